This design comes from an exercise in tuning for small area on the open sky130 flow, not from production work. Where RTL was checked, it was by simulation tests only, not by an equivalence proof against the original. Order is by start time. A run may have started before the one above it ended, and the first run may already hold edits. Some runs may be left out. An edit can pass the tests and still lose a function that they never use. No functional check of the RTL was part of runs 1 to 3, 5, 6, 8, 15 and 16. No activity file was given, so power comes from the tool's default toggle rates.

$ cat config.mk
export PLATFORM = sky130hd
export DESIGN_NAME = sync_fifo
export DESIGN_NICKNAME = sync_fifo
export VERILOG_FILES = /design/flow/design.v
export SDC_FILE = /design/flow/constraint.sdc
export NUM_CORES = 4
export LEC_CHECK = 0
export CAP_MARGIN = 20
export CORE_MARGIN = 2
export CORE_UTILIZATION = 40
export SLEW_MARGIN = 20
$ cat constraint.sdc
create_clock -name core_clock -period 5.0 [get_ports {clk}]
set_input_delay 1.0000 -clock core_clock [delete_from_list [all_inputs] [get_ports {clk}]]
set_output_delay 1.0000 -clock core_clock [all_outputs]
set_load 0.01 [all_outputs]
$ cat design.v
`timescale 1ns / 1ps
module sync_fifo #(
	parameter	DEPTH=8,
	parameter	WIDTH=32,	
	parameter	AF_LEVEL = 1,
	parameter	AE_LEVEL = 1,
  	parameter	DEPTH_LOG=$clog2(DEPTH)
)(
	input					clk, rstn,
	input					push, pop,	
	input 		[WIDTH-1:0]	din,
	output 		[WIDTH-1:0]	dout,
	output					full,empty,a_full,a_empty
);
	reg [WIDTH-1:0]		mem[DEPTH-1:0];
	reg [DEPTH_LOG-1:0]	wr_ptr, rd_ptr;
	reg [DEPTH_LOG  :0] diff_ptr;
	always @(posedge clk, negedge rstn)
	if	(!rstn)	begin
		for (int i=0;i<DEPTH;i++)	mem[i] = 0;
	end else if (push) begin
		mem[wr_ptr]	<= din;
	end
	always @(posedge clk, negedge rstn)
	if		(!rstn)	wr_ptr	<= 0;
	else if (push)	wr_ptr	<= wr_ptr + 1;
	always @(posedge clk, negedge rstn)
	if		(!rstn)	rd_ptr	<= 0;
	else if (pop)	rd_ptr	<= rd_ptr + 1;
	assign dout = mem[rd_ptr];
	always @(posedge clk, negedge rstn)
	if		(!rstn)	diff_ptr <= 0;
	else			diff_ptr <= diff_ptr + push - pop;	
	assign	full 	= diff_ptr >= DEPTH;
	assign	a_full	= diff_ptr >= DEPTH - AF_LEVEL;
	assign	empty	= diff_ptr == 0;
	assign	a_empty = diff_ptr <= AE_LEVEL;	
endmodule
$ cat run.sh
#!/bin/bash
# synth_recipe.tcl (not shown) runs the flow's synth.tcl, then flattens the netlist and writes it again
# the make line also repeats each setting of config.mk as NAME=value (left out here)
make -C /OpenROAD-flow-scripts/flow DESIGN_CONFIG=/design/flow/config.mk WORK_HOME=/design/flow/orfs CLKGATE_MAP_FILE= SYNTH_SCRIPT=/design/flow/synth_recipe.tcl finish
==> results of run 1 <==
-- worst max-delay path: stages, from the launching register on --
cell and delay, ns:
dfrtp_1 0.42, ha_1 0.24, ha_2 0.18, or4_1 0.51, or2_2 0.57, buf_12 0.28
a41oi_1 0.18, clkdlybuf4s50_1 0.56
-- per-layer routing --
metal | share of wire [%] | up-vias
li1 | - | 3374
met1 | 47 | 3960
met2 | 47 | 171
met3 | 4.3 | 41
met4 | 2.2 | 0
met5 | 0 | -
-- path summary, 6_finish.rpt --
| kind | from | to | slack, ns | cells after the start |
|---|---|---|---|---|
| worst max-delay path | rd_ptr[0] | dout[27] | 0.48 | 7 |
| worst min-delay path | mem[1][26] | mem[1][26] | 0.50 | 1 |
| worst max register to register | wr_ptr[1] | mem[5][16] | 2.68 | 5 |
| worst min register to register | mem[1][26] | mem[1][26] | 0.50 | 1 |
| max in group asynchronous | rstn | mem[7][29] | 3.29 | 2 |
| min in group asynchronous | rstn | mem[5][8] | 0.57 | 1 |
-- flip-flops by register name, indices dropped and copies added, names as in the netlist --
signal and count:
mem 256, diff_ptr 4, rd_ptr 3, wr_ptr 3
-- layout make-up --
class,instances,area (um^2)
Fill cell,2611,15520
Sequential cell,266,6658
Multi-Input combinational cell,532,5234
Timing Repair Buffer,90,903.4
Clock buffer,43,848.3
Tap cell,390,488.0
Clock inverter,8,96.34
Inverter,14,52.55
-- power groups by stage --
| stage | Combinational, uW | Clock [uW] | Sequential (uW) |
|---|---|---|---|
| 2_1_floorplan | 3240 | 0 | 3650 |
| 3_3_place_gp | 4830 | 0 | 3760 |
| 3_5_place_dp | 4890 | 0 | 3810 |
| 4_1_cts | 4920 | 2170 | 3770 |
| 5_1_grt | 5260 | 2260 | 3910 |
| 6_report | 4860 | 2120 | 3770 |
-- cell families after synthesis --
kind of cell             count (synthesis)
adder cells (fa/ha/maj)                 20
AO/OA/AOI/OAI                          103
buffers and inverters                   79
AND/OR/NAND/NOR                        117
multiplexers                           288
XOR/XNOR                                 4
flip-flops                             266
-- stage by stage --
step	hold WS [ns]	cell area [um^2]
after floorplan	0.4736	12170
after global placement	0.4811	13300
after detailed placement	0.4896	13300
after CTS	0.5032	14250
after global routing	0.5114	14280
final	0.4983	14280
-- cells in the final DEF (no fill, tap or decap), types with 2 or more instances in the layout --
cell type        count
a21oi_1              3
a222oi_1            32
a22o_1              32
a41oi_1              2
a41oi_2             30
and2_1               2
buf_12               2
buf_4               16
bufinv_16            2
clkbuf_1             7
clkbuf_16           29
clkbuf_8             7
clkdlybuf4s50_1     70
clkinv_2             4
dfrtp_1            265
ha_1                16
ha_2                 3
inv_1               14
mux2_2             288
nand2_1             67
nand2_2              4
nand3_2              3
nor2_1               2
nor2b_1              2
nor3_1              32
o21ai_0              2
xor2_1               3
==> impl_metrics.py, run 1 <==
metrics = {
    "run_status": {
        "status": "no timing/DRC/antenna violations",
    },
    "synthesis": {
        "ys_warn_count": 2,
        "yosys.area_share.adder_pct": 2.117,
        "ys_top_cells_by_count": "mux2_2 (288), dfrtp_1 (266), nand2_1 (72), clkbuf_1 (34)",
        "yosys.cell_count.top_type": "mux2_2",
        "synth_seq_cells": 266,
        "synth_top_family_by_area": "multiplexers",
        "synth.top_cells.by_area": "dfrtp_1 (55%), mux2_2 (27%), a41oi_2 (4.0%), a222oi_1 (2.6%), a22o_1 (2.3%)",
        "synth_top_area_share_pct": 54.68,
        "synthMuxAreaShare_pct": 26.64,
        "syn-cell-area_um2": 12170,
        "ys_async_sr_fraction_pct": 100.0,
        "synth_compound_area_share_pct": 9.425,
        "syn_nets": 933,
        "synth_top_area_cell": "dfrtp_1",
        "synth-edff-count": 0,
        "syn_area_per_cell_um2": 13.88,
        "yosys.area_share.simple_pct": 4.132,
        "ys_types": 28,
        "syn_inst": 877,
        "yosysSeqAreaShare_pct": 54.68,
        "synth-xor-area-share_pct": 0.2878,
        "synthFlopType": "dfrtp_1",
    },
    "power_and_ir_drop": {
        "p_int_uw": 7109,
        "swShare_pct": 33.88,
        "finalPower_uw": 10750,
        "power_density_nw_per_um2": 753.0,
        "p_comb_share_pct": 45.2,
        "seq_power_share_pct": 35.1,
        "p_leak_uw": 0.005988,
        "ir_drop_mv": 0.4066,
        "clock_power_share_pct": 19.7,
        "p_sw_uw": 3643,
    },
    "sta": {
        "hold_viol_final": 0,
        "setup_slack_ns": 0.4843,
        "max_freq_mhz": 221.5,
        "min_period_ns": 4.516,
        "setup_viol": 0,
        "max_slew.worst_pin.slew_ns": 1.109,
        "setup_tns_ns": 0,
        "rsz0062_at_grt": "no",
        "maxSlewViolCount": 0,
        "slew_headroom_pct": 25.79,
        "skew_ns": 0.008402,
        "period_share_pct": 90.31,
    },
    "min_path": {
        "hold_class": "reg -> reg",
    },
    "cts": {
        "cts_buffer_depth": 3,
        "clk_latency_ns": 0.54,
        "numCtsBuffers": 29,
        "root_buffer": "clkbuf_16",
        "clkSinkCount": 266,
        "htreeDepth": 1,
        "clk_pin_slew_ns": 0.06,
        "ctsHoldBuffers": 0,
        "cts_resized": 0,
        "cts_tree": "done",
        "post_cts_buffers": 0,
    },
    "grt": {
        "overflow": 0,
        "grt_use_total_pct": 18.89,
        "grt_pass1_wl_um": 46200,
        "grt_max_degree": 124,
        "top_usage_layer": "met2",
        "grt_use_met2_pct": 30.73,
        "antenna_found_initial": 0,
        "met3_usage_pct": 2.089,
        "grtUsageMet1_pct": 27.07,
        "grt_pass1_vias": 7871,
    },
    "place": {
        "portBuffers": 71,
        "globalplace.congestion": 0.7089,
        "dp_cells": 1291,
        "dp_hpwl_um": 16310,
        "place_ws_ns": 1.043,
    },
    "floorplanning": {
        "ioPinCount": 72,
        "chipWidth_um": 178.5,
        "die_area_um2": 31840,
        "core_area_um2": 29800,
        "fp-row-count": 63,
        "die_y_um": 178.5,
        "initial_core_util_pct": 40.85,
    },
    "detailed_routing": {
        "vias": 7546,
        "wire_per_inst_um": 21.68,
        "drc": 0,
        "drt_wl_total_um": 29120,
        "ant_nets": 0,
        "first_pass_iters": 6,
        "via_per_inst": 5.619,
        "initialDrtViolationCount": 510,
    },
    "critical_path": {
        "end_kind": "primary output",
        "path_class": "reg -> out",
        "crit_arrival_ns": 3.52,
        "cp-start-kind": "flop",
        "path_max_fanout": 17,
        "cp.required_ns": 4.00,
    },
    "finish": {
        "layout.cells.non_filler": 1343,
        "syn_to_final_growth_pct": 17.31,
        "post-route-util_pct": 47.93,
        "diodes": 0,
        "drive_gt1_share_pct": 41.66,
        "nNetsFinal": 989,
    },
    "run": {
        "cap_viol_max_count": 0,
    },
}
==> run 2, diff against run 1 <==
==> design.v (replaced) <==
`timescale 1ns / 1ps
module sync_fifo #(
	parameter	DEPTH=8,
	parameter	WIDTH=32,
	parameter	AF_LEVEL = 1,
	parameter	AE_LEVEL = 1,
	parameter	DEPTH_LOG=$clog2(DEPTH)
)(
	input					clk, rstn,
	input					push, pop,
	input 		[WIDTH-1:0]	din,
	output 		[WIDTH-1:0]	dout,
	output					full,empty,a_full,a_empty
);
	reg [WIDTH-1:0]		mem[DEPTH-1:0];
	reg [DEPTH_LOG-1:0]	wr_ptr, rd_ptr;
	reg [DEPTH_LOG  :0]	cnt;
	always @(posedge clk)
	if (push) mem[wr_ptr] <= din;
	always @(posedge clk, negedge rstn)
	if		(!rstn)	wr_ptr	<= 0;
	else if (push)	wr_ptr	<= wr_ptr + 1'b1;
	always @(posedge clk, negedge rstn)
	if		(!rstn)	rd_ptr	<= 0;
	else if (pop)	rd_ptr	<= rd_ptr + 1'b1;
	wire [DEPTH-1:0] rsel = {{(DEPTH-1){1'b0}},1'b1} << rd_ptr;
	genvar b;
	generate for (b=0;b<WIDTH;b++) begin : g_rd
		fifo_rmux u_mux (.s(rsel), .d({mem[7][b],mem[6][b],mem[5][b],mem[4][b],mem[3][b],mem[2][b],mem[1][b],mem[0][b]}), .y(dout[b]));
	end endgenerate
	always @(posedge clk, negedge rstn)
	if		(!rstn)			cnt <= 0;
	else if (push != pop)	cnt <= push ? cnt + 1'b1 : cnt - 1'b1;
	assign	full 	= cnt[DEPTH_LOG];
	assign	a_full	= cnt >= DEPTH - AF_LEVEL;
	assign	empty	= cnt == 0;
	assign	a_empty = cnt <= AE_LEVEL;
endmodule
module fifo_rmux (input [7:0] s, input [7:0] d, output y);
	assign y = |(s & d);
endmodule
--- a/config.mk
+++ b/config.mk
@@ -9,3 +9,5 @@
 export CORE_MARGIN = 2
 export CORE_UTILIZATION = 40
 export SLEW_MARGIN = 20
+export SYNTH_HIERARCHICAL = 1
+export SYNTH_MINIMUM_KEEP_SIZE = 0
==> run 2 against run 1 <==
Still clean. Cell count is 30% lower. Non-clock buffer count stayed put. Total power is 35% lower. Die area is 21% lower. Largest power group is now sequential cells.
==> impl_metrics.py, run 2 <==
metrics = {
    "critical_path": {
        "cp.required_ns": 4.00,
        "rr_startpoint": "wr_ptr[0]",
        "reg2reg_slack_ns": 2.92,
        "crit_arrival_ns": 3.10,
        "path_max_fanout": 22,
        "end_kind": "primary output",
        "cp-start-kind": "flop",
        "critPathLaunch": "rd_ptr[0]",
        "path_class": "reg -> out",
    },
    "power_and_ir_drop": {
        "swShare_pct": 29.85,
        "clock_power_share_pct": 28.0,
        "power_density_nw_per_um2": 596.3,
        "p_leak_uw": 0.003769,
        "p_sw_uw": 2102,
        "p_comb_share_pct": 30.4,
        "ir_drop_mv": 0.2498,
        "seq_power_share_pct": 41.6,
        "p_int_uw": 4940,
    },
    "floorplanning": {
        "core_area_um2": 23470,
        "chipWidth_um": 158.8,
        "ioPinCount": 72,
        "die_area_um2": 25210,
        "die_y_um": 158.8,
        "initial_core_util_pct": 40.82,
        "fp-row-count": 56,
    },
    "cts": {
        "cts_tree": "done",
        "clk_pin_slew_ns": 0.06,
        "clk_latency_ns": 0.53,
        "ctsHoldBuffers": 0,
        "cts_resized": 0,
        "cts_buffer_depth": 3,
        "htreeDepth": 1,
        "post_cts_buffers": 0,
        "numCtsBuffers": 26,
        "clkSinkCount": 266,
        "root_buffer": "clkbuf_16",
    },
    "grt": {
        "grt_pass1_wl_um": 32310,
        "overflow": 0,
        "grt_max_degree": 33,
        "grt_pass1_vias": 5449,
        "antenna_found_initial": 0,
        "grt_use_total_pct": 16.69,
    },
    "finish": {
        "largest_register_ffs": 256,
        "diodes": 0,
        "drive_gt1_share_pct": 12.14,
        "layout_commonest_cell": "edfxtp_1",
        "nNetsFinal": 653,
        "mostFrequentLayoutCells": "edfxtp_1 (256), a22oi_1 (128), clkdlybuf4s50_1 (71)",
        "nFillCells": 1906,
        "post-route-util_pct": 50.31,
        "syn_to_final_growth_pct": 23.26,
        "top_register": "mem",
        "reg.largest.list": "mem (256), cnt (4)",
    },
    "run": {
        "cap_viol_max_count": 0,
    },
    "detailed_routing": {
        "ant_nets": 0,
        "wire_per_inst_um": 22.12,
        "initialDrtViolationCount": 406,
        "drt_wl_total_um": 20900,
        "first_pass_iters": 4,
        "via_per_inst": 5.496,
        "drc": 0,
        "vias": 5194,
    },
    "sta": {
        "hold_viol_final": 0,
        "skew_ns": 0.009189,
        "setup_viol": 0,
        "max_freq_mhz": 243.7,
        "maxSlewViolCount": 0,
        "slew_headroom_pct": 47.89,
        "rsz0062_at_grt": "no",
        "setup_tns_ns": 0,
        "min_period_ns": 4.103,
        "period_share_pct": 82.05,
        "hold_ws_ns": 0.5103,
        "max_slew.worst_pin.slew_ns": 0.7798,
    },
    "run_status": {
        "status": "no timing/DRC/antenna violations",
    },
    "synthesis": {
        "syn_area_per_cell_um2": 19.55,
        "yosysSeqAreaShare_pct": 82.84,
        "ys_warn_count": 7,
        "synth.top_cells.by_area": "edfxtp_1 (80%), a22oi_1 (10%), dfrtp_1 (2.6%), nand4_1 (2.1%), ha_1 (1.4%)",
        "synth_top_area_cell": "edfxtp_1",
        "ys_async_sr_fraction_pct": 3.759,
        "synth_top_area_share_pct": 80.23,
        "ys_top_cells_by_count": "edfxtp_1 (256), a22oi_1 (128), nand4_1 (32), ha_1 (11), dfrtp_1 (10)",
        "synthFlopType": "edfxtp_1",
        "synth_seq_cells": 266,
        "syn_nets": 537,
        "syn_inst": 490,
        "synth-edff-count": 256,
        "yosys.cell_count.top_type": "edfxtp_1",
        "ys_types": 24,
        "syn-cell-area_um2": 9582,
    },
    "min_path": {
        "hp-start": "wr_ptr[0]",
        "hold_class": "reg -> reg",
    },
    "place": {
        "globalplace.congestion": 0.7085,
        "dp_hpwl_um": 12160,
        "portBuffers": 71,
    },
}
-- run 2: area by class of cell --
type	instances	area [um^2]	share of cell area (%)
sequential	266	7938	67.21
tap	319	399.1	3.380
clock buffer	30	686.9	5.816
timing repair buffer	90	918.4	7.776
multi-input combinational	217	1665	14.10
clock inverter	18	183.9	1.557
inverter	5	18.77	0.1589
-- run 2: Yosys stat by module (local to each module, per instance) --
| module | cells | times used | flip-flops and latches |
|---|---|---|---|
| sync_fifo | 330 | 1 | 266 |
| fifo_rmux | 5 | 32 | 0 |
-- run 2: final timing paths --
path	to	cells after the start
setup / recovery	dout[15]	7
hold / removal	wr_ptr[0]	1
setup reg to reg	mem[6][27]	3
hold reg to reg	wr_ptr[0]	1
max in group asynchronous	cnt[0]	1
min in group asynchronous	wr_ptr[1]	1
-- run 2: metrics by stage --
stage,cells,cell area [um^2],total power (uW),setup slack [ns]
after floorplan,490,9582,3942,1.112
after global placement,893,10840,5079,1.452
after detailed placement,896,10910,5143,1.424
after CTS,944,11780,7112,0.8585
after global routing,945,11810,7377,0.6978
final,945,11810,7042,0.8974
-- run 2: metal layers --
layer,routed length (um),global-route usage (%),vias to the layer above
met4,371,4.712,0
met1,9097,22.91,2655
li1,-,-,2326
met2,9928,27.23,181
met5,0,0,-
met3,1504,3.318,32
-- run 2: critical path, stage by stage, from the launching register on --
cell and delay (ns):
dfrtp_1 0.42, inv_1 0.10, ha_1 0.16, nor2b_2 0.58, buf_4 0.45, a22oi_1 0.15
nand4_1 0.14, clkdlybuf4s50_1 0.58
-- run 2: power by group through the flow --
stage	Clock, uW	Combinational (uW)	Sequential, uW
floorplan	0	983	2960
global placement	0	2110	2970
detailed placement	0	2160	2980
CTS	2010	2170	2930
global route	2100	2320	2960
finish	1970	2140	2930
-- run 2: kinds of logic after synthesis --
| group | count (synthesis) | share of synthesized area [%] |
|---|---|---|
| flip-flops | 266 | 82.84 |
| AO/OA/AOI/OAI | 133 | 10.47 |
| AND/OR/NAND/NOR | 64 | 3.944 |
| adder cells (fa/ha/maj) | 11 | 1.436 |
| buffers and inverters | 7 | 0.4309 |
| XOR/XNOR | 6 | 0.5484 |
| multiplexers | 3 | 0.3265 |
==> run 3, diff against run 2 <==
--- a/config.mk
+++ b/config.mk
@@ -8,6 +8,7 @@
 export CAP_MARGIN = 20
 export CORE_MARGIN = 2
 export CORE_UTILIZATION = 40
+export CTS_BUF_LIST = sky130_fd_sc_hd__clkbuf_4 sky130_fd_sc_hd__clkbuf_8
 export SLEW_MARGIN = 20
 export SYNTH_HIERARCHICAL = 1
 export SYNTH_MINIMUM_KEEP_SIZE = 0
==> run 3 against run 2 <==
Fmax down 1.2%. Worst setup slack worse by 0.048 ns. First-iteration DRC count rose by 2.7%. Global-route usage grew 0.33 points. Critical path depth did not move. Synthesized cell count unchanged. Count of clock-buffer cells in the layout rose by 31. Clock skew is 0.0084 ns higher. Sequential share of layout area increased by 0.34 points.
==> impl_metrics.py, run 3 <==
metrics = {
    "run": {
        "cap_viol_max_count": 0,
    },
    "critical_path": {
        "crit_buf_inv": 3,
        "crit_arrival_ns": 3.15,
        "cp-endpoint": "dout[14]",
        "cp-start-kind": "flop",
        "crit_chain": "inv_1, ha_1, nor2b_2, buf_4, a22oi_1, nand4_1, clkdlybuf4s50_1",
        "cp.required_ns": 4.00,
        "end_kind": "primary output",
        "rr_startpoint": "wr_ptr[0]",
        "cp_slowest_cell": "nor2b_2",
        "path_class": "reg -> out",
        "reg2reg_slack_ns": 2.92,
        "rr_worst_depth": 3,
        "critPathLaunch": "rd_ptr[1]",
        "crit_family": "buffers and inverters",
        "worst_r2r_endpoint": "mem[6][22]",
        "path_max_fanout": 22,
        "slowest_delay_ns": 0.60,
        "crit_cells": 7,
    },
    "place": {
        "globalplace.congestion": 0.7085,
        "portBuffers": 71,
        "place_area_um2": 10910,
        "dp_hpwl_um": 12160,
        "place_ws_ns": 1.424,
    },
    "detailed_routing": {
        "initialDrtViolationCount": 417,
        "vias": 5276,
        "drt_wl_total_um": 21270,
        "first_pass_iters": 4,
        "drc": 0,
        "wire_per_inst_um": 21.86,
        "ant_nets": 0,
        "via_per_inst": 5.422,
    },
    "sta": {
        "skew_ns": 0.01762,
        "slew_headroom_pct": 48.76,
        "max_slew.worst_pin.slew_ns": 0.7668,
        "setup_slack_ns": 0.8493,
        "period_share_pct": 83.01,
        "min_period_ns": 4.151,
        "setup_viol": 0,
        "maxSlewViolCount": 0,
        "hold_ws_ns": 0.5098,
        "hold_viol_final": 0,
        "setup_tns_ns": 0,
        "max_freq_mhz": 240.9,
        "rsz0062_at_grt": "no",
    },
    "synthesis": {
        "syn-cell-area_um2": 9582,
        "ys_warn_count": 7,
        "ys_async_sr_fraction_pct": 3.759,
        "synth_top_area_share_pct": 80.23,
        "syn_area_per_cell_um2": 19.55,
        "syn_nets": 537,
        "synthFlopType": "edfxtp_1",
        "ys_top_cells_by_count": "edfxtp_1 (256), a22oi_1 (128), nand4_1 (32), ha_1 (11), dfrtp_1 (10)",
        "syn_inst": 490,
        "synth-edff-count": 256,
        "synth_top_area_cell": "edfxtp_1",
        "yosys.cell_count.top_type": "edfxtp_1",
        "synth_seq_cells": 266,
        "ys_types": 24,
        "synth.top_cells.by_area": "edfxtp_1 (80%), a22oi_1 (10%), dfrtp_1 (2.6%), nand4_1 (2.1%), ha_1 (1.4%)",
        "yosysSeqAreaShare_pct": 82.84,
    },
    "grt": {
        "met3_usage_pct": 3.814,
        "overflow": 0,
        "grt_use_total_pct": 17.02,
        "grt_use_met2_pct": 27.31,
        "top_usage_layer": "met2",
        "grt_pass1_wl_um": 32660,
        "grt_max_degree": 33,
        "grtUsageMet1_pct": 22.98,
        "grt_pass1_vias": 5589,
        "antenna_found_initial": 0,
    },
    "cts": {
        "root_buffer": "clkbuf_8",
        "clk_pin_slew_ns": 0.06,
        "clk_latency_ns": 0.53,
        "htreeDepth": 2,
        "cts_buffer_depth": 3,
        "cts_resized": 0,
        "ctsHoldBuffers": 0,
        "cts_tree": "done",
        "post_cts_buffers": 0,
        "clkSinkCount": 266,
        "numCtsBuffers": 42,
    },
    "floorplanning": {
        "die_y_um": 158.8,
        "fp-row-count": 56,
        "core_area_um2": 23470,
        "chipWidth_um": 158.8,
        "die_area_um2": 25210,
        "ioPinCount": 72,
        "initial_core_util_pct": 40.82,
    },
    "finish": {
        "syn_to_final_growth_pct": 22.64,
        "design_area_um2": 11750,
        "post-route-util_pct": 50.06,
        "largest_register_ffs": 256,
        "mostFrequentLayoutCells": "edfxtp_1 (256), a22oi_1 (128), clkdlybuf4s50_1 (71)",
        "nNetsFinal": 669,
        "diodes": 0,
        "drive_gt1_share_pct": 15.29,
        "layout_commonest_cell": "edfxtp_1",
        "top_register": "mem",
        "reg.largest.list": "mem (256), cnt (4)",
    },
    "power_and_ir_drop": {
        "p_leak_uw": 0.003766,
        "power_density_nw_per_um2": 581.5,
        "ir_drop_mv": 0.2462,
    },
    "min_path": {
        "hold_class": "reg -> reg",
    },
    "run_status": {
        "status": "no timing/DRC/antenna violations",
    },
}
-- run 3: cell counts after synthesis --
Identical to the previous run, type by type.
-- run 3: final cells by class --
| type | instances | area (um^2) |
|---|---|---|
| Sequential cell | 266 | 7938 |
| Clock buffer | 61 | 752.0 |
| Clock inverter | 15 | 60.06 |
| Timing Repair Buffer | 90 | 918.4 |
| Multi-Input combinational cell | 217 | 1665 |
| Tap cell | 319 | 399.1 |
| Inverter | 5 | 18.77 |
| Fill cell | 1912 | 11720 |
-- run 3: worst min path at each step --
stage / to / slack (ns) / depth (start not counted) / startpoint
after floorplan: wr_ptr[0] / 0.48 / 1 / wr_ptr[0]
after detailed placement: wr_ptr[0] / 0.50 / 1 / wr_ptr[0]
final: wr_ptr[0] / 0.51 / 1 / wr_ptr[0]
after global routing: wr_ptr[0] / 0.55 / 1 / wr_ptr[0]
after global placement: wr_ptr[0] / 0.50 / 1 / wr_ptr[0]
after CTS: wr_ptr[0] / 0.51 / 1 / wr_ptr[0]
-- run 3: cells by family after synthesis --
logic type | share of synthesized area (%)
adders and majority gates | 1.436
xor gates and xnor gates | 0.5484
and+or+nand+nor | 3.944
DFF | 82.84
buffers and inverters | 0.4309
muxes | 0.3265
AOI/OAI and AO/OA | 10.47
-- run 3: report_power, final --
group	total, uW	switching (uW)	internal, uW
clock network	1750	793	962
registers	2930	122	2810
logic	2150	1200	946
-- run 3: metal layers --
layer,vias to the layer above,share of wire [%]
li1,2366,-
met2,180,48
met4,0,2.3
met5,-,0
met1,2681,43
met3,49,6.5
-- run 3: per-module statistics from Yosys (local to each module, per instance) --
module	area (um^2)	flops+latches	cells inside
fifo_rmux	36.28	0	5
sync_fifo	8421	266	330
-- run 3: stage by stage --
stage | instances | total power, uW
3_3_place_gp | 893 | 5079
3_5_place_dp | 896 | 5143
5_1_grt | 973 | 7169
6_report | 973 | 6834
2_1_floorplan | 490 | 3942
4_1_cts | 972 | 6903
==> run 4, diff against run 3 <==
==> design.v (replaced) <==
`timescale 1ns / 1ps
module sync_fifo #(
	parameter	DEPTH=8,
	parameter	WIDTH=32,
	parameter	AF_LEVEL = 1,
	parameter	AE_LEVEL = 1,
	parameter	DEPTH_LOG=$clog2(DEPTH)
)(
	input					clk, rstn,
	input					push, pop,
	input 		[WIDTH-1:0]	din,
	output 		[WIDTH-1:0]	dout,
	output					full,empty,a_full,a_empty
);
	reg [WIDTH-1:0]		mem[DEPTH-1:0];
	reg [DEPTH_LOG:0]	k;		 
	always @(posedge clk)
	if (push) begin
		mem[0] <= din;
		for (int i=1;i<DEPTH;i++) mem[i] <= mem[i-1];
	end
	always @(posedge clk, negedge rstn)
	if		(!rstn)			k <= {(DEPTH_LOG+1){1'b1}};
	else if (push != pop)	k <= push ? k + 1'b1 : k - 1'b1;
	assign	empty	= k[DEPTH_LOG];
	assign	full 	= k == DEPTH - 1;
	assign	a_full	= !k[DEPTH_LOG] && k >= DEPTH - 1 - AF_LEVEL;
	assign	a_empty = k[DEPTH_LOG] || k <= AE_LEVEL - 1;
	wire [DEPTH-1:0] rsel = {{(DEPTH-1){1'b0}},1'b1} << k[DEPTH_LOG-1:0];
	genvar b;
	generate for (b=0;b<WIDTH;b++) begin : g_rd
		wire n0, n1;
		fifo_aoi222 u_a (.a1(rsel[0]), .a2(mem[0][b]), .b1(rsel[1]), .b2(mem[1][b]), .c1(rsel[2]), .c2(mem[2][b]), .y(n0));
		fifo_aoi222 u_b (.a1(rsel[3]), .a2(mem[3][b]), .b1(rsel[4]), .b2(mem[4][b]), .c1(rsel[5]), .c2(mem[5][b]), .y(n1));
		fifo_rdfin  u_c (.n0(n0), .n1(n1), .a1(rsel[6]), .a2(mem[6][b]), .b1(rsel[7]), .b2(mem[7][b]), .y(dout[b]));
	end endgenerate
endmodule
module fifo_aoi222 (input a1, a2, b1, b2, c1, c2, output y);
	assign y = ~((a1 & a2) | (b1 & b2) | (c1 & c2));
endmodule
module fifo_rdfin (input n0, n1, a1, a2, b1, b2, output y);
	assign y = ~(n0 & n1) | (a1 & a2) | (b1 & b2);
endmodule
==> flow/run.sh (new file) <==
#!/bin/bash
# Standard ORFS layout (standard.sh, unchanged synthesis), with two
# changes: ports are buffered with the smallest buffer, and CTS inserts no
# dummy loads. Each tool's output is kept in the ORFS logs folder; the make
# output is also kept in standard.log here.
set -e
cp standard.sh standard.sh.txt 2>/dev/null || true
export BUFFER_PORTS_ARGS="-buffer_cell sky130_fd_sc_hd__buf_1"
export CTS_ARGS="-sink_clustering_enable -repair_clock_nets -buf_list sky130_fd_sc_hd__clkbuf_8 -sink_clustering_size 20 -sink_clustering_max_diameter 80 -dont_use_dummy_load"
bash standard.sh > standard.log 2>&1
==> standard.sh (new file) <==
#!/bin/bash
# synth_recipe.tcl (not shown) runs the flow's synth.tcl, then flattens the netlist and writes it again
# the make line also repeats each setting of config.mk as NAME=value (left out here)
make -C /OpenROAD-flow-scripts/flow DESIGN_CONFIG=/design/flow/config.mk WORK_HOME=/design/flow/orfs CLKGATE_MAP_FILE= SYNTH_SCRIPT=/design/flow/synth_recipe.tcl "${@:-finish}"
--- a/config.mk
+++ b/config.mk
@@ -7,8 +7,10 @@
 export LEC_CHECK = 0
 export CAP_MARGIN = 20
 export CORE_MARGIN = 2
-export CORE_UTILIZATION = 40
-export CTS_BUF_LIST = sky130_fd_sc_hd__clkbuf_4 sky130_fd_sc_hd__clkbuf_8
+export CORE_UTILIZATION = 60
+export CTS_BUF_LIST = sky130_fd_sc_hd__clkbuf_8
+export CTS_CLUSTER_DIAMETER = 80
+export CTS_CLUSTER_SIZE = 20
 export SLEW_MARGIN = 20
 export SYNTH_HIERARCHICAL = 1
 export SYNTH_MINIMUM_KEEP_SIZE = 0
removed: run.sh
==> run 4 against run 3 <==
Still clean on timing, DRC and antenna. Sequential cell count fell by 6. Worst setup slack gained 0.45 ns. Die area fell by 36%. Design area decreased by 16%. Clock skew shrank 0.0060 ns. Cell count is 29% lower. Clock power shrank about 50%. Critical endpoint is now dout[25]. Hold slack got worse by 0.062 ns.
==> impl_metrics.py, run 4 <==
metrics = {
    "run_status": {
        "status": "no timing/DRC/antenna violations",
    },
    "finish": {
        "mostFrequentLayoutCells": "edfxtp_1 (256), buf_1 (70), a222oi_1 (64)",
        "nFillCells": 957,
        "post-route-util_pct": 67.54,
        "layout_commonest_cell": "edfxtp_1",
        "top_register": "mem",
        "nNetsFinal": 552,
        "syn_to_final_growth_pct": 9.125,
        "reg.largest.list": "mem (256), k (4)",
        "drive_gt1_share_pct": 8.219,
        "diodes": 0,
        "largest_register_ffs": 256,
    },
    "synthesis": {
        "synth.top_cells.by_area": "edfxtp_1 (85%), a222oi_1 (7.1%), a22oi_1 (2.7%), nand3_1 (1.8%), dfstp_2 (1.2%)",
        "syn_inst": 416,
        "synth_seq_cells": 260,
        "ys_types": 24,
        "syn_area_per_cell_um2": 21.79,
        "ys_warn_count": 9,
        "syn_nets": 455,
        "synth_top_area_cell": "edfxtp_1",
        "synth_top_area_share_pct": 84.82,
        "yosys.cell_count.top_type": "edfxtp_1",
        "syn-cell-area_um2": 9064,
        "synthFlopType": "edfxtp_1",
        "ys_async_sr_fraction_pct": 1.538,
        "synth-edff-count": 256,
        "ys_top_cells_by_count": "edfxtp_1 (256), a222oi_1 (64), nand3_1 (33), a22oi_1 (32), dfstp_2 (4)",
        "yosysSeqAreaShare_pct": 85.97,
    },
    "sta": {
        "rsz0062_at_grt": "no",
        "max_freq_mhz": 270.3,
        "setup_tns_ns": 0,
        "period_share_pct": 74.00,
        "slew_headroom_pct": 31.18,
        "hold_ws_ns": 0.4473,
        "max_slew.worst_pin.slew_ns": 1.030,
        "maxSlewViolCount": 0,
        "hold_viol_final": 0,
        "setup_viol": 0,
        "min_period_ns": 3.700,
        "skew_ns": 0.01157,
    },
    "critical_path": {
        "cp_slowest_cell": "nor2_4",
        "path_class": "reg -> out",
        "slowest_delay_ns": 0.79,
        "cp.required_ns": 4.00,
        "rr_startpoint": "k[2]",
        "worst_r2r_endpoint": "k[3]",
        "path_max_fanout": 32,
        "crit_chain": "nand2_1, nor2_4, a22oi_1, nand3_1, buf_1",
        "crit_arrival_ns": 2.70,
        "rr_worst_depth": 5,
        "cp-start-kind": "flop",
        "end_kind": "primary output",
        "reg2reg_slack_ns": 3.36,
    },
    "power_and_ir_drop": {
        "ir_drop_mv": 0.3361,
        "power_density_nw_per_um2": 500.5,
        "p_leak_uw": 0.003174,
    },
    "grt": {
        "antenna_found_initial": 0,
        "grt_pass1_vias": 4680,
        "grt_use_total_pct": 20.96,
        "grt_max_degree": 142,
        "overflow": 0,
        "grt_pass1_wl_um": 26140,
    },
    "cts": {
        "cts_tree": "done",
        "numCtsBuffers": 16,
        "clkSinkCount": 260,
        "htreeDepth": 1,
        "root_buffer": "clkbuf_8",
        "clk_latency_ns": 0.50,
        "cts_buffer_depth": 3,
        "clk_pin_slew_ns": 0.11,
        "cts_resized": 0,
        "ctsHoldBuffers": 0,
        "post_cts_buffers": 0,
    },
    "place": {
        "portBuffers": 71,
        "dp_hpwl_um": 9088,
        "globalplace.congestion": 0.7318,
    },
    "floorplanning": {
        "die_area_um2": 16100,
        "die_y_um": 126.9,
        "initial_core_util_pct": 61.89,
        "core_area_um2": 14640,
        "fp-row-count": 44,
        "ioPinCount": 72,
        "chipWidth_um": 126.9,
    },
    "detailed_routing": {
        "initialDrtViolationCount": 780,
        "drt_wl_total_um": 16680,
        "first_pass_iters": 6,
        "vias": 4728,
        "via_per_inst": 6.803,
        "drc": 0,
        "wire_per_inst_um": 24.00,
        "ant_nets": 0,
    },
    "min_path": {
        "holdPathEnd": "mem[3][29]",
        "hp-start": "mem[2][29]",
        "min_path_cells": 0,
        "hold_class": "reg -> reg",
    },
    "run": {
        "cap_viol_max_count": 0,
    },
}
## run 4: cell count changes after synthesis, moves of 7 or more
cell and delta:
a22oi_1 -96, a222oi_1 +64, nand3_1 +33, nand4_1 -32, dfrtp_1 -10, ha_1 -9
nor2_1 -7
## run 4: where the power goes
| group | internal, uW | switching, uW |
|---|---|---|
| registers | 2580 | 110 |
| clock network | 293 | 583 |
| logic | 499 | 886 |
## run 4: area by class of cell
cell class | count | area (um^2) | share of cell area (%)
Sequential cell | 260 | 7792 | 78.79
Multi-Input combinational cell | 154 | 1294 | 13.08
Timing Repair Buffer | 80 | 350.3 | 3.542
Tap cell | 184 | 230.2 | 2.328
Clock buffer | 16 | 220.2 | 2.226
Inverter | 1 | 3.754 | 0.03795
## run 4: Yosys stat by module (local to each module, per instance)
module	flip-flops and latches	copies in the design
fifo_rdfin	0	32
fifo_aoi222	0	64
sync_fifo	260	1
## run 4: cells by family (layout without fill, tap and decap cells)
kind of cell | Yosys count | after routing | share of synthesized area (%)
muxes | 1 | 1 | 0.1656
xor gates and xnor gates | 4 | 4 | 0.4695
adders and majority gates | 3 | 3 | 0.4969
buffers and inverters | 2 | 97 | 0.09654
and+or+nand+nor | 46 | 46 | 2.692
DFF | 260 | 260 | 85.97
AOI/OAI and AO/OA | 100 | 100 | 10.10
## run 4: routing by layer
layer  wire, um  global-route usage (%)
met3       1285                   3.838
met2       8021                   32.67
met5          0                       0
met1       7181                   31.86
met4        193                   4.654
## run 4: critical path: cells and delay by family (launching register included)
family,cells,cell delay (ns)
flops,1,0.67
buf+inv,1,0.17
compound gates,1,0.22
simple gates,3,1.13
## run 4: worst max path at each step
stage / startpoint / to / slack, ns / cells past startpoint
floorplan: k[0] / dout[0] / 1.07 / 4
global placement: k[1] / dout[25] / 1.86 / 5
detailed placement: push / k[3] / 1.82 / 7
CTS: k[1] / dout[25] / 1.26 / 5
global route: k[1] / dout[25] / 1.14 / 5
finish: k[1] / dout[25] / 1.30 / 5
## run 4: stage by stage
step / cells / area, um^2 / setup slack [ns] / power, uW
global route: 695 / 9891 / 1.142 / 5196
finish: 695 / 9891 / 1.300 / 4950
CTS: 695 / 9891 / 1.264 / 4999
global placement: 679 / 9671 / 1.857 / 4099
floorplan: 416 / 9064 / 1.075 / 3505
detailed placement: 679 / 9671 / 1.821 / 4133
==> run 5, diff against run 4 <==
==> design.v (replaced) <==
`timescale 1ns / 1ps
module sync_fifo #(
	parameter	DEPTH=8,
	parameter	WIDTH=32,
	parameter	AF_LEVEL = 1,
	parameter	AE_LEVEL = 1,
	parameter	DEPTH_LOG=$clog2(DEPTH)
)(
	input					clk, rstn,
	input					push, pop,
	input 		[WIDTH-1:0]	din,
	output 		[WIDTH-1:0]	dout,
	output					full,empty,a_full,a_empty
);
	reg [WIDTH-1:0]		mem[DEPTH-1:0];
	reg [DEPTH_LOG:0]	k;		 
	always @(posedge clk)
	if (push) begin
		mem[0] <= din;
		for (int i=1;i<DEPTH;i++) mem[i] <= mem[i-1];
	end
	always @(posedge clk, negedge rstn)
	if		(!rstn)			k <= {(DEPTH_LOG+1){1'b1}};
	else if (push != pop)	k <= push ? k + 1'b1 : k - 1'b1;
	assign	empty	= k[DEPTH_LOG];
	assign	full 	= k == DEPTH - 1;
	assign	a_full	= !k[DEPTH_LOG] && k >= DEPTH - 1 - AF_LEVEL;
	assign	a_empty = k[DEPTH_LOG] || k <= AE_LEVEL - 1;
	wire [DEPTH-1:0] rsel_n = ~({{(DEPTH-1){1'b0}},1'b1} << k[DEPTH_LOG-1:0]);
	genvar b;
	generate for (b=0;b<WIDTH;b++) begin : g_rd
		wire [3:0] z;
		for (genvar j=0;j<4;j++) begin : g_p
			fifo_oai22 u_o (.a1(rsel_n[2*j]), .a2(mem[2*j][b]), .b1(rsel_n[2*j+1]), .b2(mem[2*j+1][b]), .y(z[j]));
		end
		assign dout[b] = ~|z;
	end endgenerate
endmodule
module fifo_oai22 (input a1, a2, b1, b2, output y);
	assign y = ~((a1 | a2) & (b1 | b2));
endmodule
--- a/config.mk
+++ b/config.mk
@@ -7,10 +7,8 @@
 export LEC_CHECK = 0
 export CAP_MARGIN = 20
 export CORE_MARGIN = 2
-export CORE_UTILIZATION = 60
-export CTS_BUF_LIST = sky130_fd_sc_hd__clkbuf_8
-export CTS_CLUSTER_DIAMETER = 80
-export CTS_CLUSTER_SIZE = 20
+export CORE_UTILIZATION = 80
+export PLACE_DENSITY = 0.85
 export SLEW_MARGIN = 20
 export SYNTH_HIERARCHICAL = 1
 export SYNTH_MINIMUM_KEEP_SIZE = 0
==> run 5 against run 4 <==
Still clean on timing, DRC and antenna. Register-to-register slack got worse by 0.03 ns. Synthesized cell count increased by 7.9%. Design area fell by 1.2%. Combinational power barely moved. Critical path depth decreased by 1. Critical path type unchanged. Largest power group unchanged. Highest routed layer unchanged.
==> impl_metrics.py, run 5 <==
metrics = {
    "grt": {
        "grt_max_degree": 205,
        "grt_use_total_pct": 30.42,
        "antenna_found_initial": 0,
        "grt_pass1_vias": 5030,
        "grt_pass1_wl_um": 26650,
        "overflow": 0,
    },
    "power_and_ir_drop": {
        "p_leak_uw": 0.003079,
        "ir_drop_mv": 0.5708,
        "power_density_nw_per_um2": 508.5,
    },
    "finish": {
        "diodes": 0,
        "nNetsFinal": 583,
        "syn_to_final_growth_pct": 8.310,
        "top_register": "mem",
        "drive_gt1_share_pct": 6.458,
        "mostFrequentLayoutCells": "edfxtp_1 (256), o22ai_1 (128), buf_1 (70)",
        "layout_commonest_cell": "edfxtp_1",
        "nFillCells": 389,
        "reg.largest.list": "mem (256), k (4)",
        "largest_register_ffs": 256,
    },
    "sta": {
        "slew_headroom_pct": 28.30,
        "min_period_ns": 3.827,
        "hold_viol_final": 0,
        "setup_slack_ns": 1.173,
        "setup_viol": 0,
        "max_freq_mhz": 261.3,
        "hold_ws_ns": 0.4472,
        "maxSlewViolCount": 0,
        "rsz0062_at_grt": "no",
        "period_share_pct": 76.54,
        "setup_tns_ns": 0,
        "max_slew.worst_pin.slew_ns": 1.076,
        "skew_ns": 0.02308,
    },
    "synthesis": {
        "synth-edff-count": 256,
        "syn_area_per_cell_um2": 20.09,
        "syn_nets": 488,
        "syn_inst": 449,
        "ys_warn_count": 9,
        "yosysSeqAreaShare_pct": 86.40,
        "yosys.cell_count.top_type": "edfxtp_1",
        "syn-cell-area_um2": 9019,
        "synth_top_area_share_pct": 85.24,
        "synth.top_cells.by_area": "edfxtp_1 (85%), o22ai_1 (8.9%), nor4_1 (2.2%), dfstp_2 (1.2%), xnor2_1 (0.39%)",
        "synth_top_area_cell": "edfxtp_1",
        "ys_top_cells_by_count": "edfxtp_1 (256), o22ai_1 (128), nor4_1 (32), dfstp_2 (4), xnor2_1 (4)",
        "ys_async_sr_fraction_pct": 1.538,
        "synthFlopType": "edfxtp_1",
        "ys_types": 22,
        "synth_seq_cells": 260,
    },
    "place": {
        "dp_hpwl_um": 10390,
        "place_ws_ns": 1.470,
        "globalplace.congestion": 0.7203,
        "portBuffers": 71,
    },
    "min_path": {
        "hp-start": "mem[6][5]",
        "holdPathEnd": "mem[7][5]",
        "hold_class": "reg -> reg",
        "min_path_cells": 0,
    },
    "detailed_routing": {
        "via_per_inst": 7.481,
        "wire_per_inst_um": 26.56,
        "initialDrtViolationCount": 815,
        "ant_nets": 0,
        "drc": 0,
        "vias": 5102,
        "first_pass_iters": 5,
        "drt_wl_total_um": 18110,
    },
    "critical_path": {
        "rr_startpoint": "k[2]",
        "cp.required_ns": 4.00,
        "rr_worst_depth": 5,
        "path_max_fanout": 32,
        "reg2reg_slack_ns": 3.33,
        "path_class": "reg -> out",
        "end_kind": "primary output",
        "crit_arrival_ns": 2.83,
        "cp-start-kind": "flop",
        "worst_r2r_endpoint": "k[3]",
    },
    "cts": {
        "numCtsBuffers": 16,
        "post_cts_buffers": 0,
        "ctsHoldBuffers": 0,
        "clk_pin_slew_ns": 0.11,
        "htreeDepth": 1,
        "clkSinkCount": 260,
        "root_buffer": "clkbuf_8",
        "cts_resized": 0,
        "clk_latency_ns": 0.51,
        "cts_buffer_depth": 3,
        "cts_tree": "done",
    },
    "run_status": {
        "status": "no timing/DRC/antenna violations",
    },
    "floorplanning": {
        "core_area_um2": 10940,
        "ioPinCount": 72,
        "chipWidth_um": 110.2,
        "fp-row-count": 38,
        "die_y_um": 110.2,
        "die_area_um2": 12140,
        "initial_core_util_pct": 82.47,
    },
    "run": {
        "cap_viol_max_count": 0,
    },
}
## run 5: per-layer routing
layer	wire length, um	track usage [%]
met1	6747	41.81
met4	506	13.84
met3	1831	6.173
met2	9029	48.55
met5	0	0
## run 5: worst max-delay path by stage
| stage | startpoint | to | slack [ns] | depth (start not counted) |
|---|---|---|---|---|
| 3_3_place_gp | k[0] | dout[19] | 1.52 | 5 |
| 4_1_cts | k[0] | dout[4] | 0.89 | 5 |
| 6_report | k[0] | dout[6] | 1.17 | 4 |
| 5_1_grt | k[0] | dout[6] | 1.02 | 4 |
| 3_5_place_dp | k[0] | dout[4] | 1.47 | 5 |
| 2_1_floorplan | k[0] | dout[0] | 2.15 | 4 |
## run 5: worst max-delay path: stages, from the launching register on
cell and delay (ns):
dfstp_2 0.68, or2_2 0.71, o22ai_1 0.21, nor4_1 0.46, buf_1 0.21
## run 5: per-module statistics from Yosys, one instance, submodules excluded
| module | flops+latches | area (um^2) | cells |
|---|---|---|---|
| sync_fifo | 260 | 8218 | 321 |
| fifo_oai22 | 0 | 6.256 | 1 |
## run 5: per-stage QoR
step | instance area [um^2] | util [%] | cells | total power (uW)
global placement | 9508 | 86.95 | 664 | 3996
finish | 9768 | 89.32 | 682 | 4967
global route | 9768 | 89.32 | 682 | 5147
detailed placement | 9508 | 86.95 | 664 | 4082
CTS | 9728 | 88.96 | 680 | 4925
floorplan | 9019 | - | 449 | 3476
## run 5: area by class of cell
class                   count  area [um^2]  area share, %
well taps                 140        175.2          1.793
repair buffers             78        359.1          3.676
inverters                   1        3.754        0.03843
clock buffers              16        220.2          2.254
multi-input cells         187         1217          12.46
flip-flops and latches    260         7792          79.77
## run 5: cells by family after synthesis
logic type | count (synthesis) | synth area share (%)
adder cells (fa/ha/maj) | 3 | 0.4994
AND/OR/NAND/NOR | 47 | 3.149
AO/OA/AOI/OAI | 132 | 9.267
flip-flops | 260 | 86.40
multiplexers | 1 | 0.1249
buffers and inverters | 2 | 0.1664
XOR/XNOR | 4 | 0.3884
## run 5: report_power, final
part	switching, uW	internal [uW]
clock	577	292
sequential	120	2580
combinational	933	465
total	1630	3340
==> run 6, diff against run 5 <==
--- a/flow/run.sh
+++ b/flow/run.sh
@@ -6,5 +6,6 @@
 set -e
 cp standard.sh standard.sh.txt 2>/dev/null || true
 export BUFFER_PORTS_ARGS="-buffer_cell sky130_fd_sc_hd__buf_1"
+export RECOVER_POWER=100
 export CTS_ARGS="-sink_clustering_enable -repair_clock_nets -buf_list sky130_fd_sc_hd__clkbuf_8 -sink_clustering_size 20 -sink_clustering_max_diameter 80 -dont_use_dummy_load"
 bash standard.sh > standard.log 2>&1
==> run 6 against run 5 <==
Now fails the layout checks on max-capacitance violations, max-slew violations. Worst setup slack worse by 0.49 ns. Hold slack better by 0.0025 ns. Critical path type unchanged. Core utilization fell by 0.17 points. Register-to-register slack got worse by 0.04 ns. Design area decreased by 0.19%. Sequential cell count is the same. Critical endpoint is now dout[18]. Largest cell class unchanged. Global-route usage unchanged. Cell count unchanged. First-iteration DRC count is 0.12% lower. Non-clock buffer count is the same. Fmax shrank 11%. Combinational power about the same.
==> impl_metrics.py, run 6 <==
metrics = {
    "run_status": {
        "status": "failed layout checks",
        "so.violations": "max-capacitance violations, max-slew violations",
    },
    "floorplanning": {
        "die_area_um2": 12140,
        "fp-row-count": 38,
        "initial_core_util_pct": 82.47,
        "die_y_um": 110.2,
        "chipWidth_um": 110.2,
        "ioPinCount": 72,
        "core_area_um2": 10940,
    },
    "critical_path": {
        "rr_worst_depth": 5,
        "cp.required_ns": 4.00,
        "rr_startpoint": "k[1]",
        "path_class": "reg -> out",
        "cp-start-kind": "flop",
        "crit_arrival_ns": 3.32,
        "reg2reg_slack_ns": 3.29,
        "worst_r2r_endpoint": "k[3]",
        "end_kind": "primary output",
        "crit_buf_inv": 2,
        "crit_family": "simple AND/OR/NAND/NOR gates",
        "path_max_fanout": 25,
        "cp_slowest_cell": "or3_1",
        "slowest_delay_ns": 0.99,
        "crit_chain": "or3_1, buf_4, o22ai_1, nor4_1, buf_1",
    },
    "detailed_routing": {
        "initialDrtViolationCount": 814,
        "vias": 5106,
        "first_pass_iters": 5,
        "drc": 0,
        "via_per_inst": 7.487,
        "drt_wl_total_um": 18070,
        "wire_per_inst_um": 26.50,
        "ant_nets": 0,
    },
    "sta": {
        "setup_slack_ns": 0.6820,
        "rsz0062_at_grt": "no",
        "min_period_ns": 4.318,
        "max_slew.worst_pin.slew_ns": 2.640,
        "period_share_pct": 86.36,
        "hold_viol_final": 0,
        "slew_headroom_pct": -76.00,
        "max_freq_mhz": 231.6,
        "maxSlewViolCount": 205,
        "setup_viol": 0,
        "skew_ns": 0.02145,
        "setup_tns_ns": 0,
    },
    "cts": {
        "cts_tree": "done",
        "clk_pin_slew_ns": 0.12,
        "ctsHoldBuffers": 0,
        "post_cts_buffers": 0,
        "root_buffer": "clkbuf_8",
        "cts_buffer_depth": 3,
        "clk_latency_ns": 0.51,
        "cts_resized": 0,
        "numCtsBuffers": 16,
        "htreeDepth": 1,
        "clkSinkCount": 260,
    },
    "min_path": {
        "holdPathEnd": "mem[7][5]",
        "hp-start": "mem[6][5]",
        "hold_class": "reg -> reg",
        "min_path_cells": 0,
    },
    "synthesis": {
        "synth-edff-count": 256,
        "synthFlopType": "edfxtp_1",
        "synth_seq_cells": 260,
        "synth.top_cells.by_area": "edfxtp_1 (85%), o22ai_1 (8.9%), nor4_1 (2.2%), dfstp_2 (1.2%), xnor2_1 (0.39%)",
        "syn_inst": 449,
        "yosys.cell_count.top_type": "edfxtp_1",
        "syn_area_per_cell_um2": 20.09,
        "synth_top_area_cell": "edfxtp_1",
        "synth_top_area_share_pct": 85.24,
        "yosysSeqAreaShare_pct": 86.40,
        "syn-cell-area_um2": 9019,
        "syn_nets": 488,
        "ys_types": 22,
        "ys_warn_count": 9,
        "ys_top_cells_by_count": "edfxtp_1 (256), o22ai_1 (128), nor4_1 (32), dfstp_2 (4), xnor2_1 (4)",
        "ys_async_sr_fraction_pct": 1.538,
    },
    "finish": {
        "diodes": 0,
        "syn_to_final_growth_pct": 8.102,
        "top_register": "mem",
        "nFillCells": 392,
        "nNetsFinal": 583,
        "drive_gt1_share_pct": 5.720,
        "layout_commonest_cell": "edfxtp_1",
        "layout.cells.non_filler": 682,
        "reg.largest.list": "mem (256), k (4)",
        "largest_register_ffs": 256,
        "mostFrequentLayoutCells": "edfxtp_1 (256), o22ai_1 (128), buf_1 (69)",
    },
    "run": {
        "cap_viol_max_count": 1,
    },
    "power_and_ir_drop": {
        "ir_drop_mv": 0.5685,
        "p_leak_uw": 0.003072,
        "power_density_nw_per_um2": 509.4,
    },
    "place": {
        "place_ws_ns": 1.470,
        "globalplace.congestion": 0.7203,
        "dp_cells": 664,
        "dp_hpwl_um": 10390,
        "portBuffers": 71,
    },
    "grt": {
        "overflow": 0,
        "grt_max_degree": 205,
        "grt_pass1_vias": 5030,
        "antenna_found_initial": 0,
        "grt_use_total_pct": 30.42,
        "grt_pass1_wl_um": 26650,
    },
}
## run 6: cell counts after synthesis
No cell type changed its count.
## run 6: cell families after synthesis
logic type | Yosys count | synth area share, %
flops | 260 | 86.40
compound gates | 132 | 9.267
simple gates | 47 | 3.149
xor+xnor | 4 | 0.3884
fa+ha+maj | 3 | 0.4994
mux | 1 | 0.1249
buf+inv | 2 | 0.1664
## run 6: worst max path at each step
stage               start  endpoint  slack (ns)  depth (start not counted)
floorplan            k[0]   dout[0]        2.15                          4
global placement     k[0]  dout[19]        1.52                          5
detailed placement   k[0]   dout[4]        1.47                          5
CTS                  k[0]   dout[4]        0.89                          5
global route         k[1]   dout[4]        0.63                          5
finish               k[1]  dout[18]        0.68                          5
## run 6: per-stage QoR
stage	utilization, %	instance area [um^2]	hold slack (ns)	total power [uW]
after floorplan	-	9019	0.4268	3476
after global placement	86.95	9508	0.4299	3996
after detailed placement	86.95	9508	0.4336	4082
after CTS	88.96	9728	0.4404	4925
after global routing	89.15	9749	0.4618	5146
final	89.15	9749	0.4497	4966
## run 6: Yosys stat by module, one instance, submodules excluded
module      flops+latches  times used  cell area [um^2]
fifo_oai22              0         128             6.256
sync_fifo             260           1              8218
## run 6: area by class of cell
| type | instances | area, um^2 | share of cell area (%) |
|---|---|---|---|
| multi-input cells | 187 | 1211 | 12.42 |
| inverters | 1 | 3.754 | 0.03850 |
| repair buffers | 78 | 346.6 | 3.555 |
| flip-flops and latches | 260 | 7792 | 79.93 |
| clock buffers | 16 | 220.2 | 2.259 |
| well taps | 140 | 175.2 | 1.797 |
## run 6: per-layer routing
metal	track usage (%)	wire, um
met1	41.81	6649
met2	48.55	9071
met3	6.173	1827
met4	13.84	524
met5	0	0
## run 6: report_power, final
part / internal, uW / switching (uW)
sequential: 2580 / 120
combinational: 463 / 932
clock: 292 / 577
total: 3340 / 1630
==> run 7, diff against run 6 <==
==> design.v (replaced) <==
`timescale 1ns / 1ps
module sync_fifo #(
	parameter	DEPTH=8,
	parameter	WIDTH=32,
	parameter	AF_LEVEL = 1,
	parameter	AE_LEVEL = 1,
	parameter	DEPTH_LOG=$clog2(DEPTH)
)(
	input					clk, rstn,
	input					push, pop,
	input 		[WIDTH-1:0]	din,
	output 		[WIDTH-1:0]	dout,
	output					full,empty,a_full,a_empty
);
	reg [WIDTH-1:0]		mem[DEPTH-1:0];
	reg					e;
	reg [2:0]			j;
	wire				e_nx;
	wire [2:0]			j_nx;
	wire [7:0]			rsel_n;
	always @(posedge clk)
	if (push) begin
		mem[0] <= din;
		for (int i=1;i<DEPTH;i++) mem[i] <= mem[i-1];
	end
	always @(posedge clk, negedge rstn)
	if (!rstn) begin
		e <= 1'b1;
		j <= 3'b111;
	end else begin
		e <= e_nx;
		j <= j_nx;
	end
	fifo_ctrl u_ctrl (.push(push), .pop(pop), .e(e), .j(j), .e_nx(e_nx), .j_nx(j_nx),
		.rsel_n(rsel_n), .empty(empty), .full(full), .a_full(a_full), .a_empty(a_empty));
	genvar b;
	generate for (b=0;b<WIDTH;b++) begin : g_rd
		wire [3:0] z;
		for (genvar i=0;i<4;i++) begin : g_p
			fifo_oai22 u_o (.a1(rsel_n[2*i]), .a2(mem[2*i][b]), .b1(rsel_n[2*i+1]), .b2(mem[2*i+1][b]), .y(z[i]));
		end
		assign dout[b] = ~|z;
	end endgenerate
endmodule
module fifo_ctrl (
	input			push, pop, e,
	input	[2:0]	j,
	output			e_nx,
	output	[2:0]	j_nx,
	output	[7:0]	rsel_n,
	output			empty, full, a_full, a_empty
);
	wire up = push & ~pop;
	wire dn = pop & ~push;
	genvar i;
	generate for (i=0;i<8;i++) begin : g_dec
		assign rsel_n[i] = ~(j == i);
	end endgenerate
	assign j_nx[0] = j[0] ^ (push ^ pop);
	assign j_nx[1] = j[1] ^ ((up & j[0]) | (dn & ~j[0]));
	assign j_nx[2] = j[2] ^ ((up & j[0] & j[1]) | (dn & ~j[0] & ~j[1]));
	assign e_nx    = (e & ~push) | (dn & ~rsel_n[0]);
	assign empty   = e;
	assign full    = ~e & ~rsel_n[7];
	assign a_full  = ~e & j[2] & j[1];
	assign a_empty = e | ~rsel_n[0];
endmodule
module fifo_oai22 (input a1, a2, b1, b2, output y);
	assign y = ~((a1 | a2) & (b1 | b2));
endmodule
==> run 7 against run 6 <==
The layout still fails its checks (max-capacitance violations, max-slew violations). Count of clock-buffer cells in the layout did not move. Routed wire length fell by 6.4%. Register-to-register slack got worse by 0.55 ns. Design area barely moved.
==> impl_metrics.py, run 7 <==
metrics = {
    "sta": {
        "setup_viol": 0,
        "rsz0062_at_grt": "no",
        "period_share_pct": 85.77,
        "setup_tns_ns": 0,
        "slew_headroom_pct": -56.43,
        "hold_ws_ns": 0.4389,
        "hold_viol_final": 0,
        "maxSlewViolCount": 125,
        "min_period_ns": 4.289,
        "setup_slack_ns": 0.7113,
        "max_freq_mhz": 233.2,
        "skew_ns": 0.02899,
        "max_slew.worst_pin.slew_ns": 2.346,
    },
    "synthesis": {
        "syn_inst": 450,
        "synth-edff-count": 256,
        "synth.top_cells.by_area": "edfxtp_1 (84%), o22ai_1 (8.7%), nor4_2 (4.3%), dfstp_2 (1.1%), xnor2_1 (0.29%)",
        "syn_nets": 488,
        "syn_area_per_cell_um2": 20.46,
        "synth_top_area_share_pct": 83.51,
        "yosysSeqAreaShare_pct": 84.65,
        "ys_types": 20,
        "synth_seq_cells": 260,
        "ys_async_sr_fraction_pct": 1.538,
        "ys_warn_count": 9,
        "yosys.cell_count.top_type": "edfxtp_1",
        "synthFlopType": "edfxtp_1",
        "ys_top_cells_by_count": "edfxtp_1 (256), o22ai_1 (128), nor4_2 (32), dfstp_2 (4), inv_1 (4)",
        "syn-cell-area_um2": 9205,
        "synth_top_area_cell": "edfxtp_1",
    },
    "cts": {
        "cts_tree": "done",
        "clkSinkCount": 260,
        "clk_latency_ns": 0.49,
        "post_cts_buffers": 0,
        "cts_buffer_depth": 3,
        "ctsHoldBuffers": 0,
        "cts_resized": 0,
        "numCtsBuffers": 16,
        "clk_pin_slew_ns": 0.11,
        "root_buffer": "clkbuf_8",
        "htreeDepth": 1,
    },
    "min_path": {
        "hold_class": "reg -> reg",
    },
    "critical_path": {
        "critPathLaunch": "push",
        "cp-start-kind": "input pin",
        "crit_chain": "clkbuf_1, clkbuf_2",
        "reg2reg_slack_ns": 2.74,
        "worst_r2r_endpoint": "e",
        "crit_cells": 2,
        "crit_buf_inv": 2,
        "cp-endpoint": "mem[2][13]",
        "path_max_fanout": 79,
        "slowest_delay_ns": 1.65,
        "cp_slowest_cell": "clkbuf_2",
        "rr_startpoint": "j[1]",
        "crit_family": "buffers and inverters",
        "rr_worst_depth": 2,
        "path_class": "in -> reg",
        "end_kind": "flop",
        "crit_arrival_ns": 4.35,
        "cp.required_ns": 5.07,
    },
    "detailed_routing": {
        "via_per_inst": 7.189,
        "ant_nets": 0,
        "vias": 4896,
        "initialDrtViolationCount": 614,
        "wire_per_inst_um": 24.85,
        "drt_wl_total_um": 16920,
        "first_pass_iters": 5,
        "drc": 0,
    },
    "floorplanning": {
        "fp-row-count": 39,
        "die_area_um2": 12380,
        "ioPinCount": 72,
        "initial_core_util_pct": 81.31,
        "core_area_um2": 11320,
        "chipWidth_um": 111.3,
        "die_y_um": 111.3,
    },
    "power_and_ir_drop": {
        "power_density_nw_per_um2": 500.3,
        "p_sw_uw": 1559,
        "ir_drop_mv": 0.3889,
        "p_int_uw": 3320,
        "swShare_pct": 31.96,
        "p_leak_uw": 0.003077,
        "seq_power_share_pct": 54.9,
        "p_comb_share_pct": 27.8,
        "clock_power_share_pct": 17.3,
    },
    "finish": {
        "largest_register_ffs": 256,
        "top_register": "mem",
        "nFillCells": 479,
        "design_area_um2": 9753,
        "layout_commonest_cell": "edfxtp_1",
        "nNetsFinal": 578,
        "diodes": 0,
        "mostFrequentLayoutCells": "edfxtp_1 (256), o22ai_1 (129), buf_1 (70)",
        "reg.largest.list": "mem (256), j (3), e (1)",
        "syn_to_final_growth_pct": 5.953,
        "post-route-util_pct": 86.15,
        "drive_gt1_share_pct": 7.249,
    },
    "run_status": {
        "so.violations": "max-capacitance violations, max-slew violations",
        "status": "failed layout checks",
    },
    "grt": {
        "antenna_found_initial": 0,
        "overflow": 0,
        "grt_pass1_wl_um": 25700,
        "grt_pass1_vias": 4922,
        "grt_use_total_pct": 26.91,
        "grt_max_degree": 138,
    },
    "place": {
        "place_ws_ns": 1.609,
        "place_area_um2": 9688,
        "dp_hpwl_um": 10100,
        "portBuffers": 71,
        "globalplace.congestion": 0.7849,
    },
    "run": {
        "cap_viol_max_count": 2,
    },
}
[run 7: worst register-to-register path: cells and delay by family (launching register included)]
kind	cells	cell delay, ns
AND/OR/NAND/NOR	1	1.17
flip-flops	1	0.70
AO/OA/AOI/OAI	1	0.25
[run 7: Yosys stat by module, one instance, submodules excluded]
module | cells inside | copies in the design | flip-flops and latches | area [um^2]
sync_fifo | 292 | 1 | 260 | 8193
fifo_oai22 | 1 | 128 | 0 | 6.256
fifo_ctrl | 30 | 1 | 0 | 211.5
[run 7: worst min-delay path by stage]
stage / start / end / slack (ns) / cells past startpoint
after floorplan: mem[0][0] / mem[1][0] / 0.43 / 0
after global placement: mem[4][11] / mem[5][11] / 0.43 / 0
after detailed placement: mem[4][9] / mem[5][9] / 0.43 / 0
after CTS: mem[4][6] / mem[5][6] / 0.43 / 0
after global routing: mem[4][6] / mem[5][6] / 0.45 / 0
final: mem[4][6] / mem[5][6] / 0.44 / 0
[run 7: stage by stage]
stage | total power [uW] | cells
after floorplan | 3621 | 450
after global placement | 4098 | 665
after detailed placement | 4173 | 665
after CTS | 4993 | 681
after global routing | 5070 | 681
final | 4879 | 681
[run 7: layer usage]
metal  up-vias  share of wire (%)  global-route usage (%)
met5         -                  0                       0
met4         0                2.5                   10.29
met3        42                9.0                   3.718
met2       289                 49                   43.66
met1      2444                 39                   38.71
li1       2121                  -                       -
[run 7: logic make-up (layout without fill, tap and decap cells)]
| group | count (synthesis) | in the layout | synth area share, % |
|---|---|---|---|
| AOI/OAI and AO/OA | 130 | 130 | 8.889 |
| xor gates and xnor gates | 3 | 3 | 0.2855 |
| adders and majority gates | 2 | 2 | 0.2718 |
| buffers and inverters | 8 | 96 | 0.5300 |
| DFF | 260 | 260 | 84.65 |
| muxes | 1 | 1 | 0.1087 |
| and+or+nand+nor | 46 | 46 | 5.260 |
[run 7: power groups by stage]
| stage | clock network, uW | logic, uW | registers [uW] |
|---|---|---|---|
| finish | 846 | 1360 | 2680 |
| global route | 924 | 1450 | 2690 |
| CTS | 860 | 1460 | 2680 |
| detailed placement | 0 | 1450 | 2720 |
| global placement | 0 | 1390 | 2710 |
| floorplan | 0 | 957 | 2660 |
[run 7: layout make-up]
type	count	area, um^2	share of cell area, %
clock buffers	16	220.2	2.258
inverters	4	15.01	0.1539
multi-input cells	182	1232	12.64
flip-flops and latches	260	7792	79.90
well taps	143	178.9	1.835
repair buffers	76	314.1	3.220
==> run 8, diff against run 7 <==
==> design.v (replaced) <==
`timescale 1ns / 1ps
module sync_fifo #(
	parameter	DEPTH=8,
	parameter	WIDTH=32,
	parameter	AF_LEVEL = 1,
	parameter	AE_LEVEL = 1,
	parameter	DEPTH_LOG=$clog2(DEPTH)
)(
	input					clk, rstn,
	input					push, pop,
	input 		[WIDTH-1:0]	din,
	output 		[WIDTH-1:0]	dout,
	output					full,empty,a_full,a_empty
);
	reg [WIDTH-1:0]		mem[DEPTH-1:0];
	reg [DEPTH_LOG:0]	k;		 
	always @(posedge clk)
	if (push) begin
		mem[0] <= din;
		for (int i=1;i<DEPTH;i++) mem[i] <= mem[i-1];
	end
	always @(posedge clk, negedge rstn)
	if		(!rstn)			k <= {(DEPTH_LOG+1){1'b1}};
	else if (push != pop)	k <= push ? k + 1'b1 : k - 1'b1;
	assign	empty	= k[DEPTH_LOG];
	assign	full 	= k == DEPTH - 1;
	assign	a_full	= !k[DEPTH_LOG] && k >= DEPTH - 1 - AF_LEVEL;
	assign	a_empty = k[DEPTH_LOG] || k <= AE_LEVEL - 1;
	wire [DEPTH-1:0] rsel_n = ~({{(DEPTH-1){1'b0}},1'b1} << k[DEPTH_LOG-1:0]);
	genvar b;
	generate for (b=0;b<WIDTH;b++) begin : g_rd
		wire [3:0] z;
		for (genvar j=0;j<4;j++) begin : g_p
			fifo_oai22 u_o (.a1(rsel_n[2*j]), .a2(mem[2*j][b]), .b1(rsel_n[2*j+1]), .b2(mem[2*j+1][b]), .y(z[j]));
		end
		assign dout[b] = ~|z;
	end endgenerate
endmodule
module fifo_oai22 (input a1, a2, b1, b2, output y);
	assign y = ~((a1 | a2) & (b1 | b2));
endmodule
==> flow/run.sh (replaced) <==
#!/bin/bash
# Standard ORFS layout (standard.sh with its unchanged synthesis),
# with three changes:
#  - after synthesis, combinational cells are set to their smallest drive
#    strength (flow/downsize.py); repair_design upsizes what needs it,
#  - ports are buffered with the smallest buffer,
#  - CTS inserts no dummy loads.
# The make output is kept in standard_*.log here, each tool's own log in
# orfs/logs/.
set -e
here=$(pwd)
res=$here/orfs/results/$FLOW_PLATFORM/sync_fifo/base
export BUFFER_PORTS_ARGS="-buffer_cell sky130_fd_sc_hd__buf_1"
export CTS_ARGS="-sink_clustering_enable -repair_clock_nets -buf_list sky130_fd_sc_hd__clkbuf_8 -sink_clustering_size 20 -sink_clustering_max_diameter 80 -dont_use_dummy_load"
bash standard.sh $res/1_2_yosys.v > standard_synth.log 2>&1
cp $res/1_2_yosys.v $res/1_2_yosys_orig.v
python3 flow/downsize.py $FLOW_HOME/platforms/$FLOW_PLATFORM/lib/sky130_fd_sc_hd__tt_025C_1v80.lib \
	$res/1_2_yosys_orig.v $res/1_2_yosys.v > downsize.log 2>&1
bash standard.sh > standard.log 2>&1
==> flow/downsize.py (new file) <==
#!/usr/bin/env python3
"""Replace each combinational standard cell in a Yosys netlist with the
smallest-area cell of the same family (same name up to the drive-strength
suffix, so the same pins and function). Flip-flops are left as they are.
The placer's repair_design later upsizes or buffers whatever needs it.
usage: downsize.py LIB NETLIST_IN NETLIST_OUT"""
import re, sys
from collections import defaultdict

lib, src, dst = sys.argv[1:4]
area = {}
name = None
for line in open(lib):
    m = re.match(r'\s*cell\s*\(\s*"?([\w]+)"?\s*\)', line)
    if m:
        name = m.group(1)
        continue
    m = re.match(r'\s*area\s*:\s*([\d.]+)', line)
    if m and name and name not in area:
        area[name] = float(m.group(1))

fam = defaultdict(list)
for c, a in area.items():
    m = re.match(r'(sky130_fd_sc_hd__\w+?)_(\d+)$', c)
    if m:
        fam[m.group(1)].append((a, 0 if m.group(2) == '1' else 1, c))

SKIP = ('df', 'edf', 'sdf', 'dl', 'conb', 'tap', 'fill', 'decap', 'lpflow',
        'probe', 'clkbuf', 'clkinv', 'clkdly', 'dlygate', 'dlymetal')
def smallest(c):
    m = re.match(r'(sky130_fd_sc_hd__(\w+?))_(\d+)$', c)
    if not m or m.group(2).startswith(SKIP):
        return c
    return min(fam[m.group(1)])[2]

count = defaultdict(int)
def sub(m):
    new = smallest(m.group(1))
    if new != m.group(1):
        count[(m.group(1), new)] += 1
    return new + m.group(2)

text = open(src).read()
text = re.sub(r'\b(sky130_fd_sc_hd__\w+)(\s+[\\\w])', sub, text)
open(dst, 'w').write(text)
for (a, b), n in sorted(count.items()):
    print(f'{n:5d} {a} -> {b}')
==> run 8 against run 7 <==
The run now finishes clean. Critical endpoint is now dout[19]. Fmax rose by 5.7%. Worst setup slack improved by 0.23 ns. Hold slack improved by 0.012 ns. Largest power group unchanged. Largest cell class unchanged.
==> impl_metrics.py, run 8 <==
metrics = {
    "min_path": {
        "hold_class": "reg -> reg",
    },
    "synthesis": {
        "synth_top_area_cell": "edfxtp_1",
        "synth_seq_cells": 260,
        "yosys_area_um2": 9019,
        "synth_top_area_share_pct": 85.24,
        "synthFlopType": "edfxtp_1",
        "synth-xor-area-share_pct": 0.3885,
        "yosys.area_share.adder_pct": 0.4994,
        "yosys.cell_count.top_type": "edfxtp_1",
        "yosysSeqAreaShare_pct": 86.40,
        "synth.top_cells.by_area": "edfxtp_1 (85%), o22ai_1 (8.9%), nor4_1 (2.2%), dfstp_2 (1.2%), xnor2_1 (0.39%)",
        "syn_area_per_cell_um2": 20.05,
        "synthMuxAreaShare_pct": 0.1249,
        "synth_top_family_by_area": "compound AO/OA/AOI/OAI gates",
        "syn_inst": 449,
        "syn_nets": 488,
        "yosys.area_share.simple_pct": 3.149,
        "ys_warn_count": 9,
        "ys_async_sr_fraction_pct": 1.538,
        "syn-cell-area_um2": 9002,
        "ys_top_cells_by_count": "edfxtp_1 (256), o22ai_1 (128), nor4_1 (32), dfstp_2 (4), xnor2_1 (4)",
        "ys_types": 22,
        "synth-edff-count": 256,
        "synth_compound_area_share_pct": 9.267,
    },
    "grt": {
        "grt_max_degree": 81,
        "overflow": 0,
        "grt_pass1_wl_um": 26570,
        "grt_pass1_vias": 4992,
        "antenna_found_initial": 0,
        "grt_use_total_pct": 30.06,
    },
    "place": {
        "dp_hpwl_um": 10900,
        "portBuffers": 71,
        "place_ws_ns": 1.473,
        "globalplace.congestion": 0.7767,
    },
    "run_status": {
        "status": "no timing/DRC/antenna violations",
    },
    "sta": {
        "setup_slack_ns": 0.9439,
        "max_freq_mhz": 246.5,
        "hold_viol_final": 0,
        "setup_viol": 0,
        "maxSlewViolCount": 0,
        "rsz0062_at_grt": "no",
        "max_slew.worst_pin.slew_ns": 1.047,
        "setup_tns_ns": 0,
        "slew_headroom_pct": 30.19,
        "period_share_pct": 81.12,
        "hold_ws_ns": 0.4510,
        "min_period_ns": 4.056,
        "skew_ns": 0.01051,
    },
    "finish": {
        "layout_commonest_cell": "edfxtp_1",
        "nNetsFinal": 586,
        "drive_gt1_share_pct": 5.872,
        "diodes": 0,
        "mostFrequentLayoutCells": "edfxtp_1 (256), o22ai_1 (128), buf_1 (70)",
        "reg.largest.list": "mem (256), k (4)",
        "syn_to_final_growth_pct": 8.242,
        "nFillCells": 360,
        "largest_register_ffs": 256,
        "top_register": "mem",
        "post-route-util_pct": 89.50,
    },
    "cts": {
        "clk_latency_ns": 0.50,
        "post_cts_buffers": 0,
        "ctsHoldBuffers": 0,
        "htreeDepth": 1,
        "root_buffer": "clkbuf_8",
        "numCtsBuffers": 16,
        "cts_buffer_depth": 3,
        "cts_resized": 0,
        "cts_tree": "done",
        "clk_pin_slew_ns": 0.11,
        "clkSinkCount": 260,
    },
    "critical_path": {
        "end_kind": "primary output",
        "rr_worst_depth": 5,
        "cp.required_ns": 4.00,
        "path_class": "reg -> out",
        "path_max_fanout": 21,
        "crit_arrival_ns": 3.06,
        "cp-start-kind": "flop",
        "reg2reg_slack_ns": 3.27,
        "worst_r2r_endpoint": "k[3]",
        "rr_startpoint": "k[2]",
        "critPathLaunch": "k[0]",
        "cp-endpoint": "dout[19]",
    },
    "power_and_ir_drop": {
        "power_density_nw_per_um2": 504.2,
        "p_leak_uw": 0.003076,
        "ir_drop_mv": 0.4471,
    },
    "floorplanning": {
        "die_y_um": 110.1,
        "ioPinCount": 72,
        "die_area_um2": 12120,
        "chipWidth_um": 110.1,
        "initial_core_util_pct": 82.68,
        "fp-row-count": 38,
        "core_area_um2": 10890,
    },
    "detailed_routing": {
        "ant_nets": 0,
        "vias": 5085,
        "first_pass_iters": 5,
        "drc": 0,
        "via_per_inst": 7.423,
        "drt_wl_total_um": 17960,
        "initialDrtViolationCount": 717,
        "wire_per_inst_um": 26.22,
    },
    "run": {
        "cap_viol_max_count": 0,
    },
}
run 8: stage by stage:
stage | cells | power, uW | cell area [um^2]
floorplan | 449 | 3463 | 9002
global placement | 669 | 4000 | 9524
detailed placement | 669 | 4069 | 9524
CTS | 685 | 4900 | 9744
global route | 685 | 5081 | 9744
finish | 685 | 4914 | 9744
run 8: worst max-delay path, cell delays in order (launching register included):
cell	delay (ns)
dfstp_2	0.67
or3b_1	0.79
buf_4	0.35
o22ai_1	0.11
nor4_1	0.44
buf_1	0.20
run 8: worst min path at each step:
stage | depth (start not counted) | slack [ns] | from | endpoint
floorplan | 0 | 0.43 | mem[0][0] | mem[1][0]
global placement | 0 | 0.43 | mem[1][17] | mem[2][17]
detailed placement | 0 | 0.43 | mem[0][21] | mem[1][21]
CTS | 0 | 0.45 | mem[1][25] | mem[2][25]
global route | 0 | 0.46 | mem[1][25] | mem[2][25]
finish | 0 | 0.45 | mem[1][25] | mem[2][25]
run 8: cell type report:
cell class | instances | area [um^2] | area share, %
well taps | 140 | 175.2 | 1.798
multi-input cells | 187 | 1207 | 12.39
flip-flops and latches | 260 | 7792 | 79.97
repair buffers | 81 | 345.3 | 3.544
clock buffers | 16 | 220.2 | 2.260
inverters | 1 | 3.754 | 0.03852
run 8: logic make-up after synthesis:
| kind of cell | count (synthesis) |
|---|---|
| adders and majority gates | 3 |
| buffers and inverters | 2 |
| and+or+nand+nor | 47 |
| DFF | 260 |
| AOI/OAI and AO/OA | 132 |
| xor gates and xnor gates | 4 |
| muxes | 1 |
run 8: report_power, final:
group          switching, uW  internal (uW)
logic                    914            446
clock network            568            292
registers                114           2580
total                   1600           3320
run 8: per-module statistics from Yosys (local to each module, per instance):
module | cell area [um^2] | copies in the design | cells | flops+latches
sync_fifo | 8218 | 1 | 321 | 260
fifo_oai22 | 6.256 | 128 | 1 | 0
run 8: metal layers:
layer / track usage [%] / up-vias / routed length [um]
met5: 0 / - / 0
met4: 11.21 / 0 / 567
met3: 5.644 / 52 / 1992
met2: 47.50 / 399 / 8656
met1: 43.21 / 2488 / 6746
li1: - / 2146 / -
==> run 9, diff against run 8 <==
==> design.v (replaced) <==
`timescale 1ns / 1ps
module sync_fifo #(
	parameter	DEPTH=8,
	parameter	WIDTH=32,
	parameter	AF_LEVEL = 1,
	parameter	AE_LEVEL = 1,
	parameter	DEPTH_LOG=$clog2(DEPTH)
)(
	input					clk, rstn,
	input					push, pop,
	input 		[WIDTH-1:0]	din,
	output 		[WIDTH-1:0]	dout,
	output					full,empty,a_full,a_empty
);
	reg [WIDTH-1:0]		mem[DEPTH-1:0];
	reg					e;
	reg [2:0]			j;
	wire				e_nx;
	wire [2:0]			j_nx;
	wire [7:0]			rsel_n;
	always @(posedge clk)
	if (push) begin
		mem[0] <= din;
		for (int i=1;i<DEPTH;i++) mem[i] <= mem[i-1];
	end
	always @(posedge clk, negedge rstn)
	if (!rstn) begin
		e <= 1'b1;
		j <= 3'b111;
	end else begin
		e <= e_nx;
		j <= j_nx;
	end
	fifo_ctrl u_ctrl (.push(push), .pop(pop), .e(e), .j(j), .e_nx(e_nx), .j_nx(j_nx),
		.rsel_n(rsel_n), .empty(empty), .full(full), .a_full(a_full), .a_empty(a_empty));
	genvar b;
	generate for (b=0;b<WIDTH;b++) begin : g_rd
		wire [3:0] z;
		for (genvar i=0;i<4;i++) begin : g_p
			fifo_oai22 u_o (.a1(rsel_n[2*i]), .a2(mem[2*i][b]), .b1(rsel_n[2*i+1]), .b2(mem[2*i+1][b]), .y(z[i]));
		end
		assign dout[b] = ~|z;
	end endgenerate
endmodule
module fifo_ctrl (
	input			push, pop, e,
	input	[2:0]	j,
	output			e_nx,
	output	[2:0]	j_nx,
	output	[7:0]	rsel_n,
	output			empty, full, a_full, a_empty
);
	wire up = push & ~pop;
	wire dn = pop & ~push;
	genvar i;
	generate for (i=0;i<8;i++) begin : g_dec
		assign rsel_n[i] = ~(j == i);
	end endgenerate
	assign j_nx[0] = j[0] ^ (push ^ pop);
	assign j_nx[1] = j[1] ^ ((up & j[0]) | (dn & ~j[0]));
	assign j_nx[2] = j[2] ^ ((up & j[0] & j[1]) | (dn & ~j[0] & ~j[1]));
	assign e_nx    = (e & ~push) | (dn & ~rsel_n[0]);
	assign empty   = e;
	assign full    = ~e & ~rsel_n[7];
	assign a_full  = ~e & j[2] & j[1];
	assign a_empty = e | ~rsel_n[0];
endmodule
module fifo_oai22 (input a1, a2, b1, b2, output y);
	assign y = ~((a1 | a2) & (b1 | b2));
endmodule
--- a/flow/run.sh
+++ b/flow/run.sh
@@ -11,7 +11,7 @@
 here=$(pwd)
 res=$here/orfs/results/$FLOW_PLATFORM/sync_fifo/base
 export BUFFER_PORTS_ARGS="-buffer_cell sky130_fd_sc_hd__buf_1"
-export CTS_ARGS="-sink_clustering_enable -repair_clock_nets -buf_list sky130_fd_sc_hd__clkbuf_8 -sink_clustering_size 20 -sink_clustering_max_diameter 80 -dont_use_dummy_load"
+export CTS_ARGS="-sink_clustering_enable -repair_clock_nets -dont_use_dummy_load -buf_list sky130_fd_sc_hd__clkbuf_16 -sink_clustering_size 30 -sink_clustering_max_diameter 50"
 bash standard.sh $res/1_2_yosys.v > standard_synth.log 2>&1
 cp $res/1_2_yosys.v $res/1_2_yosys_orig.v
 python3 flow/downsize.py $FLOW_HOME/platforms/$FLOW_PLATFORM/lib/sky130_fd_sc_hd__tt_025C_1v80.lib \
==> run 9 against run 8 <==
Still clean. Routed wire length grew 9.3%. Clock power increased by 34%. Synthesized cell count rose by 0.22%. Combinational power up 3%. Critical path depth grew 1. Sequential share of layout area decreased by 1.1 points. Die area fell by 0.30%. Synthesized area decreased by 0.31%. Register-to-register slack gained 0.31 ns. Critical path type unchanged. Critical endpoint is now dout[2].
==> impl_metrics.py, run 9 <==
metrics = {
    "min_path": {
        "hold_class": "reg -> reg",
    },
    "synthesis": {
        "syn_area_per_cell_um2": 19.94,
        "syn_nets": 488,
        "syn-cell-area_um2": 8975,
        "ys_warn_count": 9,
        "syn_inst": 450,
    },
    "sta": {
        "period_share_pct": 79.99,
        "slew_headroom_pct": 29.42,
        "setup_viol": 0,
        "rsz0062_at_grt": "no",
        "setup_tns_ns": 0,
        "max_freq_mhz": 250.0,
        "hold_viol_final": 0,
        "hold_ws_ns": 0.4291,
        "min_period_ns": 4.000,
        "maxSlewViolCount": 0,
        "max_slew.worst_pin.slew_ns": 1.056,
        "skew_ns": 0.03592,
    },
    "cts": {
        "ctsHoldBuffers": 0,
        "clk_pin_slew_ns": 0.10,
        "htreeDepth": 1,
        "post_cts_buffers": 0,
        "clkSinkCount": 260,
        "clk_latency_ns": 0.49,
        "cts_buffer_depth": 3,
        "cts_resized": 0,
        "cts_tree": "done",
        "numCtsBuffers": 15,
        "root_buffer": "clkbuf_16",
    },
    "run_status": {
        "status": "no timing/DRC/antenna violations",
    },
    "finish": {
        "mostFrequentLayoutCells": "edfxtp_1 (256), o22ai_1 (129), buf_1 (70)",
        "nFillCells": 345,
        "regArea_um2": 7792,
        "largest_register_ffs": 256,
        "multiInputGateArea_um2": 1157,
        "layout_commonest_cell": "edfxtp_1",
        "top_register": "mem",
        "drive_gt1_share_pct": 5.730,
        "syn_to_final_growth_pct": 10.07,
        "nNetsFinal": 581,
        "diodes": 0,
        "reg.largest.list": "mem (256), j (3), e (1)",
    },
    "place": {
        "dp_hpwl_um": 10460,
        "portBuffers": 71,
        "globalplace.congestion": 0.7978,
    },
    "critical_path": {
        "crit_buf_inv": 2,
        "cp_slowest_cell": "nand2_1",
        "cp-start-kind": "flop",
        "end_kind": "primary output",
        "path_max_fanout": 17,
        "crit_arrival_ns": 3.00,
        "slowest_delay_ns": 0.67,
        "crit_family": "simple AND/OR/NAND/NOR gates",
        "cp.required_ns": 4.00,
        "crit_chain": "nor2_1, nand2_1, buf_4, o22ai_1, nor4_1, buf_1",
        "path_class": "reg -> out",
    },
    "floorplanning": {
        "core_area_um2": 10890,
        "die_y_um": 109.9,
        "initial_core_util_pct": 82.43,
        "fp-row-count": 38,
        "die_area_um2": 12080,
        "chipWidth_um": 109.9,
        "ioPinCount": 72,
    },
    "detailed_routing": {
        "ant_nets": 0,
        "via_per_inst": 7.667,
        "drt_wl_total_um": 19640,
        "first_pass_iters": 6,
        "wire_per_inst_um": 28.84,
        "initialDrtViolationCount": 841,
        "drc": 0,
        "vias": 5221,
    },
    "grt": {
        "grt_pass1_wl_um": 28670,
        "grt_max_degree": 111,
        "antenna_found_initial": 0,
        "grt_use_total_pct": 32.99,
        "grt_pass1_vias": 5152,
        "overflow": 0,
    },
    "power_and_ir_drop": {
        "power_density_nw_per_um2": 529.9,
        "p_leak_uw": 0.003158,
        "ir_drop_mv": 0.5147,
    },
    "run": {
        "cap_viol_max_count": 0,
    },
}
==> run 9: per-layer routing <==
layer | vias to the layer above | global-route usage (%) | share of wire, %
met1 | 2514 | 45.98 | 35
li1 | 2132 | - | -
met4 | 0 | 12.93 | 3.3
met3 | 69 | 6.935 | 12
met2 | 506 | 52.54 | 49
met5 | - | 0 | 0
==> run 9: path summary, 6_finish.rpt <==
path,from,end,slack (ns),cells past startpoint
max in group asynchronous,rstn,e,4.35,1
min in group asynchronous,rstn,j[2],0.60,1
worst max register to register,j[0],e,3.58,2
worst min-delay path,mem[5][12],mem[6][12],0.43,0
worst min register to register,mem[5][12],mem[6][12],0.43,0
worst max-delay path,j[0],dout[2],1.00,6
==> run 9: per-stage QoR <==
step | util (%) | cell area, um^2 | cells | worst slack, ns | total power [uW]
finish | 90.73 | 9878 | 681 | 1.000 | 5235
global route | 90.73 | 9878 | 681 | 0.9587 | 5372
CTS | 90.73 | 9878 | 681 | 0.9934 | 5193
detailed placement | 87.28 | 9503 | 666 | 1.462 | 4034
global placement | 87.28 | 9503 | 666 | 1.549 | 3965
floorplan | - | 8975 | 450 | 1.960 | 3439
==> run 9: worst reg2reg max path, stage by stage, from the launching register on <==
cell     delay [ns]
dfstp_2        0.66
or3_1          0.47
o22ai_1        0.18
==> run 9: area by class of cell <==
| class | instances | share of cell area [%] |
|---|---|---|
| clock buffers | 15 | 3.800 |
| inverters | 4 | 0.1520 |
| multi-input cells | 182 | 11.72 |
| flip-flops and latches | 260 | 78.89 |
| well taps | 140 | 1.773 |
| repair buffers | 80 | 3.673 |
==> run 9: report_power, final <==
| group | switching, uW | internal (uW) |
|---|---|---|
| clock network | 609 | 537 |
| registers | 116 | 2580 |
| logic | 965 | 430 |
| total | 1690 | 3540 |
==> run 10, diff against run 9 <==
--- a/flow/run.sh
+++ b/flow/run.sh
@@ -11,7 +11,7 @@
 here=$(pwd)
 res=$here/orfs/results/$FLOW_PLATFORM/sync_fifo/base
 export BUFFER_PORTS_ARGS="-buffer_cell sky130_fd_sc_hd__buf_1"
-export CTS_ARGS="-sink_clustering_enable -repair_clock_nets -dont_use_dummy_load -buf_list sky130_fd_sc_hd__clkbuf_16 -sink_clustering_size 30 -sink_clustering_max_diameter 50"
+export CTS_ARGS="-sink_clustering_enable -repair_clock_nets -dont_use_dummy_load -buf_list sky130_fd_sc_hd__clkbuf_4 -sink_clustering_size 12 -sink_clustering_max_diameter 40"
 bash standard.sh $res/1_2_yosys.v > standard_synth.log 2>&1
 cp $res/1_2_yosys.v $res/1_2_yosys_orig.v
 python3 flow/downsize.py $FLOW_HOME/platforms/$FLOW_PLATFORM/lib/sky130_fd_sc_hd__tt_025C_1v80.lib \
==> run 10 against run 9 <==
Worst setup slack worse by 0.23 ns. Fmax is 5.5% lower. Critical path depth decreased by 1. Largest cell class unchanged.
==> impl_metrics.py, run 10 <==
metrics = {
    "grt": {
        "overflow": 0,
        "grt_max_degree": 111,
        "grt_use_total_pct": 29.63,
        "grt_pass1_vias": 4926,
        "grt_pass1_wl_um": 26160,
        "antenna_found_initial": 0,
    },
    "finish": {
        "nFillCells": 393,
        "post-route-util_pct": 89.14,
        "layout_commonest_cell": "edfxtp_1",
        "diodes": 0,
        "reg.largest.list": "mem (256), j (3), e (1)",
        "syn_to_final_growth_pct": 8.142,
        "largest_register_ffs": 256,
        "nNetsFinal": 593,
        "drive_gt1_share_pct": 7.595,
        "design_area_um2": 9706,
        "top_register": "mem",
        "mostFrequentLayoutCells": "edfxtp_1 (256), o22ai_1 (129), buf_1 (70)",
    },
    "sta": {
        "setup_viol": 0,
        "min_period_ns": 4.234,
        "skew_ns": 0.04140,
        "setup_tns_ns": 0,
        "hold_viol_final": 0,
        "period_share_pct": 84.67,
        "rsz0062_at_grt": "no",
        "max_freq_mhz": 236.2,
        "max_slew.worst_pin.slew_ns": 1.157,
        "slew_headroom_pct": 22.88,
        "maxSlewViolCount": 0,
    },
    "detailed_routing": {
        "vias": 5158,
        "wire_per_inst_um": 25.49,
        "first_pass_iters": 5,
        "ant_nets": 0,
        "drt_wl_total_um": 17670,
        "via_per_inst": 7.443,
        "initialDrtViolationCount": 838,
        "drc": 0,
    },
    "floorplanning": {
        "die_y_um": 109.9,
        "initial_core_util_pct": 82.43,
        "fp-row-count": 38,
        "chipWidth_um": 109.9,
        "die_area_um2": 12080,
        "core_area_um2": 10890,
        "ioPinCount": 72,
    },
    "cts": {
        "htreeDepth": 1,
        "cts_resized": 0,
        "cts_tree": "done",
        "ctsHoldBuffers": 0,
        "clkSinkCount": 260,
        "post_cts_buffers": 0,
        "cts_buffer_depth": 3,
        "clk_pin_slew_ns": 0.11,
        "clk_latency_ns": 0.62,
        "numCtsBuffers": 27,
        "root_buffer": "clkbuf_4",
    },
    "critical_path": {
        "rr_startpoint": "j[0]",
        "cp-start-kind": "flop",
        "crit_arrival_ns": 3.23,
        "cp.required_ns": 4.00,
        "end_kind": "primary output",
        "path_class": "reg -> out",
        "path_max_fanout": 25,
        "critPathLaunch": "j[0]",
    },
    "min_path": {
        "hp-start": "mem[6][12]",
        "hold_class": "reg -> reg",
    },
    "run": {
        "cap_viol_max_count": 0,
    },
    "synthesis": {
        "syn_nets": 488,
        "ys_warn_count": 9,
        "syn_area_per_cell_um2": 19.94,
        "syn-cell-area_um2": 8975,
        "syn_inst": 450,
    },
    "power_and_ir_drop": {
        "seq_power_share_pct": 55.3,
        "p_sw_uw": 1593,
        "power_density_nw_per_um2": 499.3,
        "clock_power_share_pct": 17.2,
        "swShare_pct": 32.87,
        "p_comb_share_pct": 27.5,
        "ir_drop_mv": 0.3818,
        "p_leak_uw": 0.003097,
        "p_int_uw": 3253,
    },
    "place": {
        "globalplace.congestion": 0.7978,
        "portBuffers": 71,
        "place_area_um2": 9503,
        "dp_hpwl_um": 10460,
    },
    "run_status": {
        "status": "no timing/DRC/antenna violations",
    },
}
run 10: final cells by class:
type	instances	area (um^2)	share of cell area, %
Sequential cell	260	7792	80.29
Multi-Input combinational cell	182	1157	11.92
Timing Repair Buffer	80	362.8	3.739
Clock buffer	27	202.7	2.088
Tap cell	140	175.2	1.805
Inverter	4	15.01	0.1547
run 10: layer usage:
| metal | global-route usage [%] | wire, um | share of wire (%) | up-vias |
|---|---|---|---|---|
| li1 | - | - | - | 2157 |
| met1 | 44.27 | 6713 | 38 | 2518 |
| met2 | 45.79 | 8452 | 48 | 429 |
| met3 | 4.624 | 1982 | 11 | 54 |
| met4 | 11.03 | 520 | 2.9 | 0 |
| met5 | 0 | 0 | 0 | - |
run 10: critical path: stages (launching register included):
cell and delay (ns):
dfstp_2 0.66, or3b_1 0.92, buf_4 0.34, o22ai_1 0.10, nor4_1 0.40, buf_1 0.19
run 10: power groups by stage:
stage	Sequential [uW]	Clock, uW	Combinational (uW)
2_1_floorplan	2660	0	776
3_3_place_gp	2710	0	1260
3_5_place_dp	2720	0	1310
4_1_cts	2680	852	1310
5_1_grt	2700	915	1410
6_report	2680	834	1330
run 10: stage by stage:
step	cells	setup WS (ns)	hold WS [ns]	power [uW]
final	693	0.7665	0.4152	4846
after global routing	693	0.6588	0.4344	5023
after CTS	693	0.7556	0.3854	4845
after detailed placement	666	1.462	0.4357	4034
after global placement	666	1.549	0.4288	3965
after floorplan	450	1.960	0.4268	3439
run 10: path summary, 6_finish.rpt:
check / end / slack (ns) / depth (start not counted)
min in group asynchronous: j[0] / 0.43 / 1
hold reg to reg: mem[7][12] / 0.42 / 0
setup reg to reg: e / 3.63 / 2
setup / recovery: dout[2] / 0.77 / 5
hold / removal: mem[7][12] / 0.42 / 0
max in group asynchronous: j[2] / 4.50 / 1
==> run 11, diff against run 10 <==
--- a/config.mk
+++ b/config.mk
@@ -5,10 +5,10 @@
 export SDC_FILE = /design/flow/constraint.sdc
 export NUM_CORES = 4
 export LEC_CHECK = 0
-export CAP_MARGIN = 20
+export CAP_MARGIN = 5
 export CORE_MARGIN = 2
 export CORE_UTILIZATION = 80
 export PLACE_DENSITY = 0.85
-export SLEW_MARGIN = 20
+export SLEW_MARGIN = 5
 export SYNTH_HIERARCHICAL = 1
 export SYNTH_MINIMUM_KEEP_SIZE = 0
==> run 11 against run 10 <==
Still clean on timing, DRC and antenna. Critical path depth unchanged. Sequential power about the same. Highest routed layer unchanged. Die area unchanged. Combinational power about the same. Routed wire length unchanged.
==> impl_metrics.py, run 11 <==
metrics = {
    "detailed_routing": {
        "initialDrtViolationCount": 838,
        "drc": 0,
        "via_per_inst": 7.443,
        "vias": 5158,
        "first_pass_iters": 5,
        "drt_wl_total_um": 17670,
        "ant_nets": 0,
        "wire_per_inst_um": 25.49,
    },
    "power_and_ir_drop": {
        "clock_power_share_pct": 17.2,
        "ir_drop_mv": 0.3818,
        "swShare_pct": 32.87,
        "seq_power_share_pct": 55.3,
        "p_leak_uw": 0.003097,
        "p_int_uw": 3253,
        "power_density_nw_per_um2": 499.3,
        "p_sw_uw": 1593,
        "p_comb_share_pct": 27.5,
    },
    "sta": {
        "skew_ns": 0.04140,
        "min_period_ns": 4.234,
        "hold_viol_final": 0,
        "max_freq_mhz": 236.2,
        "slew_headroom_pct": 22.88,
        "max_slew.worst_pin.slew_ns": 1.157,
        "setup_tns_ns": 0,
        "period_share_pct": 84.67,
        "setup_viol": 0,
        "rsz0062_at_grt": "no",
        "maxSlewViolCount": 0,
    },
    "place": {
        "portBuffers": 71,
        "place_area_um2": 9503,
        "dp_hpwl_um": 10460,
        "globalplace.congestion": 0.7978,
    },
    "finish": {
        "design_area_um2": 9706,
        "mostFrequentLayoutCells": "edfxtp_1 (256), o22ai_1 (129), buf_1 (70)",
        "drive_gt1_share_pct": 7.595,
        "top_register": "mem",
        "reg.largest.list": "mem (256), j (3), e (1)",
        "syn_to_final_growth_pct": 8.142,
        "nNetsFinal": 593,
        "layout_commonest_cell": "edfxtp_1",
        "largest_register_ffs": 256,
        "diodes": 0,
    },
    "critical_path": {
        "worst_r2r_endpoint": "e",
        "rr_worst_depth": 2,
        "path_class": "reg -> out",
        "critPathLaunch": "j[0]",
        "end_kind": "primary output",
        "rr_startpoint": "j[0]",
        "cp-start-kind": "flop",
        "cp-endpoint": "dout[2]",
        "path_max_fanout": 25,
        "reg2reg_slack_ns": 3.63,
        "cp.required_ns": 4.00,
        "crit_arrival_ns": 3.23,
    },
    "cts": {
        "cts_buffer_depth": 3,
        "clk_pin_slew_ns": 0.11,
        "htreeDepth": 1,
        "cts_tree": "done",
        "ctsHoldBuffers": 0,
        "clkSinkCount": 260,
        "clk_latency_ns": 0.62,
        "cts_resized": 0,
        "root_buffer": "clkbuf_4",
        "post_cts_buffers": 0,
        "numCtsBuffers": 27,
    },
    "grt": {
        "grt_max_degree": 111,
        "grt_pass1_wl_um": 26160,
        "grt_pass1_vias": 4926,
        "overflow": 0,
        "antenna_found_initial": 0,
        "grt_use_total_pct": 29.63,
    },
    "floorplanning": {
        "fp-row-count": 38,
        "die_y_um": 109.9,
        "die_area_um2": 12080,
        "core_area_um2": 10890,
        "initial_core_util_pct": 82.43,
        "chipWidth_um": 109.9,
        "ioPinCount": 72,
    },
    "run": {
        "cap_viol_max_count": 0,
    },
    "synthesis": {
        "syn_inst": 450,
        "syn_area_per_cell_um2": 19.94,
        "syn_nets": 488,
        "ys_warn_count": 9,
        "syn-cell-area_um2": 8975,
    },
    "min_path": {
        "hold_class": "reg -> reg",
        "min_path_cells": 0,
    },
    "run_status": {
        "status": "no timing/DRC/antenna violations",
    },
}
==> run 11: per-stage QoR <==
stage / total power [uW] / instances / util [%] / setup WS (ns) / hold slack (ns)
finish: 4846 / 693 / 89.14 / 0.7665 / 0.4152
global route: 5023 / 693 / 89.14 / 0.6588 / 0.4344
CTS: 4845 / 693 / 89.14 / 0.7556 / 0.3854
detailed placement: 4034 / 666 / 87.28 / 1.462 / 0.4357
global placement: 3965 / 666 / 87.28 / 1.549 / 0.4288
floorplan: 3439 / 450 / - / 1.960 / 0.4268
==> run 11: layer usage <==
| layer | vias up | GRT usage, % | routed length, um |
|---|---|---|---|
| li1 | 2157 | - | - |
| met1 | 2518 | 44.27 | 6713 |
| met2 | 429 | 45.79 | 8452 |
| met3 | 54 | 4.624 | 1982 |
| met4 | 0 | 11.03 | 520 |
| met5 | - | 0 | 0 |
==> run 11: worst max-delay path, cell delays in order (launching register included) <==
cell and delay [ns]:
dfstp_2 0.66, or3b_1 0.92, buf_4 0.34, o22ai_1 0.10
nor4_1 0.40, buf_1 0.19
==> run 11: power by group through the flow <==
stage                     Clock, uW  Sequential, uW  Combinational (uW)
after floorplan                   0            2660                 776
after global placement            0            2710                1260
after detailed placement          0            2720                1310
after CTS                       852            2680                1310
after global routing            915            2700                1410
final                           834            2680                1330
==> run 11: how the worst min path moves through the flow <==
stage,start,to
after floorplan,mem[0][0],mem[1][0]
after global routing,mem[2][24],mem[3][24]
after detailed placement,mem[5][30],mem[6][30]
after CTS,rstn,e
final,mem[6][12],mem[7][12]
after global placement,mem[1][14],mem[2][14]
==> run 11: layout make-up <==
cell class / instances / area [um^2]
timing repair buffer: 80 / 362.8
fill: 393 / 1182
clock buffer: 27 / 202.7
tap: 140 / 175.2
multi-input combinational: 182 / 1157
inverter: 4 / 15.01
sequential: 260 / 7792
==> run 12, diff against run 11 <==
--- a/flow/run.sh
+++ b/flow/run.sh
@@ -11,7 +11,7 @@
 here=$(pwd)
 res=$here/orfs/results/$FLOW_PLATFORM/sync_fifo/base
 export BUFFER_PORTS_ARGS="-buffer_cell sky130_fd_sc_hd__buf_1"
-export CTS_ARGS="-sink_clustering_enable -repair_clock_nets -dont_use_dummy_load -buf_list sky130_fd_sc_hd__clkbuf_4 -sink_clustering_size 12 -sink_clustering_max_diameter 40"
+export CTS_ARGS="-sink_clustering_enable -repair_clock_nets -dont_use_dummy_load -buf_list sky130_fd_sc_hd__clkbuf_4 -sink_clustering_size 11 -sink_clustering_max_diameter 40"
 bash standard.sh $res/1_2_yosys.v > standard_synth.log 2>&1
 cp $res/1_2_yosys.v $res/1_2_yosys_orig.v
 python3 flow/downsize.py $FLOW_HOME/platforms/$FLOW_PLATFORM/lib/sky130_fd_sc_hd__tt_025C_1v80.lib \
--- a/config.mk
+++ b/config.mk
@@ -5,10 +5,10 @@
 export SDC_FILE = /design/flow/constraint.sdc
 export NUM_CORES = 4
 export LEC_CHECK = 0
-export CAP_MARGIN = 5
+export CAP_MARGIN = 20
 export CORE_MARGIN = 2
 export CORE_UTILIZATION = 80
 export PLACE_DENSITY = 0.85
-export SLEW_MARGIN = 5
+export SLEW_MARGIN = 20
 export SYNTH_HIERARCHICAL = 1
 export SYNTH_MINIMUM_KEEP_SIZE = 0
==> run 12 against run 11 <==
Hold slack better by 0.0095 ns. Design area is 0.15% higher. Cell count is 0.29% higher. Critical path depth stayed put. Core utilization is 0.14 points higher. Register-to-register slack worse by 0.04 ns. Largest power group unchanged. Still clean. Total power is 0.88% higher. Synthesized area stayed put. Via count is 0.76% lower.
==> impl_metrics.py, run 12 <==
metrics = {
    "grt": {
        "grt_max_degree": 111,
        "met3_usage_pct": 7.410,
        "grt_pass1_vias": 5037,
        "top_usage_layer": "met2",
        "overflow": 0,
        "grt_use_met2_pct": 47.72,
        "grt_pass1_wl_um": 26890,
        "antenna_found_initial": 0,
        "grtUsageMet1_pct": 43.71,
        "grt_use_total_pct": 30.69,
    },
    "cts": {
        "ctsHoldBuffers": 0,
        "htreeDepth": 1,
        "cts_buffer_depth": 3,
        "clk_latency_ns": 0.62,
        "clkSinkCount": 260,
        "root_buffer": "clkbuf_4",
        "post_cts_buffers": 0,
        "cts_tree": "done",
        "numCtsBuffers": 29,
        "cts_resized": 0,
        "clk_pin_slew_ns": 0.11,
    },
    "critical_path": {
        "path_max_fanout": 17,
        "rr_worst_depth": 2,
        "worst_r2r_endpoint": "e",
        "slowest_delay_ns": 0.80,
        "rr_startpoint": "j[0]",
        "cp_slowest_cell": "nand3b_1",
        "cp-start-kind": "flop",
        "crit_arrival_ns": 3.11,
        "crit_buf_inv": 2,
        "crit_chain": "nand3b_1, buf_4, o22ai_1, nor4_1, buf_1",
        "reg2reg_slack_ns": 3.59,
        "cp.required_ns": 4.00,
        "end_kind": "primary output",
        "crit_family": "simple AND/OR/NAND/NOR gates",
        "path_class": "reg -> out",
    },
    "finish": {
        "nFillCells": 387,
        "mostFrequentLayoutCells": "edfxtp_1 (256), o22ai_1 (129), buf_1 (70)",
        "nNetsFinal": 595,
        "reg.largest.list": "mem (256), j (3), e (1)",
        "syn_to_final_growth_pct": 8.309,
        "layout_commonest_cell": "edfxtp_1",
        "design_area_um2": 9721,
        "diodes": 0,
        "largest_register_ffs": 256,
        "top_register": "mem",
        "drive_gt1_share_pct": 8.108,
    },
    "floorplanning": {
        "die_area_um2": 12080,
        "fp-row-count": 38,
        "chipWidth_um": 109.9,
        "ioPinCount": 72,
        "initial_core_util_pct": 82.43,
        "core_area_um2": 10890,
        "die_y_um": 109.9,
    },
    "detailed_routing": {
        "vias": 5119,
        "via_per_inst": 7.365,
        "drc": 0,
        "initialDrtViolationCount": 824,
        "wire_per_inst_um": 26.15,
        "ant_nets": 0,
        "drt_wl_total_um": 18170,
        "first_pass_iters": 6,
    },
    "sta": {
        "hold_ws_ns": 0.4246,
        "max_slew.worst_pin.slew_ns": 1.078,
        "skew_ns": 0.04560,
        "period_share_pct": 82.14,
        "min_period_ns": 4.107,
        "max_freq_mhz": 243.5,
        "setup_viol": 0,
        "rsz0062_at_grt": "no",
        "maxSlewViolCount": 0,
        "hold_viol_final": 0,
        "slew_headroom_pct": 27.93,
        "setup_tns_ns": 0,
    },
    "synthesis": {
        "syn-cell-area_um2": 8975,
        "ys_warn_count": 9,
        "syn_area_per_cell_um2": 19.94,
        "syn_inst": 450,
        "syn_nets": 488,
    },
    "power_and_ir_drop": {
        "ir_drop_mv": 0.3600,
        "p_leak_uw": 0.003106,
        "power_density_nw_per_um2": 502.9,
        "finalPower_uw": 4889,
    },
    "place": {
        "portBuffers": 71,
        "globalplace.congestion": 0.7978,
        "place_area_um2": 9503,
        "dp_hpwl_um": 10460,
    },
    "run": {
        "cap_viol_max_count": 0,
    },
    "min_path": {
        "holdPathEnd": "mem[2][22]",
        "min_path_cells": 0,
        "hold_class": "reg -> reg",
        "hp-start": "mem[1][22]",
    },
    "run_status": {
        "status": "no timing/DRC/antenna violations",
    },
}
run 12: cell count changes in the layout (fill, tap and decap cells not counted), sizes merged:
cell	change
clkbuf	+2
run 12: final cells by class:
cell class	count	area, um^2	share of cell area (%)
repair buffers	80	362.8	3.733
flip-flops and latches	260	7792	80.16
clock buffers	29	217.7	2.240
multi-input cells	182	1157	11.91
inverters	4	15.01	0.1545
well taps	140	175.2	1.802
run 12: per-stage QoR:
| stage | cells | util, % | setup WS [ns] |
|---|---|---|---|
| final | 695 | 89.28 | 0.8929 |
| after global routing | 695 | 89.28 | 0.7725 |
| after CTS | 695 | 89.28 | 0.7835 |
| after detailed placement | 666 | 87.28 | 1.462 |
| after global placement | 666 | 87.28 | 1.549 |
| after floorplan | 450 | - | 1.960 |
run 12: worst reg2reg max path, stage by stage (launching register included):
cell     delay (ns)
dfstp_2        0.65
or3_1          0.46
o22ai_1        0.18
run 12: power by group:
group / switching [uW] / total, uW / internal [uW]
clock network: 601 / 867 / 266
logic: 910 / 1340 / 430
registers: 106 / 2680 / 2580
run 12: metal layers:
layer | wire length, um | share of wire [%]
met1 | 6795 | 37
met2 | 8977 | 49
met3 | 2002 | 11
met4 | 399 | 2.2
met5 | 0 | 0
run 12: worst max-delay path by stage:
| stage | to | depth (start not counted) | start | slack (ns) |
|---|---|---|---|---|
| floorplan | dout[0] | 4 | j[0] | 1.96 |
| global placement | dout[2] | 5 | j[0] | 1.55 |
| detailed placement | dout[11] | 5 | j[0] | 1.46 |
| CTS | dout[11] | 5 | j[0] | 0.78 |
| global route | dout[2] | 6 | j[0] | 0.77 |
| finish | dout[22] | 5 | j[1] | 0.89 |
==> run 13, diff against run 12 <==
--- a/flow/run.sh
+++ b/flow/run.sh
@@ -11,7 +11,7 @@
 here=$(pwd)
 res=$here/orfs/results/$FLOW_PLATFORM/sync_fifo/base
 export BUFFER_PORTS_ARGS="-buffer_cell sky130_fd_sc_hd__buf_1"
-export CTS_ARGS="-sink_clustering_enable -repair_clock_nets -dont_use_dummy_load -buf_list sky130_fd_sc_hd__clkbuf_4 -sink_clustering_size 11 -sink_clustering_max_diameter 40"
+export CTS_ARGS="-sink_clustering_enable -repair_clock_nets -dont_use_dummy_load -buf_list sky130_fd_sc_hd__clkbuf_4 -sink_clustering_size 12 -sink_clustering_max_diameter 30"
 bash standard.sh $res/1_2_yosys.v > standard_synth.log 2>&1
 cp $res/1_2_yosys.v $res/1_2_yosys_orig.v
 python3 flow/downsize.py $FLOW_HOME/platforms/$FLOW_PLATFORM/lib/sky130_fd_sc_hd__tt_025C_1v80.lib \
==> run 13 against run 12 <==
Critical endpoint is now dout[9]. Routed wire length shrank 1.3%. First-iteration DRC count grew 10%. Clock power grew about 10%. Still clean. Largest cell class unchanged. Die area is the same. Critical path type unchanged.
==> impl_metrics.py, run 13 <==
metrics = {
    "place": {
        "place_area_um2": 9503,
        "dp_cells": 666,
        "globalplace.congestion": 0.7978,
        "dp_hpwl_um": 10460,
        "portBuffers": 71,
    },
    "min_path": {
        "hold_class": "reg -> reg",
        "hp-start": "mem[4][24]",
        "min_path_cells": 0,
        "holdPathEnd": "mem[5][24]",
    },
    "grt": {
        "antenna_found_initial": 0,
        "overflow": 0,
        "grt_use_total_pct": 30.45,
        "grt_pass1_wl_um": 26730,
        "grt_pass1_vias": 5012,
        "grt_max_degree": 111,
    },
    "run": {
        "cap_viol_max_count": 0,
    },
    "sta": {
        "setup_tns_ns": 0,
        "setup_viol": 0,
        "max_freq_mhz": 247.8,
        "slew_headroom_pct": 27.37,
        "hold_viol_final": 0,
        "skew_ns": 0.04348,
        "period_share_pct": 80.70,
        "rsz0062_at_grt": "no",
        "max_slew.worst_pin.slew_ns": 1.086,
        "min_period_ns": 4.035,
        "maxSlewViolCount": 0,
    },
    "floorplanning": {
        "ioPinCount": 72,
        "core_area_um2": 10890,
        "die_y_um": 109.9,
        "fp-row-count": 38,
        "die_area_um2": 12080,
        "initial_core_util_pct": 82.43,
        "chipWidth_um": 109.9,
    },
    "power_and_ir_drop": {
        "ir_drop_mv": 0.4096,
        "power_density_nw_per_um2": 508.2,
        "seq_power_share_pct": 53.9,
        "p_sw_uw": 1622,
        "clock_power_share_pct": 19.2,
        "swShare_pct": 32.63,
        "finalPower_uw": 4971,
        "p_comb_share_pct": 26.9,
        "p_leak_uw": 0.003143,
        "p_int_uw": 3349,
    },
    "critical_path": {
        "crit_buf_inv": 2,
        "worst_r2r_endpoint": "e",
        "rr_worst_depth": 2,
        "path_max_fanout": 17,
        "cp_slowest_cell": "nand3b_1",
        "path_class": "reg -> out",
        "reg2reg_slack_ns": 3.63,
        "crit_cells": 5,
        "slowest_delay_ns": 0.80,
        "rr_startpoint": "j[0]",
        "end_kind": "primary output",
        "cp.required_ns": 4.00,
        "cp-start-kind": "flop",
        "crit_arrival_ns": 3.04,
        "crit_family": "simple AND/OR/NAND/NOR gates",
        "crit_chain": "nand3b_1, buf_4, o22ai_1, nor4_1, buf_1",
    },
    "finish": {
        "design_area_um2": 9781,
        "drive_gt1_share_pct": 9.414,
        "reg.largest.list": "mem (256), j (3), e (1)",
        "layout.cells.non_filler": 703,
        "largest_register_ffs": 256,
        "nNetsFinal": 603,
        "post-route-util_pct": 89.83,
        "diodes": 0,
        "mostFrequentLayoutCells": "edfxtp_1 (256), o22ai_1 (129), buf_1 (70)",
        "layout_commonest_cell": "edfxtp_1",
        "syn_to_final_growth_pct": 8.978,
        "top_register": "mem",
        "nFillCells": 380,
    },
    "synthesis": {
        "syn-cell-area_um2": 8975,
        "ys_warn_count": 9,
        "syn_nets": 488,
        "syn_area_per_cell_um2": 19.94,
        "syn_inst": 450,
    },
    "detailed_routing": {
        "wire_per_inst_um": 25.52,
        "via_per_inst": 7.414,
        "drc": 0,
        "ant_nets": 0,
        "vias": 5212,
        "initialDrtViolationCount": 908,
        "drt_wl_total_um": 17940,
        "first_pass_iters": 5,
    },
    "cts": {
        "post_cts_buffers": 0,
        "htreeDepth": 2,
        "clk_pin_slew_ns": 0.11,
        "numCtsBuffers": 37,
        "cts_buffer_depth": 3,
        "ctsHoldBuffers": 0,
        "cts_resized": 0,
        "cts_tree": "done",
        "clk_latency_ns": 0.57,
        "root_buffer": "clkbuf_4",
        "clkSinkCount": 260,
    },
    "run_status": {
        "status": "no timing/DRC/antenna violations",
    },
}
[run 13: final cells by class]
cell class / count / area (um^2) / area share (%)
Timing Repair Buffer: 80 / 362.8 / 3.710
Multi-Input combinational cell: 182 / 1157 / 11.83
Tap cell: 140 / 175.2 / 1.791
Inverter: 4 / 15.01 / 0.1535
Clock buffer: 37 / 277.8 / 2.840
Sequential cell: 260 / 7792 / 79.67
[run 13: layer usage]
metal  track usage [%]  vias up  part of all wire, %
li1                  -     2183                    -
met1             45.18     2558                   38
met2             45.97      432                   49
met3             6.580       39                   11
met4             11.48        0                  2.2
met5                 0        -                    0
[run 13: power by group through the flow]
stage | Clock [uW] | Combinational, uW | Sequential, uW
floorplan | 0 | 776 | 2660
global placement | 0 | 1260 | 2710
detailed placement | 0 | 1310 | 2720
CTS | 967 | 1320 | 2680
global route | 1050 | 1420 | 2700
finish | 955 | 1340 | 2680
[run 13: how the worst max path moves through the flow]
stage / startpoint / endpoint / slack (ns)
after floorplan: j[0] / dout[0] / 1.96
after global placement: j[0] / dout[2] / 1.55
after detailed placement: j[0] / dout[11] / 1.46
after CTS: j[0] / dout[11] / 0.84
after global routing: j[1] / dout[5] / 0.87
final: j[1] / dout[9] / 0.96
[run 13: through the flow]
step	hold WS, ns	worst slack [ns]
2_1_floorplan	0.4268	1.960
3_5_place_dp	0.4357	1.462
3_3_place_gp	0.4288	1.549
6_report	0.4134	0.9650
4_1_cts	0.4059	0.8423
5_1_grt	0.4199	0.8750
==> run 14, diff against run 13 <==
--- a/flow/run.sh
+++ b/flow/run.sh
@@ -11,7 +11,7 @@
 here=$(pwd)
 res=$here/orfs/results/$FLOW_PLATFORM/sync_fifo/base
 export BUFFER_PORTS_ARGS="-buffer_cell sky130_fd_sc_hd__buf_1"
-export CTS_ARGS="-sink_clustering_enable -repair_clock_nets -dont_use_dummy_load -buf_list sky130_fd_sc_hd__clkbuf_4 -sink_clustering_size 12 -sink_clustering_max_diameter 30"
+export CTS_ARGS="-sink_clustering_enable -repair_clock_nets -dont_use_dummy_load -buf_list sky130_fd_sc_hd__clkbuf_4 -sink_clustering_size 11 -sink_clustering_max_diameter 40"
 bash standard.sh $res/1_2_yosys.v > standard_synth.log 2>&1
 cp $res/1_2_yosys.v $res/1_2_yosys_orig.v
 python3 flow/downsize.py $FLOW_HOME/platforms/$FLOW_PLATFORM/lib/sky130_fd_sc_hd__tt_025C_1v80.lib \
--- a/config.mk
+++ b/config.mk
@@ -7,8 +7,8 @@
 export LEC_CHECK = 0
 export CAP_MARGIN = 20
 export CORE_MARGIN = 2
-export CORE_UTILIZATION = 80
-export PLACE_DENSITY = 0.85
+export CORE_UTILIZATION = 90
+export PLACE_DENSITY = 0.93
 export SLEW_MARGIN = 20
 export SYNTH_HIERARCHICAL = 1
 export SYNTH_MINIMUM_KEEP_SIZE = 0
==> run 14 against run 13 <==
The run now fails in 3_5_place_dp. Synthesized area is the same. Synthesized cell count is the same.
==> impl_metrics.py, run 14 <==
metrics = {
    "synthesis": {
        "syn_area_per_cell_um2": 19.94,
        "syn_inst": 450,
        "syn-cell-area_um2": 8975,
        "syn_nets": 488,
        "ys_warn_count": 9,
    },
    "floorplanning": {
        "chipWidth_um": 103.9,
        "initial_core_util_pct": 92.25,
        "die_y_um": 103.9,
        "fp-row-count": 36,
        "ioPinCount": 72,
    },
    "run_status": {
        "error": "[ERROR DPL-0033] detailed placement checks failed during check placement.",
        "status": "stopped before the end",
        "haltStage": "3_5_place_dp",
    },
    "place": {
        "dp_hpwl_um": 14820,
        "portBuffers": 71,
        "globalplace.congestion": 0.7851,
    },
}
[run 14: how the worst max path moves through the flow]
stage             startpoint  cells past startpoint       to  slack [ns]
floorplan               j[0]                      4  dout[0]        1.96
global placement        j[0]                      5  dout[1]        1.48
[run 14: per-stage QoR]
stage          instances  hold slack, ns
2_1_floorplan        450          0.4268
3_3_place_gp         659          0.4296
[run 14: power by group through the flow]
stage,combinational (uW),clock (uW),sequential (uW)
floorplan,776,0,2660
global placement,1240,0,2710
==> run 15, diff against run 14 <==
--- a/design.v
+++ b/design.v
@@ -52,10 +52,7 @@
 );
 	wire up = push & ~pop;
 	wire dn = pop & ~push;
-	genvar i;
-	generate for (i=0;i<8;i++) begin : g_dec
-		assign rsel_n[i] = ~(j == i);
-	end endgenerate
+	fifo_dec u_dec (.j(j), .rsel_n(rsel_n));
 	assign j_nx[0] = j[0] ^ (push ^ pop);
 	assign j_nx[1] = j[1] ^ ((up & j[0]) | (dn & ~j[0]));
 	assign j_nx[2] = j[2] ^ ((up & j[0] & j[1]) | (dn & ~j[0] & ~j[1]));
@@ -68,3 +65,9 @@
 module fifo_oai22 (input a1, a2, b1, b2, output y);
 	assign y = ~((a1 | a2) & (b1 | b2));
 endmodule
+module fifo_dec (input [2:0] j, output [7:0] rsel_n);
+	genvar i;
+	generate for (i=0;i<8;i++) begin : g_dec
+		assign rsel_n[i] = ~(j == i);
+	end endgenerate
+endmodule
--- a/flow/run.sh
+++ b/flow/run.sh
@@ -11,7 +11,7 @@
 here=$(pwd)
 res=$here/orfs/results/$FLOW_PLATFORM/sync_fifo/base
 export BUFFER_PORTS_ARGS="-buffer_cell sky130_fd_sc_hd__buf_1"
-export CTS_ARGS="-sink_clustering_enable -repair_clock_nets -dont_use_dummy_load -buf_list sky130_fd_sc_hd__clkbuf_4 -sink_clustering_size 11 -sink_clustering_max_diameter 40"
+export CTS_ARGS="-sink_clustering_enable -repair_clock_nets -dont_use_dummy_load -buf_list sky130_fd_sc_hd__clkbuf_4 -sink_clustering_size 12 -sink_clustering_max_diameter 40"
 bash standard.sh $res/1_2_yosys.v > standard_synth.log 2>&1
 cp $res/1_2_yosys.v $res/1_2_yosys_orig.v
 python3 flow/downsize.py $FLOW_HOME/platforms/$FLOW_PLATFORM/lib/sky130_fd_sc_hd__tt_025C_1v80.lib \
--- a/config.mk
+++ b/config.mk
@@ -7,8 +7,8 @@
 export LEC_CHECK = 0
 export CAP_MARGIN = 20
 export CORE_MARGIN = 2
-export CORE_UTILIZATION = 90
-export PLACE_DENSITY = 0.93
+export CORE_UTILIZATION = 80
+export PLACE_DENSITY = 0.85
 export SLEW_MARGIN = 20
 export SYNTH_HIERARCHICAL = 1
 export SYNTH_MINIMUM_KEEP_SIZE = 0
==> run 15 against run 14 <==
Now clean on timing, DRC and antenna. Synthesized cell count fell by 1.1%. Synthesized area barely moved.
==> impl_metrics.py, run 15 <==
metrics = {
    "run_status": {
        "status": "no timing/DRC/antenna violations",
    },
    "critical_path": {
        "path_max_fanout": 21,
        "end_kind": "primary output",
        "crit_chain": "or3b_1, buf_4, o22ai_1, nor4_1, buf_1",
        "crit_arrival_ns": 3.09,
        "path_class": "reg -> out",
        "slowest_delay_ns": 0.83,
        "crit_family": "simple AND/OR/NAND/NOR gates",
        "cp.required_ns": 4.00,
        "crit_buf_inv": 2,
        "cp_slowest_cell": "or3b_1",
        "cp-start-kind": "flop",
    },
    "cts": {
        "root_buffer": "clkbuf_4",
        "cts_resized": 0,
        "post_cts_buffers": 0,
        "cts_tree": "done",
        "cts_buffer_depth": 3,
        "clkSinkCount": 260,
        "htreeDepth": 1,
        "clk_pin_slew_ns": 0.12,
        "clk_latency_ns": 0.66,
        "ctsHoldBuffers": 0,
        "numCtsBuffers": 28,
    },
    "detailed_routing": {
        "first_pass_iters": 6,
        "vias": 5157,
        "drc": 0,
        "wire_per_inst_um": 26.78,
        "via_per_inst": 7.420,
        "ant_nets": 0,
        "initialDrtViolationCount": 948,
        "drt_wl_total_um": 18610,
    },
    "sta": {
        "max_freq_mhz": 244.3,
        "hold_ws_ns": 0.4027,
        "setup_tns_ns": 0,
        "max_slew.worst_pin.slew_ns": 1.069,
        "min_period_ns": 4.093,
        "slew_headroom_pct": 28.70,
        "period_share_pct": 81.86,
        "maxSlewViolCount": 0,
        "hold_viol_final": 0,
        "rsz0062_at_grt": "no",
        "skew_ns": 0.07512,
        "setup_viol": 0,
    },
    "power_and_ir_drop": {
        "power_density_nw_per_um2": 504.7,
        "p_comb_share_pct": 27.9,
        "seq_power_share_pct": 54.7,
        "finalPower_uw": 4915,
        "p_leak_uw": 0.003110,
        "swShare_pct": 33.31,
        "clock_power_share_pct": 17.4,
        "p_sw_uw": 1637,
        "ir_drop_mv": 0.4646,
        "p_int_uw": 3278,
    },
    "finish": {
        "drive_gt1_share_pct": 8.288,
        "design_area_um2": 9739,
        "syn_to_final_growth_pct": 8.609,
        "nNetsFinal": 595,
        "layout_commonest_cell": "edfxtp_1",
        "reg.largest.list": "mem (256), j (3), e (1)",
        "mostFrequentLayoutCells": "edfxtp_1 (256), o22ai_1 (129), buf_1 (70)",
        "top_register": "mem",
        "largest_register_ffs": 256,
        "diodes": 0,
    },
    "place": {
        "portBuffers": 71,
        "dp_hpwl_um": 10680,
        "place_area_um2": 9529,
        "globalplace.congestion": 0.8005,
    },
    "grt": {
        "grt_use_total_pct": 31.91,
        "grt_pass1_vias": 5201,
        "grt_max_degree": 97,
        "grt_pass1_wl_um": 27970,
        "overflow": 0,
        "antenna_found_initial": 0,
    },
    "synthesis": {
        "ys_warn_count": 9,
        "syn-cell-area_um2": 8967,
        "syn_inst": 445,
        "syn_nets": 483,
        "syn_area_per_cell_um2": 20.15,
    },
    "floorplanning": {
        "initial_core_util_pct": 82.36,
        "die_y_um": 109.9,
        "fp-row-count": 38,
        "chipWidth_um": 109.9,
        "die_area_um2": 12070,
        "core_area_um2": 10890,
        "ioPinCount": 72,
    },
    "min_path": {
        "hold_class": "reg -> reg",
    },
    "run": {
        "cap_viol_max_count": 0,
    },
}
-- run 15: metal layers --
layer,share of wire [%],GRT usage [%]
met1,36,45.32
met4,2.5,12.66
met2,49,50.92
met5,0,0
met3,12,5.394
-- run 15: area by class of cell --
cell class / count / area (um^2)
Clock buffer: 28 / 210.2
Fill cell: 359 / 1149
Timing Repair Buffer: 83 / 385.4
Multi-Input combinational cell: 180 / 1161
Inverter: 4 / 15.01
Sequential cell: 260 / 7792
Tap cell: 140 / 175.2
-- run 15: path summary, 6_finish.rpt --
check | startpoint | endpoint | slack, ns | cells after the start
setup / recovery | j[0] | dout[29] | 0.91 | 5
hold / removal | mem[0][27] | mem[1][27] | 0.40 | 0
setup reg to reg | j[0] | e | 3.41 | 3
hold reg to reg | mem[0][27] | mem[1][27] | 0.40 | 0
max in group asynchronous | rstn | j[1] | 4.48 | 1
min in group asynchronous | rstn | e | 0.46 | 1
-- run 15: worst reg2reg max path: cells and delay by family (launching register included) --
family,cells,cell delay (ns)
AOI/OAI and AO/OA,1,0.12
buffers and inverters,1,0.31
DFF,1,0.67
and+or+nand+nor,1,0.39
-- run 15: per-stage QoR --
step                      setup slack, ns  utilization (%)  std cells
after global placement              1.653            87.52        667
after detailed placement            1.671            87.52        667
after floorplan                     2.154                -        445
after global routing               0.8571            89.45        695
after CTS                          0.9275            89.45        695
final                              0.9071            89.45        695
-- run 15: power groups by stage --
stage / Combinational (uW) / Clock (uW) / Sequential, uW
2_1_floorplan: 749 / 0 / 2690
6_report: 1370 / 856 / 2690
3_3_place_gp: 1280 / 0 / 2710
5_1_grt: 1450 / 930 / 2710
3_5_place_dp: 1320 / 0 / 2730
4_1_cts: 1350 / 857 / 2690
==> run 16, diff against run 15 <==
--- a/flow/run.sh
+++ b/flow/run.sh
@@ -11,7 +11,7 @@
 here=$(pwd)
 res=$here/orfs/results/$FLOW_PLATFORM/sync_fifo/base
 export BUFFER_PORTS_ARGS="-buffer_cell sky130_fd_sc_hd__buf_1"
-export CTS_ARGS="-sink_clustering_enable -repair_clock_nets -dont_use_dummy_load -buf_list sky130_fd_sc_hd__clkbuf_4 -sink_clustering_size 12 -sink_clustering_max_diameter 40"
+export CTS_ARGS="-sink_clustering_enable -repair_clock_nets -dont_use_dummy_load -buf_list sky130_fd_sc_hd__clkbuf_4 -sink_clustering_size 11 -sink_clustering_max_diameter 40"
 bash standard.sh $res/1_2_yosys.v > standard_synth.log 2>&1
 cp $res/1_2_yosys.v $res/1_2_yosys_orig.v
 python3 flow/downsize.py $FLOW_HOME/platforms/$FLOW_PLATFORM/lib/sky130_fd_sc_hd__tt_025C_1v80.lib \
==> run 16 against run 15 <==
Critical path depth is the same. Count of clock-buffer cells in the layout is 2 higher. Routed wire length fell by 2.2%. Clock power is 2.5% higher. Non-clock buffer count stayed put. Via count grew 1.2%. Critical endpoint is now dout[13]. Cell count grew 0.29%. Largest cell class unchanged. Global-route usage down 1.2 points.
==> impl_metrics.py, run 16 <==
metrics = {
    "sta": {
        "min_period_ns": 4.025,
        "max_freq_mhz": 248.5,
        "slew_headroom_pct": 29.55,
        "hold_viol_final": 0,
        "rsz0062_at_grt": "no",
        "maxSlewViolCount": 0,
        "setup_tns_ns": 0,
        "period_share_pct": 80.50,
        "max_slew.worst_pin.slew_ns": 1.057,
        "setup_viol": 0,
        "skew_ns": 0.05391,
    },
    "synthesis": {
        "syn_inst": 445,
        "syn-cell-area_um2": 8967,
        "ys_warn_count": 9,
        "syn_area_per_cell_um2": 20.15,
        "syn_nets": 483,
    },
    "place": {
        "dp_hpwl_um": 10680,
        "portBuffers": 71,
        "dp_cells": 667,
        "globalplace.congestion": 0.8005,
    },
    "detailed_routing": {
        "vias": 5218,
        "wire_per_inst_um": 26.12,
        "wl_met2_um": 8838,
        "first_pass_iters": 7,
        "drt_wl_total_um": 18200,
        "ant_nets": 0,
        "route.top_layer_used": "met4",
        "drt-met1-wl_um": 6607,
        "initialDrtViolationCount": 819,
        "met3_length_um": 2297,
        "via_per_inst": 7.486,
        "drc": 0,
    },
    "floorplanning": {
        "fp-row-count": 38,
        "initial_core_util_pct": 82.36,
        "die_area_um2": 12070,
        "die_y_um": 109.9,
        "core_area_um2": 10890,
        "chipWidth_um": 109.9,
        "ioPinCount": 72,
    },
    "critical_path": {
        "reg2reg_slack_ns": 3.44,
        "worst_r2r_endpoint": "e",
        "critPathLaunch": "j[0]",
        "path_class": "reg -> out",
        "rr_worst_depth": 3,
        "rr_startpoint": "j[0]",
        "path_max_fanout": 21,
        "cp-endpoint": "dout[13]",
        "cp-start-kind": "flop",
        "crit_arrival_ns": 3.02,
        "end_kind": "primary output",
        "cp.required_ns": 4.00,
    },
    "cts": {
        "clkSinkCount": 260,
        "cts_tree": "done",
        "root_buffer": "clkbuf_4",
        "ctsHoldBuffers": 0,
        "cts_buffer_depth": 3,
        "post_cts_buffers": 0,
        "htreeDepth": 1,
        "numCtsBuffers": 30,
        "cts_resized": 0,
        "clk_latency_ns": 0.65,
        "clk_pin_slew_ns": 0.11,
    },
    "finish": {
        "nNetsFinal": 597,
        "largest_register_ffs": 256,
        "layout.cells.non_filler": 697,
        "top_register": "mem",
        "nFillCells": 364,
        "drive_gt1_share_pct": 8.618,
        "layout_commonest_cell": "edfxtp_1",
        "diodes": 0,
        "mostFrequentLayoutCells": "edfxtp_1 (256), o22ai_1 (129), buf_1 (70)",
        "syn_to_final_growth_pct": 8.776,
        "reg.largest.list": "mem (256), j (3), e (1)",
    },
    "min_path": {
        "hp-start": "mem[4][18]",
        "hold_class": "reg -> reg",
    },
    "grt": {
        "grt_max_degree": 97,
        "antenna_found_initial": 0,
        "grt_use_total_pct": 30.73,
        "grt_pass1_wl_um": 26970,
        "overflow": 0,
        "grt_pass1_vias": 5103,
    },
    "run": {
        "cap_viol_max_count": 0,
    },
    "run_status": {
        "status": "no timing/DRC/antenna violations",
    },
    "power_and_ir_drop": {
        "ir_drop_mv": 0.3931,
        "p_leak_uw": 0.003119,
        "power_density_nw_per_um2": 504.8,
    },
}
[run 16: area by class of cell]
| type | instances | area (um^2) | area share (%) |
|---|---|---|---|
| multi-input cells | 180 | 1161 | 11.90 |
| clock buffers | 30 | 225.2 | 2.309 |
| flip-flops and latches | 260 | 7792 | 79.89 |
| well taps | 140 | 175.2 | 1.796 |
| repair buffers | 83 | 385.4 | 3.951 |
| inverters | 4 | 15.01 | 0.1539 |
[run 16: how the worst min path moves through the flow]
stage / to / slack [ns] / cells after the start
after floorplan: mem[1][0] / 0.43 / 0
after global placement: mem[2][26] / 0.43 / 0
after detailed placement: mem[4][31] / 0.43 / 0
after CTS: j[2] / 0.40 / 1
after global routing: mem[5][18] / 0.41 / 0
final: mem[5][18] / 0.41 / 0
[run 16: per-stage QoR]
stage / total power, uW / cell area, um^2 / setup slack, ns / hold slack, ns / utilization [%]
global route: 5092 / 9754 / 0.8664 / 0.4140 / 89.59
detailed placement: 4054 / 9529 / 1.671 / 0.4323 / 87.52
global placement: 3986 / 9529 / 1.653 / 0.4293 / 87.52
CTS: 4909 / 9754 / 0.9828 / 0.3965 / 89.59
finish: 4924 / 9754 / 0.9751 / 0.4074 / 89.59
floorplan: 3436 / 8967 / 2.154 / 0.4268 / -
[run 16: critical path, cell delays in order (launching register included)]
cell and delay (ns):
dfstp_2 0.66, or3b_1 0.78, buf_4 0.36, o22ai_1 0.12
nor4_1 0.29, buf_1 0.19
[run 16: metal layers]
| metal | up-vias | track usage (%) |
|---|---|---|
| li1 | 2168 | - |
| met1 | 2505 | 43.57 |
| met2 | 490 | 47.63 |
| met3 | 55 | 6.698 |
| met4 | 0 | 13.02 |
| met5 | - | 0 |
[run 16: where the power goes]
part	total, uW	internal (uW)	switching [uW]
logic	1360	445	915
registers	2690	2580	111
clock network	877	275	602
total	4920	3300	1630
==> run 17, diff against run 16 <==
--- a/design.v
+++ b/design.v
@@ -52,7 +52,10 @@
 );
 	wire up = push & ~pop;
 	wire dn = pop & ~push;
-	fifo_dec u_dec (.j(j), .rsel_n(rsel_n));
+	genvar i;
+	generate for (i=0;i<8;i++) begin : g_dec
+		assign rsel_n[i] = ~(j == i);
+	end endgenerate
 	assign j_nx[0] = j[0] ^ (push ^ pop);
 	assign j_nx[1] = j[1] ^ ((up & j[0]) | (dn & ~j[0]));
 	assign j_nx[2] = j[2] ^ ((up & j[0] & j[1]) | (dn & ~j[0] & ~j[1]));
@@ -65,9 +68,3 @@
 module fifo_oai22 (input a1, a2, b1, b2, output y);
 	assign y = ~((a1 | a2) & (b1 | b2));
 endmodule
-module fifo_dec (input [2:0] j, output [7:0] rsel_n);
-	genvar i;
-	generate for (i=0;i<8;i++) begin : g_dec
-		assign rsel_n[i] = ~(j == i);
-	end endgenerate
-endmodule
--- a/config.mk
+++ b/config.mk
@@ -7,8 +7,8 @@
 export LEC_CHECK = 0
 export CAP_MARGIN = 20
 export CORE_MARGIN = 2
-export CORE_UTILIZATION = 80
-export PLACE_DENSITY = 0.85
+export CORE_UTILIZATION = 85
+export PLACE_DENSITY = 0.88
 export SLEW_MARGIN = 20
 export SYNTH_HIERARCHICAL = 1
 export SYNTH_MINIMUM_KEEP_SIZE = 0
==> run 17 against run 16 <==
The flow now stops in 3_5_place_dp. Synthesized cell count is 1.1% higher. Synthesized area about the same.
==> impl_metrics.py, run 17 <==
metrics = {
    "synthesis": {
        "syn-cell-area_um2": 8975,
        "syn_nets": 488,
        "ys_warn_count": 9,
        "syn_area_per_cell_um2": 19.94,
        "syn_inst": 450,
    },
    "run_status": {
        "error": "[ERROR DPL-0033] detailed placement checks failed during check placement.",
        "status": "stopped before the end",
        "haltStage": "3_5_place_dp",
    },
    "floorplanning": {
        "ioPinCount": 72,
        "initial_core_util_pct": 87.33,
        "fp-row-count": 37,
        "chipWidth_um": 106.8,
        "die_y_um": 106.8,
    },
    "place": {
        "dp_hpwl_um": 13500,
        "globalplace.congestion": 0.8077,
        "portBuffers": 71,
    },
}
run 17: per-stage QoR:
step	cell area, um^2	power, uW	hold WS, ns	instances
after floorplan	8975	3439	0.4268	450
after global placement	9493	3958	0.4284	663
run 17: worst max-delay path by stage:
stage,from,to,depth (start not counted)
floorplan,j[0],dout[0],4
global placement,j[2],dout[14],5
run 17: power groups by stage:
stage	Combinational, uW	Sequential [uW]	Clock, uW
floorplan	776	2660	0
global placement	1250	2700	0
==> run 18, diff against run 17 <==
--- a/config.mk
+++ b/config.mk
@@ -7,8 +7,8 @@
 export LEC_CHECK = 0
 export CAP_MARGIN = 20
 export CORE_MARGIN = 2
-export CORE_UTILIZATION = 85
-export PLACE_DENSITY = 0.88
+export CORE_UTILIZATION = 75
+export PLACE_DENSITY = 0.8
 export SLEW_MARGIN = 20
 export SYNTH_HIERARCHICAL = 1
 export SYNTH_MINIMUM_KEEP_SIZE = 0
==> run 18 against run 17 <==
Now clean on timing, DRC and antenna. Synthesized area unchanged. Synthesized cell count unchanged.
==> impl_metrics.py, run 18 <==
metrics = {
    "finish": {
        "design_area_um2": 9732,
        "diodes": 0,
        "top_register": "mem",
        "nFillCells": 515,
        "layout_commonest_cell": "edfxtp_1",
        "reg.largest.list": "mem (256), j (3), e (1)",
        "syn_to_final_growth_pct": 8.434,
        "nNetsFinal": 596,
        "mostFrequentLayoutCells": "edfxtp_1 (256), o22ai_1 (129), buf_1 (70)",
        "largest_register_ffs": 256,
        "drive_gt1_share_pct": 8.094,
    },
    "floorplanning": {
        "fp-row-count": 39,
        "initial_core_util_pct": 77.60,
        "chipWidth_um": 113.4,
        "ioPinCount": 72,
        "die_y_um": 113.4,
        "core_area_um2": 11560,
        "die_area_um2": 12860,
    },
    "cts": {
        "numCtsBuffers": 30,
        "clk_latency_ns": 0.64,
        "cts_tree": "done",
        "clk_pin_slew_ns": 0.12,
        "htreeDepth": 1,
        "ctsHoldBuffers": 0,
        "post_cts_buffers": 0,
        "cts_resized": 0,
        "root_buffer": "clkbuf_4",
        "clkSinkCount": 260,
        "cts_buffer_depth": 3,
    },
    "critical_path": {
        "cp-start-kind": "flop",
        "rr_worst_depth": 2,
        "rr_startpoint": "j[0]",
        "crit_arrival_ns": 3.13,
        "worst_r2r_endpoint": "e",
        "path_class": "reg -> out",
        "end_kind": "primary output",
        "cp.required_ns": 4.00,
        "reg2reg_slack_ns": 3.48,
        "path_max_fanout": 18,
    },
    "sta": {
        "setup_slack_ns": 0.8707,
        "rsz0062_at_grt": "no",
        "hold_viol_final": 0,
        "setup_tns_ns": 0,
        "min_period_ns": 4.129,
        "max_freq_mhz": 242.2,
        "skew_ns": 0.02603,
        "maxSlewViolCount": 0,
        "slew_headroom_pct": 30.76,
        "max_slew.worst_pin.slew_ns": 1.039,
        "setup_viol": 0,
        "period_share_pct": 82.59,
        "hold_ws_ns": 0.3918,
    },
    "synthesis": {
        "syn_area_per_cell_um2": 19.94,
        "syn_nets": 488,
        "syn_inst": 450,
        "syn-cell-area_um2": 8975,
        "ys_warn_count": 9,
    },
    "power_and_ir_drop": {
        "ir_drop_mv": 0.3769,
        "finalPower_uw": 4867,
        "p_leak_uw": 0.003111,
        "power_density_nw_per_um2": 500.1,
    },
    "detailed_routing": {
        "ant_nets": 0,
        "initialDrtViolationCount": 683,
        "vias": 4952,
        "drt_wl_total_um": 16930,
        "first_pass_iters": 5,
        "drc": 0,
        "via_per_inst": 7.084,
        "wire_per_inst_um": 24.22,
    },
    "grt": {
        "grt_max_degree": 107,
        "antenna_found_initial": 0,
        "overflow": 0,
        "grt_pass1_wl_um": 25660,
        "grt_pass1_vias": 4936,
        "grt_use_total_pct": 26.16,
    },
    "place": {
        "globalplace.congestion": 0.7790,
        "place_ws_ns": 1.608,
        "dp_hpwl_um": 9742,
        "portBuffers": 71,
        "place_area_um2": 9507,
    },
    "run_status": {
        "status": "no timing/DRC/antenna violations",
    },
    "run": {
        "cap_viol_max_count": 0,
    },
    "min_path": {
        "hold_class": "in -> async",
    },
}
[run 18: worst max-delay path, cell delays in order, from the launching register on]
cell and delay, ns:
dfstp_2 0.66, or3b_1 0.68, buf_4 0.39, o22ai_1 0.12
nor4_1 0.42, buf_1 0.21
[run 18: area by class of cell]
class	instances	area, um^2	share of cell area (%)
multi-input cells	182	1157	11.89
clock buffers	30	225.2	2.314
flip-flops and latches	260	7792	80.07
well taps	143	178.9	1.839
inverters	4	15.01	0.1543
repair buffers	80	362.8	3.728
[run 18: worst max path at each step]
stage	from	end	slack (ns)
final	j[0]	dout[29]	0.87
after global placement	j[0]	dout[1]	1.61
after CTS	j[0]	dout[7]	0.83
after global routing	j[0]	dout[29]	0.70
after floorplan	j[0]	dout[0]	1.96
after detailed placement	j[0]	dout[7]	1.61
[run 18: layer usage]
metal	part of all wire (%)	GRT usage [%]	vias up
met2	49	40.64	312
met1	40	38.60	2440
met3	9.2	5.260	38
li1	-	-	2162
met5	0	0	-
met4	1.8	9.350	0
[run 18: power by group]
group	internal, uW	leakage, uW	switching (uW)	total (uW)
combinational	429	0.000426	883	1310
sequential	2580	0.00255	105	2680
clock	275	0.000138	599	874
total	3280	0.00311	1590	4870
[run 18: through the flow]
| step | utilization, % | std cells |
|---|---|---|
| global route | 84.15 | 699 |
| floorplan | - | 450 |
| finish | 84.15 | 699 |
| global placement | 82.20 | 669 |
| detailed placement | 82.20 | 669 |
| CTS | 84.15 | 699 |
==> run 19, diff against run 18 <==
--- a/flow/run.sh
+++ b/flow/run.sh
@@ -11,7 +11,7 @@
 here=$(pwd)
 res=$here/orfs/results/$FLOW_PLATFORM/sync_fifo/base
 export BUFFER_PORTS_ARGS="-buffer_cell sky130_fd_sc_hd__buf_1"
-export CTS_ARGS="-sink_clustering_enable -repair_clock_nets -dont_use_dummy_load -buf_list sky130_fd_sc_hd__clkbuf_4 -sink_clustering_size 11 -sink_clustering_max_diameter 40"
+export CTS_ARGS='-repair_clock_nets -dont_use_dummy_load -buf_list sky130_fd_sc_hd__clkbuf_4'
 bash standard.sh $res/1_2_yosys.v > standard_synth.log 2>&1
 cp $res/1_2_yosys.v $res/1_2_yosys_orig.v
 python3 flow/downsize.py $FLOW_HOME/platforms/$FLOW_PLATFORM/lib/sky130_fd_sc_hd__tt_025C_1v80.lib \
--- a/config.mk
+++ b/config.mk
@@ -7,8 +7,8 @@
 export LEC_CHECK = 0
 export CAP_MARGIN = 20
 export CORE_MARGIN = 2
-export CORE_UTILIZATION = 75
-export PLACE_DENSITY = 0.8
+export CORE_UTILIZATION = 80
+export PLACE_DENSITY = 0.85
 export SLEW_MARGIN = 20
 export SYNTH_HIERARCHICAL = 1
 export SYNTH_MINIMUM_KEEP_SIZE = 0
==> run 19 against run 18 <==
Combinational power rose by 3%. Die area fell by 6.0%. Synthesized cell count did not move. Non-clock buffer count did not move. Routed wire length rose by 12%.
==> impl_metrics.py, run 19 <==
metrics = {
    "run_status": {
        "status": "no timing/DRC/antenna violations",
    },
    "finish": {
        "largest_register_ffs": 256,
        "top_register": "mem",
        "reg.largest.list": "mem (256), j (3), e (1)",
        "layout.cells.non_filler": 715,
        "regArea_um2": 7792,
        "mostFrequentLayoutCells": "edfxtp_1 (256), o22ai_1 (129), buf_1 (70)",
        "nNetsFinal": 615,
        "layout_commonest_cell": "edfxtp_1",
        "nFillCells": 365,
        "diodes": 0,
        "drive_gt1_share_pct": 11.13,
        "multiInputGateArea_um2": 1157,
        "syn_to_final_growth_pct": 9.982,
    },
    "floorplanning": {
        "core_area_um2": 10890,
        "fp-row-count": 38,
        "chipWidth_um": 109.9,
        "ioPinCount": 72,
        "die_area_um2": 12080,
        "die_y_um": 109.9,
        "initial_core_util_pct": 82.43,
    },
    "critical_path": {
        "cp.required_ns": 4.00,
        "cp_slowest_cell": "or3b_1",
        "rr_startpoint": "j[0]",
        "crit_arrival_ns": 3.31,
        "path_max_fanout": 25,
        "rr_worst_depth": 2,
        "crit_chain": "or3b_1, buf_4, o22ai_1, nor4_1, buf_1",
        "slowest_delay_ns": 0.95,
        "worst_r2r_endpoint": "e",
        "end_kind": "primary output",
        "path_class": "reg -> out",
        "cp-start-kind": "flop",
        "reg2reg_slack_ns": 3.62,
    },
    "power_and_ir_drop": {
        "finalPower_uw": 5176,
        "p_leak_uw": 0.003199,
        "ir_drop_mv": 0.4240,
        "power_density_nw_per_um2": 524.4,
    },
    "cts": {
        "clk_pin_slew_ns": 0.08,
        "cts_buffer_depth": 3,
        "root_buffer": "clkbuf_4",
        "htreeDepth": 5,
        "clk_latency_ns": 0.71,
        "clkSinkCount": 260,
        "post_cts_buffers": 0,
        "ctsHoldBuffers": 0,
        "numCtsBuffers": 49,
        "cts_tree": "done",
        "cts_resized": 0,
    },
    "detailed_routing": {
        "ant_nets": 0,
        "initialDrtViolationCount": 858,
        "vias": 5359,
        "wire_per_inst_um": 26.53,
        "via_per_inst": 7.495,
        "drc": 0,
        "drt_wl_total_um": 18970,
        "first_pass_iters": 5,
    },
    "place": {
        "place_ws_ns": 1.462,
        "globalplace.congestion": 0.7978,
        "portBuffers": 71,
        "dp_hpwl_um": 10460,
        "dp_cells": 666,
    },
    "min_path": {
        "hold_class": "in -> async",
    },
    "grt": {
        "grt_pass1_wl_um": 27680,
        "antenna_found_initial": 0,
        "grt_use_total_pct": 32.73,
        "grt_max_degree": 111,
        "grt_pass1_vias": 5184,
        "overflow": 0,
    },
    "sta": {
        "max_slew.worst_pin.slew_ns": 1.202,
        "slew_headroom_pct": 19.85,
        "skew_ns": 0.03866,
        "max_freq_mhz": 232.1,
        "hold_viol_final": 0,
        "setup_tns_ns": 0,
        "setup_viol": 0,
        "hold_ws_ns": 0.3771,
        "min_period_ns": 4.308,
        "rsz0062_at_grt": "no",
        "period_share_pct": 86.16,
        "setup_slack_ns": 0.6918,
        "maxSlewViolCount": 0,
    },
    "synthesis": {
        "syn_nets": 488,
        "syn_area_per_cell_um2": 19.94,
        "ys_warn_count": 9,
        "syn_inst": 450,
        "syn-cell-area_um2": 8975,
    },
    "run": {
        "cap_viol_max_count": 0,
    },
}
[run 19: worst max-delay path by stage]
stage,slack (ns),end,from,depth (start not counted)
finish,0.69,dout[2],j[0],5
global placement,1.55,dout[2],j[0],5
detailed placement,1.46,dout[11],j[0],5
global route,0.58,dout[11],j[0],5
floorplan,1.96,dout[0],j[0],4
CTS,0.73,dout[11],j[0],5
[run 19: critical path: cells and delay by family (launching register included)]
| family | cells | cell delay, ns |
|---|---|---|
| simple gates | 2 | 1.36 |
| flops | 1 | 0.64 |
| buf+inv | 2 | 0.53 |
| compound gates | 1 | 0.09 |
[run 19: layout make-up]
| cell class | instances | area share [%] |
|---|---|---|
| sequential | 260 | 78.95 |
| multi-input combinational | 182 | 11.73 |
| clock buffer | 49 | 3.727 |
| timing repair buffer | 80 | 3.676 |
| tap | 140 | 1.775 |
| inverter | 4 | 0.1521 |
[run 19: where the power goes]
group	switching [uW]	leakage (uW)	internal, uW
registers	107	0.00255	2580
logic	920	0.000426	430
clock network	693	0.000225	451
[run 19: per-stage QoR]
| stage | instance area, um^2 | util [%] |
|---|---|---|
| finish | 9871 | 90.66 |
| global route | 9871 | 90.66 |
| CTS | 9871 | 90.66 |
| detailed placement | 9503 | 87.28 |
| global placement | 9503 | 87.28 |
| floorplan | 8975 | - |
[run 19: metal layers]
layer	vias up	part of all wire [%]	track usage, %
met3	72	14	12.63
met2	516	48	47.94
met1	2562	35	43.74
li1	2209	-	-
met4	0	3.3	16.64
met5	-	0	0
==> run 20, diff against run 19 <==
==> design.v (replaced) <==
`timescale 1ns / 1ps
module sync_fifo #(
	parameter	DEPTH=8,
	parameter	WIDTH=32,
	parameter	AF_LEVEL = 1,
	parameter	AE_LEVEL = 1,
	parameter	DEPTH_LOG=$clog2(DEPTH)
)(
	input					clk, rstn,
	input					push, pop,
	input 		[WIDTH-1:0]	din,
	output 		[WIDTH-1:0]	dout,
	output					full,empty,a_full,a_empty
);
	reg [WIDTH-1:0]		mem[DEPTH-1:0];
	reg [DEPTH_LOG:0]	k;		 
	always @(posedge clk)
	if (push) begin
		mem[0] <= din;
		for (int i=1;i<DEPTH;i++) mem[i] <= mem[i-1];
	end
	always @(posedge clk, negedge rstn)
	if		(!rstn)			k <= {(DEPTH_LOG+1){1'b1}};
	else if (push != pop)	k <= push ? k + 1'b1 : k - 1'b1;
	assign	empty	= k[DEPTH_LOG];
	assign	full 	= k == DEPTH - 1;
	assign	a_full	= !k[DEPTH_LOG] && k >= DEPTH - 1 - AF_LEVEL;
	assign	a_empty = k[DEPTH_LOG] || k <= AE_LEVEL - 1;
	wire [DEPTH-1:0] rsel = {{(DEPTH-1){1'b0}},1'b1} << k[DEPTH_LOG-1:0];
	genvar b;
	generate for (b=0;b<WIDTH;b++) begin : g_rd
		wire n0, n1;
		fifo_aoi222 u_a (.a1(rsel[0]), .a2(mem[0][b]), .b1(rsel[1]), .b2(mem[1][b]), .c1(rsel[2]), .c2(mem[2][b]), .y(n0));
		fifo_aoi222 u_b (.a1(rsel[3]), .a2(mem[3][b]), .b1(rsel[4]), .b2(mem[4][b]), .c1(rsel[5]), .c2(mem[5][b]), .y(n1));
		fifo_rdfin  u_c (.n0(n0), .n1(n1), .a1(rsel[6]), .a2(mem[6][b]), .b1(rsel[7]), .b2(mem[7][b]), .y(dout[b]));
	end endgenerate
endmodule
module fifo_aoi222 (input a1, a2, b1, b2, c1, c2, output y);
	assign y = ~((a1 & a2) | (b1 & b2) | (c1 & c2));
endmodule
module fifo_rdfin (input n0, n1, a1, a2, b1, b2, output y);
	assign y = ~(n0 & n1) | (a1 & a2) | (b1 & b2);
endmodule
==> run.sh (new file) <==
#!/bin/bash
# synth_recipe.tcl (not shown) runs the flow's synth.tcl, then flattens the netlist and writes it again
# the make line also repeats each setting of config.mk as NAME=value (left out here)
make -C /OpenROAD-flow-scripts/flow DESIGN_CONFIG=/design/flow/config.mk WORK_HOME=/design/flow/orfs CLKGATE_MAP_FILE= SYNTH_SCRIPT=/design/flow/synth_recipe.tcl finish
--- a/config.mk
+++ b/config.mk
@@ -7,8 +7,10 @@
 export LEC_CHECK = 0
 export CAP_MARGIN = 20
 export CORE_MARGIN = 2
-export CORE_UTILIZATION = 80
-export PLACE_DENSITY = 0.85
+export CORE_UTILIZATION = 60
+export CTS_BUF_LIST = sky130_fd_sc_hd__clkbuf_8
+export CTS_CLUSTER_DIAMETER = 80
+export CTS_CLUSTER_SIZE = 20
 export SLEW_MARGIN = 20
 export SYNTH_HIERARCHICAL = 1
 export SYNTH_MINIMUM_KEEP_SIZE = 0
removed: flow/run.sh
removed: flow/downsize.py
removed: standard.sh
==> run 20 against run 19 <==
Design area increased by 5.0%. Cell count decreased by 2.0%. Sequential share of layout area down 3.8 points. Routed wire length fell by 11%. Synthesized area increased by 0.99%. Worst setup slack better by 0.029 ns. Total power grew 3.3%. Largest power group unchanged.
==> impl_metrics.py, run 20 <==
metrics = {
    "run_status": {
        "status": "no timing/DRC/antenna violations",
    },
    "critical_path": {
        "cp-start-kind": "flop",
        "cp_slowest_cell": "nor3_2",
        "path_class": "reg -> out",
        "crit_family": "simple AND/OR/NAND/NOR gates",
        "crit_chain": "nor3_2, buf_4, a222oi_1, nand3_1, clkdlybuf4s50_1",
        "crit_arrival_ns": 3.28,
        "path_max_fanout": 19,
        "crit_buf_inv": 2,
        "end_kind": "primary output",
        "slowest_delay_ns": 0.94,
        "cp.required_ns": 4.00,
    },
    "grt": {
        "grt_pass1_vias": 4607,
        "overflow": 0,
        "grt_pass1_wl_um": 26030,
        "antenna_found_initial": 0,
        "grt_use_total_pct": 20.95,
        "grt_max_degree": 168,
    },
    "finish": {
        "nNetsFinal": 552,
        "mostFrequentLayoutCells": "edfxtp_1 (256), clkdlybuf4s50_1 (70), a222oi_1 (64)",
        "diodes": 0,
        "layout_commonest_cell": "edfxtp_1",
        "top_register": "mem",
        "drive_gt1_share_pct": 8.317,
        "syn_to_final_growth_pct": 14.40,
        "regArea_um2": 7792,
        "nFillCells": 940,
        "multiInputGateArea_um2": 1294,
        "largest_register_ffs": 256,
        "reg.largest.list": "mem (256), k (4)",
    },
    "place": {
        "place_ws_ns": 1.351,
        "globalplace.congestion": 0.7620,
        "dp_hpwl_um": 9405,
        "portBuffers": 71,
    },
    "min_path": {
        "hold_class": "reg -> reg",
    },
    "floorplanning": {
        "initial_core_util_pct": 61.89,
        "core_area_um2": 14640,
        "chipWidth_um": 126.9,
        "fp-row-count": 44,
        "die_area_um2": 16100,
        "ioPinCount": 72,
        "die_y_um": 126.9,
    },
    "synthesis": {
        "yosysSeqAreaShare_pct": 85.97,
        "syn_inst": 416,
        "yosys.cell_count.top_type": "edfxtp_1",
        "ys_types": 24,
        "syn-cell-area_um2": 9064,
        "ys_top_cells_by_count": "edfxtp_1 (256), a222oi_1 (64), nand3_1 (33), a22oi_1 (32), dfstp_2 (4)",
        "synth_top_area_share_pct": 84.82,
        "syn_area_per_cell_um2": 21.79,
        "synthFlopType": "edfxtp_1",
        "ys_async_sr_fraction_pct": 1.538,
        "synth_seq_cells": 260,
        "synth-edff-count": 256,
        "ys_warn_count": 9,
        "synth.top_cells.by_area": "edfxtp_1 (85%), a222oi_1 (7.1%), a22oi_1 (2.7%), nand3_1 (1.8%), dfstp_2 (1.2%)",
        "syn_nets": 455,
        "synth_top_area_cell": "edfxtp_1",
    },
    "cts": {
        "clk_latency_ns": 0.52,
        "post_cts_buffers": 0,
        "clk_pin_slew_ns": 0.12,
        "ctsHoldBuffers": 0,
        "cts_tree": "done",
        "htreeDepth": 1,
        "clkSinkCount": 260,
        "cts_buffer_depth": 3,
        "numCtsBuffers": 16,
        "cts_resized": 0,
        "root_buffer": "clkbuf_8",
    },
    "sta": {
        "setup_viol": 0,
        "min_period_ns": 4.279,
        "hold_viol_final": 0,
        "skew_ns": 0.01604,
        "max_freq_mhz": 233.7,
        "rsz0062_at_grt": "no",
        "setup_slack_ns": 0.7212,
        "max_slew.worst_pin.slew_ns": 1.139,
        "setup_tns_ns": 0,
        "maxSlewViolCount": 0,
        "period_share_pct": 85.58,
        "slew_headroom_pct": 23.63,
    },
    "detailed_routing": {
        "drt_wl_total_um": 16850,
        "wire_per_inst_um": 24.03,
        "initialDrtViolationCount": 917,
        "ant_nets": 0,
        "drc": 0,
        "via_per_inst": 6.765,
        "first_pass_iters": 6,
        "vias": 4742,
    },
    "power_and_ir_drop": {
        "p_leak_uw": 0.003399,
        "power_density_nw_per_um2": 515.7,
        "ir_drop_mv": 0.3506,
    },
    "run": {
        "cap_viol_max_count": 0,
    },
}
run 20: final timing paths:
kind,slack (ns),startpoint,depth (start not counted),end
worst min register to register,0.45,mem[6][3],0,mem[7][3]
worst max register to register,3.37,k[2],5,k[3]
max in group asynchronous,4.08,rstn,1,k[1]
worst max-delay path,0.72,k[0],5,dout[4]
min in group asynchronous,0.90,rstn,1,k[2]
worst min-delay path,0.45,mem[6][3],0,mem[7][3]
run 20: routing by layer:
layer / wire length (um) / up-vias / GRT usage [%]
met4: 251 / 0 / 4.008
met3: 1479 / 17 / 4.344
met2: 7894 / 241 / 31.31
met5: 0 / - / 0
li1: - / 2072 / -
met1: 7221 / 2412 / 33.07
run 20: Yosys stat by module (local to each module, per instance):
| module | cells inside | flops+latches | times used | cell area, um^2 |
|---|---|---|---|---|
| fifo_rdfin | 2 | 0 | 32 | 12.51 |
| sync_fifo | 288 | 260 | 1 | 8023 |
| fifo_aoi222 | 1 | 0 | 64 | 10.01 |
run 20: per-stage QoR:
step / std cells / cell area (um^2) / power (uW) / hold WS (ns) / utilization (%)
6_report: 701 / 10370 / 5347 / 0.4521 / 70.80
5_1_grt: 701 / 10370 / 5584 / 0.4668 / 70.80
4_1_cts: 701 / 10370 / 5390 / 0.4540 / 70.80
3_5_place_dp: 679 / 10120 / 4485 / 0.4334 / 69.08
3_3_place_gp: 679 / 10120 / 4459 / 0.4296 / 69.08
2_1_floorplan: 416 / 9064 / 3505 / 0.4252 / -
run 20: worst register-to-register path: stages (launching register included):
cell and delay (ns):
dfstp_2 0.66, ha_1 0.31, a21oi_2 0.17, a211oi_2 0.08, a41oi_1 0.20, xnor2_1 0.15
run 20: cell type report:
type | count | share of cell area, %
Timing Repair Buffer | 80 | 7.675
Inverter | 1 | 0.03620
Clock inverter | 5 | 0.1810
Sequential cell | 260 | 75.15
Multi-Input combinational cell | 154 | 12.48
Tap cell | 184 | 2.220
Clock buffer | 17 | 2.257
run 20: cells by family (layout without fill, tap and decap cells):
| group | after synthesis | after routing | share of synthesized area (%) |
|---|---|---|---|
| AOI/OAI and AO/OA | 100 | 100 | 10.10 |
| xor gates and xnor gates | 4 | 4 | 0.4695 |
| adders and majority gates | 3 | 3 | 0.4969 |
| buffers and inverters | 2 | 103 | 0.09654 |
| DFF | 260 | 260 | 85.97 |
| muxes | 1 | 1 | 0.1656 |
| and+or+nand+nor | 46 | 46 | 2.692 |
run 20: power breakdown:
group          internal [uW]  switching (uW)  total, uW
logic                    861             876       1740
clock network            314             604        918
registers               2580             113       2690

separate check: timing with driven ports:
In the flow no input, the clock included, has a driving cell. The finished layouts below were timed again as built, in two steps.
Step 1, drivers: a clkbuf_16 drives clk and a buf_2 each remaining input, both assumed.
Step 2, shift: input delay + t, output delay - t, t = (earliest + latest rising clock arrival at the registers) / 2. This alone moves slack from input paths to output paths.
a / b / c = no drivers / after step 1 / after step 2; a / b = the first two.
run | shift t [ns] | slack for setup (ns) | worst setup path at the end
run 1 | 0.587 | 0.484 / 0.439 / 1.025 | register to output
run 2 | 0.566 | 0.897 / 0.854 / 1.420 | register to output
run 3 | 0.569 | 0.849 / 0.807 / 1.376 | register to output
run 4 | 0.533 | 1.300 / 1.262 / 1.795 | register to output
run 5 | 0.540 | 1.173 / 1.138 / 1.678 | register to output
run 6 | 0.540 | 0.682 / 0.647 / 0.743 | input to register
run 7 | 0.508 | 0.711 / 0.677 / 0.200 | input to register
run 8 | 0.528 | 0.944 / 0.908 / 1.436 | register to output
run 9 | 0.508 | 1.000 / 0.958 / 1.466 | register to output
run 10 | 0.633 | 0.766 / 0.735 / 1.368 | register to output
run 11 | 0.633 | 0.766 / 0.735 / 1.368 | register to output
run 12 | 0.641 | 0.893 / 0.860 / 1.501 | register to output
run 13 | 0.581 | 0.965 / 0.931 / 1.512 | register to output
run 15 | 0.652 | 0.907 / 0.873 / 1.525 | register to output
run 16 | 0.659 | 0.975 / 0.942 / 1.601 | register to output
run 18 | 0.667 | 0.871 / 0.837 / 1.504 | register to output
run 19 | 0.711 | 0.692 / 0.660 / 1.370 | register to output
run 20 | 0.548 | 0.721 / 0.683 / 1.231 | register to output
The setup slack of run 7, which loses most, moves by -0.034 ns with the drivers and by -0.511 ns with both steps.
